This design comes from an exercise in tuning for small area on the open sky130 flow, not from production work. RTL that was checked went through simulation tests only; none was proved equivalent to the original. Order is by start time. A run may have started before the one above it ended, and the first run may already hold edits. The series may have gaps, and a smaller design here may also do less where the tests do not look. Function not checked in runs 3 to 5 and 14: the RTL went through the layout flow alone. Power and IR drop assume default switching activity.

$ cat run.sh
#!/bin/bash
# synth_recipe.tcl (not shown) runs the flow's synth.tcl, then flattens the netlist and writes it again
# the make line also repeats each setting of config.mk as NAME=value (left out here)
make -C /OpenROAD-flow-scripts/flow DESIGN_CONFIG=/design/flow/config.mk WORK_HOME=/design/flow/orfs CLKGATE_MAP_FILE= SYNTH_SCRIPT=/design/flow/synth_recipe.tcl finish
$ cat config.mk
export PLATFORM = sky130hd
export DESIGN_NAME = k580vm80a
export DESIGN_NICKNAME = k580vm80a
export VERILOG_FILES = /design/flow/design.v
export SDC_FILE = /design/flow/constraint.sdc
export NUM_CORES = 4
export LEC_CHECK = 0
export CAP_MARGIN = 20
export CORE_MARGIN = 2
export CORE_UTILIZATION = 40
export SLEW_MARGIN = 20
$ cat constraint.sdc
create_clock -name core_clock -period 8.0 [get_ports {pin_clk}]
set_input_delay 1.6000 -clock core_clock [delete_from_list [all_inputs] [get_ports {pin_clk}]]
set_output_delay 1.6000 -clock core_clock [all_outputs]
set_load 0.01 [all_outputs]
$ cat design.v
`timescale 1ns / 1ns
module k580vm80a
(
   input         pin_clk,        
   input         pin_f1,         
   input         pin_f2,         
   input         pin_reset,      
   output [15:0] pin_a,          
   output  [7:0] pin_dout,       
   input   [7:0] pin_din,        
   output        pin_aena,       
   output        pin_dena,       
   input         pin_hold,      
   output        pin_hlda,      
   input         pin_ready,     
   output        pin_wait,      
   input         pin_int,       
   output        pin_inte,      
   output        pin_sync,      
   output        pin_dbin,      
   output        pin_wr_n
);
wire  [7:0]    d;
reg   [7:0]    db, di;
reg   [15:0]   a;
wire           clk, f1, f2;
reg            abufena, db_ena, db_stb, dbin_pin, dbinf2;
reg            reset;
wire           ready;
wire           dbin_ext;
reg            t851, t404, t382, t383, t712, t735, t773;
reg            hold, hlda_pin;
wire           hlda, h889;
reg            wr_n, t1124, t1011, sync;
wire           ready_int;
reg   [15:0]   r16_pc, r16_hl, r16_de, r16_bc, r16_sp, r16_wz, mxo;
wire  [15:0]   mxi;
wire           mxr0, mxr1, mxr2, mxr3, mxr4, mxr5;
wire           mxwh, mxwl, mxrh, mxrl, mxw16, mxwadr;
wire           dec16, inc16, iad16;
reg            xchg_dh, xchg_tt, t3144;
wire           t1460, t1467, t1513, t1514, t1519;
wire           sy_inta, sy_wo_n, sy_hlta, sy_out, sy_m1, sy_inp, sy_memr;
reg            sy_stack;
wire           thalt, twt2;
reg            t1, t2, tw, t3, t4, t5;
reg            t1f1, t2f1, twf1, t3f1, t4f1, t5f1;
reg            m1, m2, m3, m4, m5;
reg            m1f1, m2f1, m3f1, m4f1, m5f1;
wire           start, ms0, ms1, m836, m839, m871;
reg            eom, t789, t887, t953, t976, t980;
reg            intr, inta, inte, mstart, minta;
wire           irq;
reg   [7:0]    i;
reg            i25, i14, i03;
wire           imx, acc_sel;
wire           id_op, id_io, id_in, id_popsw, id_pupsw,
               id_nop, id_lxi, id_inx, id_inr, id_dcr, id_idr, id_mvi, id_dad,
               id_dcx, id_opa, id_idm, id_hlt, id_mov, id_opm, id_pop, id_rst,
               id_cxx, id_jxx, id_rxx, id_ret, id_jmp, id_opi, id_out, id_11x,
               id_rlc, id_rxc, id_rar, id_sha, id_daa, id_cma, id_stc, id_cmc,
               id_add, id_adc, id_sub, id_sbb, id_ana, id_xra, id_ora, id_cmp,
               id_lsax, id_mvim, id_shld, id_lhld, id_mvmr, id_mvrm, id_push,
               id_xthl, id_sphl, id_pchl, id_xchg, id_call, id_eidi, id_stlda;
wire           id80, id81, id82, id83, id84, id85, id86, id00, id01,
               id02, id03, id04, id05, id06, id07, id08, id09, id10;
wire           goto, jmpflag;
reg            jmptake, tree0, tree1, tree2;
reg            t2806, t2817, t2819, t3047, t2998, t3363, t3403, t3335, t3361;
reg   [7:0]    xr, r, acc;
wire  [7:0]    x, s, c;
wire           cl, ch, daa, daa_6x, daa_x6;
wire           a398;
reg            a327, a357, a358;
wire           alu_xout, alu_xwr, alu_xrd, alu_ald, alu_awr, alu_ard,
               alu_rld, alu_r00, alu_rwr, alu_srd, alu_zrd, alu_frd;
reg            psw_z, psw_s, psw_p, psw_c, psw_ac, tmp_c;
reg            t2222, t1375, t1497, t1698, t1668, t1780, t1993, t1994;
reg            psw_ld, psw_wr, t2046, t2133, t2175;
assign clk        = pin_clk;
assign f1         = pin_f1;
assign f2         = pin_f2;
assign pin_a      = a;
assign pin_aena   = abufena;
assign pin_dout   = db;
assign pin_dena   = db_ena;
assign dbin_ext = dbinf2;
assign d[7]    = ~reset & ~alu_zrd &
               ( dbin_ext & di[7]
               | mxrl & mxo[7]
               | mxrh & mxo[15]
               | t1f1 & sy_memr
               | alu_xrd & xr[7]
               | alu_ard & acc[7]
               | alu_frd & psw_s
               | alu_srd & s[7] );
assign d[6]    = ~reset & ~alu_zrd &
               ( dbin_ext & di[6]
               | mxrl & mxo[6]
               | mxrh & mxo[14]
               | t1f1 & sy_inp
               | alu_xrd & xr[6]
               | alu_ard & acc[6]
               | alu_frd & psw_z
               | alu_srd & s[6] );
assign d[5]    = ~reset & ~alu_zrd &
               ( dbin_ext & di[5]
               | mxrl & mxo[5]
               | mxrh & mxo[13]
               | t1f1 & sy_m1
               | alu_xrd & xr[5]
               | alu_ard & acc[5]
               | alu_frd & 1'b0
               | alu_srd & s[5] );
assign d[4]    = ~reset & ~alu_zrd &
               ( dbin_ext & di[4]
               | mxrl & mxo[4]
               | mxrh & mxo[12]
               | t1f1 & sy_out
               | alu_xrd & xr[4]
               | alu_ard & acc[4]
               | alu_frd & psw_ac
               | alu_srd & s[4] );
assign d[3]    = ~reset & ~alu_zrd &
               ( dbin_ext & di[3]
               | mxrl & mxo[3]
               | mxrh & mxo[11]
               | t1f1 & sy_hlta
               | alu_xrd & xr[3]
               | alu_ard & acc[3]
               | alu_frd & 1'b0
               | alu_srd & s[3] );
assign d[2]    = ~reset & ~alu_zrd &
               ( dbin_ext & di[2]
               | mxrl & mxo[2]
               | mxrh & mxo[10]
               | t1f1 & sy_stack
               | alu_xrd & xr[2]
               | alu_ard & acc[2]
               | alu_frd & psw_p
               | alu_srd & s[2] );
assign d[1]    = ~reset & ~alu_zrd &
               ( dbin_ext & di[1]
               | mxrl & mxo[1]
               | mxrh & mxo[9]
               | t1f1 & sy_wo_n
               | alu_xrd & xr[1]
               | alu_ard & acc[1]
               | alu_frd & 1'b1
               | alu_srd & s[1] );
assign d[0]    = ~reset & ~alu_zrd &
               ( dbin_ext & di[0]
               | mxrl & mxo[0]
               | mxrh & mxo[8]
               | t1f1 & sy_inta
               | alu_xrd & xr[0]
               | alu_ard & acc[0]
               | alu_frd & psw_c
               | alu_srd & s[0] );
always @(posedge clk)
begin
   if (f2 & db_stb) db <= d;
   if (f2) abufena <=  (~twt2 | ~thalt) & ~hlda_pin;
   if (f1) db_stb <= t1 | (~sy_wo_n & t2);
   if (f1) t851 <= t1 | (~sy_wo_n & (t2 | tw | t3));
   if (f2) db_ena <= ~reset & t851;
end
always @(posedge clk)
begin
   if (f1) t404  <= pin_reset;
   if (f2) reset <= t404;
end
assign pin_hlda = hlda_pin;
assign hlda = hold & (t773 | (t3 & sy_wo_n) | (~m1 & sy_hlta) | t735);
assign h889 = t2f1 | twf1;
always @(posedge clk)
begin
   if (f1)  t712 <= ~sy_wo_n & t3;
   if (f2)  t735 <= t712;
   if (~f2) t382 <= pin_hold;
   if (f2)  t383 <= ((~t382 & hold) | t383);  
   if (~f2) t383 <= 1'b0;
   if (f2)  t773 <= hlda_pin;
   if (f1)  hlda_pin <= hlda;
end
always @(posedge clk)
begin
   if (reset)
      hold <= 1'b0;
   else
      if (f2)
         begin
            if (t382)
               begin
                  if (~sy_inta & h889) hold <= 1'b1;
               end
            else
               hold <= 1'b0;
         end
end
assign pin_dbin   = dbin_pin;
assign pin_wr_n   = wr_n;
assign pin_sync   = sync;
always @(posedge clk)
begin
   dbinf2 <= (f2 | dbin_pin) & ((t1124 & (m1f1 | ~sy_hlta)) | dbinf2);
   if (dbin_pin) di <= pin_din;
   if (f2) dbin_pin <= t1124 & (m1f1 | ~sy_hlta);
   if (f2) sync <= ~ready_int & t1011;
   if (f1) t1011 <= t1 & ~reset;
   if (f1) t1124 <= (t2 | tw) & sy_wo_n;
   if (f1) wr_n <= ~(t3 | tw) | ready_int | sy_wo_n;
end
assign ready_int = (m4 | m5) & id_dad;
assign ready = ready_int | pin_ready;
assign pin_wait = twf1;
assign      t1467    = tree1 | (id04 & t4f1 & ~id_xthl);
assign      t1519    = tree2 | (id00 & t4f1 & ~id_xthl);
assign      mxi      = inc16 ? (a + 16'h0001)
                     : dec16 ? (a - 16'h0001)
                     : a;
assign      inc16    = iad16 & ~dec16;
assign      dec16    = iad16 & id05 & (t4f1 | t5f1 | m4f1 | m5f1);
assign      iad16    = ~(id00 & (t4f1 | t5f1)) & (~minta | m5 | t3144);
assign      mxw16    = t3403;
assign      mxwadr   = t3363 | (t4f1 & ~id_dad & ~id_hlt);
assign      t1513    = (t4f1 & id07) | t3335;
assign      t1514    = (t4f1 & id08) | t3361;
assign      mxrh     = t2998 | (id08 & t4f1 & ~i03);
assign      mxrl     = t3047 | (id08 & t4f1 & i03);
assign      mxwh     = t2817 | (t2806 & ~i03);
assign      mxwl     = t2819 | (t2806 & i03);
assign      mxr0     = tree0;
assign      mxr1     =  xchg_dh & (((t1513 | t1514) & (~i14 & i25)) | t1519)
                     | ~xchg_dh & (t1513 | t1514) & (i14 & ~i25);
assign      mxr2     =  xchg_dh & (t1513 | t1514) & (i14 & ~i25)
                     | ~xchg_dh & (((t1513 | t1514) & (~i14 & i25)) | t1519);
assign      mxr3     = (t1513 | t1514) & (~i14 & ~i25);
assign      mxr4     = t1467 | (t1513 & i14 & i25);
assign      mxr5     = ~(t1467 | t1513 | t1514 | t1519 | mxr0);
always @ (posedge clk)
begin
      if (f1) t3144 <= t4 | t5 | (m4 & ~id02);
      xchg_tt <= id_xchg & t2;
      xchg_dh <= ~reset & ((xchg_tt & ~(id_xchg & t2)) ? ~xchg_dh : xchg_dh);
end
always @ (*)
case ({mxr0, mxr1, mxr2, mxr3, mxr4, mxr5})
   6'b100000:  mxo = r16_pc;
   6'b010000:  mxo = r16_hl;
   6'b001000:  mxo = r16_de;
   6'b000100:  mxo = r16_bc;
   6'b000010:  mxo = r16_sp;
   6'b000001:  mxo = r16_wz;
   default:    mxo = 16'h0000;
endcase
always @ (posedge clk)
if (f2)
begin
   if (mxwadr) a <= mxo;
   if (mxw16)
      begin
         if (mxr0) r16_pc <= mxi;
         if (mxr1) r16_hl <= mxi;
         if (mxr2) r16_de <= mxi;
         if (mxr3) r16_bc <= mxi;
         if (mxr4) r16_sp <= mxi;
         if (mxr5) r16_wz <= mxi;
      end
   else
      begin
         if (mxwl)
            begin
               if (mxr0) r16_pc[7:0] <= d;
               if (mxr1) r16_hl[7:0] <= d;
               if (mxr2) r16_de[7:0] <= d;
               if (mxr3) r16_bc[7:0] <= d;
               if (mxr4) r16_sp[7:0] <= d;
               if (mxr5) r16_wz[7:0] <= d;
            end
         if (mxwh)
            begin
               if (mxr0) r16_pc[15:8] <= d;
               if (mxr1) r16_hl[15:8] <= d;
               if (mxr2) r16_de[15:8] <= d;
               if (mxr3) r16_bc[15:8] <= d;
               if (mxr4) r16_sp[15:8] <= d;
               if (mxr5) r16_wz[15:8] <= d;
            end
      end
end
assign sy_hlta = id_hlt;
assign sy_m1   = m1;
assign sy_inp  = m5 & id_in;
assign sy_out  = m5 & id_out;
assign sy_inta = inta;
assign sy_memr = sy_wo_n & ~sy_inp & ~minta;
assign sy_wo_n  = m1 | m2 | m3 | (((m4 & ~id86) | (m5 & ~id85)) & ~ready_int);
always @(posedge clk)
begin
   if (f1)
      begin
         sy_stack <= (t1 & t1460)
                   | (t3 & m3 & id_cxx & ~jmptake)
                   | (t5 & m1 & id_rxx & ~jmptake);
      end
end
assign twt2    = (t2f1 | twf1) & ~start;
assign thalt   = ~m1 & sy_hlta;
always @(posedge clk)
begin
   if (f1)
      begin
         t1f1 <= t1 & ~reset;  
         t2f1 <= t2;
         twf1 <= tw;
         t3f1 <= t3;
         t4f1 <= t4;
         t5f1 <= t5;
      end
   if (f2)
      begin
         t1 <= start;
         t2 <= ~start & t1f1;
         tw <= ~start & (t2f1 | twf1) & (~ready | thalt);
         t3 <= ~start & (t2f1 | twf1) &  ready & ~thalt;
         t4 <= ~start & t3f1 & ms0 & ~ms1;
         t5 <= ~start & t4f1 & ms0 & ~ms1;
      end
end
assign m836 = m1f1 & id82;
assign m839 = ~t976 | ~sy_hlta;
assign m871 = t789 | id81;
assign start = ~m839
             | t953
             | (eom & ~(hold & t887))
             | (f2 & ((~t382 & hold) | t383) & ~(twf1 | t3f1 | t4f1 | t5f1));
assign ms0 = ~reset & m839 & ~(sy_stack & ~t1f1) & ~(eom & ~m836);
assign ms1 = ~reset & m839 & ~(sy_stack & ~t1f1) & ~(m871 & ~m836) & eom;
always @(posedge clk)
begin
   if (f1)
      begin
         t789 <= (id84 & m3) | (id83 & ~id_mvim & m4) | m5;
         t887 <= hold;
         t953 <= reset;
         t976 <= t980 & m4;
         eom <= t5
              | t4 & m1 & id80
              | t3 & m2
              | t3 & m3
              | t3 & m4
              | t3 & m5 & ~id_xthl;
      end
   if (f2)
      begin
         t980 <= sy_inta;
      end
end
always @(posedge clk)
begin
   if (f1)
      begin
         m1f1 <= m1;
         m2f1 <= m2;
         m3f1 <= m3;
         m4f1 <= m4;
         m5f1 <= m5;
      end
   if (f2)
      begin
         m1 <= (~ms0 & ~ms1) | (~ms1 & m1f1);
         m2 <= (~ms0 | ~ms1) & ((ms0 & m2f1) | (ms1 & m1f1));
         m3 <= (ms0 & m3f1) | (ms1 & m2f1);
         m4 <= (ms0 & m4f1) | (ms1 & m3f1) | (ms0 & ms1);
         m5 <= (ms0 & m5f1) | (ms1 & m4f1);
      end
end
assign irq = intr & inte & ~reset & ~hold;
assign pin_inte = inte;
always @(posedge clk)
begin
   if (f2) intr <= pin_int;
   if (f2) mstart <= ~ms0 & ~ms1;
   if (sy_inta) minta <= 1;
   if (f1 & t1 & m1) minta <= 0;
end
always @(posedge clk or posedge reset)
begin
   if (reset)
      begin
         inta <= 0;
         inte <= 0;
      end
   else
      begin
         if (f1)
            begin
               if (irq & ((tw & sy_hlta) | (mstart & ~id_eidi))) inta <= 1;
               if (~intr | id_eidi | (t5 & id_rst)) inta <= 0;
            end
         if (f2)
            begin
               if (t1f1 & id_eidi) inte <= i[3];
               if (t1f1 & sy_inta) inte <= 0;
            end
      end
end
function cmp
(
   input [7:0] i,
   input [7:0] c,
   input [7:0] m
);
   cmp = &(~(i ^ c) | m);
endfunction
assign imx     = ~(id_op | (id_mov & t4));
assign acc_sel = imx ? (i[5:3] == 3'b111) : (i[2:0] == 3'b111);
assign jmpflag =    (psw_c &  i14 & ~i25)     
                  | (psw_p & ~i14 &  i25)     
                  | (psw_z & ~i14 & ~i25)     
                  | (psw_s &  i14 &  i25);    
always @(posedge clk)
begin
   if (~f2 & (reset | (m1 & t3))) i <= pin_din;
   if (f1)
      begin
         i25 <= imx ? i[5] : i[2];
         i14 <= imx ? i[4] : i[1];
         i03 <= imx ? i[3] : i[0];
      end
end
assign goto    = id_rst | id_jmp | id_call | (jmptake & (id_cxx | id_jxx));
assign t1460   = (t1 & ( (m2 & id00)
                      | (m3 & id00)
                      | (m4 & (id01 | id04))
                      | (m5 & (id01 | id04)))
               | t2 & ( (m2 & id00)
                      | (m4 & id01)
                      | (m5 & id01))
               | t3 & ( (m4 & (id04 | id_sphl)))
               | t5 & ( (m1 & (id04 | id_sphl)))) & ~(~jmptake & id_cxx & t5);
always @(posedge clk)
begin
   if (f2 & t4f1)
      begin
         jmptake <= i03 ? jmpflag : ~jmpflag;
      end
   if (f1)
      begin
         tree0 <= t1 & ( (m1 & ~goto)
                       | (m2 & ~id_xthl)
                       | (m3 & ~id_xthl)
                       | (m4 & id02))
                | t2 & (  m1
                       | (m2 & ~id_xthl)
                       | (m3 & ~id_xthl)
                       | (m4 & (id02 | id_rst | id_cxx | id_call))
                       | (m5 & (id_rst | id_cxx | id_call)))
                | t3 & ( (m4 & (id_ret | id_rxx))
                       | (m5 & (id_ret | id_rxx)))
                | t5 & id_pchl;
         tree1 <= t1460;
         tree2 <= t1 & ( (m4 & (id_mov | id_idr | id_op))
                       | (m5 & id08))
                | t2 & ( (m4 & (id_shld | id00 | id_dad))
                       | (m5 & (id_shld | id00 | id_dad)))
                | t3 & ( (m4 & (id_lhld | id_dad))
                       | (m5 & (id_lhld | id_dad)))
                | t5 & m5;
         t2806 <= id08 & ((t3 & m4) | (t5 & m1));
         t2817 <= reset | (t3 & (m1 | m3 | (m4 & id_io) | (m5 & id06)));
         t2819 <= reset | (t3 & (m2 | (m4 & id06) | (m5 & id_rst)));
         t3047 <= m4 & (t1 | t2) & id_dad
                | t2 & ((m4 & id_shld) | (m5 & id03));
         t2998 <= (t1 | t2) & m5 & id_dad
                | t2 & ((m5 & id_shld) | (m4 & id03));
         t3403 <= t2 & ( (m1 | m2)
                       | (m3 & ~id_xthl)
                       | ((m4 | m5) & ~id_dad & ~id09))
                | t3 & m4 & id09
                | t5 & (m5 | (m1 & ~id08));
         t3363 <= t1 & (m1 | m2 | m3 | ((m4 | m5) & ~id_hlt & ~id_dad));
         t3335 <= id07 & ((t1 & (m4 | m5)) | (t3 & (m2 | m3)) | t5);
         t3361 <= t1 & m4 & id_lsax
                | t2 & id10 & ~sy_wo_n
                | t3 & id10 & sy_wo_n & (m4 | m5)
                | t5 & id08 & m1;
      end
end
assign id_nop     = cmp(i, 8'b00xxx000, 8'b00111000);
assign id_lxi     = cmp(i, 8'b00xx0001, 8'b00110000);
assign id_lsax    = cmp(i, 8'b000xx010, 8'b00011000);
assign id_inx     = cmp(i, 8'b00xx0011, 8'b00110000);
assign id_inr     = cmp(i, 8'b00xxx100, 8'b00111000);
assign id_dcr     = cmp(i, 8'b00xxx101, 8'b00111000);
assign id_idr     = cmp(i, 8'b00xxx10x, 8'b00111001);
assign id_mvi     = cmp(i, 8'b00xxx110, 8'b00111000);
assign id_dad     = cmp(i, 8'b00xx1001, 8'b00110000);
assign id_dcx     = cmp(i, 8'b00xx1011, 8'b00110000);
assign id_opa     = cmp(i, 8'b00xxx111, 8'b00111000);
assign id_idm     = cmp(i, 8'b0011010x, 8'b00000001);
assign id_stlda   = cmp(i, 8'b0011x010, 8'b00001000);
assign id_mvim    = cmp(i, 8'b00110110, 8'b00000000);
assign id_shld    = cmp(i, 8'b00100010, 8'b00000000);
assign id_lhld    = cmp(i, 8'b00101010, 8'b00000000);
assign id_mvmr    = cmp(i, 8'b01110xxx, 8'b00000111) & ~id_hlt;
assign id_mvrm    = cmp(i, 8'b01xxx110, 8'b00111000) & ~id_hlt;
assign id_hlt     = cmp(i, 8'b01110110, 8'b00000000);
assign id_mov     = cmp(i, 8'b01xxxxxx, 8'b00111111);
assign id_op      = cmp(i, 8'b10xxxxxx, 8'b00111111);
assign id_opm     = cmp(i, 8'b10xxx110, 8'b00111000);
assign id_pop     = cmp(i, 8'b11xx0001, 8'b00110000);
assign id_push    = cmp(i, 8'b11xx0101, 8'b00110000);
assign id_rst     = cmp(i, 8'b11xxx111, 8'b00111000);
assign id_xthl    = cmp(i, 8'b11100011, 8'b00000000);
assign id_sphl    = cmp(i, 8'b11111001, 8'b00000000);
assign id_pchl    = cmp(i, 8'b11101001, 8'b00000000);
assign id_xchg    = cmp(i, 8'b11101011, 8'b00000000);
assign id_cxx     = cmp(i, 8'b11xxx100, 8'b00111000);
assign id_jxx     = cmp(i, 8'b11xxx010, 8'b00111000);
assign id_rxx     = cmp(i, 8'b11xxx000, 8'b00111000);
assign id_ret     = cmp(i, 8'b110x1001, 8'b00010000);
assign id_call    = cmp(i, 8'b11xx1101, 8'b00110000);
assign id_eidi    = cmp(i, 8'b1111x011, 8'b00001000);
assign id_jmp     = cmp(i, 8'b1100x011, 8'b00001000);
assign id_io      = cmp(i, 8'b1101x011, 8'b00001000);
assign id_opi     = cmp(i, 8'b11xxx110, 8'b00111000);
assign id_in      = cmp(i, 8'b11011011, 8'b00000000);
assign id_popsw   = cmp(i, 8'b11110001, 8'b00000000);
assign id_out     = cmp(i, 8'b11010011, 8'b00000000);
assign id_11x     = cmp(i, 8'b11xxxxxx, 8'b00111111);
assign id_pupsw   = cmp(i, 8'b11110101, 8'b00000000);
assign id_rxc     = ~i[5] & i[3] & id_opa;
assign id_sha     = ~i[5]        & id_opa;
assign id_rlc     = (i[5:3] == 3'b000) & id_opa;
assign id_rar     = (i[5:3] == 3'b011) & id_opa;
assign id_daa     = (i[5:3] == 3'b100) & id_opa;
assign id_cma     = (i[5:3] == 3'b101) & id_opa;
assign id_stc     = (i[5:3] == 3'b110) & id_opa;
assign id_cmc     = (i[5:3] == 3'b111) & id_opa;
assign id_add     = (i[5:3] == 3'b000) & (id_op | id_opi);
assign id_adc     = (i[5:3] == 3'b001) & (id_op | id_opi);
assign id_sub     = (i[5:3] == 3'b010) & (id_op | id_opi);
assign id_sbb     = (i[5:3] == 3'b011) & (id_op | id_opi);
assign id_ana     = (i[5:3] == 3'b100) & (id_op | id_opi);
assign id_xra     = (i[5:3] == 3'b101) & (id_op | id_opi);
assign id_ora     = (i[5:3] == 3'b110) & (id_op | id_opi);
assign id_cmp     = (i[5:3] == 3'b111) & (id_op | id_opi);
assign id80       = id_lxi  | id_pop   | id_opm  | id_idm  | id_dad
                  | id_xthl | id_xchg  | id_jxx  | id_ret  | id_eidi
                  | id_nop  | id_stlda | id_mvmr | id_mvrm | id_hlt
                  | id_opa  | id_mvim  | id_jmp  | id_io   | id_opi
                  | id_mvi  | id_lsax  | id_lhld | id_shld | id_op;
assign id81       = id_dcx  | id_inx   | id_sphl | id_pchl | id_xchg
                  | id_eidi | id_nop   | id_opa  | id_op   | id_mov
                  | (id_idr & ~id82);
assign id82       = id_pop  | id_push  | id_opm  | id_idm  | id_dad
                  | id_rst  | id_ret   | id_rxx  | id_mvrm | id_mvmr
                  | id_hlt  | id_mvim  | id_io   | id_opi  | id_mvi
                  | id_lsax;
assign id83       = id_opm  | id_stlda | id_mvmr | id_mvrm | id_opi
                  | id_mvi  | id_lsax;
assign id84       = id_lxi  | id_jxx   | id_jmp;
assign id85       = id_push | id_idm   | id_rst  | id_xthl | id_cxx
                  | id_call | id_mvim  | id_shld | (id_io & ~i[3]);
assign id86       = id_push | id_rst   | id_xthl | id_cxx  | id_call
                  | id_mvmr | id_shld  | (~i[3] & (id_lsax | id_stlda));
assign id00       = id_xthl   | id_pchl  | id_sphl;
assign id01       = id_pop    | id_rxx   | id_ret;
assign id02       = id_mvi    | id_opi   | id_io;
assign id03       = id_rst    | id_push  | id_xthl | id_cxx  | id_call;
assign id04       = id_rst    | id_push  | id_xthl | id_cxx  | id_call;
assign id05       = id_rst    | id_push  | id_xthl | id_cxx  | id_call | id_dcx;
assign id06       = id_pop    | id_rxx   | id_ret  | id_dad  | id_lhld | id_io;
assign id07       = id_dcx    | id_inx   | id_lxi  | id_dad;
assign id08       = id_mov    | id_mvi   | id_idr  | id_op;
assign id09       = id_rst    | id_push  | id_xthl | id_cxx  | id_call | id_shld;
assign id10       = id_pop    | id_push  | id_mvrm | id_mvi;
assign alu_xwr  =  (a327 | t4f1 & (id_rst | id_out | ~id_11x));
assign alu_xout = ~(id_sub | id_sbb | id_cmp | id_cma);
assign alu_xrd  = t1698 | a358;
assign x = alu_xout ? xr : ~xr;
assign alu_ald = t2222 & ( id_adc | id_add | id_daa | id_xra | id_sbb
                         | id_sub | id_ana | id_ora | id_sha | id_cma);
assign alu_ard = t1375 | a398;
assign alu_awr = t1497 | a357;
assign alu_r00 = id_dcr & t4f1;
assign alu_srd = t1668;
assign alu_rwr = t1780;
assign alu_rld = t4f1 & (id_sha | id_op | id_opi);
assign daa = id_daa & t4f1;
assign daa_x6 = (acc[3] & (acc[2] | acc[1])) | psw_ac;
assign daa_6x = ((acc[3] & (acc[2] | acc[1])) & acc[4] & acc[7])
              | (acc[7] & (acc[6] | acc[5])) | tmp_c;
assign s  = {7'b0000000, id_rlc & c[7]}
          | ((id_rxc | id_ora | id_ana | id_xra) ? 8'h00 : (x + r + cl))
          | (id_rxc  ? {ch, r[7:1]} : 8'h00)
          | (id_ora  ? (x | r) : 8'h00)
          | (id_ana  ? (x & r) : 8'h00)
          | (id_xra  ? (x ^ r) : 8'h00);
assign cl = tmp_c & ~id_daa & ~id_rlc & ~id_ora & ~id_xra & ~id_rxc;
assign ch = tmp_c & id_rar | r[0] & ~id_rar;
assign c[0] = (r[0] & x[0]) | (cl & (r[0] | x[0]));
assign c[1] = (r[1] & x[1]) | (c[0] & (r[1] | x[1]));
assign c[2] = (r[2] & x[2]) | (c[1] & (r[2] | x[2]));
assign c[3] = (r[3] & x[3]) | (c[2] & (r[3] | x[3]));
assign c[4] = (r[4] & x[4]) | (c[3] & (r[4] | x[4]));
assign c[5] = (r[5] & x[5]) | (c[4] & (r[5] | x[5]));
assign c[6] = (r[6] & x[6]) | (c[5] & (r[6] | x[6]));
assign c[7] = (r[7] & x[7]) | (c[6] & (r[7] | x[7]));
assign alu_frd = t2046;  
assign alu_zrd = m1f1 & t3f1;
assign a398 = t1993 & ((t1994 & id08) | id_opa | id_stlda | id_lsax | id_io);
always @(posedge clk)
begin
   if (f1)
      begin
         t1375 <= t2 & m4 & id_pupsw;
         t1497 <= t3 & m5 & id_popsw;
         t1698 <= t5 & m1 & ~id_inr & ~id_dcr
                | t3 & m5 & id_rst;
         t1668 <= t2 & m5 & (id_inr | id_dcr)
                | t3 & m5 & id_dad
                | t3 & m4 & id_dad
                | t5 & m1 & (id_inr | id_dcr);
         t1780 <= t3 & m1
                | t1 & (m4 | m5) & id_dad;
         t2222 <= (t2 & m1) | (t1 & m5);
         a327  <= t3 & m4 & ~(id_dad | id_out | id_rst)
                | t2 & (m4 | m5) & id_dad;
         a357  <= t3 & m5 & (id_io | id_mvim) & sy_wo_n
                | t3 & m4 & (id_stlda | id_lsax | id_mvmr) & sy_wo_n
                | acc_sel & id08 & (t5 & m1 | t3 & m4);
         a358  <= t2 &  ~sy_wo_n & (id_io | id_mvim | id_stlda | id_lsax | id_mvmr);
         psw_ld   <= t3 & m4 & id_popsw;
         psw_wr   <= t2 & m1 & (id_opi | id_inr | id_dcr | id_daa | id_op);
         t2046    <= t2 & m5 & id_pupsw;   
         t1993    <= t4 & m1;
         t1994    <= acc_sel;
         t2133    <= ~id_rxc & c[7];
         t2175    <= t3 & m1
                   | t2 & m5 & id_dad;
      end
end
always @(posedge clk)
begin
   if (f2)
      begin
         if (alu_xwr) xr <= id_rst ? (i & 8'b00111000) : d;
         if (alu_awr) acc <= d;
         if (alu_ald) acc <= s;
         if (alu_rld) r <= acc;
         if (alu_rwr) r <= d;
         if (alu_r00) r <= 8'hff;
         if (daa)
            begin
               r[1] <= daa_x6;
               r[2] <= daa_x6;
               r[5] <= daa_6x;
               r[6] <= daa_6x;
            end
         if (psw_ld)
            begin
               psw_c  <= d[0];  
               psw_p  <= d[2];
               psw_ac <= d[4];
               psw_z  <= d[6];
               psw_s  <= d[7];
            end
         if (psw_wr)
            begin
               psw_p  <= ~(^s);
               psw_ac <= (c[3] & ~id_xra & ~id_ora & ~id_rxc) | (id_ana & (x[3] | r[3]));
               psw_z  <= ~(|s);
               psw_s  <= s[7];
            end
         if (t2222)
            begin
               if (id_xra | id_stc | id_ora | id_ana | id_cmc)
                  psw_c <= ~tmp_c;
               if (id_cmp | id_sbb | id_sub)
                  psw_c <= ~(t2133 | id_rxc & x[0]);
               if (id_dad | id_sha | id_adc | id_add)
                  psw_c <= t2133 | id_rxc & x[0];
            end
         if (daa & daa_6x)
                  psw_c <= 1'b1;
         if (t2175)
            tmp_c <= psw_c;
         if (t4f1)
            begin
               if (id_sbb)
                  tmp_c <= ~psw_c;
               if (id_inr | id_ora | id_xra | id_ana | id_cmp | id_sub)
                  tmp_c <= 1'b1;
               if (id_dad | id_cma | id_dcr | id_add | id_stc)
                  tmp_c <= 1'b0;
            end
      end
end
endmodule
==> results of run 1 <==
kinds of logic after synthesis:
kind of cell	after synthesis	synth area share, %
multiplexers	16	1.25
flip-flops	253	53.4
XOR/XNOR	29	1.80
buffers and inverters	126	3.79
AND/OR/NAND/NOR	460	16.0
AO/OA/AOI/OAI	412	21.6
adder cells (fa/ha/maj)	23	2.15
how the worst min path moves through the flow:
| stage | startpoint | endpoint | slack [ns] | cells past startpoint |
|---|---|---|---|---|
| global route | t712 | t735 | 0.43 | 0 |
| detailed placement | t712 | t735 | 0.41 | 0 |
| CTS | t712 | t735 | 0.42 | 0 |
| floorplan | reset | inta | 0.27 | 1 |
| finish | t712 | t735 | 0.42 | 0 |
| global placement | t404 | reset | 0.40 | 0 |
synthesized netlist by cell type, drive strengths merged (7+ instances only):
master | n | area, µm²
o31ai | 10 | 75.1
nor4 | 7 | 43.8
nand4 | 12 | 81.3
ha | 21 | 263
nand2 | 141 | 529
nor2b | 19 | 119
nand2b | 21 | 131
a22oi | 11 | 82.6
a222oi | 15 | 150
inv | 54 | 203
or3 | 12 | 75.1
nor3 | 34 | 193
and2 | 18 | 113
o22ai | 14 | 87.6
nor2 | 107 | 402
and3 | 11 | 68.8
xor2 | 17 | 149
clkbuf | 43 | 161
edfxtp | 245 | 7360
o21ai | 93 | 480
a21oi | 84 | 428
mux2i | 12 | 120
nand3 | 48 | 245
o221ai | 7 | 61.3
a31oi | 14 | 118
a211oi | 8 | 60.1
a221o | 11 | 110
o211ai | 16 | 120
a221oi | 18 | 183
buf | 29 | 170
a22o | 14 | 123
xnor2 | 12 | 105
per-stage QoR:
step | util [%] | hold slack (ns) | instance area (µm²) | std cells | setup WS, ns
2_1_floorplan | - | 0.271 | 14100 | 1319 | 3.08
4_1_cts | 46.0 | 0.421 | 15900 | 1825 | 1.92
3_3_place_gp | 43.3 | 0.401 | 15000 | 1773 | 2.06
5_1_grt | 46.0 | 0.429 | 15900 | 1825 | 1.35
6_report | 46.0 | 0.422 | 15900 | 1825 | 1.71
3_5_place_dp | 43.3 | 0.406 | 15000 | 1773 | 1.95
worst register-to-register path: stages, from the launching register on:
cell and delay [ns]:
edfxtp_1 0.83, nand3b_1 0.36, a21oi_1 0.29, buf_4 0.25, a22oi_1 0.12, o21ai_1 0.74
xor2_1 0.26, ha_1 0.30, inv_1 0.09, a2111oi_0 0.92, o2111a_1 0.32, a221oi_1 0.05
o2111ai_1 0.11, a21oi_1 0.14, nor2_1 0.24, o21ai_1 0.17, o21ai_0 0.77
layout make-up:
type                            instances  area (µm²)  area share (%)
Sequential cell                       253        7530            47.3
Multi-Input combinational cell        940        6050            38.0
Clock buffer                           37         764            4.80
Timing Repair Buffer                   71         643            4.04
Tap cell                              455         569            3.58
Inverter                               54         203            1.27
Clock inverter                         15         168            1.05
layer usage:
layer  vias to the layer above  GRT usage (%)  part of all wire, %
met2                       721           38.9                   43
li1                       5167              -                    -
met5                         -              0                    0
met3                       144           5.57                   10
met1                      5781           37.2                   43
met4                         0           10.9                  4.2
cells in the final DEF (no fill, tap or decap), types with 15 or more instances in the layout:
master and count:
a21oi_1 82, a222oi_1 15, and2_1 18, buf_4 25, clkbuf_16 28, clkdlybuf4s50_1 45
edfxtp_1 245, ha_1 21, inv_1 51, nand2_1 141, nand2b_1 21, nand3_1 47
nor2_1 107, nor2b_1 19, nor3_1 31, o211ai_1 16, o21ai_0 81, xor2_1 17
registers in the layout, indices dropped and copies added (netlist names), 8 cells and up:
signal and cells:
a 16, acc 8, db 8, di 8
i 8, r 8, r16_bc 16, r16_de 16
r16_hl 16, r16_pc 16, r16_sp 16, r16_wz 16
xr 8
report_power, final:
part / leakage (nW) / switching [W] / internal, W
combinational: 2.67 / 0.000404 / 0.000215
sequential: 2.44 / 0.0000838 / 0.00158
clock: 0.456 / 0.000556 / 0.000770
total: 5.57 / 0.00104 / 0.00256
==> results.py, run 1 <==
metrics = {
    "run_status": {
        "outcome": "no timing/DRC/antenna violations",
    },
    "synth": {
        "synth.avg_cell_area_um2": 10.7,
        "synthFlopType": "edfxtp_1",
        "synth_cell_types": 99,
        "async_flop_share_pct": 0.791,
        "ys_seq_area_share_pct": 53.4,
        "ys_ff_latch": 253,
        "synth_area_um2": 14100,
        "syn_inst": 1319,
        "synth_edf_count": 245,
        "syn-num-nets": 1357,
        "yosysWarnings": 1,
    },
    "place": {
        "finalWeightedCongestion": 0.987,
        "place_hpwl_mm": 34.5,
        "portBuffers": 46,
    },
    "setup_path": {
        "cp.depth": 16,
        "critPathSlowestCell": "a2111oi_0",
        "crit_buf_inv": 2,
        "crit_path_end": "r16_bc[8]",
        "cp_data_arrival_time_ns": 6.53,
        "crit_chain": "nand3b_1 -> a21oi_1 -> buf_4 -> a22oi_1 -> o21ai_1 -> xor2_1 -> ha_1 -> inv_1 -> a2111oi_0 -> o2111a_1 -> a221oi_1 -> o2111ai_1 -> a21oi_1 -> nor2_1 -> o21ai_1 -> o21ai_0",
        "crit_required_ns": 8.24,
        "crit_type": "reg -> reg",
        "cpLargestDelayFamily": "compound AO/OA/AOI/OAI gates",
        "crit_path_max_incr_delay_ns": 0.92,
        "reg2reg_slack_ns": 1.71,
        "end_kind": "register",
        "reg2reg_to": "r16_bc[8]",
        "crit_fanout": 24,
        "start_kind": "register",
        "r2r-start": "i[1]",
        "crit_path_start": "i[1]",
        "reg2reg_depth": 16,
    },
    "route": {
        "wl_per_cell_um": 26.5,
        "routed_via_density": 6.47,
        "wirelength_mm": 48.3,
        "via_count": 11800,
        "drc": 0,
        "dr.first_iter.drc_count": 1680,
        "drt_pass1_iterations": 6,
        "postRouteAntennaNets": 0,
    },
    "floorplanning": {
        "die_area_um2": 36800,
        "die_h_um": 192,
        "die_w_um": 192,
        "coreArea_um2": 34600,
        "core.rowCount": 68,
        "io_pins": 47,
        "start_util_pct": 40.7,
    },
    "clocking": {
        "cts-resized-gates": 0,
        "clk_pin_slew_worst_paths_ns": 0.06,
        "clock_latency_ns": 0.57,
        "ctsHoldBuffers": 0,
        "cts_buffer_depth": 3,
        "cts_sinks": 253,
        "root_buffer": "clkbuf_16",
        "htree_levels": 1,
        "cts_tree": "built",
        "cts_setup_buffers": 0,
        "cts-buffers-inserted": 28,
    },
    "global_route": {
        "grt_pass1_vias": 11200,
        "grt_start_max_net_pins": 60,
        "gr-total-overflow": 0,
        "antenna_found_initial": 0,
        "grtUsageTotal_pct": 26.2,
        "grt_first_pass_wirelength_mm": 71.4,
    },
    "sta": {
        "worstMarginPinSlew_ns": 1.08,
        "setup-tns-final_ns": 0,
        "min_period_over_period_pct": 78.6,
        "max_freq_mhz": 159,
        "max_slew_margin_pct": 26.5,
        "clock_skew_ns": 0.0167,
        "setup_violations": 0,
        "rsz0062_at_grt": "no",
        "slew_viol_final": 0,
        "finalCriticalPeriod_ns": 6.29,
        "hold_violations": 0,
    },
    "power_and_ir_drop": {
        "leakagePower_nw": 5.57,
        "pwr_density_cell_nw_per_um2": 227,
        "peakVddDrop_v": 0.000137,
        "power_w": 0.00361,
    },
    "worst_hold_path": {
        "hp-class": "reg -> reg",
    },
    "final_layout": {
        "diodes": 0,
        "n_fill_cell": 3185,
        "finalNetCount": 1386,
        "syn2layout_area_growth_pct": 12.9,
        "drive_above_1_share_pct": 8.54,
    },
    "job": {
        "maxCapViolations": 0,
    },
}
==> run 2, diff against run 1 <==
--- a/config.mk
+++ b/config.mk
@@ -5,6 +5,7 @@
 export SDC_FILE = /design/flow/constraint.sdc
 export NUM_CORES = 4
 export LEC_CHECK = 0
+export ABC_AREA = 1
 export CAP_MARGIN = 20
 export CORE_MARGIN = 2
 export CORE_UTILIZATION = 40
==> run 2 against run 1 <==
  * Final cell count rose by 3.1%
  * Highest routed layer unchanged
  * Largest cell class unchanged
  * Sequential power barely moved
  * First-iteration DRC count fell by 31%
==> results.py, run 2 <==
metrics = {
    "run_status": {
        "outcome": "no timing/DRC/antenna violations",
    },
    "final_layout": {
        "drive_above_1_share_pct": 8.27,
        "finalNetCount": 1458,
        "utilization_pct": 46.1,
        "layout_common_cells": "275 x nand2_1, 245 x edfxtp_1, 194 x inv_1, 137 x nor2_1, 76 x o21ai_0",
        "syn2layout_area_growth_pct": 13.8,
        "diodes": 0,
        "final_common_cell": "nand2_1",
    },
    "route": {
        "wl_per_cell_um": 22.5,
        "routed_via_density": 5.60,
        "postRouteAntennaNets": 0,
        "drc": 0,
        "via_count": 10500,
        "drt_pass1_iterations": 6,
        "wirelength_mm": 42.3,
        "dr.first_iter.drc_count": 1162,
    },
    "synth": {
        "synth.most_common_cell": "nand2_1",
        "async_flop_share_pct": 0.791,
        "ys_top_cells_by_area": "edfxtp_1 56%, nand2_1 7.8%, inv_1 5.5%, nor2_1 3.9%, o21ai_0 2.9%",
        "ys_ff_latch": 253,
        "yosys.area.top_type": "edfxtp_1",
        "synth_cell_types": 68,
        "synth_area_um2": 13200,
        "synth.top_cells.by_count": "275 x nand2_1, 245 x edfxtp_1, 194 x inv_1",
        "ys_seq_area_share_pct": 57.2,
        "syn_inst": 1364,
        "synthFlopType": "edfxtp_1",
        "yosysWarnings": 1,
        "synth_edf_count": 245,
        "yosysTopAreaCellShare_pct": 55.9,
        "synth.avg_cell_area_um2": 9.64,
        "syn-num-nets": 1402,
    },
    "setup_path": {
        "crit_path_start": "i[2]",
        "start_kind": "register",
        "critPathSlowestCell": "edfxtp_1",
        "crit_type": "reg -> reg",
        "crit_buf_inv": 4,
        "end_kind": "register",
        "reg2reg_slack_ns": 2.77,
        "r2r-start": "i[2]",
        "cp_data_arrival_time_ns": 5.46,
        "crit_fanout": 11,
        "crit_top_cell": "a21oi_1",
        "crit_required_ns": 8.23,
        "crit_path_max_incr_delay_ns": 0.56,
        "cpLargestDelayFamily": "compound AO/OA/AOI/OAI gates",
    },
    "place": {
        "portBuffers": 46,
        "finalWeightedCongestion": 0.960,
        "place_hpwl_mm": 31.8,
    },
    "global_route": {
        "grt_pass1_vias": 9931,
        "grtUsageTotal_pct": 25.0,
        "grt_start_max_net_pins": 47,
        "top_usage_layer": "met2",
        "use_met3_pct": 2.97,
        "grt_use_met2_pct": 39.2,
        "grt_first_pass_wirelength_mm": 63.3,
        "gr-total-overflow": 0,
        "antenna_found_initial": 0,
        "met1_usage_pct": 36.2,
    },
    "floorplanning": {
        "coreArea_um2": 32500,
        "die_w_um": 185,
        "die_area_um2": 34400,
        "core.rowCount": 66,
        "die_h_um": 185,
        "io_pins": 47,
        "start_util_pct": 40.5,
    },
    "sta": {
        "rsz0062_at_grt": "no",
        "max_freq_mhz": 191,
        "hold_violations": 0,
        "min_period_over_period_pct": 65.4,
        "max_slew_margin_pct": 31.5,
        "slew_viol_final": 0,
        "clock_skew_ns": 0.0132,
        "setup-tns-final_ns": 0,
        "finalCriticalPeriod_ns": 5.23,
        "setup_violations": 0,
        "worstMarginPinSlew_ns": 1.03,
    },
    "clocking": {
        "htree_levels": 1,
        "root_buffer": "clkbuf_16",
        "ctsHoldBuffers": 0,
        "cts_tree": "built",
        "clk_pin_slew_worst_paths_ns": 0.06,
        "cts_setup_buffers": 0,
        "cts_sinks": 253,
        "cts-buffers-inserted": 28,
        "cts_buffer_depth": 3,
        "clock_latency_ns": 0.57,
        "cts-resized-gates": 0,
    },
    "worst_hold_path": {
        "hp-class": "reg -> reg",
        "hp-start": "t712",
    },
    "power_and_ir_drop": {
        "pwr_density_cell_nw_per_um2": 232,
        "peakVddDrop_v": 0.000183,
        "leakagePower_nw": 5.94,
    },
    "job": {
        "maxCapViolations": 0,
    },
}
[run 2: changes by cell type after synthesis, moves of 15 or more]
| cell | previous run | this run |
|---|---|---|
| a21oi_1 | 82 | 61 |
| a222oi_1 | 15 | 0 |
| and2_1 | 18 | 1 |
| clkbuf_1 | 43 | 15 |
| inv_1 | 51 | 194 |
| inv_2 | 3 | 20 |
| nand2_1 | 141 | 275 |
| nand2b_1 | 21 | 0 |
| nand3_1 | 47 | 67 |
| nor2_1 | 107 | 137 |
| nor2b_1 | 19 | 0 |
| nor3_1 | 32 | 17 |
[run 2: worst paths after layout]
check	to	depth (start not counted)
worst max-delay path	r16_wz[14]	27
worst max register to register	r16_wz[14]	27
max in group asynchronous	inta	1
min in group asynchronous	inte	1
worst min register to register	t735	0
worst min-delay path	t735	0
[run 2: cells by family after synthesis]
kind of cell	synth area share (%)
AND/OR/NAND/NOR	19.0
AO/OA/AOI/OAI	12.8
buffers and inverters	7.18
XOR/XNOR	1.53
adder cells (fa/ha/maj)	2.30
flip-flops	57.2
[run 2: worst reg2reg max path, cell delays in order, from the launching register on]
cell and delay, ns:
edfxtp_1 0.56, nand3_1 0.17, nor2_2 0.29, inv_1 0.17, nor2_2 0.14, nand2_1 0.24
nand2_1 0.20, nor2_1 0.07, inv_1 0.08, fa_1 0.17, inv_1 0.07, fa_1 0.43
a21oi_1 0.14, o21ai_0 0.15, a21oi_1 0.16, o21ai_0 0.10, o21ai_0 0.16, a21oi_1 0.06
a21oi_1 0.11, o221ai_1 0.12, a21oi_1 0.33, nor2_1 0.09, a2111oi_2 0.24, nand3_1 0.13
nand2_2 0.13, inv_2 0.06, nand2_1 0.09, o21ai_0 0.22
[run 2: per-layer routing]
layer | routed length, µm | up-vias | part of all wire, %
met1 | 19100 | 5117 | 45
met2 | 19000 | 507 | 45
met4 | 1290 | 0 | 3.0
met5 | 0 | - | 0
met3 | 2830 | 86 | 6.7
li1 | - | 4822 | -
[run 2: area by class of cell]
| cell class | count | area [µm²] |
|---|---|---|
| fill | 3124 | 17500 |
| sequential | 253 | 7530 |
| multi-input combinational | 870 | 4680 |
| inverter | 216 | 812 |
| clock buffer | 37 | 764 |
| tap | 442 | 553 |
| timing repair buffer | 51 | 493 |
| clock inverter | 12 | 135 |
[run 2: power by group]
part	switching, W	internal [W]	total (W)	leakage [nW]
combinational	0.000365	0.000168	0.000533	3.08
clock	0.000539	0.000735	0.00127	0.432
sequential	0.0000779	0.00159	0.00166	2.43
[run 2: through the flow]
| step | power [W] | instance area (µm²) | cells | setup slack (ns) | hold slack, ns |
|---|---|---|---|---|---|
| floorplan | 0.00199 | 13200 | 1364 | 3.91 | 0.269 |
| global placement | 0.00221 | 14100 | 1832 | 3.00 | 0.404 |
| detailed placement | 0.00221 | 14100 | 1832 | 2.89 | 0.417 |
| CTS | 0.00349 | 15000 | 1881 | 2.88 | 0.427 |
| global route | 0.00361 | 15000 | 1881 | 2.27 | 0.431 |
| finish | 0.00347 | 15000 | 1881 | 2.77 | 0.427 |
==> run 3, diff against run 2 <==
--- a/design.v
+++ b/design.v
@@ -24,14 +24,15 @@
 reg   [7:0]    db, di;
 reg   [15:0]   a;
 wire           clk, f1, f2;
-reg            abufena, db_ena, db_stb, dbin_pin, dbinf2;
+reg            abufena, db_ena, dbin_pin, dbinf2;
 reg            reset;
 wire           ready;
 wire           dbin_ext;
-reg            t851, t404, t382, t383, t712, t735, t773;
+reg            t404, t382, t383, t735, t773;
 reg            hold, hlda_pin;
 wire           hlda, h889;
-reg            wr_n, t1124, t1011, sync;
+reg            wr_n, t1124, sync;
+wire           t1011;
 wire           ready_int;
 reg   [15:0]   r16_pc, r16_hl, r16_de, r16_bc, r16_sp, r16_wz, mxo;
 wire  [15:0]   mxi;
@@ -41,14 +42,16 @@
 reg            xchg_dh, xchg_tt, t3144;
 wire           t1460, t1467, t1513, t1514, t1519;
 wire           sy_inta, sy_wo_n, sy_hlta, sy_out, sy_m1, sy_inp, sy_memr;
-reg            sy_stack;
 wire           thalt, twt2;
 reg            t1, t2, tw, t3, t4, t5;
-reg            t1f1, t2f1, twf1, t3f1, t4f1, t5f1;
+reg            twf1;
+wire           t1f1, t2f1, t3f1, t4f1, t5f1;
 reg            m1, m2, m3, m4, m5;
-reg            m1f1, m2f1, m3f1, m4f1, m5f1;
+reg            m1f1;
+wire           m2f1, m3f1, m4f1, m5f1;
 wire           start, ms0, ms1, m836, m839, m871;
-reg            eom, t789, t887, t953, t976, t980;
+reg            t980;
+wire           t887, t953, t976;
 reg            intr, inta, inte, mstart, minta;
 wire           irq;
 reg   [7:0]    i;
@@ -66,17 +69,33 @@
                id02, id03, id04, id05, id06, id07, id08, id09, id10;
 wire           goto, jmpflag;
 reg            jmptake, tree0, tree1, tree2;
-reg            t2806, t2817, t2819, t3047, t2998, t3363, t3403, t3335, t3361;
+reg            t3403, t3361;
 reg   [7:0]    xr, r, acc;
 wire  [7:0]    x, s, c;
 wire           cl, ch, daa, daa_6x, daa_x6;
 wire           a398;
-reg            a327, a357, a358;
+reg            a327, a357;
 wire           alu_xout, alu_xwr, alu_xrd, alu_ald, alu_awr, alu_ard,
                alu_rld, alu_r00, alu_rwr, alu_srd, alu_zrd, alu_frd;
 reg            psw_z, psw_s, psw_p, psw_c, psw_ac, tmp_c;
-reg            t2222, t1375, t1497, t1698, t1668, t1780, t1993, t1994;
-reg            psw_ld, psw_wr, t2046, t2133, t2175;
+reg            t1497;
+wire           t2222, t1993;
+reg            psw_ld;
+assign t1011 = t1 & ~reset;
+assign t1f1  = t1 & ~reset;
+assign t2f1  = t2;
+assign t3f1  = t3;
+assign t4f1  = t4;
+assign t5f1  = t5;
+assign m2f1  = m2;
+assign m3f1  = m3;
+assign m4f1  = m4;
+assign m5f1  = m5;
+assign t887  = hold;
+assign t953  = reset;
+assign t976  = t980 & m4;
+assign t2222 = (t2 & m1) | (t1 & m5);
+assign t1993 = t4 & m1;
 assign clk        = pin_clk;
 assign f1         = pin_f1;
 assign f2         = pin_f2;
@@ -161,8 +180,6 @@
 begin
    if (f2 & db_stb) db <= d;
    if (f2) abufena <=  (~twt2 | ~thalt) & ~hlda_pin;
-   if (f1) db_stb <= t1 | (~sy_wo_n & t2);
-   if (f1) t851 <= t1 | (~sy_wo_n & (t2 | tw | t3));
    if (f2) db_ena <= ~reset & t851;
 end
 always @(posedge clk)
@@ -175,7 +192,6 @@
 assign h889 = t2f1 | twf1;
 always @(posedge clk)
 begin
-   if (f1)  t712 <= ~sy_wo_n & t3;
    if (f2)  t735 <= t712;
    if (~f2) t382 <= pin_hold;
    if (f2)  t383 <= ((~t382 & hold) | t383);  
@@ -207,7 +223,6 @@
    if (dbin_pin) di <= pin_din;
    if (f2) dbin_pin <= t1124 & (m1f1 | ~sy_hlta);
    if (f2) sync <= ~ready_int & t1011;
-   if (f1) t1011 <= t1 & ~reset;
    if (f1) t1124 <= (t2 | tw) & sy_wo_n;
    if (f1) wr_n <= ~(t3 | tw) | ready_int | sy_wo_n;
 end
@@ -300,9 +315,6 @@
 begin
    if (f1)
       begin
-         sy_stack <= (t1 & t1460)
-                   | (t3 & m3 & id_cxx & ~jmptake)
-                   | (t5 & m1 & id_rxx & ~jmptake);
       end
 end
 assign twt2    = (t2f1 | twf1) & ~start;
@@ -311,12 +323,7 @@
 begin
    if (f1)
       begin
-         t1f1 <= t1 & ~reset;  
-         t2f1 <= t2;
          twf1 <= tw;
-         t3f1 <= t3;
-         t4f1 <= t4;
-         t5f1 <= t5;
       end
    if (f2)
       begin
@@ -341,16 +348,6 @@
 begin
    if (f1)
       begin
-         t789 <= (id84 & m3) | (id83 & ~id_mvim & m4) | m5;
-         t887 <= hold;
-         t953 <= reset;
-         t976 <= t980 & m4;
-         eom <= t5
-              | t4 & m1 & id80
-              | t3 & m2
-              | t3 & m3
-              | t3 & m4
-              | t3 & m5 & ~id_xthl;
       end
    if (f2)
       begin
@@ -362,10 +359,6 @@
    if (f1)
       begin
          m1f1 <= m1;
-         m2f1 <= m2;
-         m3f1 <= m3;
-         m4f1 <= m4;
-         m5f1 <= m5;
       end
    if (f2)
       begin
@@ -468,20 +461,11 @@
                 | t3 & ( (m4 & (id_lhld | id_dad))
                        | (m5 & (id_lhld | id_dad)))
                 | t5 & m5;
-         t2806 <= id08 & ((t3 & m4) | (t5 & m1));
-         t2817 <= reset | (t3 & (m1 | m3 | (m4 & id_io) | (m5 & id06)));
-         t2819 <= reset | (t3 & (m2 | (m4 & id06) | (m5 & id_rst)));
-         t3047 <= m4 & (t1 | t2) & id_dad
-                | t2 & ((m4 & id_shld) | (m5 & id03));
-         t2998 <= (t1 | t2) & m5 & id_dad
-                | t2 & ((m5 & id_shld) | (m4 & id03));
          t3403 <= t2 & ( (m1 | m2)
                        | (m3 & ~id_xthl)
                        | ((m4 | m5) & ~id_dad & ~id09))
                 | t3 & m4 & id09
                 | t5 & (m5 | (m1 & ~id08));
-         t3363 <= t1 & (m1 | m2 | m3 | ((m4 | m5) & ~id_hlt & ~id_dad));
-         t3335 <= id07 & ((t1 & (m4 | m5)) | (t3 & (m2 | m3)) | t5);
          t3361 <= t1 & m4 & id_lsax
                 | t2 & id10 & ~sy_wo_n
                 | t3 & id10 & sy_wo_n & (m4 | m5)
@@ -616,31 +600,13 @@
 begin
    if (f1)
       begin
-         t1375 <= t2 & m4 & id_pupsw;
          t1497 <= t3 & m5 & id_popsw;
-         t1698 <= t5 & m1 & ~id_inr & ~id_dcr
-                | t3 & m5 & id_rst;
-         t1668 <= t2 & m5 & (id_inr | id_dcr)
-                | t3 & m5 & id_dad
-                | t3 & m4 & id_dad
-                | t5 & m1 & (id_inr | id_dcr);
-         t1780 <= t3 & m1
-                | t1 & (m4 | m5) & id_dad;
-         t2222 <= (t2 & m1) | (t1 & m5);
          a327  <= t3 & m4 & ~(id_dad | id_out | id_rst)
                 | t2 & (m4 | m5) & id_dad;
          a357  <= t3 & m5 & (id_io | id_mvim) & sy_wo_n
                 | t3 & m4 & (id_stlda | id_lsax | id_mvmr) & sy_wo_n
                 | acc_sel & id08 & (t5 & m1 | t3 & m4);
-         a358  <= t2 &  ~sy_wo_n & (id_io | id_mvim | id_stlda | id_lsax | id_mvmr);
          psw_ld   <= t3 & m4 & id_popsw;
-         psw_wr   <= t2 & m1 & (id_opi | id_inr | id_dcr | id_daa | id_op);
-         t2046    <= t2 & m5 & id_pupsw;   
-         t1993    <= t4 & m1;
-         t1994    <= acc_sel;
-         t2133    <= ~id_rxc & c[7];
-         t2175    <= t3 & m1
-                   | t2 & m5 & id_dad;
       end
 end
 always @(posedge clk)
@@ -699,4 +665,43 @@
             end
       end
 end
+wire           db_stb, t851, t712, sy_stack, eom, t789, t2806, t2817, t2819, t3047, t2998, t3363, t3335, t1375, t1698, t1668, t1780, a358, psw_wr, t2046, t1994, t2133, t2175;
+assign db_stb = t1 | (~sy_wo_n & t2);
+assign t851 = t1 | (~sy_wo_n & (t2 | tw | t3));
+assign t712 = ~sy_wo_n & t3;
+assign sy_stack = (t1 & t1460)
+                   | (t3 & m3 & id_cxx & ~jmptake)
+                   | (t5 & m1 & id_rxx & ~jmptake);
+assign eom = t5
+              | t4 & m1 & id80
+              | t3 & m2
+              | t3 & m3
+              | t3 & m4
+              | t3 & m5 & ~id_xthl;
+assign t789 = (id84 & m3) | (id83 & ~id_mvim & m4) | m5;
+assign t2806 = id08 & ((t3 & m4) | (t5 & m1));
+assign t2817 = reset | (t3 & (m1 | m3 | (m4 & id_io) | (m5 & id06)));
+assign t2819 = reset | (t3 & (m2 | (m4 & id06) | (m5 & id_rst)));
+assign t3047 = m4 & (t1 | t2) & id_dad
+                | t2 & ((m4 & id_shld) | (m5 & id03));
+assign t2998 = (t1 | t2) & m5 & id_dad
+                | t2 & ((m5 & id_shld) | (m4 & id03));
+assign t3363 = t1 & (m1 | m2 | m3 | ((m4 | m5) & ~id_hlt & ~id_dad));
+assign t3335 = id07 & ((t1 & (m4 | m5)) | (t3 & (m2 | m3)) | t5);
+assign t1375 = t2 & m4 & id_pupsw;
+assign t1698 = t5 & m1 & ~id_inr & ~id_dcr
+                | t3 & m5 & id_rst;
+assign t1668 = t2 & m5 & (id_inr | id_dcr)
+                | t3 & m5 & id_dad
+                | t3 & m4 & id_dad
+                | t5 & m1 & (id_inr | id_dcr);
+assign t1780 = t3 & m1
+                | t1 & (m4 | m5) & id_dad;
+assign a358 = t2 &  ~sy_wo_n & (id_io | id_mvim | id_stlda | id_lsax | id_mvmr);
+assign psw_wr = t2 & m1 & (id_opi | id_inr | id_dcr | id_daa | id_op);
+assign t2046 = t2 & m5 & id_pupsw;   
+assign t1994 = acc_sel;
+assign t2133 = ~id_rxc & c[7];
+assign t2175 = t3 & m1
+                   | t2 & m5 & id_dad;
 endmodule
--- a/config.mk
+++ b/config.mk
@@ -8,5 +8,8 @@
 export ABC_AREA = 1
 export CAP_MARGIN = 20
 export CORE_MARGIN = 2
-export CORE_UTILIZATION = 40
+export CORE_UTILIZATION = 55
+export CTS_BUF_LIST = sky130_fd_sc_hd__clkbuf_4
+export CTS_CLUSTER_DIAMETER = 40
+export CTS_CLUSTER_SIZE = 10
 export SLEW_MARGIN = 20
==> run 3 against run 2 <==
  * Still clean on timing, DRC and antenna
  * Cell area decreased by 11%
  * Area after synthesis decreased by 6.7%
  * Synthesized cell count decreased by 1.6%
  * Combinational power increased by 2%
  * Flip-flop and latch count decreased by 37
  * Sequential share of layout area decreased by 2.3 points
  * Critical path type unchanged
  * Critical endpoint is now r16_sp[6]
  * Largest cell class unchanged
  * Highest routed layer unchanged
==> results.py, run 3 <==
metrics = {
    "clocking": {
        "clock_latency_ns": 0.66,
        "cts_sinks": 216,
        "clk_pin_slew_worst_paths_ns": 0.11,
        "htree_levels": 2,
        "ctsHoldBuffers": 0,
        "root_buffer": "clkbuf_4",
        "cts_buffer_depth": 3,
        "cts_tree": "built",
        "cts_setup_buffers": 0,
        "cts-resized-gates": 0,
        "cts-buffers-inserted": 34,
    },
    "setup_path": {
        "crit_type": "reg -> reg",
        "reg2reg_slack_ns": 3.03,
        "crit_top_cell": "nand2_1",
        "reg2reg_depth": 27,
        "crit_path_max_incr_delay_ns": 0.66,
        "start_kind": "register",
        "crit_buf_inv": 6,
        "crit_fanout": 13,
        "cpLargestDelayFamily": "simple AND/OR/NAND/NOR gates",
        "cp.depth": 27,
        "critPathSlowestCell": "edfxtp_1",
        "end_kind": "register",
        "cp_data_arrival_time_ns": 5.32,
        "crit_required_ns": 8.34,
    },
    "sta": {
        "hold_violations": 0,
        "max_slew_margin_pct": 27.7,
        "setup-tns-final_ns": 0,
        "hold_ws_ns": 0.411,
        "min_period_over_period_pct": 62.2,
        "slew_viol_final": 0,
        "worstMarginPinSlew_ns": 1.08,
        "max_freq_mhz": 201,
        "rsz0062_at_grt": "no",
        "finalCriticalPeriod_ns": 4.97,
        "setup_violations": 0,
        "clock_skew_ns": 0.0418,
    },
    "place": {
        "dp_cells": 1643,
        "finalWeightedCongestion": 1.01,
        "place_hpwl_mm": 28.6,
        "portBuffers": 46,
    },
    "floorplanning": {
        "die_w_um": 153,
        "io_pins": 47,
        "core.rowCount": 54,
        "die_h_um": 153,
        "coreArea_um2": 21900,
        "die_area_um2": 23500,
        "start_util_pct": 56.0,
    },
    "final_layout": {
        "final_common_cell": "nand2_1",
        "drive_above_1_share_pct": 11.1,
        "instances_no_fill": 1701,
        "finalNetCount": 1438,
        "layout_common_cells": "287 x nand2_1, 208 x edfxtp_1, 164 x inv_1, 129 x nor2_1, 96 x nand3_1",
        "n_fill_cell": 1957,
        "syn2layout_area_growth_pct": 8.92,
    },
    "power_and_ir_drop": {
        "peakVddDrop_v": 0.000170,
        "leakagePower_nw": 5.40,
        "power_w": 0.00269,
        "pwr_density_cell_nw_per_um2": 201,
    },
    "route": {
        "drt_pass1_iterations": 6,
        "routed_via_density": 6.09,
        "drc": 0,
        "wl_per_cell_um": 22.4,
        "wirelength_mm": 38.0,
        "via_count": 10400,
        "postRouteAntennaNets": 0,
        "dr.first_iter.drc_count": 1436,
    },
    "synth": {
        "synth.most_common_cell": "nand2_1",
        "yosysTopAreaCellShare_pct": 50.9,
        "synth_area_um2": 12300,
        "yosys.area.top_type": "edfxtp_1",
        "synth.avg_cell_area_um2": 9.14,
        "syn-num-nets": 1381,
        "synth.top_cells.by_count": "287 x nand2_1, 208 x edfxtp_1, 164 x inv_1",
        "synthFlopType": "edfxtp_1",
        "ys_top_cells_by_area": "edfxtp_1 51%, nand2_1 8.8%, inv_1 5.0%, nor2_1 3.9%, nand3_1 3.9%",
        "syn_inst": 1342,
        "async_flop_share_pct": 0.926,
        "yosysWarnings": 1,
        "synth_edf_count": 208,
        "ys_ff_latch": 216,
        "ys_seq_area_share_pct": 52.3,
        "synth_cell_types": 63,
    },
    "global_route": {
        "gr-total-overflow": 0,
        "grt_pass1_vias": 9835,
        "grtUsageTotal_pct": 32.1,
        "grt_start_max_net_pins": 33,
        "grt_first_pass_wirelength_mm": 57.8,
        "antenna_found_initial": 1,
    },
    "job": {
        "maxCapViolations": 0,
    },
    "run_status": {
        "outcome": "no timing/DRC/antenna violations",
    },
    "worst_hold_path": {
        "hold_path_depth": 0,
        "hp-class": "reg -> reg",
    },
}
[run 3: changes by cell type in the layout (fill, tap and decap cells not counted), moves of 11 or more]
| cell | change |
|---|---|
| clkbuf_16 | -28 |
| clkbuf_4 | +42 |
| edfxtp_1 | -37 |
| inv_1 | -30 |
| nand2_1 | +12 |
| nand2_2 | +13 |
| nand3_1 | +29 |
| nand3_2 | +11 |
| nand4_1 | +18 |
| o21ai_0 | -27 |
[run 3: cells by family (layout without fill, tap and decap cells)]
family                   count (synthesis)  in the layout  synth area share, %
AND/OR/NAND/NOR                        637            637                 24.2
other                                    0              1                    0
AO/OA/AOI/OAI                          226            226                 11.9
buffers and inverters                  214            292                 7.24
adder cells (fa/ha/maj)                 24             24                 2.57
multiplexers                             1              1               0.0816
XOR/XNOR                                24             24                 1.71
flip-flops                             216            216                 52.3
[run 3: worst paths after layout]
path                                  end   from
worst max-delay path            r16_sp[6]   i[2]
worst min-delay path                reset   t404
worst max register to register  r16_sp[6]   i[2]
worst min register to register      reset   t404
max in group asynchronous            inte  reset
min in group asynchronous            inta  reset
[run 3: area by class of cell]
class	instances	area (µm²)	area share, %
diodes	1	2.50	0.0187
flip-flops and latches	216	6420	48.0
well taps	280	350	2.62
inverters	186	706	5.28
clock buffers	42	315	2.36
repair buffers	49	483	3.61
multi-input cells	912	4970	37.2
clock inverters	15	119	0.889
[run 3: power by group]
part	switching [W]	total (W)	leakage [nW]	internal [W]
Sequential	0.0000714	0.00143	2.07	0.00136
Combinational	0.000369	0.000545	3.08	0.000175
Clock	0.000424	0.000717	0.248	0.000293
[run 3: routing by layer]
metal | GRT usage (%) | up-vias | part of all wire [%]
li1 | - | 4780 | -
met1 | 47.9 | 4931 | 43
met2 | 48.1 | 560 | 44
met3 | 6.12 | 95 | 9.5
met4 | 9.44 | 0 | 2.9
met5 | 0 | - | 0
[run 3: stage by stage]
stage	area [µm²]	utilization, %	setup WS, ns
2_1_floorplan	12300	-	3.87
3_3_place_gp	12900	59.0	3.17
3_5_place_dp	12900	59.0	3.08
4_1_cts	13400	61.0	3.07
5_1_grt	13400	61.0	2.41
6_report	13400	61.0	3.03
==> run 4, diff against run 3 <==
--- a/config.mk
+++ b/config.mk
@@ -9,7 +9,7 @@
 export CAP_MARGIN = 20
 export CORE_MARGIN = 2
 export CORE_UTILIZATION = 55
-export CTS_BUF_LIST = sky130_fd_sc_hd__clkbuf_4
-export CTS_CLUSTER_DIAMETER = 40
-export CTS_CLUSTER_SIZE = 10
+export CTS_BUF_LIST = sky130_fd_sc_hd__clkbuf_8
+export CTS_CLUSTER_DIAMETER = 60
+export CTS_CLUSTER_SIZE = 20
 export SLEW_MARGIN = 20
==> run 4 against run 3 <==
  * Hold slack gained 0.00054 ns
  * Clock power shrank 6.6%
  * Sequential power is essentially flat
  * Combinational power is essentially flat
  * Total power shrank 1.7%
  * Sequential share of layout area grew 0.19 points
  * Count of clock-buffer cells in the layout shrank 23
  * Critical path depth is the same
  * Via count grew 0.11%
  * Routed wire length shrank 0.17%
  * Core utilization shrank 0.23 points
==> results.py, run 4 <==
metrics = {
    "route": {
        "wl_met1_mm": 16.2,
        "met3_length_mm": 3.85,
        "postRouteAntennaNets": 0,
        "dr.max_layer_used": "met4",
        "wirelength_mm": 38.0,
        "drc": 0,
        "drt_pass1_iterations": 19,
        "via_count": 10400,
        "met2_length_mm": 16.7,
        "wl_per_cell_um": 22.6,
        "dr.first_iter.drc_count": 1443,
        "routed_via_density": 6.19,
    },
    "global_route": {
        "grt_start_max_net_pins": 33,
        "gr-total-overflow": 0,
        "antenna_found_initial": 0,
        "grtUsageTotal_pct": 31.8,
        "grt_pass1_vias": 9737,
        "grt_first_pass_wirelength_mm": 57.5,
    },
    "worst_hold_path": {
        "hp-class": "reg -> async",
    },
    "setup_path": {
        "start_kind": "register",
        "crit_top_cell": "nand2_1",
        "critPathSlowestCell": "edfxtp_1",
        "end_kind": "register",
        "reg2reg_to": "r16_hl[6]",
        "crit_required_ns": 8.25,
        "cp_data_arrival_time_ns": 5.25,
        "r2r-start": "i[2]",
        "reg2reg_slack_ns": 3.00,
        "crit_fanout": 13,
        "crit_path_max_incr_delay_ns": 0.67,
        "reg2reg_depth": 27,
        "cpLargestDelayFamily": "simple AND/OR/NAND/NOR gates",
        "crit_buf_inv": 6,
        "crit_type": "reg -> reg",
    },
    "clocking": {
        "htree_levels": 1,
        "cts_sinks": 216,
        "clock_latency_ns": 0.58,
        "cts-buffers-inserted": 19,
        "cts_buffer_depth": 3,
        "root_buffer": "clkbuf_8",
        "clk_pin_slew_worst_paths_ns": 0.11,
        "cts-resized-gates": 0,
        "cts_setup_buffers": 0,
        "ctsHoldBuffers": 0,
        "cts_tree": "built",
    },
    "synth": {
        "yosysTopAreaCellShare_pct": 50.9,
        "ys_ff_latch": 216,
        "synth.most_common_cell": "nand2_1",
        "async_flop_share_pct": 0.926,
        "ys_top_cells_by_area": "edfxtp_1 51%, nand2_1 8.8%, inv_1 5.0%, nor2_1 3.9%, nand3_1 3.9%",
        "synth_cell_types": 63,
        "syn_inst": 1342,
        "yosys.area.top_type": "edfxtp_1",
        "synth_edf_count": 208,
        "synth.avg_cell_area_um2": 9.14,
        "yosysWarnings": 1,
        "synth.top_cells.by_count": "287 x nand2_1, 208 x edfxtp_1, 164 x inv_1",
        "syn-num-nets": 1381,
        "synthFlopType": "edfxtp_1",
        "ys_seq_area_share_pct": 52.3,
        "synth_area_um2": 12300,
    },
    "sta": {
        "slew_viol_final": 0,
        "max_freq_mhz": 200,
        "worstMarginPinSlew_ns": 1.08,
        "hold_violations": 0,
        "finalCriticalPeriod_ns": 5.00,
        "setup_violations": 0,
        "clock_skew_ns": 0.0417,
        "min_period_over_period_pct": 62.5,
        "setup-tns-final_ns": 0,
        "max_slew_margin_pct": 28.0,
        "rsz0062_at_grt": "no",
    },
    "floorplanning": {
        "die_w_um": 153,
        "die_area_um2": 23500,
        "die_h_um": 153,
        "io_pins": 47,
        "core.rowCount": 54,
        "start_util_pct": 56.0,
        "coreArea_um2": 21900,
    },
    "final_layout": {
        "finalNetCount": 1423,
        "instances_no_fill": 1677,
        "syn2layout_area_growth_pct": 8.51,
        "final_common_cell": "nand2_1",
        "diodes": 0,
        "layout_common_cells": "287 x nand2_1, 208 x edfxtp_1, 169 x inv_1, 129 x nor2_1, 96 x nand3_1",
        "drive_above_1_share_pct": 9.38,
    },
    "place": {
        "portBuffers": 46,
        "dp_cells": 1643,
        "place_hpwl_mm": 28.6,
        "finalWeightedCongestion": 1.01,
    },
    "job": {
        "maxCapViolations": 0,
    },
    "run_status": {
        "outcome": "no timing/DRC/antenna violations",
    },
    "power_and_ir_drop": {
        "peakVddDrop_v": 0.000182,
        "pwr_density_cell_nw_per_um2": 199,
        "leakagePower_nw": 5.36,
    },
}
==> run 4: per-layer routing <==
layer / vias to the layer above / GRT usage (%)
li1: 4740 / -
met4: 0 / 9.70
met2: 613 / 48.1
met5: - / 0
met1: 4937 / 47.5
met3: 87 / 5.36
==> run 4: power breakdown <==
part | switching (W) | total (W) | internal (W)
Sequential | 0.0000717 | 0.00143 | 0.00136
Clock | 0.000424 | 0.000670 | 0.000246
Combinational | 0.000370 | 0.000545 | 0.000175
==> run 4: layout make-up <==
type | count | area, µm²
fillers | 1933 | 8580
flip-flops and latches | 216 | 6420
multi-input cells | 912 | 4970
inverters | 186 | 706
repair buffers | 49 | 483
well taps | 280 | 350
clock buffers | 19 | 262
clock inverters | 15 | 124
==> run 4: worst max path at each step <==
stage | startpoint | endpoint | depth (start not counted)
floorplan | i[2] | psw_p | 31
global placement | i[4] | r16_hl[6] | 25
detailed placement | i[2] | r16_de[6] | 27
CTS | i[2] | r16_hl[6] | 27
global route | i[2] | r16_hl[6] | 27
finish | i[2] | r16_hl[6] | 27
==> run 4: cell families (layout without fill, tap and decap cells) <==
kind of cell | Yosys count | in the layout | synth area share (%)
mux | 1 | 1 | 0.0816
flops | 216 | 216 | 52.3
simple gates | 637 | 637 | 24.2
compound gates | 226 | 226 | 11.9
buf+inv | 214 | 269 | 7.24
fa+ha+maj | 24 | 24 | 2.57
xor+xnor | 24 | 24 | 1.71
==> run 4: per-stage QoR <==
stage,cell area [µm²],worst slack [ns],utilization (%),total power (W),hold WS [ns]
final,13300,3.00,60.8,0.00264,0.412
after global routing,13300,2.43,60.8,0.00274,0.446
after CTS,13300,3.07,60.8,0.00263,0.413
after detailed placement,12900,3.08,59.0,0.00199,0.376
after global placement,12900,3.17,59.0,0.00198,0.368
after floorplan,12300,3.87,-,0.00178,0.238
==> run 5, diff against run 4 <==
==> flow/run.sh (new file) <==
#!/bin/bash
# The standard layout (standard.sh), with two changes:
#  - synthesis maps the logic with an area-oriented ABC script (flow/abc_area.script,
#    used in place of ORFS's abc_area.script; registers are not touched by ABC);
#  - port buffers use the smallest buffer cell.
# Each tool's output is in ./logs_flow and under orfs/logs.
set -euo pipefail
here=$PWD
mkdir -p "$here/logs_flow"
rm -rf "$here/scripts_area"
cp -r "$FLOW_HOME/scripts" "$here/scripts_area"
cp "$here/flow/abc_area.script" "$here/scripts_area/abc_area.script"
bash "$here/standard.sh" SCRIPTS_DIR="$here/scripts_area" \
     BUFFER_PORTS_ARGS="-buffer_cell sky130_fd_sc_hd__buf_1" finish \
     > "$here/logs_flow/standard.log" 2>&1
==> flow/abc_area.script (new file) <==
strash
&get -n
&deepsyn -T 60
&put
dch -f
amap
topo
==> standard.sh (new file) <==
#!/bin/bash
# synth_recipe.tcl (not shown) runs the flow's synth.tcl, then flattens the netlist and writes it again
# the make line also repeats each setting of config.mk as NAME=value (left out here)
make -C /OpenROAD-flow-scripts/flow DESIGN_CONFIG=/design/flow/config.mk WORK_HOME=/design/flow/orfs CLKGATE_MAP_FILE= SYNTH_SCRIPT=/design/flow/synth_recipe.tcl "${@:-finish}"
--- a/config.mk
+++ b/config.mk
@@ -11,5 +11,5 @@
 export CORE_UTILIZATION = 55
 export CTS_BUF_LIST = sky130_fd_sc_hd__clkbuf_8
 export CTS_CLUSTER_DIAMETER = 60
-export CTS_CLUSTER_SIZE = 20
+export CTS_CLUSTER_SIZE = 16
 export SLEW_MARGIN = 20
removed: run.sh
==> run 5 against run 4 <==
  * Combinational power down 17%
  * Routed wire length down 7.5%
  * Clock power up 9.9%
  * Highest routed layer unchanged
==> results.py, run 5 <==
metrics = {
    "final_layout": {
        "n_fill_cell": 1654,
        "syn2layout_area_growth_pct": 10.2,
        "layout_common_cells": "208 x edfxtp_1, 196 x nor2_1, 148 x clkinv_1, 89 x nand2_1, 52 x o21ai_0",
        "finalNetCount": 1187,
        "final_common_cell": "edfxtp_1",
        "drive_above_1_share_pct": 4.93,
    },
    "global_route": {
        "gr-total-overflow": 0,
        "use_met3_pct": 6.26,
        "met1_usage_pct": 48.0,
        "grt_start_max_net_pins": 32,
        "grt_pass1_vias": 8809,
        "grt_first_pass_wirelength_mm": 53.5,
        "antenna_found_initial": 1,
        "grtUsageTotal_pct": 33.6,
        "grt_use_met2_pct": 50.6,
        "top_usage_layer": "met2",
    },
    "route": {
        "dr.first_iter.drc_count": 1487,
        "wirelength_mm": 35.1,
        "drc": 0,
        "drt_pass1_iterations": 7,
        "postRouteAntennaNets": 0,
        "routed_via_density": 6.54,
        "wl_per_cell_um": 24.7,
        "via_count": 9309,
    },
    "synth": {
        "synth-xor-area-share_pct": 0.0801,
        "synth_edf_count": 208,
        "synth.most_common_cell": "edfxtp_1",
        "syn-num-nets": 1098,
        "synth_fa_ha_area_share_pct": 2.88,
        "synth_top_family_by_area": "compound AO/OA/AOI/OAI gates",
        "synth_area_um2": 10900,
        "synthFlopType": "edfxtp_1",
        "syn_inst": 1059,
        "muxShareOfSynthArea_pct": 0,
        "yosysTopAreaCellShare_pct": 57.1,
        "yosysWarnings": 1,
        "async_flop_share_pct": 0.926,
        "ys_top_cells_by_area": "edfxtp_1 57%, nor2_1 6.8%, clkinv_1 5.1%, nand2_1 3.1%, a222oi_1 3.0%",
        "yosys.area_share.simple_pct": 14.7,
        "synth.top_cells.by_count": "208 x edfxtp_1, 198 x nor2_1, 148 x clkinv_1",
        "ys_seq_area_share_pct": 58.7,
        "yosys.area.top_type": "edfxtp_1",
        "ys_ff_latch": 216,
        "synth.avg_cell_area_um2": 10.3,
        "synth_compound_area_share_pct": 18.6,
        "synth_cell_types": 49,
    },
    "clocking": {
        "root_buffer": "clkbuf_8",
        "clk_pin_slew_worst_paths_ns": 0.09,
        "cts_buffer_depth": 3,
        "htree_levels": 1,
        "cts-buffers-inserted": 21,
        "clock_latency_ns": 0.55,
        "cts_tree": "built",
        "ctsHoldBuffers": 0,
        "cts_setup_buffers": 0,
        "cts_sinks": 216,
        "cts-resized-gates": 0,
    },
    "sta": {
        "slew_viol_final": 0,
        "hold_violations": 0,
        "clock_skew_ns": 0.0353,
        "finalCriticalPeriod_ns": 7.28,
        "setup-tns-final_ns": 0,
        "max_freq_mhz": 137,
        "max_slew_margin_pct": 23.6,
        "worstMarginPinSlew_ns": 1.14,
        "setup_violations": 0,
        "rsz0062_at_grt": "no",
        "min_period_over_period_pct": 91.0,
    },
    "setup_path": {
        "reg2reg_slack_ns": 0.72,
        "cp_data_arrival_time_ns": 7.47,
        "end_kind": "register",
        "crit_required_ns": 8.19,
        "crit_fanout": 10,
        "reg2reg_to": "r16_hl[14]",
        "reg2reg_depth": 23,
        "start_kind": "register",
        "crit_path_end": "r16_hl[14]",
        "crit_type": "reg -> reg",
        "r2r-start": "i[1]",
        "crit_path_start": "i[1]",
    },
    "worst_hold_path": {
        "hp-class": "reg -> async",
    },
    "floorplanning": {
        "coreArea_um2": 19500,
        "die_h_um": 145,
        "die_w_um": 145,
        "core.rowCount": 51,
        "io_pins": 47,
        "die_area_um2": 21000,
        "start_util_pct": 56.2,
    },
    "run_status": {
        "outcome": "no timing/DRC/antenna violations",
    },
    "place": {
        "finalWeightedCongestion": 0.995,
        "place_hpwl_mm": 26.5,
        "portBuffers": 46,
    },
    "power_and_ir_drop": {
        "peakVddDrop_v": 0.000199,
        "leakagePower_nw": 3.98,
        "pwr_density_cell_nw_per_um2": 216,
        "power_w": 0.00261,
    },
    "job": {
        "maxCapViolations": 0,
    },
}
==> run 5: changes by cell type after synthesis, sizes merged, moves of 17 or more <==
cell / delta
inv: -181
xor2: -17
a31oi: +19
clkinv: +143
nand4: -28
buf: -20
nor2: +54
a222oi: +33
o21ai: -20
nand3: -96
o22ai: +39
nand2: -224
a21oi: -20
==> run 5: final cells by class <==
type	count	area, µm²	share of cell area [%]
clock inverter	11	144	1.19
sequential	216	6420	53.3
antenna	1	2.50	0.0208
tap	265	332	2.75
timing repair buffer	66	324	2.69
clock buffer	21	289	2.40
inverter	148	556	4.61
multi-input combinational	695	3990	33.1
==> run 5: cells by family (layout without fill, tap and decap cells) <==
| logic type | after synthesis | in the layout |
|---|---|---|
| AND/OR/NAND/NOR | 379 | 379 |
| AO/OA/AOI/OAI | 291 | 291 |
| flip-flops | 216 | 216 |
| buffers and inverters | 148 | 246 |
| adder cells (fa/ha/maj) | 24 | 24 |
| XOR/XNOR | 1 | 1 |
| other | 0 | 1 |
==> run 5: report_power, final <==
part	leakage, nW	internal, W	total (W)	switching, W
logic	1.69	0.000139	0.000452	0.000313
registers	2.07	0.00135	0.00142	0.0000649
clock network	0.222	0.000326	0.000736	0.000410
total	3.98	0.00182	0.00261	0.000788
==> run 5: how the worst min path moves through the flow <==
stage                     endpoint  slack, ns  depth (start not counted)
after global placement       reset       0.40                          0
after floorplan               inta       0.26                          1
final                         inte       0.44                          1
after detailed placement     reset       0.41                          0
after CTS                    reset       0.44                          0
after global routing         reset       0.45                          0
==> run 5: critical path, stage by stage, from the launching register on <==
cell and delay (ns):
edfxtp_1 0.38, clkinv_1 0.19, nor2_1 0.25, nand2_1 0.17, clkinv_1 0.14, nor2_1 0.07, nor2_1 0.35, clkinv_1 0.24
o22ai_1 0.64, clkinv_1 0.42, o22ai_1 0.44, fa_1 0.29, clkinv_1 0.11, fa_1 0.45, a21oi_1 0.14, o21ai_0 0.10
nand2_1 0.09, a21boi_0 0.10, or3_1 0.36, a311oi_1 0.52, o221ai_1 0.17, o41ai_1 0.86, buf_4 0.26, o22ai_1 0.19
==> run 5: stage by stage <==
stage / worst slack (ns) / instance area [µm²] / hold slack [ns] / util, % / std cells
after floorplan: 1.99 / 10900 / 0.263 / - / 1059
after global placement: 1.09 / 11600 / 0.403 / 59.7 / 1390
after detailed placement: 0.930 / 11600 / 0.408 / 59.7 / 1390
after CTS: 0.899 / 12000 / 0.439 / 61.9 / 1422
after global routing: 0.0904 / 12000 / 0.454 / 61.9 / 1422
final: 0.722 / 12000 / 0.436 / 61.9 / 1423
==> run 5: routing by layer <==
layer  routed length [µm]  vias to the layer above
li1                     -                     4187
met1                14100                     4375
met2                15400                      626
met3                 3840                      121
met4                 1770                        0
met5                    0                        -
==> run 6, diff against run 5 <==
--- a/design.v
+++ b/design.v
@@ -21,14 +21,16 @@
    output        pin_wr_n
 );
 wire  [7:0]    d;
-reg   [7:0]    db, di;
+reg   [7:0]    db;
+wire  [7:0]    di;
 reg   [15:0]   a;
 wire           clk, f1, f2;
 reg            abufena, db_ena, dbin_pin, dbinf2;
 reg            reset;
 wire           ready;
 wire           dbin_ext;
-reg            t404, t382, t383, t735, t773;
+reg            t404, t382, t383, t735;
+wire           t773;
 reg            hold, hlda_pin;
 wire           hlda, h889;
 reg            wr_n, t1124, sync;
@@ -39,7 +41,7 @@
 wire           mxr0, mxr1, mxr2, mxr3, mxr4, mxr5;
 wire           mxwh, mxwl, mxrh, mxrl, mxw16, mxwadr;
 wire           dec16, inc16, iad16;
-reg            xchg_dh, xchg_tt, t3144;
+reg            xchg_dh, t3144;
 wire           t1460, t1467, t1513, t1514, t1519;
 wire           sy_inta, sy_wo_n, sy_hlta, sy_out, sy_m1, sy_inp, sy_memr;
 wire           thalt, twt2;
@@ -104,6 +106,7 @@
 assign pin_dout   = db;
 assign pin_dena   = db_ena;
 assign dbin_ext = dbinf2;
+assign di       = pin_din;
 assign d[7]    = ~reset & ~alu_zrd &
                ( dbin_ext & di[7]
                | mxrl & mxo[7]
@@ -188,6 +191,7 @@
    if (f2) reset <= t404;
 end
 assign pin_hlda = hlda_pin;
+assign t773 = hlda_pin;
 assign hlda = hold & (t773 | (t3 & sy_wo_n) | (~m1 & sy_hlta) | t735);
 assign h889 = t2f1 | twf1;
 always @(posedge clk)
@@ -196,7 +200,6 @@
    if (~f2) t382 <= pin_hold;
    if (f2)  t383 <= ((~t382 & hold) | t383);  
    if (~f2) t383 <= 1'b0;
-   if (f2)  t773 <= hlda_pin;
    if (f1)  hlda_pin <= hlda;
 end
 always @(posedge clk)
@@ -220,7 +223,6 @@
 always @(posedge clk)
 begin
    dbinf2 <= (f2 | dbin_pin) & ((t1124 & (m1f1 | ~sy_hlta)) | dbinf2);
-   if (dbin_pin) di <= pin_din;
    if (f2) dbin_pin <= t1124 & (m1f1 | ~sy_hlta);
    if (f2) sync <= ~ready_int & t1011;
    if (f1) t1124 <= (t2 | tw) & sy_wo_n;
@@ -256,8 +258,7 @@
 always @ (posedge clk)
 begin
       if (f1) t3144 <= t4 | t5 | (m4 & ~id02);
-      xchg_tt <= id_xchg & t2;
-      xchg_dh <= ~reset & ((xchg_tt & ~(id_xchg & t2)) ? ~xchg_dh : xchg_dh);
+      xchg_dh <= (xchg_dh & ~reset) ^ (f2 & t2 & id_xchg);
 end
 always @ (*)
 case ({mxr0, mxr1, mxr2, mxr3, mxr4, mxr5})
==> flow/run.sh (replaced) <==
#!/bin/bash
# The standard layout (standard.sh), with three changes:
#  - synthesis maps the logic with an area-oriented ABC script (flow/abc_area.script,
#    used in place of ORFS's abc_area.script; ABC does not touch the registers);
#  - port buffers use the smallest buffer cell;
#  - clock tree synthesis inserts no dummy loads.
# The make output is in ./logs_flow/standard.log, each step's log under orfs/logs.
set -euo pipefail
here=$PWD
mkdir -p "$here/logs_flow"
rm -rf "$here/scripts_area"
cp -r "$FLOW_HOME/scripts" "$here/scripts_area"
cp "$here/flow/abc_area.script" "$here/scripts_area/abc_area.script"
bash "$here/standard.sh" SCRIPTS_DIR="$here/scripts_area" \
     BUFFER_PORTS_ARGS="-buffer_cell sky130_fd_sc_hd__buf_1" \
     CTS_ARGS="-sink_clustering_enable -repair_clock_nets -sink_clustering_size 16 -sink_clustering_max_diameter 60 -buf_list sky130_fd_sc_hd__clkbuf_8 -dont_use_dummy_load" \
     finish > "$here/logs_flow/standard.log" 2>&1
==> flow/abc_area.script (replaced) <==
strash
balance
rewrite
refactor
balance
rewrite
rewrite -z
balance
refactor -z
rewrite -z
balance
dch -f
amap -F 4 -A 8
topo
==> run 6 against run 5 <==
  * Total power down 9.6%
  * Routed wire length up 3.7%
  * Global-route usage increased by 1.6 points
  * Combinational power grew 4%
  * Sequential share of layout area decreased by 0.31 points
  * Clock power down 29%
  * Via count grew 1.8%
  * Synthesized cell count fell by 1.3%
  * Hold slack got worse by 0.021 ns
  * Count of clock-buffer cells in the layout is 4 lower
  * Area after synthesis shrank 2.1%
  * Core utilization down 1.9 points
  * Critical endpoint is now r16_hl[6]
  * Largest power group unchanged
==> results.py, run 6 <==
metrics = {
    "sta": {
        "setup-tns-final_ns": 0,
        "rsz0062_at_grt": "no",
        "finalCriticalPeriod_ns": 6.55,
        "max_freq_mhz": 153,
        "layout_setup_ws_ns": 1.45,
        "slew_viol_final": 0,
        "worstMarginPinSlew_ns": 1.13,
        "hold_violations": 0,
        "clock_skew_ns": 0.0433,
        "max_slew_margin_pct": 22.6,
        "min_period_over_period_pct": 81.9,
        "setup_violations": 0,
    },
    "synth": {
        "yosysWarnings": 1,
        "synth_edf_count": 199,
        "ys_top_cells_by_area": "edfxtp_1 56%, nor2_1 5.8%, clkinv_1 4.8%, o21ai_0 4.0%, a222oi_1 3.8%",
        "yosys.area.top_type": "edfxtp_1",
        "async_flop_share_pct": 0.971,
        "synth_area_um2": 10700,
        "synthFlopType": "edfxtp_1",
        "synth.most_common_cell": "edfxtp_1",
        "syn_inst": 1045,
        "synth.avg_cell_area_um2": 10.2,
        "synth.top_cells.by_count": "199 x edfxtp_1, 166 x nor2_1, 136 x clkinv_1",
        "ys_seq_area_share_pct": 57.2,
        "ys_ff_latch": 206,
        "syn-num-nets": 1084,
        "synth_cell_types": 48,
        "yosysTopAreaCellShare_pct": 55.8,
    },
    "clocking": {
        "ctsHoldBuffers": 0,
        "cts-buffers-inserted": 17,
        "clock_latency_ns": 0.53,
        "cts_setup_buffers": 0,
        "cts_tree": "built",
        "cts_sinks": 206,
        "root_buffer": "clkbuf_8",
        "htree_levels": 1,
        "cts_buffer_depth": 3,
        "cts-resized-gates": 0,
        "clk_pin_slew_worst_paths_ns": 0.10,
    },
    "route": {
        "drt_pass1_iterations": 6,
        "wirelength_mm": 36.4,
        "postRouteAntennaNets": 0,
        "wl_per_cell_um": 26.3,
        "routed_via_density": 6.84,
        "via_count": 9477,
        "dr.first_iter.drc_count": 1746,
        "drc": 0,
    },
    "global_route": {
        "grt_pass1_vias": 8780,
        "antenna_found_initial": 0,
        "grt_start_max_net_pins": 30,
        "grt_first_pass_wirelength_mm": 53.5,
        "gr-total-overflow": 0,
        "grtUsageTotal_pct": 35.2,
    },
    "power_and_ir_drop": {
        "power_w": 0.00236,
        "p_seq_share_pct": 57.8,
        "leakagePower_nw": 3.78,
        "peakVddDrop_v": 0.000176,
        "power.share.clock_pct": 22.3,
        "p_comb_share_pct": 20.0,
        "pwr_density_cell_nw_per_um2": 204,
        "internal_power_w": 0.00162,
        "swShare_pct": 31.2,
        "p_sw_w": 0.000736,
    },
    "place": {
        "dp_slack_ns": 1.41,
        "portBuffers": 46,
        "dpl_cell_area_um2": 11300,
        "place_hpwl_mm": 27.1,
        "finalWeightedCongestion": 1.07,
    },
    "final_layout": {
        "final_area_um2": 11600,
        "final_common_cell": "edfxtp_1",
        "syn2layout_area_growth_pct": 8.09,
        "utilization_pct": 60.0,
        "layout_common_cells": "199 x edfxtp_1, 166 x nor2_1, 136 x clkinv_1, 84 x o21ai_0, 82 x nand2_1",
        "finalNetCount": 1162,
        "drive_above_1_share_pct": 3.21,
        "n_fill_cell": 1720,
        "diodes": 0,
    },
    "job": {
        "maxCapViolations": 0,
    },
    "floorplanning": {
        "coreArea_um2": 19300,
        "io_pins": 47,
        "die_w_um": 144,
        "start_util_pct": 55.5,
        "core.rowCount": 51,
        "die_area_um2": 20600,
        "die_h_um": 144,
    },
    "setup_path": {
        "crit_fanout": 10,
        "crit_required_ns": 8.26,
        "reg2reg_slack_ns": 1.45,
        "crit_type": "reg -> reg",
        "end_kind": "register",
        "reg2reg_depth": 25,
        "cp_data_arrival_time_ns": 6.81,
        "r2r-start": "i[0]",
        "reg2reg_to": "r16_hl[6]",
        "start_kind": "register",
    },
    "run_status": {
        "outcome": "no timing/DRC/antenna violations",
    },
    "worst_hold_path": {
        "hp-class": "reg -> async",
    },
}
-- run 6: changes by cell type after synthesis, sizes merged, moves of 5 or more --
cell    delta
nor2      -32
o21ai     +32
a31oi     -16
clkinv    -12
edfxtp     -9
a222oi     +8
nand2      -7
nor4       +7
o31ai      +6
nand4      +5
o221a      -5
-- run 6: through the flow --
stage	std cells	hold WS (ns)
floorplan	1045	0.243
global placement	1368	0.350
detailed placement	1368	0.378
CTS	1385	0.406
global route	1386	0.427
finish	1386	0.415
-- run 6: cell families after synthesis --
logic type | count (synthesis) | share of synthesized area (%)
simple gates | 355 | 14.4
compound gates | 321 | 20.4
flops | 206 | 57.2
buf+inv | 136 | 4.77
fa+ha+maj | 24 | 2.95
xor+xnor | 3 | 0.246
-- run 6: how the worst max path moves through the flow --
stage                     slack, ns   endpoint  start  cells past startpoint
after detailed placement       1.41  r16_wz[5]   i[0]                     22
after CTS                      1.39  r16_wz[6]   i[0]                     25
after global routing           0.86  r16_wz[6]   i[0]                     25
after floorplan                3.06  r16_bc[6]   i[0]                     24
after global placement         1.37  r16_de[6]   i[0]                     25
final                          1.45  r16_hl[6]   i[0]                     25
-- run 6: cell type report --
type / instances / area (µm²) / area share (%)
Tap cell: 265 / 332 / 2.87
Clock buffer: 17 / 234 / 2.02
Inverter: 136 / 510 / 4.41
Sequential cell: 206 / 6130 / 52.9
Multi-Input combinational cell: 703 / 4100 / 35.4
Timing Repair Buffer: 59 / 272 / 2.35
-- run 6: layer usage --
| layer | up-vias | global-route usage (%) | share of wire (%) | wire length [µm] |
|---|---|---|---|---|
| met4 | 0 | 15.1 | 5.2 | 1890 |
| li1 | 4171 | - | - | - |
| met2 | 645 | 53.4 | 45 | 16300 |
| met3 | 144 | 6.53 | 11 | 4150 |
| met5 | - | 0 | 0 | 0 |
| met1 | 4517 | 50.0 | 39 | 14100 |
-- run 6: worst max-delay path: stages, from the launching register on --
cell and delay, ns:
edfxtp_1 0.57, clkinv_1 0.34, nand3_1 0.28, o21ai_1 0.27, o21ai_0 0.24, nor2b_1 0.54, clkinv_1 0.37, o22ai_1 0.41
fa_1 0.30, clkinv_1 0.11, fa_1 0.44, a21oi_1 0.16, o21ai_0 0.10, nand2_1 0.09, nand2_1 0.06, a21oi_1 0.17
o21ai_0 0.09, a21oi_1 0.15, nor3_1 0.13, nor2_1 0.11, a21oi_1 0.05, o211ai_1 0.14, a221oi_1 0.07, nor2_1 0.25
clkinv_1 0.33, o22ai_1 0.49
-- run 6: power by group through the flow --
| stage | registers (W) | clock network, W | logic (W) |
|---|---|---|---|
| 2_1_floorplan | 0.00137 | 0 | 0.000284 |
| 3_3_place_gp | 0.00138 | 0 | 0.000453 |
| 3_5_place_dp | 0.00138 | 0 | 0.000456 |
| 4_1_cts | 0.00136 | 0.000528 | 0.000458 |
| 5_1_grt | 0.00137 | 0.000556 | 0.000513 |
| 6_report | 0.00136 | 0.000525 | 0.000470 |
==> run 7, diff against run 6 <==
--- a/design.v
+++ b/design.v
@@ -21,8 +21,7 @@
    output        pin_wr_n
 );
 wire  [7:0]    d;
-reg   [7:0]    db;
-wire  [7:0]    di;
+reg   [7:0]    db, di;
 reg   [15:0]   a;
 wire           clk, f1, f2;
 reg            abufena, db_ena, dbin_pin, dbinf2;
@@ -106,7 +105,6 @@
 assign pin_dout   = db;
 assign pin_dena   = db_ena;
 assign dbin_ext = dbinf2;
-assign di       = pin_din;
 assign d[7]    = ~reset & ~alu_zrd &
                ( dbin_ext & di[7]
                | mxrl & mxo[7]
@@ -223,6 +221,7 @@
 always @(posedge clk)
 begin
    dbinf2 <= (f2 | dbin_pin) & ((t1124 & (m1f1 | ~sy_hlta)) | dbinf2);
+   if (dbin_pin) di <= pin_din;
    if (f2) dbin_pin <= t1124 & (m1f1 | ~sy_hlta);
    if (f2) sync <= ~ready_int & t1011;
    if (f1) t1124 <= (t2 | tw) & sy_wo_n;
==> run.sh (new file) <==
#!/bin/bash
# synth_recipe.tcl (not shown) runs the flow's synth.tcl, then flattens the netlist and writes it again
# the make line also repeats each setting of config.mk as NAME=value (left out here)
make -C /OpenROAD-flow-scripts/flow DESIGN_CONFIG=/design/flow/config.mk WORK_HOME=/design/flow/orfs CLKGATE_MAP_FILE= SYNTH_SCRIPT=/design/flow/synth_recipe.tcl finish
removed: flow/run.sh
removed: flow/abc_area.script
removed: standard.sh
==> run 7 against run 6 <==
  * Synthesized cell count increased by 30%
  * Largest power group unchanged
  * Sequential power increased by 4%
  * Count of clock-buffer cells in the layout increased by 4
==> results.py, run 7 <==
metrics = {
    "route": {
        "dr.first_iter.drc_count": 1261,
        "drt_pass1_iterations": 5,
        "wl_per_cell_um": 22.9,
        "routed_via_density": 6.17,
        "wirelength_mm": 38.9,
        "drc": 0,
        "postRouteAntennaNets": 0,
        "via_count": 10500,
    },
    "synth": {
        "synth_cell_types": 57,
        "syn-num-nets": 1402,
        "syn_inst": 1363,
        "synth.top_cells.by_count": "324 x nand2_1, 207 x edfxtp_1, 163 x inv_1",
        "synth.most_common_cell": "nand2_1",
        "ys_top_cells_by_area": "edfxtp_1 52%, nand2_1 10%, inv_1 5.1%, nor2_1 4.1%, nand3_1 3.5%",
        "yosysWarnings": 1,
        "async_flop_share_pct": 0.935,
        "yosysTopAreaCellShare_pct": 51.6,
        "synth_edf_count": 207,
        "synth.avg_cell_area_um2": 8.84,
        "yosys.area.top_type": "edfxtp_1",
        "ys_ff_latch": 214,
        "ys_seq_area_share_pct": 52.9,
        "synthFlopType": "edfxtp_1",
        "synth_area_um2": 12000,
    },
    "clocking": {
        "cts_tree": "built",
        "ctsHoldBuffers": 0,
        "cts_sinks": 214,
        "htree_levels": 1,
        "clock_latency_ns": 0.56,
        "cts_buffer_depth": 3,
        "cts-resized-gates": 0,
        "clk_pin_slew_worst_paths_ns": 0.10,
        "cts_setup_buffers": 0,
        "root_buffer": "clkbuf_8",
        "cts-buffers-inserted": 20,
    },
    "sta": {
        "hold_ws_ns": 0.412,
        "max_freq_mhz": 195,
        "setup-tns-final_ns": 0,
        "setup_violations": 0,
        "worstMarginPinSlew_ns": 1.04,
        "min_period_over_period_pct": 64.1,
        "rsz0062_at_grt": "no",
        "finalCriticalPeriod_ns": 5.13,
        "slew_viol_final": 0,
        "max_slew_margin_pct": 30.2,
        "hold_violations": 0,
        "clock_skew_ns": 0.0265,
    },
    "job": {
        "maxCapViolations": 0,
    },
    "setup_path": {
        "crit_type": "reg -> reg",
        "cp_data_arrival_time_ns": 5.33,
        "crit_path_max_incr_delay_ns": 0.53,
        "end_kind": "register",
        "critPathSlowestCell": "edfxtp_1",
        "crit_fanout": 8,
        "crit_top_cell": "nand2_1",
        "crit_required_ns": 8.21,
        "start_kind": "register",
    },
    "global_route": {
        "grt_pass1_vias": 10000,
        "gr-total-overflow": 0,
        "use_met3_pct": 4.59,
        "grt_first_pass_wirelength_mm": 59.2,
        "top_usage_layer": "met2",
        "grt_use_met2_pct": 53.0,
        "grtUsageTotal_pct": 33.3,
        "met1_usage_pct": 46.4,
        "grt_start_max_net_pins": 35,
        "antenna_found_initial": 0,
    },
    "power_and_ir_drop": {
        "p_sw_w": 0.000859,
        "peakVddDrop_v": 0.000163,
        "pwr_density_cell_nw_per_um2": 201,
        "p_seq_share_pct": 53.8,
        "power.share.clock_pct": 25.7,
        "leakagePower_nw": 5.35,
        "swShare_pct": 32.5,
        "internal_power_w": 0.00178,
        "p_comb_share_pct": 20.5,
    },
    "final_layout": {
        "drive_above_1_share_pct": 7.61,
        "syn2layout_area_growth_pct": 8.91,
        "diodes": 0,
        "finalNetCount": 1446,
        "final_common_cell": "nand2_1",
        "instances_no_fill": 1700,
        "layout_common_cells": "324 x nand2_1, 207 x edfxtp_1, 168 x inv_1, 132 x nor2_1, 85 x nand3_1",
        "final_area_um2": 13100,
    },
    "floorplanning": {
        "io_pins": 47,
        "die_area_um2": 23100,
        "die_h_um": 152,
        "coreArea_um2": 21700,
        "start_util_pct": 55.5,
        "core.rowCount": 54,
        "die_w_um": 152,
    },
    "place": {
        "portBuffers": 46,
        "finalWeightedCongestion": 1.07,
        "dpl_cell_area_um2": 12700,
        "dp_cells": 1665,
        "place_hpwl_mm": 29.4,
    },
    "worst_hold_path": {
        "hp-class": "reg -> reg",
    },
    "run_status": {
        "outcome": "no timing/DRC/antenna violations",
    },
}
-- run 7: path summary, 6_finish.rpt --
kind	startpoint	endpoint	slack, ns	depth (start not counted)
setup / recovery	i[0]	r16_pc[15]	2.87	31
max in group asynchronous	reset	inte	7.24	1
hold reg to reg	t404	reset	0.41	0
min in group asynchronous	reset	inta	0.46	1
setup reg to reg	i[0]	r16_pc[15]	2.87	31
hold / removal	t404	reset	0.41	0
-- run 7: area by class of cell --
class	count	area, µm²
Timing Repair Buffer	49	478
Clock inverter	14	103
Sequential cell	214	6370
Tap cell	280	350
Clock buffer	21	289
Fill cell	1901	8570
Multi-Input combinational cell	938	4840
Inverter	184	691
-- run 7: layer usage --
layer,vias to the layer above,share of wire [%],routed length (µm)
met3,132,9.4,3650
met5,-,0,0
li1,4767,-,-
met2,652,46,17800
met1,4943,40,15600
met4,0,4.9,1910
-- run 7: kinds of logic (layout without fill, tap and decap cells) --
kind of cell / Yosys count / count (layout) / synth area share, %
simple gates: 667 / 667 / 24.7
flops: 214 / 214 / 52.9
buf+inv: 211 / 268 / 7.01
compound gates: 222 / 222 / 11.0
xor+xnor: 25 / 25 / 1.82
fa+ha+maj: 24 / 24 / 2.62
-- run 7: worst max-delay path, delay by kind of cell, from the launching register on --
family	cells	cell delay, ns
flip-flops	1	0.53
AO/OA/AOI/OAI	3	0.58
XOR/XNOR	1	0.23
buffers and inverters	6	0.61
adder cells (fa/ha/maj)	1	0.41
AND/OR/NAND/NOR	20	2.41
-- run 7: stage by stage --
| stage | power (W) | worst slack (ns) | util [%] |
|---|---|---|---|
| global placement | 0.00197 | 3.16 | 58.7 |
| detailed placement | 0.00197 | 2.96 | 58.7 |
| global route | 0.00275 | 2.39 | 60.5 |
| floorplan | 0.00177 | 3.82 | - |
| CTS | 0.00263 | 2.95 | 60.5 |
| finish | 0.00264 | 2.87 | 60.5 |
-- run 7: power by group through the flow --
stage | combinational, W | sequential (W) | clock [W]
floorplan | 0.000354 | 0.00141 | 0
global placement | 0.000527 | 0.00144 | 0
detailed placement | 0.000531 | 0.00144 | 0
CTS | 0.000535 | 0.00142 | 0.000683
global route | 0.000597 | 0.00143 | 0.000723
finish | 0.000543 | 0.00142 | 0.000679
==> run 8, diff against run 7 <==
--- a/design.v
+++ b/design.v
@@ -21,14 +21,17 @@
    output        pin_wr_n
 );
 wire  [7:0]    d;
-reg   [7:0]    db, di;
+reg   [7:0]    db;
+wire  [7:0]    di;
 reg   [15:0]   a;
 wire           clk, f1, f2;
-reg            abufena, db_ena, dbin_pin, dbinf2;
+reg            abufena, db_ena, dbin_pin;
+wire           dbinf2;
 reg            reset;
 wire           ready;
 wire           dbin_ext;
-reg            t404, t382, t383, t735;
+reg            t404, t382, t735;
+wire           t383;
 wire           t773;
 reg            hold, hlda_pin;
 wire           hlda, h889;
@@ -48,7 +51,7 @@
 reg            twf1;
 wire           t1f1, t2f1, t3f1, t4f1, t5f1;
 reg            m1, m2, m3, m4, m5;
-reg            m1f1;
+wire           m1f1;
 wire           m2f1, m3f1, m4f1, m5f1;
 wire           start, ms0, ms1, m836, m839, m871;
 reg            t980;
@@ -85,6 +88,9 @@
 assign t1011 = t1 & ~reset;
 assign t1f1  = t1 & ~reset;
 assign t2f1  = t2;
+assign m1f1  = m1;
+assign dbinf2 = dbin_pin;
+assign t383 = 1'b0;
 assign t3f1  = t3;
 assign t4f1  = t4;
 assign t5f1  = t5;
@@ -105,6 +111,7 @@
 assign pin_dout   = db;
 assign pin_dena   = db_ena;
 assign dbin_ext = dbinf2;
+assign di       = pin_din;
 assign d[7]    = ~reset & ~alu_zrd &
                ( dbin_ext & di[7]
                | mxrl & mxo[7]
@@ -196,8 +203,6 @@
 begin
    if (f2)  t735 <= t712;
    if (~f2) t382 <= pin_hold;
-   if (f2)  t383 <= ((~t382 & hold) | t383);  
-   if (~f2) t383 <= 1'b0;
    if (f1)  hlda_pin <= hlda;
 end
 always @(posedge clk)
@@ -220,8 +225,6 @@
 assign pin_sync   = sync;
 always @(posedge clk)
 begin
-   dbinf2 <= (f2 | dbin_pin) & ((t1124 & (m1f1 | ~sy_hlta)) | dbinf2);
-   if (dbin_pin) di <= pin_din;
    if (f2) dbin_pin <= t1124 & (m1f1 | ~sy_hlta);
    if (f2) sync <= ~ready_int & t1011;
    if (f1) t1124 <= (t2 | tw) & sy_wo_n;
@@ -232,9 +235,16 @@
 assign pin_wait = twf1;
 assign      t1467    = tree1 | (id04 & t4f1 & ~id_xthl);
 assign      t1519    = tree2 | (id00 & t4f1 & ~id_xthl);
-assign      mxi      = inc16 ? (a + 16'h0001)
-                     : dec16 ? (a - 16'h0001)
-                     : a;
+wire  [16:0]   mxc;
+assign      mxc[0]   = iad16;
+genvar gk;
+generate
+   for (gk = 0; gk < 16; gk = gk + 1)
+   begin : g_incdec
+      assign mxc[gk+1] = mxc[gk] & (a[gk] ^ dec16);
+      assign mxi[gk]   = a[gk] ^ mxc[gk];
+   end
+endgenerate
 assign      inc16    = iad16 & ~dec16;
 assign      dec16    = iad16 & id05 & (t4f1 | t5f1 | m4f1 | m5f1);
 assign      iad16    = ~(id00 & (t4f1 | t5f1)) & (~minta | m5 | t3144);
@@ -358,7 +368,6 @@
 begin
    if (f1)
       begin
-         m1f1 <= m1;
       end
    if (f2)
       begin
@@ -578,7 +587,7 @@
 assign daa_6x = ((acc[3] & (acc[2] | acc[1])) & acc[4] & acc[7])
               | (acc[7] & (acc[6] | acc[5])) | tmp_c;
 assign s  = {7'b0000000, id_rlc & c[7]}
-          | ((id_rxc | id_ora | id_ana | id_xra) ? 8'h00 : (x + r + cl))
+          | ((id_rxc | id_ora | id_ana | id_xra) ? 8'h00 : (x ^ r ^ {c[6:0], cl}))
           | (id_rxc  ? {ch, r[7:1]} : 8'h00)
           | (id_ora  ? (x | r) : 8'h00)
           | (id_ana  ? (x & r) : 8'h00)
==> flow/run.sh (new file) <==
#!/bin/bash
# The standard layout (standard.sh), with these changes:
#  - synthesis maps the logic with an area-oriented ABC script (flow/abc_area.script,
#    used in place of ORFS's abc_area.script; ABC does not touch the registers),
#    and leaves adders to ABC instead of extracting full/half-adder cells first;
#  - port buffers use the smallest buffer cell;
#  - clock tree synthesis inserts no dummy loads.
# The make output is in ./logs_flow/standard.log, each step's log under orfs/logs.
set -euo pipefail
here=$PWD
mkdir -p "$here/logs_flow"
rm -rf "$here/scripts_area"
cp -r "$FLOW_HOME/scripts" "$here/scripts_area"
cp "$here/flow/abc_area.script" "$here/scripts_area/abc_area.script"
bash "$here/standard.sh" SCRIPTS_DIR="$here/scripts_area" ADDER_MAP_FILE= \
     BUFFER_PORTS_ARGS="-buffer_cell sky130_fd_sc_hd__buf_1" \
     CTS_ARGS="-sink_clustering_enable -repair_clock_nets -sink_clustering_size 16 -sink_clustering_max_diameter 60 -buf_list sky130_fd_sc_hd__clkbuf_8 -dont_use_dummy_load" \
     finish > "$here/logs_flow/standard.log" 2>&1
==> flow/abc_area.script (new file) <==
strash
balance
rewrite
refactor
balance
rewrite
rewrite -z
balance
refactor -z
rewrite -z
balance
dch -f
amap -F 4 -A 8
topo
==> standard.sh (new file) <==
#!/bin/bash
# synth_recipe.tcl (not shown) runs the flow's synth.tcl, then flattens the netlist and writes it again
# the make line also repeats each setting of config.mk as NAME=value (left out here)
make -C /OpenROAD-flow-scripts/flow DESIGN_CONFIG=/design/flow/config.mk WORK_HOME=/design/flow/orfs CLKGATE_MAP_FILE= SYNTH_SCRIPT=/design/flow/synth_recipe.tcl "${@:-finish}"
removed: run.sh
==> run 8 against run 7 <==
  * Critical path depth is 2 lower
  * Sequential power decreased by 6%
  * Register-to-register slack got worse by 2.2 ns
  * Hold slack improved by 0.0011 ns
==> results.py, run 8 <==
metrics = {
    "route": {
        "routed_via_density": 6.85,
        "wl_met1_mm": 14.1,
        "drc": 0,
        "wl_per_cell_um": 26.0,
        "met2_length_mm": 15.6,
        "dr.first_iter.drc_count": 1525,
        "wirelength_mm": 35.7,
        "drt_pass1_iterations": 7,
        "met3_length_mm": 4.41,
        "postRouteAntennaNets": 0,
        "dr.max_layer_used": "met4",
        "via_count": 9421,
    },
    "floorplanning": {
        "core.rowCount": 50,
        "coreArea_um2": 18600,
        "die_h_um": 142,
        "start_util_pct": 56.0,
        "die_w_um": 142,
        "die_area_um2": 20100,
        "io_pins": 47,
    },
    "power_and_ir_drop": {
        "pwr_density_cell_nw_per_um2": 204,
        "leakagePower_nw": 3.64,
        "peakVddDrop_v": 0.000188,
        "power_w": 0.00233,
    },
    "global_route": {
        "grt_pass1_vias": 8734,
        "antenna_found_initial": 0,
        "grt_first_pass_wirelength_mm": 52.4,
        "grtUsageTotal_pct": 35.2,
        "gr-total-overflow": 0,
        "grt_start_max_net_pins": 25,
    },
    "final_layout": {
        "layout_common_cells": "198 x edfxtp_1, 164 x clkinv_1, 160 x nor2_1, 99 x o21ai_0, 80 x nand2_1",
        "diodes": 0,
        "finalNetCount": 1158,
        "final_common_cell": "edfxtp_1",
        "syn2layout_area_growth_pct": 9.43,
        "drive_above_1_share_pct": 4.91,
    },
    "synth": {
        "ys_ff_latch": 203,
        "synth_area_um2": 10400,
        "synth.top_cells.by_count": "198 x edfxtp_1, 165 x clkinv_1, 160 x nor2_1",
        "syn_inst": 1048,
        "yosysTopAreaCellShare_pct": 56.9,
        "yosys.area.top_type": "edfxtp_1",
        "synth.avg_cell_area_um2": 9.96,
        "synth_edf_count": 198,
        "yosysWarnings": 1,
        "ys_top_cells_by_area": "edfxtp_1 57%, clkinv_1 5.9%, nor2_1 5.8%, o21ai_0 4.8%, o221ai_1 3.1%",
        "syn-num-nets": 1063,
        "async_flop_share_pct": 0.985,
        "synth.most_common_cell": "edfxtp_1",
        "ys_seq_area_share_pct": 58.0,
        "synth_cell_types": 46,
        "synthFlopType": "edfxtp_1",
    },
    "setup_path": {
        "critPathSlowestCell": "edfxtp_1",
        "crit_buf_inv": 5,
        "cpLargestDelayFamily": "compound AO/OA/AOI/OAI gates",
        "crit_path_max_incr_delay_ns": 0.42,
        "cp_data_arrival_time_ns": 7.64,
        "end_kind": "register",
        "start_kind": "register",
        "crit_type": "reg -> reg",
        "crit_top_cell": "o221ai_1",
        "crit_required_ns": 8.33,
        "crit_fanout": 15,
    },
    "sta": {
        "finalCriticalPeriod_ns": 7.30,
        "worstMarginPinSlew_ns": 1.07,
        "max_freq_mhz": 137,
        "slew_viol_final": 0,
        "hold_violations": 0,
        "max_slew_margin_pct": 28.2,
        "min_period_over_period_pct": 91.3,
        "setup_violations": 0,
        "clock_skew_ns": 0.0660,
        "hold_ws_ns": 0.413,
    },
    "clocking": {
        "cts_tree": "built",
        "ctsHoldBuffers": 0,
        "cts_buffer_depth": 3,
        "clk_pin_slew_worst_paths_ns": 0.11,
        "clock_latency_ns": 0.55,
        "root_buffer": "clkbuf_8",
        "htree_levels": 1,
        "cts_sinks": 203,
        "cts-buffers-inserted": 19,
    },
    "run_status": {
        "outcome": "no timing/DRC/antenna violations",
    },
    "worst_hold_path": {
        "hp-class": "reg -> async",
    },
    "place": {
        "place_hpwl_mm": 26.6,
        "portBuffers": 46,
        "finalWeightedCongestion": 1.01,
    },
    "job": {
        "maxCapViolations": 0,
    },
}
-- run 8: power breakdown --
| part | switching, W | leakage, nW | internal [W] |
|---|---|---|---|
| logic | 0.000319 | 1.56 | 0.000121 |
| clock network | 0.000342 | 0.137 | 0.000213 |
| registers | 0.0000595 | 1.95 | 0.00128 |
-- run 8: timing repair --
| action | 4_1_cts | 5_1_grt |
|---|---|---|
| resized for setup | 1 | 5 |
| hold endpoints to repair | 0 | 0 |
| endpoints found under the setup margin | 6 | 18 |
| pin swaps | 0 | 0 |
| buffers inserted | 0 | 0 |
-- run 8: worst register-to-register path: cells and delay by family (launching register included) --
| kind | cells | cell delay, ns |
|---|---|---|
| compound gates | 18 | 4.89 |
| xor+xnor | 1 | 0.18 |
| buf+inv | 5 | 0.72 |
| flops | 1 | 0.42 |
| simple gates | 5 | 0.90 |
-- run 8: area by class of cell --
class / count / area (µm²)
Fill cell: 1599 / 7220
Clock buffer: 19 / 262
Multi-Input combinational cell: 680 / 3810
Inverter: 165 / 619
Tap cell: 234 / 293
Timing Repair Buffer: 74 / 383
Sequential cell: 203 / 6060
-- run 8: cells by family (layout without fill, tap and decap cells) --
kind of cell | count (synthesis) | count (layout) | share of synthesized area (%)
AO/OA/AOI/OAI | 341 | 341 | 22.0
buffers and inverters | 165 | 258 | 5.93
AND/OR/NAND/NOR | 337 | 337 | 13.9
flip-flops | 203 | 203 | 58.0
XOR/XNOR | 2 | 2 | 0.168
-- run 8: metrics by stage --
| stage | setup slack, ns | util, % | instances | area (µm²) | setup TNS (ns) |
|---|---|---|---|---|---|
| 2_1_floorplan | 0.200 | - | 1048 | 10400 | 0 |
| 3_3_place_gp | 0.399 | 59.8 | 1356 | 11100 | 0 |
| 3_5_place_dp | -0.0422 | 59.8 | 1356 | 11100 | -0.253 |
| 4_1_cts | 0.115 | 61.2 | 1375 | 11400 | 0 |
| 5_1_grt | -0.0240 | 61.3 | 1375 | 11400 | -0.154 |
| 6_report | 0.696 | 61.3 | 1375 | 11400 | 0 |
-- run 8: path summary, 6_finish.rpt --
path                       startpoint         end  slack (ns)  cells past startpoint
min in group core_clock          t404       reset        0.43                      0
max reg2reg                      i[7]  r16_de[15]        0.70                     29
max in group asynchronous       reset        inta        7.41                      1
max                              i[7]  r16_de[15]        0.70                     29
min reg2reg                     reset        inte        0.41                      1
min                             reset        inte        0.41                      1
-- run 8: routing by layer --
layer  global-route usage (%)  up-vias
met4                     13.2        0
li1                         -     4181
met5                        0        -
met3                     6.41      133
met2                     53.8      713
met1                     50.7     4394
==> run 9, diff against run 8 <==
--- a/flow/run.sh
+++ b/flow/run.sh
@@ -14,5 +14,5 @@
 cp "$here/flow/abc_area.script" "$here/scripts_area/abc_area.script"
 bash "$here/standard.sh" SCRIPTS_DIR="$here/scripts_area" ADDER_MAP_FILE= \
      BUFFER_PORTS_ARGS="-buffer_cell sky130_fd_sc_hd__buf_1" \
-     CTS_ARGS="-sink_clustering_enable -repair_clock_nets -sink_clustering_size 16 -sink_clustering_max_diameter 60 -buf_list sky130_fd_sc_hd__clkbuf_8 -dont_use_dummy_load" \
+     CTS_ARGS="-sink_clustering_enable -repair_clock_nets -sink_clustering_size 10 -sink_clustering_max_diameter 40 -buf_list sky130_fd_sc_hd__clkbuf_4 -dont_use_dummy_load" \
      finish > "$here/logs_flow/standard.log" 2>&1
--- a/config.mk
+++ b/config.mk
@@ -8,8 +8,8 @@
 export ABC_AREA = 1
 export CAP_MARGIN = 20
 export CORE_MARGIN = 2
-export CORE_UTILIZATION = 55
-export CTS_BUF_LIST = sky130_fd_sc_hd__clkbuf_8
-export CTS_CLUSTER_DIAMETER = 60
-export CTS_CLUSTER_SIZE = 16
+export CORE_UTILIZATION = 65
+export CTS_BUF_LIST = sky130_fd_sc_hd__clkbuf_4
+export CTS_CLUSTER_DIAMETER = 40
+export CTS_CLUSTER_SIZE = 10
 export SLEW_MARGIN = 20
==> run 9 against run 8 <==
  * Still clean
  * Critical path depth is 1 higher
  * Area after synthesis stayed put
  * Clock power is 9.0% lower
  * Global-route usage up 8.0 points
  * Total power decreased by 1.2%
  * Highest routed layer unchanged
  * Flip-flop and latch count did not move
  * Largest cell class unchanged
==> results.py, run 9 <==
metrics = {
    "route": {
        "via_count": 10000,
        "routed_via_density": 7.31,
        "dr.first_iter.drc_count": 2093,
        "postRouteAntennaNets": 0,
        "wl_met1_mm": 13.0,
        "drc": 0,
        "wirelength_mm": 36.7,
        "dr.max_layer_used": "met4",
        "drt_pass1_iterations": 12,
        "met2_length_mm": 15.9,
        "met3_length_mm": 5.56,
        "wl_per_cell_um": 26.8,
    },
    "synth": {
        "ys_top_cells_by_area": "edfxtp_1 57%, clkinv_1 5.9%, nor2_1 5.8%, o21ai_0 4.8%, o221ai_1 3.1%",
        "synth.top_cells.by_count": "198 x edfxtp_1, 165 x clkinv_1, 160 x nor2_1",
        "synth.most_common_cell": "edfxtp_1",
        "synth_edf_count": 198,
        "async_flop_share_pct": 0.985,
        "syn_inst": 1048,
        "yosys.area.top_type": "edfxtp_1",
        "synth_cell_types": 46,
        "yosysWarnings": 1,
        "synth.avg_cell_area_um2": 9.96,
        "synth_area_um2": 10400,
        "synthFlopType": "edfxtp_1",
        "ys_ff_latch": 203,
        "ys_seq_area_share_pct": 58.0,
        "yosysTopAreaCellShare_pct": 56.9,
        "syn-num-nets": 1063,
    },
    "final_layout": {
        "finalNetCount": 1169,
        "final_common_cell": "edfxtp_1",
        "drive_above_1_share_pct": 5.90,
        "layout_common_cells": "198 x edfxtp_1, 165 x clkinv_1, 160 x nor2_1, 99 x o21ai_0, 80 x nand2_1",
        "syn2layout_area_growth_pct": 8.97,
    },
    "power_and_ir_drop": {
        "power.share.clock_pct": 21.9,
        "p_seq_share_pct": 58.2,
        "leakagePower_nw": 3.64,
        "pwr_density_cell_nw_per_um2": 202,
        "swShare_pct": 31.9,
        "p_sw_w": 0.000734,
        "internal_power_w": 0.00157,
        "peakVddDrop_v": 0.000184,
        "p_comb_share_pct": 19.9,
    },
    "setup_path": {
        "crit_required_ns": 8.49,
        "crit_fanout": 15,
        "crit_type": "reg -> reg",
        "critPathSlowestCell": "edfxtp_1",
        "reg2reg_depth": 30,
        "crit_top_cell": "o221ai_1",
        "end_kind": "register",
        "cp_data_arrival_time_ns": 7.64,
        "start_kind": "register",
        "crit_path_max_incr_delay_ns": 0.46,
    },
    "clocking": {
        "cts_setup_buffers": 0,
        "ctsHoldBuffers": 0,
        "cts_sinks": 203,
        "clock_latency_ns": 0.74,
        "cts_tree": "built",
        "root_buffer": "clkbuf_4",
        "htree_levels": 1,
        "cts-buffers-inserted": 30,
        "cts-resized-gates": 0,
        "clk_pin_slew_worst_paths_ns": 0.10,
        "cts_buffer_depth": 3,
    },
    "sta": {
        "setup-tns-final_ns": 0,
        "min_period_over_period_pct": 89.4,
        "slew_viol_final": 0,
        "setup_violations": 0,
        "worstMarginPinSlew_ns": 0.984,
        "finalCriticalPeriod_ns": 7.15,
        "clock_skew_ns": 0.164,
        "max_slew_margin_pct": 34.1,
        "layout_setup_ws_ns": 0.850,
        "hold_violations": 0,
        "max_freq_mhz": 140,
        "rsz0062_at_grt": "no",
    },
    "global_route": {
        "gr-total-overflow": 0,
        "grt_pass1_vias": 9189,
        "grt_first_pass_wirelength_mm": 54.2,
        "antenna_found_initial": 1,
        "grt_start_max_net_pins": 30,
        "grtUsageTotal_pct": 43.2,
    },
    "floorplanning": {
        "core.rowCount": 46,
        "start_util_pct": 66.2,
        "die_h_um": 131,
        "io_pins": 47,
        "die_area_um2": 17100,
        "die_w_um": 131,
        "coreArea_um2": 15800,
    },
    "job": {
        "maxCapViolations": 0,
    },
    "place": {
        "portBuffers": 46,
        "finalWeightedCongestion": 1.06,
        "place_hpwl_mm": 26.6,
        "dp_slack_ns": 0.285,
    },
    "worst_hold_path": {
        "hold_path_depth": 0,
        "hp-class": "reg -> reg",
    },
    "run_status": {
        "outcome": "no timing/DRC/antenna violations",
    },
}
run 9: cell counts after synthesis:
No cell type changed its count.
run 9: final timing paths:
check | start | to | slack (ns)
setup / recovery | i[1] | r16_wz[15] | 0.85
hold / removal | t404 | reset | 0.45
setup reg to reg | i[1] | r16_wz[15] | 0.85
hold reg to reg | t404 | reset | 0.45
max in group asynchronous | reset | inte | 7.24
min in group asynchronous | reset | inta | 0.57
run 9: area by class of cell:
cell class	count	area [µm²]
Sequential cell	203	6060
Fill cell	1110	4390
Tap cell	216	270
Antenna cell	1	2.50
Inverter	165	619
Timing Repair Buffer	74	380
Multi-Input combinational cell	680	3830
Clock buffer	30	225
run 9: cell families after synthesis:
logic type             synth area share (%)
XOR/XNOR                              0.168
AND/OR/NAND/NOR                        13.9
AO/OA/AOI/OAI                          22.0
flip-flops                             58.0
buffers and inverters                  5.93
run 9: worst max-delay path: cells and delay by family, from the launching register on:
kind / cells / cell delay [ns]
buffers and inverters: 6 / 0.93
AND/OR/NAND/NOR: 5 / 0.89
XOR/XNOR: 1 / 0.17
AO/OA/AOI/OAI: 18 / 4.61
flip-flops: 1 / 0.46
run 9: metal layers:
layer / global-route usage [%] / vias to the layer above
met1: 60.2 / 4560
met3: 10.9 / 230
met2: 64.7 / 1012
met4: 19.9 / 0
li1: - / 4207
met5: 0 / -
run 9: power groups by stage:
stage	clock, W	combinational, W	sequential (W)
CTS	0.000499	0.000429	0.00133
floorplan	0	0.000255	0.00134
detailed placement	0	0.000425	0.00136
finish	0.000504	0.000458	0.00134
global route	0.000532	0.000487	0.00134
global placement	0	0.000412	0.00135
run 9: stage by stage:
stage / hold WS (ns) / util, % / cells / instance area (µm²) / total power (W)
2_1_floorplan: 0.237 / - / 1048 / 10400 / 0.00160
3_3_place_gp: 0.405 / 70.5 / 1337 / 11100 / 0.00176
3_5_place_dp: 0.395 / 70.5 / 1337 / 11100 / 0.00178
4_1_cts: 0.454 / 71.9 / 1367 / 11300 / 0.00226
5_1_grt: 0.455 / 72.2 / 1369 / 11400 / 0.00236
6_report: 0.449 / 72.2 / 1369 / 11400 / 0.00230
==> run 10, diff against run 9 <==
--- a/flow/run.sh
+++ b/flow/run.sh
@@ -14,5 +14,5 @@
 cp "$here/flow/abc_area.script" "$here/scripts_area/abc_area.script"
 bash "$here/standard.sh" SCRIPTS_DIR="$here/scripts_area" ADDER_MAP_FILE= \
      BUFFER_PORTS_ARGS="-buffer_cell sky130_fd_sc_hd__buf_1" \
-     CTS_ARGS="-sink_clustering_enable -repair_clock_nets -sink_clustering_size 10 -sink_clustering_max_diameter 40 -buf_list sky130_fd_sc_hd__clkbuf_4 -dont_use_dummy_load" \
+     CTS_ARGS="-sink_clustering_enable -repair_clock_nets -sink_clustering_size 16 -sink_clustering_max_diameter 60 -buf_list sky130_fd_sc_hd__clkbuf_8 -dont_use_dummy_load" \
      finish > "$here/logs_flow/standard.log" 2>&1
==> flow/abc_area.script (replaced) <==
strash
ifraig
balance
rewrite
refactor
balance
rewrite
rewrite -z
balance
refactor -z
rewrite -z
balance
dc2
dch -f
amap -F 4 -A 8
strash
balance
rewrite
refactor
balance
rewrite
rewrite -z
balance
refactor -z
rewrite -z
balance
dch -f
amap -F 4 -A 8
strash
balance
rewrite
refactor
balance
rewrite
rewrite -z
balance
refactor -z
rewrite -z
balance
dch -f
amap -F 4 -A 8
topo
--- a/config.mk
+++ b/config.mk
@@ -8,8 +8,9 @@
 export ABC_AREA = 1
 export CAP_MARGIN = 20
 export CORE_MARGIN = 2
-export CORE_UTILIZATION = 65
-export CTS_BUF_LIST = sky130_fd_sc_hd__clkbuf_4
-export CTS_CLUSTER_DIAMETER = 40
-export CTS_CLUSTER_SIZE = 10
+export CORE_UTILIZATION = 55
+export CTS_BUF_LIST = sky130_fd_sc_hd__clkbuf_8
+export CTS_CLUSTER_DIAMETER = 60
+export CTS_CLUSTER_SIZE = 16
+export GPL_TIMING_DRIVEN = 0
 export SLEW_MARGIN = 20
==> run 10 against run 9 <==
  * Global-route usage down 9.3 points
  * First-iteration DRC count down 25%
  * Count of clock-buffer cells in the layout down 12
  * Clock skew down 0.074 ns
  * Core utilization down 11 points
  * Non-clock buffer count down 19
  * Final cell count down 4.5%
  * Critical path depth down 2
  * Maximum frequency down 2.4%
==> results.py, run 10 <==
metrics = {
    "run_status": {
        "outcome": "no timing/DRC/antenna violations",
    },
    "synth": {
        "synthFlopType": "edfxtp_1",
        "yosys.area.top_type": "edfxtp_1",
        "syn_inst": 1005,
        "async_flop_share_pct": 0.985,
        "yosysTopAreaCellShare_pct": 58.2,
        "yosysWarnings": 1,
        "ys_top_cells_by_area": "edfxtp_1 58%, nor2_1 6.1%, clkinv_1 5.0%, o21ai_0 4.6%, a222oi_1 3.9%",
        "synth_cell_types": 44,
        "ys_ff_latch": 203,
        "ys_seq_area_share_pct": 59.3,
        "syn-num-nets": 1020,
        "synth_edf_count": 198,
        "synth.top_cells.by_count": "198 x edfxtp_1, 166 x nor2_1, 136 x clkinv_1",
        "synth_area_um2": 10200,
        "synth.avg_cell_area_um2": 10.2,
        "synth.most_common_cell": "edfxtp_1",
    },
    "setup_path": {
        "critPathSlowestCell": "edfxtp_1",
        "cp_data_arrival_time_ns": 7.65,
        "start_kind": "register",
        "reg2reg_slack_ns": 0.68,
        "crit_fanout": 11,
        "cp.depth": 28,
        "end_kind": "register",
        "crit_buf_inv": 7,
        "crit_path_max_incr_delay_ns": 0.66,
        "reg2reg_depth": 28,
        "crit_top_cell": "clkinv_1",
        "crit_required_ns": 8.33,
        "cpLargestDelayFamily": "compound AO/OA/AOI/OAI gates",
        "crit_type": "reg -> reg",
    },
    "sta": {
        "max_slew_margin_pct": 21.2,
        "worstMarginPinSlew_ns": 1.18,
        "rsz0062_at_grt": "no",
        "layout_setup_ws_ns": 0.675,
        "setup_violations": 0,
        "finalCriticalPeriod_ns": 7.32,
        "min_period_over_period_pct": 91.6,
        "hold_violations": 0,
        "max_freq_mhz": 137,
        "clock_skew_ns": 0.0902,
        "slew_viol_final": 0,
    },
    "global_route": {
        "antenna_found_initial": 0,
        "met1_usage_pct": 47.0,
        "gr-total-overflow": 0,
        "grt_use_met2_pct": 52.9,
        "grtUsageTotal_pct": 33.9,
        "use_met3_pct": 6.84,
        "top_usage_layer": "met2",
        "grt_pass1_vias": 8407,
        "grt_start_max_net_pins": 30,
        "grt_first_pass_wirelength_mm": 50.3,
    },
    "clocking": {
        "cts_sinks": 203,
        "cts_buffer_depth": 3,
        "cts_tree": "built",
        "cts-buffers-inserted": 18,
        "clk_pin_slew_worst_paths_ns": 0.11,
        "cts_setup_buffers": 0,
        "ctsHoldBuffers": 0,
        "clock_latency_ns": 0.56,
        "root_buffer": "clkbuf_8",
        "htree_levels": 1,
    },
    "place": {
        "dpl_cell_area_um2": 10800,
        "finalWeightedCongestion": 1.04,
        "place_hpwl_mm": 25.0,
        "portBuffers": 46,
        "dp_cells": 1289,
        "dp_slack_ns": 0.479,
    },
    "job": {
        "maxCapViolations": 0,
    },
    "final_layout": {
        "layout_common_cells": "198 x edfxtp_1, 164 x nor2_1, 136 x clkinv_1, 92 x o21ai_0, 89 x nand2_1",
        "syn2layout_area_growth_pct": 8.50,
        "utilization_pct": 61.3,
        "finalNetCount": 1095,
        "seq_area_um2": 6060,
        "final_area_um2": 11100,
        "final_common_cell": "edfxtp_1",
        "drive_above_1_share_pct": 3.99,
        "diodes": 0,
        "multi_input_area_um2": 3720,
        "n_fill_cell": 1519,
        "instances_no_fill": 1307,
    },
    "power_and_ir_drop": {
        "pwr_density_cell_nw_per_um2": 206,
        "peakVddDrop_v": 0.000130,
        "leakagePower_nw": 3.54,
    },
    "floorplanning": {
        "io_pins": 47,
        "die_w_um": 140,
        "coreArea_um2": 18100,
        "die_h_um": 140,
        "start_util_pct": 56.5,
        "die_area_um2": 19700,
        "core.rowCount": 49,
    },
    "worst_hold_path": {
        "hp-class": "reg -> async",
    },
    "route": {
        "routed_via_density": 6.88,
        "drc": 0,
        "postRouteAntennaNets": 0,
        "via_count": 8995,
        "dr.first_iter.drc_count": 1560,
        "wirelength_mm": 33.8,
        "drt_pass1_iterations": 9,
        "wl_per_cell_um": 25.8,
    },
}
[run 10: cell count changes after synthesis, sizes merged, moves of 6 or more]
cell and delta:
nor3 +6, clkinv -29, o221ai -9, nand2 +9, or3 -6, nor2 +6
nor4 -10, o21ai -6, a222oi +14, a21boi -11
[run 10: kinds of logic after synthesis]
group | after synthesis | share of synthesized area [%]
flip-flops | 203 | 59.3
XOR/XNOR | 2 | 0.172
AND/OR/NAND/NOR | 336 | 13.7
AO/OA/AOI/OAI | 328 | 21.9
buffers and inverters | 136 | 5.00
[run 10: cell type report]
type	count	share of cell area (%)
inverter	136	4.61
sequential	203	54.7
timing repair buffer	55	2.31
multi-input combinational	666	33.6
tap	229	2.59
clock buffer	18	2.24
[run 10: power breakdown]
part / total [W] / switching (W) / leakage, nW / internal, W
logic: 0.000412 / 0.000299 / 1.46 / 0.000113
registers: 0.00133 / 0.0000558 / 1.95 / 0.00127
clock network: 0.000536 / 0.000333 / 0.129 / 0.000202
total: 0.00228 / 0.000688 / 3.54 / 0.00159
[run 10: final timing paths]
check	from	to
min	reset	inte
max in group asynchronous	reset	inta
max	i[0]	psw_c
min reg2reg	reset	inte
min in group core_clock	t404	reset
max reg2reg	i[0]	psw_c
[run 10: routing by layer]
metal / up-vias / part of all wire (%)
met2: 656 / 44
li1: 4019 / -
met4: 0 / 4.8
met5: - / 0
met1: 4187 / 39
met3: 133 / 12
[run 10: stage by stage]
| stage | power [W] | setup TNS [ns] | hold slack [ns] |
|---|---|---|---|
| 6_report | 0.00228 | 0 | 0.378 |
| 5_1_grt | 0.00235 | 0 | 0.403 |
| 4_1_cts | 0.00226 | 0 | 0.382 |
| 3_5_place_dp | 0.00175 | 0 | 0.410 |
| 3_3_place_gp | 0.00174 | -27.30 | 0.401 |
| 2_1_floorplan | 0.00158 | 0 | 0.248 |
[run 10: repair_timing]
item | 4_1_cts | 5_1_grt
endpoints found under the setup margin | 0 | 50
hold endpoints to repair | 0 | 0
resized for setup | 0 | 5
==> run 11, diff against run 10 <==
--- a/flow/run.sh
+++ b/flow/run.sh
@@ -14,5 +14,5 @@
 cp "$here/flow/abc_area.script" "$here/scripts_area/abc_area.script"
 bash "$here/standard.sh" SCRIPTS_DIR="$here/scripts_area" ADDER_MAP_FILE= \
      BUFFER_PORTS_ARGS="-buffer_cell sky130_fd_sc_hd__buf_1" \
-     CTS_ARGS="-sink_clustering_enable -repair_clock_nets -sink_clustering_size 16 -sink_clustering_max_diameter 60 -buf_list sky130_fd_sc_hd__clkbuf_8 -dont_use_dummy_load" \
+     CTS_ARGS="-sink_clustering_enable -repair_clock_nets -sink_clustering_size 10 -sink_clustering_max_diameter 40 -buf_list sky130_fd_sc_hd__clkbuf_4 -dont_use_dummy_load" \
      finish > "$here/logs_flow/standard.log" 2>&1
==> config.mk (replaced) <==
export PLATFORM = sky130hd
export DESIGN_NAME = k580vm80a
export DESIGN_NICKNAME = k580vm80a
export VERILOG_FILES = /design/flow/design.v
export SDC_FILE = /design/flow/constraint.sdc
export NUM_CORES = 4
export LEC_CHECK = 0
export ABC_AREA = 1
export CAP_MARGIN = 10
export CORE_MARGIN = 2
export CORE_UTILIZATION = 55
export CTS_BUF_LIST = sky130_fd_sc_hd__clkbuf_4
export CTS_CLUSTER_DIAMETER = 40
export CTS_CLUSTER_SIZE = 10
export GPL_TIMING_DRIVEN = 0
export SLEW_MARGIN = 10
==> run 11 against run 10 <==
  * First-iteration DRC count fell by 4.7%
  * Count of clock-buffer cells in the layout rose by 12
  * Critical endpoint unchanged
  * Global-route usage rose by 0.46 points
  * Final cell count rose by 1.1%
  * Sequential power barely moved
  * Cell area fell by 0.21%
  * Largest power group unchanged
  * Via count rose by 0.67%
==> results.py, run 11 <==
metrics = {
    "place": {
        "finalWeightedCongestion": 1.04,
        "place_hpwl_mm": 25.2,
        "dp_cells": 1290,
        "dp_slack_ns": 0.0784,
        "portBuffers": 46,
    },
    "worst_hold_path": {
        "hp-class": "reg -> async",
    },
    "synth": {
        "ys_ff_latch": 203,
        "synth.most_common_cell": "edfxtp_1",
        "syn_inst": 1005,
        "synth_area_um2": 10200,
        "ys_top_cells_by_area": "edfxtp_1 58%, nor2_1 6.1%, clkinv_1 5.0%, o21ai_0 4.6%, a222oi_1 3.9%",
        "yosys.area.top_type": "edfxtp_1",
        "async_flop_share_pct": 0.985,
        "synth_cell_types": 44,
        "synth_edf_count": 198,
        "synthFlopType": "edfxtp_1",
        "syn-num-nets": 1020,
        "synth.avg_cell_area_um2": 10.2,
        "synth.top_cells.by_count": "198 x edfxtp_1, 166 x nor2_1, 136 x clkinv_1",
        "yosysWarnings": 1,
        "yosysTopAreaCellShare_pct": 58.2,
        "ys_seq_area_share_pct": 59.3,
    },
    "power_and_ir_drop": {
        "pwr_density_cell_nw_per_um2": 204,
        "leakagePower_nw": 3.55,
        "power_w": 0.00225,
        "peakVddDrop_v": 0.000133,
    },
    "final_layout": {
        "syn2layout_area_growth_pct": 8.27,
        "drive_above_1_share_pct": 4.77,
        "n_fill_cell": 1536,
        "final_common_cell": "edfxtp_1",
        "utilization_pct": 61.1,
        "seq_area_um2": 6060,
        "multi_input_area_um2": 3700,
        "finalNetCount": 1108,
        "instances_no_fill": 1322,
        "layout_common_cells": "198 x edfxtp_1, 164 x nor2_1, 136 x clkinv_1, 92 x o21ai_0, 89 x nand2_1",
    },
    "setup_path": {
        "crit_required_ns": 8.52,
        "critPathSlowestCell": "edfxtp_1",
        "start_kind": "register",
        "reg2reg_slack_ns": 0.70,
        "end_kind": "register",
        "reg2reg_depth": 29,
        "reg2reg_to": "psw_c",
        "r2r-start": "i[6]",
        "crit_path_max_incr_delay_ns": 0.53,
        "crit_top_cell": "clkinv_1",
        "cp_data_arrival_time_ns": 7.82,
        "crit_fanout": 9,
        "crit_type": "reg -> reg",
    },
    "sta": {
        "max_slew_margin_pct": 15.0,
        "clock_skew_ns": 0.0713,
        "max_freq_mhz": 137,
        "hold_ws_ns": 0.452,
        "finalCriticalPeriod_ns": 7.30,
        "layout_setup_ws_ns": 0.699,
        "worstMarginPinSlew_ns": 1.27,
        "rsz0062_at_grt": "no",
        "slew_viol_final": 0,
        "min_period_over_period_pct": 91.3,
        "hold_violations": 0,
        "setup_violations": 0,
    },
    "global_route": {
        "antenna_found_initial": 2,
        "grt_use_met2_pct": 54.0,
        "met1_usage_pct": 47.6,
        "top_usage_layer": "met2",
        "grt_start_max_net_pins": 30,
        "grt_pass1_vias": 8519,
        "use_met3_pct": 7.38,
        "gr-total-overflow": 0,
        "grt_first_pass_wirelength_mm": 51.0,
        "grtUsageTotal_pct": 34.4,
    },
    "route": {
        "dr.first_iter.drc_count": 1487,
        "wirelength_mm": 34.0,
        "via_count": 9055,
        "routed_via_density": 6.85,
        "postRouteAntennaNets": 0,
        "wl_per_cell_um": 25.7,
        "drc": 0,
        "drt_pass1_iterations": 6,
    },
    "clocking": {
        "cts_buffer_depth": 3,
        "clk_pin_slew_worst_paths_ns": 0.10,
        "cts_setup_buffers": 0,
        "clock_latency_ns": 0.71,
        "cts-resized-gates": 0,
        "htree_levels": 1,
        "cts-buffers-inserted": 30,
        "cts_sinks": 203,
        "root_buffer": "clkbuf_4",
        "cts_tree": "built",
        "ctsHoldBuffers": 0,
    },
    "floorplanning": {
        "die_h_um": 140,
        "die_w_um": 140,
        "io_pins": 47,
        "coreArea_um2": 18100,
        "core.rowCount": 49,
        "die_area_um2": 19700,
        "start_util_pct": 56.5,
    },
    "job": {
        "maxCapViolations": 0,
    },
    "run_status": {
        "outcome": "no timing/DRC/antenna violations",
    },
}
[run 11: cell types whose count changed in the layout (fill, tap and decap cells not counted), sizes merged]
| cell | change |
|---|---|
| clkbuf | +12 |
| diode | +2 |
| buf | +1 |
[run 11: logic make-up (layout without fill, tap and decap cells)]
family                 after synthesis  after routing  share of synthesized area (%)
XOR/XNOR                             2              2                          0.172
buffers and inverters              136            222                           5.00
flip-flops                         203            203                           59.3
AO/OA/AOI/OAI                      328            328                           21.9
other                                0              2                              0
AND/OR/NAND/NOR                    336            336                           13.7
[run 11: final cells by class]
| class | instances | share of cell area (%) |
|---|---|---|
| flip-flops and latches | 203 | 54.8 |
| multi-input cells | 666 | 33.5 |
| inverters | 136 | 4.62 |
| well taps | 229 | 2.59 |
| repair buffers | 56 | 2.44 |
| clock buffers | 30 | 2.04 |
| diodes | 2 | 0.0453 |
[run 11: worst max path at each step]
stage,end,cells past startpoint,startpoint,slack (ns)
finish,psw_c,29,i[6],0.70
detailed placement,r16_de[7],26,i[0],0.08
global placement,psw_c,23,i[2],-0.38
CTS,r16_de[7],27,i[6],0.004
floorplan,r16_bc[15],27,i[7],2.24
global route,r16_pc[6],24,i[0],0.13
[run 11: critical path: cells and delay by family, from the launching register on]
family	cells	cell delay, ns
AOI/OAI and AO/OA	15	3.57
buffers and inverters	7	1.33
DFF	1	0.53
and+or+nand+nor	7	1.69
[run 11: per-stage QoR]
stage | instance area (µm²) | TNS (ns)
6_report | 11100 | 0
5_1_grt | 11100 | 0
4_1_cts | 11000 | 0
3_5_place_dp | 10800 | 0
3_3_place_gp | 10700 | -27.30
2_1_floorplan | 10200 | 0
[run 11: routing by layer]
| layer | routed length, µm | part of all wire (%) |
|---|---|---|
| met2 | 15300 | 45 |
| met3 | 3920 | 12 |
| met4 | 1440 | 4.2 |
| met5 | 9 | 0.026 |
| met1 | 13300 | 39 |
[run 11: power by group]
group	switching (W)	internal, W	leakage (nW)
logic	0.000299	0.000113	1.47
registers	0.0000561	0.00127	1.95
clock network	0.000340	0.000170	0.138
==> run 12, diff against run 11 <==
--- a/design.v
+++ b/design.v
@@ -43,7 +43,8 @@
 wire           mxr0, mxr1, mxr2, mxr3, mxr4, mxr5;
 wire           mxwh, mxwl, mxrh, mxrl, mxw16, mxwadr;
 wire           dec16, inc16, iad16;
-reg            xchg_dh, t3144;
+reg            xchg_dh;
+wire           t3144;
 wire           t1460, t1467, t1513, t1514, t1519;
 wire           sy_inta, sy_wo_n, sy_hlta, sy_out, sy_m1, sy_inp, sy_memr;
 wire           thalt, twt2;
@@ -248,6 +249,7 @@
 assign      inc16    = iad16 & ~dec16;
 assign      dec16    = iad16 & id05 & (t4f1 | t5f1 | m4f1 | m5f1);
 assign      iad16    = ~(id00 & (t4f1 | t5f1)) & (~minta | m5 | t3144);
+assign      t3144    = t4 | t5 | (m4 & (~id02 | (t3 & t3403)));
 assign      mxw16    = t3403;
 assign      mxwadr   = t3363 | (t4f1 & ~id_dad & ~id_hlt);
 assign      t1513    = (t4f1 & id07) | t3335;
@@ -266,7 +268,6 @@
 assign      mxr5     = ~(t1467 | t1513 | t1514 | t1519 | mxr0);
 always @ (posedge clk)
 begin
-      if (f1) t3144 <= t4 | t5 | (m4 & ~id02);
       xchg_dh <= (xchg_dh & ~reset) ^ (f2 & t2 & id_xchg);
 end
 always @ (*)
--- a/config.mk
+++ b/config.mk
@@ -6,11 +6,11 @@
 export NUM_CORES = 4
 export LEC_CHECK = 0
 export ABC_AREA = 1
-export CAP_MARGIN = 10
+export CAP_MARGIN = 0
 export CORE_MARGIN = 2
 export CORE_UTILIZATION = 55
 export CTS_BUF_LIST = sky130_fd_sc_hd__clkbuf_4
 export CTS_CLUSTER_DIAMETER = 40
 export CTS_CLUSTER_SIZE = 10
 export GPL_TIMING_DRIVEN = 0
-export SLEW_MARGIN = 10
+export SLEW_MARGIN = 0
==> run 12 against run 11 <==
  * Critical path type unchanged
  * Hold slack got worse by 0.048 ns
  * Die area stayed put
  * Via count grew 2.5%
  * First-iteration DRC count rose by 3.3%
  * Area after synthesis did not move
  * Cell area fell by 0.37%
  * Global-route usage rose by 0.13 points
  * Critical path depth unchanged
  * Maximum frequency decreased by 1.7%
  * Clock skew grew 0.072 ns
  * Highest routed layer unchanged
  * Sequential share of layout area decreased by 0.067 points
==> results.py, run 12 <==
metrics = {
    "setup_path": {
        "crit_fanout": 10,
        "reg2reg_slack_ns": 0.57,
        "reg2reg_depth": 29,
        "reg2reg_to": "r16_de[15]",
        "crit_path_end": "r16_de[15]",
        "crit_type": "reg -> reg",
        "end_kind": "register",
        "crit_required_ns": 8.44,
        "cp.depth": 29,
        "r2r-start": "i[7]",
        "crit_path_start": "i[7]",
        "cpLargestDelayFamily": "compound AO/OA/AOI/OAI gates",
        "crit_buf_inv": 10,
        "cp_data_arrival_time_ns": 7.87,
        "crit_path_max_incr_delay_ns": 0.62,
        "start_kind": "register",
        "critPathSlowestCell": "nor2_1",
        "crit_top_cell": "clkinv_1",
    },
    "synth": {
        "yosys.area_share.simple_pct": 14.9,
        "synth_edf_count": 197,
        "yosysWarnings": 1,
        "synth-xor-area-share_pct": 0.0858,
        "yosys.area.top_type": "edfxtp_1",
        "ys_ff_latch": 202,
        "syn-num-nets": 1032,
        "async_flop_share_pct": 0.990,
        "synth_top_family_by_area": "compound AO/OA/AOI/OAI gates",
        "ys_top_cells_by_area": "edfxtp_1 58%, nor2_1 6.9%, o21ai_0 4.9%, clkinv_1 4.5%, a222oi_1 4.0%",
        "synth_compound_area_share_pct": 21.5,
        "syn_inst": 1017,
        "synth_fa_ha_area_share_pct": 0,
        "synth_cell_types": 48,
        "synthFlopType": "edfxtp_1",
        "synth_area_um2": 10200,
        "synth.top_cells.by_count": "197 x edfxtp_1, 189 x nor2_1, 123 x clkinv_1",
        "yosysTopAreaCellShare_pct": 57.9,
        "muxShareOfSynthArea_pct": 0,
        "synth.avg_cell_area_um2": 10.0,
        "ys_seq_area_share_pct": 59.0,
        "synth.most_common_cell": "edfxtp_1",
    },
    "power_and_ir_drop": {
        "pwr_density_cell_nw_per_um2": 203,
        "power_w": 0.00224,
        "leakagePower_nw": 3.56,
        "peakVddDrop_v": 0.000170,
    },
    "clocking": {
        "cts_setup_buffers": 0,
        "cts_buffer_depth": 3,
        "cts_sinks": 202,
        "cts_tree": "built",
        "cts-buffers-inserted": 30,
        "clock_latency_ns": 0.72,
        "ctsHoldBuffers": 0,
        "htree_levels": 1,
        "root_buffer": "clkbuf_4",
        "clk_pin_slew_worst_paths_ns": 0.10,
    },
    "route": {
        "postRouteAntennaNets": 0,
        "drt_pass1_iterations": 8,
        "routed_via_density": 6.97,
        "via_count": 9280,
        "dr.first_iter.drc_count": 1536,
        "wirelength_mm": 34.6,
        "drc": 0,
        "wl_per_cell_um": 26.0,
    },
    "floorplanning": {
        "die_area_um2": 19700,
        "die_w_um": 140,
        "coreArea_um2": 18100,
        "die_h_um": 140,
        "start_util_pct": 56.5,
        "core.rowCount": 49,
        "io_pins": 47,
    },
    "worst_hold_path": {
        "hp-class": "reg -> async",
    },
    "global_route": {
        "gr-total-overflow": 0,
        "grt_first_pass_wirelength_mm": 50.9,
        "grt_start_max_net_pins": 29,
        "grtUsageTotal_pct": 34.5,
        "antenna_found_initial": 2,
        "grt_pass1_vias": 8414,
    },
    "final_layout": {
        "final_common_cell": "edfxtp_1",
        "utilization_pct": 60.9,
        "finalNetCount": 1117,
        "drive_above_1_share_pct": 4.27,
        "final_area_um2": 11000,
        "n_fill_cell": 1553,
        "syn2layout_area_growth_pct": 7.87,
        "instances_no_fill": 1331,
        "layout_common_cells": "197 x edfxtp_1, 187 x nor2_1, 123 x clkinv_1, 99 x nand2_1, 99 x o21ai_0",
    },
    "place": {
        "finalWeightedCongestion": 1.04,
        "place_hpwl_mm": 25.7,
        "portBuffers": 46,
        "dp_cells": 1299,
        "dpl_cell_area_um2": 10800,
    },
    "sta": {
        "setup_violations": 0,
        "slew_viol_final": 0,
        "finalCriticalPeriod_ns": 7.43,
        "clock_skew_ns": 0.144,
        "max_slew_margin_pct": 18.9,
        "worstMarginPinSlew_ns": 1.20,
        "min_period_over_period_pct": 92.9,
        "rsz0062_at_grt": "no",
        "max_freq_mhz": 135,
        "hold_violations": 0,
        "hold_ws_ns": 0.404,
    },
    "job": {
        "maxCapViolations": 0,
    },
    "run_status": {
        "outcome": "no timing/DRC/antenna violations",
    },
}
-- run 12: logic make-up (layout without fill, tap and decap cells) --
group	Yosys count	in the layout
AND/OR/NAND/NOR	365	365
flip-flops	202	202
other	0	2
AO/OA/AOI/OAI	326	326
buffers and inverters	123	206
XOR/XNOR	1	1
-- run 12: timing repair --
action                                  CTS  global route
resized for setup                         0             3
endpoints found under the setup margin    0            33
endpoints found under the hold margin     0             0
-- run 12: per-layer routing --
layer / vias to the layer above / global-route usage [%] / routed length, µm / part of all wire, %
li1: 4086 / - / - / -
met1: 4363 / 51.8 / 13800 / 40
met2: 712 / 50.6 / 15100 / 44
met3: 117 / 5.71 / 4340 / 13
met4: 2 / 13.6 / 1420 / 4.1
met5: - / 0 / 10 / 0.029
-- run 12: report_power, final --
| part | switching, W | total (W) | internal [W] |
|---|---|---|---|
| Clock | 0.000329 | 0.000500 | 0.000170 |
| Combinational | 0.000297 | 0.000408 | 0.000110 |
| Sequential | 0.0000639 | 0.00133 | 0.00127 |
| Total | 0.000691 | 0.00224 | 0.00155 |
-- run 12: worst reg2reg max path, delay by kind of cell (launching register included) --
| family | cells | cell delay [ns] |
|---|---|---|
| AO/OA/AOI/OAI | 11 | 2.31 |
| XOR/XNOR | 1 | 0.16 |
| buffers and inverters | 10 | 2.06 |
| flip-flops | 1 | 0.44 |
| AND/OR/NAND/NOR | 7 | 2.30 |
-- run 12: worst min path at each step --
stage	to	startpoint	slack (ns)
after floorplan	inta	reset	0.24
after global routing	inte	reset	0.43
final	inte	reset	0.40
after CTS	inte	reset	0.40
after detailed placement	inta	reset	0.39
after global placement	inta	reset	0.38
-- run 12: through the flow --
| stage | setup TNS, ns | setup WS [ns] |
|---|---|---|
| 2_1_floorplan | 0 | 2.82 |
| 3_3_place_gp | -84.80 | -0.894 |
| 3_5_place_dp | 0 | 0.518 |
| 4_1_cts | 0 | 0.572 |
| 5_1_grt | 0 | 0.160 |
| 6_report | 0 | 0.571 |
-- run 12: layout make-up --
cell class                 count  area [µm²]  share of cell area [%]
tap                          229         287                    2.60
multi-input combinational    692        3770                    34.2
antenna                        2        5.00                  0.0454
inverter                     123         462                    4.19
clock buffer                  30         225                    2.04
timing repair buffer          53         245                    2.23
sequential                   202        6030                    54.7
==> run 13, diff against run 12 <==
--- a/config.mk
+++ b/config.mk
@@ -6,11 +6,11 @@
 export NUM_CORES = 4
 export LEC_CHECK = 0
 export ABC_AREA = 1
-export CAP_MARGIN = 0
+export CAP_MARGIN = 10
 export CORE_MARGIN = 2
 export CORE_UTILIZATION = 55
 export CTS_BUF_LIST = sky130_fd_sc_hd__clkbuf_4
 export CTS_CLUSTER_DIAMETER = 40
 export CTS_CLUSTER_SIZE = 10
 export GPL_TIMING_DRIVEN = 0
-export SLEW_MARGIN = 0
+export SLEW_MARGIN = 10
==> run 13 against run 12 <==
  * Routed wire length decreased by 0.13%
  * Critical path type unchanged
  * Die area stayed put
  * Combinational power about the same
  * Via count is essentially flat
  * Synthesized cell count unchanged
  * Area after synthesis is the same
  * Still clean
  * Cell area is essentially flat
  * Critical endpoint is now r16_pc[15]
  * Highest routed layer is now met4
  * First-iteration DRC count shrank 0.20%
  * Core utilization barely moved
  * Non-clock buffer count increased by 1
==> results.py, run 13 <==
metrics = {
    "floorplanning": {
        "core.rowCount": 49,
        "die_h_um": 140,
        "start_util_pct": 56.5,
        "die_area_um2": 19700,
        "io_pins": 47,
        "coreArea_um2": 18100,
        "die_w_um": 140,
    },
    "power_and_ir_drop": {
        "peakVddDrop_v": 0.000185,
        "internal_power_w": 0.00154,
        "p_comb_share_pct": 18.2,
        "swShare_pct": 30.9,
        "leakagePower_nw": 3.56,
        "pwr_density_cell_nw_per_um2": 203,
        "power.share.clock_pct": 22.2,
        "p_sw_w": 0.000691,
        "p_seq_share_pct": 59.6,
    },
    "setup_path": {
        "start_kind": "register",
        "crit_buf_inv": 10,
        "cp.depth": 29,
        "reg2reg_depth": 29,
        "crit_path_start": "i[7]",
        "reg2reg_to": "r16_pc[15]",
        "reg2reg_slack_ns": 0.50,
        "r2r-start": "i[7]",
        "critPathSlowestCell": "nor2_1",
        "crit_top_cell": "clkinv_1",
        "crit_path_max_incr_delay_ns": 0.63,
        "crit_type": "reg -> reg",
        "end_kind": "register",
        "cpLargestDelayFamily": "simple AND/OR/NAND/NOR gates",
        "crit_fanout": 10,
        "cp_data_arrival_time_ns": 7.92,
        "crit_required_ns": 8.42,
    },
    "global_route": {
        "antenna_found_initial": 1,
        "grtUsageTotal_pct": 34.8,
        "gr-total-overflow": 0,
        "grt_first_pass_wirelength_mm": 51.4,
        "grt_start_max_net_pins": 29,
        "grt_pass1_vias": 8547,
    },
    "route": {
        "drc": 0,
        "wirelength_mm": 34.6,
        "via_count": 9282,
        "drt_pass1_iterations": 6,
        "routed_via_density": 6.97,
        "wl_per_cell_um": 26.0,
        "dr.first_iter.drc_count": 1533,
        "postRouteAntennaNets": 0,
    },
    "clocking": {
        "clk_pin_slew_worst_paths_ns": 0.10,
        "htree_levels": 1,
        "cts_setup_buffers": 0,
        "cts_tree": "built",
        "cts-buffers-inserted": 29,
        "clock_latency_ns": 0.70,
        "cts_sinks": 202,
        "cts_buffer_depth": 3,
        "root_buffer": "clkbuf_4",
    },
    "sta": {
        "finalCriticalPeriod_ns": 7.50,
        "slew_viol_final": 0,
        "min_period_over_period_pct": 93.7,
        "rsz0062_at_grt": "no",
        "worstMarginPinSlew_ns": 1.18,
        "setup_violations": 0,
        "max_slew_margin_pct": 20.5,
        "setup-tns-final_ns": 0,
        "max_freq_mhz": 133,
        "clock_skew_ns": 0.0607,
        "hold_violations": 0,
    },
    "synth": {
        "synth.avg_cell_area_um2": 10.0,
        "yosysWarnings": 1,
        "yosysTopAreaCellShare_pct": 57.9,
        "syn-num-nets": 1032,
        "async_flop_share_pct": 0.990,
        "synth.top_cells.by_count": "197 x edfxtp_1, 189 x nor2_1, 123 x clkinv_1",
        "synthFlopType": "edfxtp_1",
        "yosys.area.top_type": "edfxtp_1",
        "ys_seq_area_share_pct": 59.0,
        "ys_top_cells_by_area": "edfxtp_1 58%, nor2_1 6.9%, o21ai_0 4.9%, clkinv_1 4.5%, a222oi_1 4.0%",
        "synth.most_common_cell": "edfxtp_1",
        "synth_area_um2": 10200,
        "synth_edf_count": 197,
        "syn_inst": 1017,
        "synth_cell_types": 48,
        "ys_ff_latch": 202,
    },
    "place": {
        "place_hpwl_mm": 25.7,
        "finalWeightedCongestion": 1.04,
        "dp_cells": 1300,
        "portBuffers": 46,
    },
    "final_layout": {
        "multi_input_area_um2": 3770,
        "layout_common_cells": "197 x edfxtp_1, 187 x nor2_1, 123 x clkinv_1, 99 x nand2_1, 99 x o21ai_0",
        "instances_no_fill": 1331,
        "seq_area_um2": 6030,
        "finalNetCount": 1117,
        "syn2layout_area_growth_pct": 7.94,
        "drive_above_1_share_pct": 4.27,
        "final_common_cell": "edfxtp_1",
        "n_fill_cell": 1573,
    },
    "job": {
        "maxCapViolations": 0,
    },
    "worst_hold_path": {
        "hp-class": "reg -> async",
    },
    "run_status": {
        "outcome": "no timing/DRC/antenna violations",
    },
}
-- run 13: cell counts after synthesis --
Identical to the previous run, type by type.
-- run 13: repair_timing --
| action | CTS | global route |
|---|---|---|
| endpoints found under the hold margin | 0 | 0 |
| setup endpoints to repair | 0 | 42 |
| resized for setup | 0 | 3 |
| hold buffers | 0 | 0 |
-- run 13: kinds of logic (layout without fill, tap and decap cells) --
family	count (synthesis)	count (layout)	share of synthesized area [%]
buf+inv	123	206	4.52
compound gates	326	326	21.5
other cells	0	2	0
xor+xnor	1	1	0.0858
flops	202	202	59.0
simple gates	365	365	14.9
-- run 13: how the worst max path moves through the flow --
stage	to	slack (ns)
after floorplan	r16_bc[15]	2.82
after global placement	r16_bc[6]	-0.89
after detailed placement	r16_bc[7]	0.51
after CTS	r16_bc[7]	0.52
after global routing	r16_bc[7]	0.07
final	r16_pc[15]	0.50
-- run 13: routing by layer --
metal	track usage [%]	part of all wire (%)	vias to the layer above
met1	50.9	39	4360
met4	12.6	4.1	0
met5	0	0	-
li1	-	-	4092
met2	52.9	44	709
met3	5.74	12	121
-- run 13: worst register-to-register path: cells and delay by family (launching register included) --
kind	cells	cell delay (ns)
compound gates	11	2.29
xor+xnor	1	0.15
buf+inv	10	2.07
flops	1	0.45
simple gates	7	2.33
-- run 13: area by class of cell --
class	count	area share, %
multi-input cells	692	34.2
flip-flops and latches	202	54.7
clock buffers	29	1.98
well taps	229	2.60
inverters	123	4.19
diodes	2	0.0454
repair buffers	54	2.36
-- run 13: through the flow --
step / area [µm²] / util (%) / hold slack (ns) / total power, W / setup slack, ns
detailed placement: 10800 / 59.7 / 0.386 / 0.00175 / 0.513
finish: 11000 / 60.9 / 0.402 / 0.00224 / 0.502
floorplan: 10200 / - / 0.240 / 0.00158 / 2.82
CTS: 11000 / 60.9 / 0.398 / 0.00223 / 0.521
global route: 11000 / 60.9 / 0.425 / 0.00232 / 0.0678
global placement: 10700 / 59.0 / 0.383 / 0.00173 / -0.894
-- run 13: power groups by stage --
stage	combinational, W	sequential, W	clock, W
2_1_floorplan	0.000244	0.00133	0
3_3_place_gp	0.000383	0.00135	0
3_5_place_dp	0.000395	0.00135	0
4_1_cts	0.000397	0.00133	0.000502
5_1_grt	0.000443	0.00134	0.000537
6_report	0.000407	0.00133	0.000496
==> run 14, diff against run 13 <==
--- a/design.v
+++ b/design.v
@@ -35,7 +35,8 @@
 wire           t773;
 reg            hold, hlda_pin;
 wire           hlda, h889;
-reg            wr_n, t1124, sync;
+reg            wr_n, sync;
+wire           t1124;
 wire           t1011;
 wire           ready_int;
 reg   [15:0]   r16_pc, r16_hl, r16_de, r16_bc, r16_sp, r16_wz, mxo;
@@ -73,19 +74,17 @@
 wire           id80, id81, id82, id83, id84, id85, id86, id00, id01,
                id02, id03, id04, id05, id06, id07, id08, id09, id10;
 wire           goto, jmpflag;
-reg            jmptake, tree0, tree1, tree2;
-reg            t3403, t3361;
+reg            jmptake, tree1;
+reg            t3403;
 reg   [7:0]    xr, r, acc;
 wire  [7:0]    x, s, c;
 wire           cl, ch, daa, daa_6x, daa_x6;
 wire           a398;
-reg            a327, a357;
+reg            a327;
 wire           alu_xout, alu_xwr, alu_xrd, alu_ald, alu_awr, alu_ard,
                alu_rld, alu_r00, alu_rwr, alu_srd, alu_zrd, alu_frd;
 reg            psw_z, psw_s, psw_p, psw_c, psw_ac, tmp_c;
-reg            t1497;
 wire           t2222, t1993;
-reg            psw_ld;
 assign t1011 = t1 & ~reset;
 assign t1f1  = t1 & ~reset;
 assign t2f1  = t2;
@@ -227,8 +226,11 @@
 always @(posedge clk)
 begin
    if (f2) dbin_pin <= t1124 & (m1f1 | ~sy_hlta);
+end
+assign t1124 = (t2 | tw) & sy_wo_n & wr_n;
+always @(posedge clk)
+begin
    if (f2) sync <= ~ready_int & t1011;
-   if (f1) t1124 <= (t2 | tw) & sy_wo_n;
    if (f1) wr_n <= ~(t3 | tw) | ready_int | sy_wo_n;
 end
 assign ready_int = (m4 | m5) & id_dad;
@@ -432,6 +434,9 @@
          i14 <= imx ? i[4] : i[1];
          i03 <= imx ? i[3] : i[0];
       end
+   if (f1)
+      begin
+      end
 end
 assign goto    = id_rst | id_jmp | id_call | (jmptake & (id_cxx | id_jxx));
 assign t1460   = (t1 & ( (m2 & id00)
@@ -451,35 +456,12 @@
       end
    if (f1)
       begin
-         tree0 <= t1 & ( (m1 & ~goto)
-                       | (m2 & ~id_xthl)
-                       | (m3 & ~id_xthl)
-                       | (m4 & id02))
-                | t2 & (  m1
-                       | (m2 & ~id_xthl)
-                       | (m3 & ~id_xthl)
-                       | (m4 & (id02 | id_rst | id_cxx | id_call))
-                       | (m5 & (id_rst | id_cxx | id_call)))
-                | t3 & ( (m4 & (id_ret | id_rxx))
-                       | (m5 & (id_ret | id_rxx)))
-                | t5 & id_pchl;
          tree1 <= t1460;
-         tree2 <= t1 & ( (m4 & (id_mov | id_idr | id_op))
-                       | (m5 & id08))
-                | t2 & ( (m4 & (id_shld | id00 | id_dad))
-                       | (m5 & (id_shld | id00 | id_dad)))
-                | t3 & ( (m4 & (id_lhld | id_dad))
-                       | (m5 & (id_lhld | id_dad)))
-                | t5 & m5;
          t3403 <= t2 & ( (m1 | m2)
                        | (m3 & ~id_xthl)
                        | ((m4 | m5) & ~id_dad & ~id09))
                 | t3 & m4 & id09
                 | t5 & (m5 | (m1 & ~id08));
-         t3361 <= t1 & m4 & id_lsax
-                | t2 & id10 & ~sy_wo_n
-                | t3 & id10 & sy_wo_n & (m4 | m5)
-                | t5 & id08 & m1;
       end
 end
 assign id_nop     = cmp(i, 8'b00xxx000, 8'b00111000);
@@ -610,13 +592,8 @@
 begin
    if (f1)
       begin
-         t1497 <= t3 & m5 & id_popsw;
          a327  <= t3 & m4 & ~(id_dad | id_out | id_rst)
                 | t2 & (m4 | m5) & id_dad;
-         a357  <= t3 & m5 & (id_io | id_mvim) & sy_wo_n
-                | t3 & m4 & (id_stlda | id_lsax | id_mvmr) & sy_wo_n
-                | acc_sel & id08 & (t5 & m1 | t3 & m4);
-         psw_ld   <= t3 & m4 & id_popsw;
       end
 end
 always @(posedge clk)
@@ -714,4 +691,35 @@
 assign t2133 = ~id_rxc & c[7];
 assign t2175 = t3 & m1
                    | t2 & m5 & id_dad;
+wire           busclash;
+assign busclash = reset & dbin_pin & ~wr_n;
+wire           tree0, tree2, t3361, t1497, psw_ld, a357;
+assign tree0 = (t1 & ( (m1 & ~goto)
+                       | (m2 & ~id_xthl)
+                       | (m3 & ~id_xthl)
+                       | (m4 & id02))
+                | t2 & (  m1
+                       | (m2 & ~id_xthl)
+                       | (m3 & ~id_xthl)
+                       | (m4 & (id02 | id_rst | id_cxx | id_call))
+                       | (m5 & (id_rst | id_cxx | id_call)))
+                | t3 & ( (m4 & (id_ret | id_rxx))
+                       | (m5 & (id_ret | id_rxx)))
+                | t5 & id_pchl) & ~busclash;
+assign tree2 = (t1 & ( (m4 & (id_mov | id_idr | id_op))
+                       | (m5 & id08))
+                | t2 & ( (m4 & (id_shld | id00 | id_dad))
+                       | (m5 & (id_shld | id00 | id_dad)))
+                | t3 & ( (m4 & (id_lhld | id_dad))
+                       | (m5 & (id_lhld | id_dad)))
+                | t5 & m5) & ~busclash;
+assign t3361 = (t1 & m4 & id_lsax
+                | t2 & id10 & ~sy_wo_n
+                | t3 & id10 & sy_wo_n & (m4 | m5)
+                | t5 & id08 & m1) & ~busclash;
+assign t1497 = (t3 & m5 & id_popsw) & ~busclash;
+assign psw_ld = (t3 & m4 & id_popsw) & ~busclash;
+assign a357 = (t3 & m5 & (id_io | id_mvim) & sy_wo_n
+                | t3 & m4 & (id_stlda | id_lsax | id_mvmr) & sy_wo_n
+                | acc_sel & id08 & (t5 & m1 | t3 & m4)) & ~busclash;
 endmodule
--- a/flow/run.sh
+++ b/flow/run.sh
@@ -14,5 +14,5 @@
 cp "$here/flow/abc_area.script" "$here/scripts_area/abc_area.script"
 bash "$here/standard.sh" SCRIPTS_DIR="$here/scripts_area" ADDER_MAP_FILE= \
      BUFFER_PORTS_ARGS="-buffer_cell sky130_fd_sc_hd__buf_1" \
-     CTS_ARGS="-sink_clustering_enable -repair_clock_nets -sink_clustering_size 10 -sink_clustering_max_diameter 40 -buf_list sky130_fd_sc_hd__clkbuf_4 -dont_use_dummy_load" \
+     CTS_ARGS="-sink_clustering_enable -repair_clock_nets -sink_clustering_size 16 -sink_clustering_max_diameter 60 -buf_list sky130_fd_sc_hd__clkbuf_8 -dont_use_dummy_load" \
      finish > "$here/logs_flow/standard.log" 2>&1
--- a/flow/abc_area.script
+++ b/flow/abc_area.script
@@ -1,5 +1,4 @@
 strash
-ifraig
 balance
 rewrite
 refactor
@@ -10,7 +9,32 @@
 refactor -z
 rewrite -z
 balance
-dc2
+dch -f
+amap -F 4 -A 8
+strash
+balance
+rewrite
+refactor
+balance
+rewrite
+rewrite -z
+balance
+refactor -z
+rewrite -z
+balance
+dch -f
+amap -F 4 -A 8
+strash
+balance
+rewrite
+refactor
+balance
+rewrite
+rewrite -z
+balance
+refactor -z
+rewrite -z
+balance
 dch -f
 amap -F 4 -A 8
 strash
--- a/config.mk
+++ b/config.mk
@@ -9,8 +9,8 @@
 export CAP_MARGIN = 10
 export CORE_MARGIN = 2
 export CORE_UTILIZATION = 55
-export CTS_BUF_LIST = sky130_fd_sc_hd__clkbuf_4
-export CTS_CLUSTER_DIAMETER = 40
-export CTS_CLUSTER_SIZE = 10
+export CTS_BUF_LIST = sky130_fd_sc_hd__clkbuf_8
+export CTS_CLUSTER_DIAMETER = 60
+export CTS_CLUSTER_SIZE = 16
 export GPL_TIMING_DRIVEN = 0
 export SLEW_MARGIN = 10
==> run 14 against run 13 <==
  * Critical path depth fell by 2
  * Count of clock-buffer cells in the layout fell by 12
  * Clock skew fell by 0.017 ns
==> results.py, run 14 <==
metrics = {
    "run_status": {
        "outcome": "no timing/DRC/antenna violations",
    },
    "synth": {
        "ys_top_cells_by_area": "edfxtp_1 57%, nor2_1 6.3%, clkinv_1 5.2%, o21ai_0 4.6%, a222oi_1 4.3%",
        "yosysTopAreaCellShare_pct": 56.9,
        "async_flop_share_pct": 1.03,
        "synth_compound_area_share_pct": 22.1,
        "ys_ff_latch": 195,
        "synth.avg_cell_area_um2": 9.99,
        "yosys.area_share.simple_pct": 14.6,
        "yosysWarnings": 1,
        "yosys.area.top_type": "edfxtp_1",
        "synth_area_um2": 10000,
        "syn-num-nets": 1019,
        "synth_edf_count": 190,
        "synth-xor-area-share_pct": 0.175,
        "syn_inst": 1004,
        "synth.top_cells.by_count": "190 x edfxtp_1, 167 x nor2_1, 138 x clkinv_1",
        "synth_cell_types": 47,
        "synth_fa_ha_area_share_pct": 0,
        "ys_seq_area_share_pct": 58.0,
        "synth_top_family_by_area": "compound AO/OA/AOI/OAI gates",
        "muxShareOfSynthArea_pct": 0,
        "synthFlopType": "edfxtp_1",
        "synth.most_common_cell": "edfxtp_1",
    },
    "final_layout": {
        "diodes": 0,
        "multi_input_area_um2": 3840,
        "syn2layout_area_growth_pct": 10.1,
        "instances_no_fill": 1316,
        "layout_common_cells": "190 x edfxtp_1, 163 x nor2_1, 135 x clkinv_1, 99 x nand2_1, 88 x o21ai_0",
        "n_fill_cell": 1534,
        "final_common_cell": "edfxtp_1",
        "seq_area_um2": 5820,
        "drive_above_1_share_pct": 6.16,
        "utilization_pct": 61.7,
        "finalNetCount": 1104,
    },
    "setup_path": {
        "critPathSlowestCell": "edfxtp_1",
        "crit_path_max_incr_delay_ns": 0.48,
        "crit_fanout": 10,
        "r2r-start": "i[0]",
        "reg2reg_depth": 27,
        "crit_path_end": "psw_c",
        "reg2reg_slack_ns": 0.62,
        "cp_data_arrival_time_ns": 7.55,
        "crit_path_start": "i[0]",
        "end_kind": "register",
        "crit_required_ns": 8.17,
        "reg2reg_to": "psw_c",
        "crit_top_cell": "clkinv_1",
        "crit_type": "reg -> reg",
        "start_kind": "register",
    },
    "sta": {
        "finalCriticalPeriod_ns": 7.38,
        "max_freq_mhz": 135,
        "max_slew_margin_pct": 24.1,
        "clock_skew_ns": 0.0438,
        "slew_viol_final": 0,
        "setup_violations": 0,
        "hold_ws_ns": 0.438,
        "hold_violations": 0,
        "setup-tns-final_ns": 0,
        "min_period_over_period_pct": 92.3,
        "layout_setup_ws_ns": 0.618,
        "worstMarginPinSlew_ns": 1.12,
    },
    "route": {
        "drc": 0,
        "via_count": 9017,
        "dr.first_iter.drc_count": 1359,
        "routed_via_density": 6.85,
        "postRouteAntennaNets": 0,
        "wirelength_mm": 33.6,
        "drt_pass1_iterations": 9,
        "wl_per_cell_um": 25.5,
    },
    "floorplanning": {
        "core.rowCount": 49,
        "die_w_um": 139,
        "die_area_um2": 19300,
        "start_util_pct": 56.0,
        "coreArea_um2": 17900,
        "die_h_um": 139,
        "io_pins": 47,
    },
    "global_route": {
        "antenna_found_initial": 1,
        "grtUsageTotal_pct": 34.6,
        "grt_pass1_vias": 8456,
        "gr-total-overflow": 0,
        "grt_first_pass_wirelength_mm": 50.5,
        "grt_start_max_net_pins": 30,
    },
    "clocking": {
        "cts_sinks": 195,
        "cts-buffers-inserted": 17,
        "clk_pin_slew_worst_paths_ns": 0.09,
        "clock_latency_ns": 0.48,
        "cts_buffer_depth": 2,
        "ctsHoldBuffers": 0,
        "cts_tree": "built",
        "htree_levels": 4,
        "root_buffer": "clkbuf_8",
    },
    "power_and_ir_drop": {
        "peakVddDrop_v": 0.000159,
        "pwr_density_cell_nw_per_um2": 201,
        "leakagePower_nw": 3.56,
    },
    "place": {
        "place_hpwl_mm": 24.7,
        "dp_cells": 1290,
        "portBuffers": 46,
        "dp_slack_ns": -1.47,
        "finalWeightedCongestion": 1.02,
    },
    "job": {
        "maxCapViolations": 0,
    },
    "worst_hold_path": {
        "hp-class": "reg -> async",
    },
}
-- run 14: cell count changes after synthesis, sizes merged, moves of 6 or more --
| cell | previous run | this run |
|---|---|---|
| edfxtp | 197 | 190 |
| a221oi | 4 | 13 |
| o21a | 7 | 1 |
| nor2 | 189 | 167 |
| clkinv | 123 | 138 |
| o21ai | 100 | 93 |
-- run 14: cell type report --
type / count / area share [%]
tap: 229 / 2.59
sequential: 195 / 52.7
timing repair buffer: 66 / 3.07
inverter: 138 / 4.76
multi-input combinational: 671 / 34.8
clock buffer: 17 / 2.12
-- run 14: kinds of logic (layout without fill, tap and decap cells) --
| family | after synthesis | count (layout) |
|---|---|---|
| buf+inv | 138 | 221 |
| flops | 195 | 195 |
| compound gates | 322 | 322 |
| xor+xnor | 2 | 2 |
| simple gates | 347 | 347 |
-- run 14: timing repair --
action                     4_1_cts  5_1_grt
setup endpoints to repair      128       43
resized for setup               14       18
pin swaps                        0        2
setup buffers                    0        9
-- run 14: worst max-delay path: cells and delay by family (launching register included) --
family / cells / cell delay, ns
AND/OR/NAND/NOR: 11 / 2.63
AO/OA/AOI/OAI: 10 / 2.31
flip-flops: 1 / 0.48
buffers and inverters: 6 / 1.67
-- run 14: per-stage QoR --
step	power, W	area [µm²]
finish	0.00222	11000
global route	0.00230	11000
CTS	0.00220	10900
detailed placement	0.00172	10600
global placement	0.00170	10500
floorplan	0.00155	10000
-- run 14: routing by layer --
layer	GRT usage (%)	part of all wire [%]
met1	48.7	39
met2	53.9	45
met4	13.1	4.0
met5	0	0
met3	6.56	11
-- run 14: how the worst min path moves through the flow --
stage	cells after the start	from	endpoint
after floorplan	1	reset	inta
after global placement	1	reset	inta
after detailed placement	0	t404	reset
after CTS	1	reset	inta
after global routing	1	reset	inta
final	1	reset	inta
-- run 14: report_power, final --
| part | leakage (nW) | switching, W | internal [W] |
|---|---|---|---|
| logic | 1.58 | 0.000318 | 0.000122 |
| registers | 1.86 | 0.0000585 | 0.00123 |
| clock network | 0.122 | 0.000309 | 0.000189 |
==> run 15, diff against run 14 <==
--- a/design.v
+++ b/design.v
@@ -61,7 +61,6 @@
 reg            intr, inta, inte, mstart, minta;
 wire           irq;
 reg   [7:0]    i;
-reg            i25, i14, i03;
 wire           imx, acc_sel;
 wire           id_op, id_io, id_in, id_popsw, id_pupsw,
                id_nop, id_lxi, id_inx, id_inr, id_dcr, id_idr, id_mvi, id_dad,
@@ -430,12 +429,6 @@
    if (~f2 & (reset | (m1 & t3))) i <= pin_din;
    if (f1)
       begin
-         i25 <= imx ? i[5] : i[2];
-         i14 <= imx ? i[4] : i[1];
-         i03 <= imx ? i[3] : i[0];
-      end
-   if (f1)
-      begin
       end
 end
 assign goto    = id_rst | id_jmp | id_call | (jmptake & (id_cxx | id_jxx));
@@ -693,7 +686,7 @@
                    | t2 & m5 & id_dad;
 wire           busclash;
 assign busclash = reset & dbin_pin & ~wr_n;
-wire           tree0, tree2, t3361, t1497, psw_ld, a357;
+wire           tree0, tree2, t3361, t1497, psw_ld, a357, i25, i14, i03;
 assign tree0 = (t1 & ( (m1 & ~goto)
                        | (m2 & ~id_xthl)
                        | (m3 & ~id_xthl)
@@ -722,4 +715,7 @@
 assign a357 = (t3 & m5 & (id_io | id_mvim) & sy_wo_n
                 | t3 & m4 & (id_stlda | id_lsax | id_mvmr) & sy_wo_n
                 | acc_sel & id08 & (t5 & m1 | t3 & m4)) & ~busclash;
+assign i25 = imx ? i[5] : i[2];
+assign i14 = imx ? i[4] : i[1];
+assign i03 = imx ? i[3] : i[0];
 endmodule
--- a/config.mk
+++ b/config.mk
@@ -12,5 +12,5 @@
 export CTS_BUF_LIST = sky130_fd_sc_hd__clkbuf_8
 export CTS_CLUSTER_DIAMETER = 60
 export CTS_CLUSTER_SIZE = 16
-export GPL_TIMING_DRIVEN = 0
+export GPL_TIMING_DRIVEN = 1
 export SLEW_MARGIN = 10
==> run 15 against run 14 <==
  * Still clean
  * Non-clock buffer count rose by 13
  * Critical path depth fell by 1
  * Combinational power rose by 2%
  * Sequential share of layout area rose by 0.23 points
  * Die area fell by 1.8%
  * Critical endpoint is now r16_pc[15]
  * Highest routed layer unchanged
==> results.py, run 15 <==
metrics = {
    "synth": {
        "muxShareOfSynthArea_pct": 0,
        "synth.most_common_cell": "edfxtp_1",
        "ys_ff_latch": 192,
        "async_flop_share_pct": 1.04,
        "synth.avg_cell_area_um2": 10.2,
        "synth.top_cells.by_count": "187 x edfxtp_1, 168 x nor2_1, 131 x clkinv_1",
        "synth_fa_ha_area_share_pct": 0,
        "synth_top_family_by_area": "compound AO/OA/AOI/OAI gates",
        "yosys.area_share.simple_pct": 13.7,
        "ys_top_cells_by_area": "edfxtp_1 57%, nor2_1 6.4%, clkinv_1 5.0%, a222oi_1 4.9%, o21ai_0 4.5%",
        "synth_cell_types": 45,
        "syn-num-nets": 977,
        "yosysTopAreaCellShare_pct": 57.1,
        "ys_seq_area_share_pct": 58.2,
        "yosysWarnings": 1,
        "synth_compound_area_share_pct": 22.5,
        "synth_edf_count": 187,
        "synth-xor-area-share_pct": 0.623,
        "synth_area_um2": 9840,
        "synthFlopType": "edfxtp_1",
        "syn_inst": 962,
        "yosys.area.top_type": "edfxtp_1",
    },
    "sta": {
        "min_period_over_period_pct": 92.7,
        "hold_ws_ns": 0.442,
        "slew_viol_final": 0,
        "max_slew_margin_pct": 27.0,
        "worstMarginPinSlew_ns": 1.09,
        "setup_violations": 0,
        "clock_skew_ns": 0.0441,
        "max_freq_mhz": 135,
        "finalCriticalPeriod_ns": 7.42,
        "hold_violations": 0,
    },
    "floorplanning": {
        "core.rowCount": 48,
        "start_util_pct": 56.5,
        "coreArea_um2": 17400,
        "io_pins": 47,
        "die_area_um2": 19000,
        "die_h_um": 138,
        "die_w_um": 138,
    },
    "setup_path": {
        "start_kind": "register",
        "crit_fanout": 16,
        "end_kind": "register",
        "crit_top_cell": "o221ai_1",
        "cp_data_arrival_time_ns": 7.65,
        "crit_path_max_incr_delay_ns": 0.53,
        "crit_required_ns": 8.23,
        "critPathSlowestCell": "edfxtp_1",
        "crit_type": "reg -> reg",
    },
    "global_route": {
        "grt_start_max_net_pins": 28,
        "gr-total-overflow": 0,
        "grt_pass1_vias": 8201,
        "grt_first_pass_wirelength_mm": 49.8,
        "antenna_found_initial": 0,
        "grtUsageTotal_pct": 36.3,
    },
    "clocking": {
        "clock_latency_ns": 0.48,
        "root_buffer": "clkbuf_8",
        "cts_buffer_depth": 2,
        "htree_levels": 4,
        "clk_pin_slew_worst_paths_ns": 0.09,
        "ctsHoldBuffers": 0,
        "cts_tree": "built",
        "cts-resized-gates": 0,
        "cts_setup_buffers": 0,
        "cts-buffers-inserted": 17,
        "cts_sinks": 192,
    },
    "place": {
        "place_hpwl_mm": 24.7,
        "finalWeightedCongestion": 1.05,
        "portBuffers": 46,
    },
    "power_and_ir_drop": {
        "pwr_density_cell_nw_per_um2": 205,
        "peakVddDrop_v": 0.000115,
        "leakagePower_nw": 3.44,
        "power_w": 0.00222,
    },
    "route": {
        "via_count": 8926,
        "dr.first_iter.drc_count": 1754,
        "routed_via_density": 6.96,
        "postRouteAntennaNets": 0,
        "drc": 0,
        "drt_pass1_iterations": 8,
        "wirelength_mm": 33.5,
        "wl_per_cell_um": 26.1,
    },
    "final_layout": {
        "final_common_cell": "edfxtp_1",
        "drive_above_1_share_pct": 5.67,
        "syn2layout_area_growth_pct": 10.0,
        "utilization_pct": 62.2,
        "finalNetCount": 1075,
        "layout_common_cells": "187 x edfxtp_1, 166 x nor2_1, 130 x clkinv_1, 85 x o21ai_0, 82 x nand2_1",
        "n_fill_cell": 1468,
        "diodes": 0,
    },
    "worst_hold_path": {
        "hp-class": "reg -> async",
    },
    "job": {
        "maxCapViolations": 0,
    },
    "run_status": {
        "outcome": "no timing/DRC/antenna violations",
    },
}
run 15: cell families after synthesis:
| kind of cell | count (synthesis) |
|---|---|
| buffers and inverters | 131 |
| AND/OR/NAND/NOR | 322 |
| XOR/XNOR | 7 |
| AO/OA/AOI/OAI | 310 |
| flip-flops | 192 |
run 15: per-layer routing:
metal  routed length [µm]  track usage, %  vias up  part of all wire, %
li1                     -               -     3936                    -
met5                    0               0        -                    0
met1                13300            51.9     4205                   40
met4                 1390            15.1        0                  4.1
met2                14800            54.2      679                   44
met3                 4030            7.65      106                   12
run 15: area by class of cell:
type / count / area, µm² / share of cell area [%]
clock buffer: 17 / 234 / 2.16
inverter: 131 / 495 / 4.58
sequential: 192 / 5730 / 52.9
timing repair buffer: 79 / 420 / 3.88
tap: 225 / 282 / 2.60
multi-input combinational: 639 / 3670 / 33.9
run 15: path summary, 6_finish.rpt:
| kind | from | cells after the start | end | slack [ns] |
|---|---|---|---|---|
| max | i[0] | 26 | r16_pc[15] | 0.58 |
| min | reset | 1 | inta | 0.44 |
| max reg2reg | i[0] | 26 | r16_pc[15] | 0.58 |
| min reg2reg | reset | 1 | inta | 0.44 |
| max in group asynchronous | reset | 1 | inte | 7.43 |
| min in group core_clock | t404 | 0 | reset | 0.44 |
run 15: metrics by stage:
| step | area, µm² | instances | worst slack, ns | setup TNS (ns) |
|---|---|---|---|---|
| after floorplan | 9840 | 962 | 1.07 | 0 |
| after global placement | 10600 | 1266 | 0.510 | 0 |
| after detailed placement | 10600 | 1266 | 0.273 | 0 |
| after CTS | 10800 | 1283 | 0.125 | 0 |
| after global routing | 10800 | 1283 | -0.0462 | -0.214 |
| final | 10800 | 1283 | 0.584 | 0 |
run 15: power breakdown:
group          switching, W  internal (W)  leakage (nW)  total, W
sequential        0.0000579       0.00121          1.83   0.00127
combinational      0.000320      0.000128          1.49  0.000448
clock              0.000310      0.000189         0.122  0.000499
run 15: worst max-delay path: cells and delay by family, from the launching register on:
family	cells	cell delay, ns
AO/OA/AOI/OAI	17	4.70
flip-flops	1	0.53
XOR/XNOR	1	0.18
AND/OR/NAND/NOR	4	0.86
buffers and inverters	4	0.92
==> run 16, diff against run 15 <==
--- a/flow/run.sh
+++ b/flow/run.sh
@@ -14,5 +14,5 @@
 cp "$here/flow/abc_area.script" "$here/scripts_area/abc_area.script"
 bash "$here/standard.sh" SCRIPTS_DIR="$here/scripts_area" ADDER_MAP_FILE= \
      BUFFER_PORTS_ARGS="-buffer_cell sky130_fd_sc_hd__buf_1" \
-     CTS_ARGS="-sink_clustering_enable -repair_clock_nets -sink_clustering_size 16 -sink_clustering_max_diameter 60 -buf_list sky130_fd_sc_hd__clkbuf_8 -dont_use_dummy_load" \
+     CTS_ARGS="-sink_clustering_enable -repair_clock_nets -sink_clustering_size 14 -sink_clustering_max_diameter 50 -buf_list sky130_fd_sc_hd__clkbuf_8 -dont_use_dummy_load" \
      finish > "$here/logs_flow/standard.log" 2>&1
--- a/config.mk
+++ b/config.mk
@@ -10,7 +10,7 @@
 export CORE_MARGIN = 2
 export CORE_UTILIZATION = 55
 export CTS_BUF_LIST = sky130_fd_sc_hd__clkbuf_8
-export CTS_CLUSTER_DIAMETER = 60
-export CTS_CLUSTER_SIZE = 16
+export CTS_CLUSTER_DIAMETER = 50
+export CTS_CLUSTER_SIZE = 14
 export GPL_TIMING_DRIVEN = 1
 export SLEW_MARGIN = 10
==> run 16 against run 15 <==
  * Sequential power is essentially flat
  * Count of clock-buffer cells in the layout unchanged
  * Maximum frequency unchanged
  * Core utilization unchanged
  * Critical path type unchanged
  * Cell area unchanged
  * Largest power group unchanged
==> results.py, run 16 <==
metrics = {
    "sta": {
        "max_freq_mhz": 135,
        "finalCriticalPeriod_ns": 7.42,
        "clock_skew_ns": 0.0441,
        "layout_setup_ws_ns": 0.584,
        "min_period_over_period_pct": 92.7,
        "setup_violations": 0,
        "worstMarginPinSlew_ns": 1.09,
        "max_slew_margin_pct": 27.0,
        "setup-tns-final_ns": 0,
        "slew_viol_final": 0,
        "hold_violations": 0,
    },
    "route": {
        "routed_via_density": 6.96,
        "postRouteAntennaNets": 0,
        "wirelength_mm": 33.5,
        "wl_per_cell_um": 26.1,
        "drc": 0,
        "via_count": 8926,
        "dr.first_iter.drc_count": 1754,
        "drt_pass1_iterations": 8,
    },
    "global_route": {
        "grtUsageTotal_pct": 36.3,
        "gr-total-overflow": 0,
        "grt_start_max_net_pins": 28,
        "grt_pass1_vias": 8201,
        "antenna_found_initial": 0,
        "grt_first_pass_wirelength_mm": 49.8,
    },
    "final_layout": {
        "syn2layout_area_growth_pct": 10.0,
        "final_area_um2": 10800,
        "diodes": 0,
        "layout_common_cells": "187 x edfxtp_1, 166 x nor2_1, 130 x clkinv_1, 85 x o21ai_0, 82 x nand2_1",
        "finalNetCount": 1075,
        "final_common_cell": "edfxtp_1",
        "n_fill_cell": 1468,
        "instances_no_fill": 1283,
        "utilization_pct": 62.2,
        "drive_above_1_share_pct": 5.67,
    },
    "clocking": {
        "cts-resized-gates": 0,
        "clk_pin_slew_worst_paths_ns": 0.09,
        "cts-buffers-inserted": 17,
        "cts_setup_buffers": 0,
        "ctsHoldBuffers": 0,
        "clock_latency_ns": 0.48,
        "cts_sinks": 192,
        "cts_buffer_depth": 2,
        "htree_levels": 4,
        "root_buffer": "clkbuf_8",
        "cts_tree": "built",
    },
    "floorplanning": {
        "start_util_pct": 56.5,
        "die_area_um2": 19000,
        "die_h_um": 138,
        "io_pins": 47,
        "coreArea_um2": 17400,
        "core.rowCount": 48,
        "die_w_um": 138,
    },
    "place": {
        "dp_cells": 1266,
        "dpl_cell_area_um2": 10600,
        "finalWeightedCongestion": 1.05,
        "portBuffers": 46,
        "dp_slack_ns": 0.273,
        "place_hpwl_mm": 24.7,
    },
    "synth": {
        "ys_ff_latch": 192,
        "syn_inst": 962,
        "synth.top_cells.by_count": "187 x edfxtp_1, 168 x nor2_1, 131 x clkinv_1",
        "synth_area_um2": 9840,
        "synth_cell_types": 45,
        "syn-num-nets": 977,
        "async_flop_share_pct": 1.04,
        "yosysTopAreaCellShare_pct": 57.1,
        "synth.avg_cell_area_um2": 10.2,
        "yosys.area.top_type": "edfxtp_1",
        "synth.most_common_cell": "edfxtp_1",
        "yosysWarnings": 1,
        "synthFlopType": "edfxtp_1",
        "ys_seq_area_share_pct": 58.2,
        "synth_edf_count": 187,
        "ys_top_cells_by_area": "edfxtp_1 57%, nor2_1 6.4%, clkinv_1 5.0%, a222oi_1 4.9%, o21ai_0 4.5%",
    },
    "setup_path": {
        "crit_type": "reg -> reg",
        "cp_data_arrival_time_ns": 7.65,
        "crit_fanout": 16,
        "crit_required_ns": 8.23,
        "start_kind": "register",
        "end_kind": "register",
    },
    "worst_hold_path": {
        "hp-class": "reg -> async",
    },
    "power_and_ir_drop": {
        "leakagePower_nw": 3.44,
        "peakVddDrop_v": 0.000115,
        "pwr_density_cell_nw_per_um2": 205,
    },
    "run_status": {
        "outcome": "no timing/DRC/antenna violations",
    },
    "job": {
        "maxCapViolations": 0,
    },
}
-- run 16: cell counts after synthesis --
No cell type changed its count.
-- run 16: layer usage --
metal / track usage, % / vias up / part of all wire [%]
li1: - / 3936 / -
met1: 51.9 / 4205 / 40
met2: 54.2 / 679 / 44
met3: 7.65 / 106 / 12
met4: 15.1 / 0 / 4.1
met5: 0 / - / 0
-- run 16: worst max-delay path, stage by stage, from the launching register on --
cell        delay, ns
edfxtp_1         0.53
clkinv_1         0.22
nor2_2           0.26
nand3_1          0.19
nor3_2           0.32
clkinv_1         0.13
o21ai_1          0.22
o21ai_0          0.16
nand2_1          0.09
a41oi_1          0.19
o221ai_1         0.15
buf_4            0.28
clkinvlp_4       0.29
a221oi_1         0.46
o221ai_1         0.24
a221oi_1         0.37
o221ai_1         0.26
a221oi_2         0.31
o221ai_1         0.25
a221oi_1         0.36
o221ai_1         0.24
a221oi_1         0.35
o221ai_1         0.25
a221oi_1         0.37
o221ai_1         0.21
xor2_1           0.18
o21ai_1          0.31
-- run 16: worst paths after layout --
path | from | end | slack [ns] | cells past startpoint
max | i[0] | r16_pc[15] | 0.58 | 26
min | reset | inta | 0.44 | 1
max reg2reg | i[0] | r16_pc[15] | 0.58 | 26
min reg2reg | reset | inta | 0.44 | 1
max in group asynchronous | reset | inte | 7.43 | 1
min in group core_clock | t404 | reset | 0.44 | 0
-- run 16: cell families after synthesis --
| family | count (synthesis) | synth area share (%) |
|---|---|---|
| buffers and inverters | 131 | 5.00 |
| flip-flops | 192 | 58.2 |
| AO/OA/AOI/OAI | 310 | 22.5 |
| XOR/XNOR | 7 | 0.623 |
| AND/OR/NAND/NOR | 322 | 13.7 |
-- run 16: power by group --
part / total [W] / switching, W / internal [W]
Combinational: 0.000448 / 0.000320 / 0.000128
Clock: 0.000499 / 0.000310 / 0.000189
Sequential: 0.00127 / 0.0000579 / 0.00121
-- run 16: cell type report --
type / instances / area (µm²) / area share, %
sequential: 192 / 5730 / 52.9
multi-input combinational: 639 / 3670 / 33.9
inverter: 131 / 495 / 4.58
timing repair buffer: 79 / 420 / 3.88
tap: 225 / 282 / 2.60
clock buffer: 17 / 234 / 2.16
-- run 16: through the flow --
stage	hold slack, ns	power, W
6_report	0.442	0.00222
5_1_grt	0.450	0.00229
4_1_cts	0.432	0.00220
3_5_place_dp	0.408	0.00172
3_3_place_gp	0.406	0.00172
2_1_floorplan	0.254	0.00154
==> run 17, diff against run 16 <==
--- a/flow/run.sh
+++ b/flow/run.sh
@@ -14,5 +14,5 @@
 cp "$here/flow/abc_area.script" "$here/scripts_area/abc_area.script"
 bash "$here/standard.sh" SCRIPTS_DIR="$here/scripts_area" ADDER_MAP_FILE= \
      BUFFER_PORTS_ARGS="-buffer_cell sky130_fd_sc_hd__buf_1" \
-     CTS_ARGS="-sink_clustering_enable -repair_clock_nets -sink_clustering_size 14 -sink_clustering_max_diameter 50 -buf_list sky130_fd_sc_hd__clkbuf_8 -dont_use_dummy_load" \
+     CTS_ARGS="-sink_clustering_enable -repair_clock_nets -sink_clustering_size 16 -sink_clustering_max_diameter 60 -buf_list sky130_fd_sc_hd__clkbuf_8 -dont_use_dummy_load" \
      finish > "$here/logs_flow/standard.log" 2>&1
--- a/config.mk
+++ b/config.mk
@@ -6,11 +6,11 @@
 export NUM_CORES = 4
 export LEC_CHECK = 0
 export ABC_AREA = 1
-export CAP_MARGIN = 10
+export CAP_MARGIN = 0
 export CORE_MARGIN = 2
 export CORE_UTILIZATION = 55
 export CTS_BUF_LIST = sky130_fd_sc_hd__clkbuf_8
-export CTS_CLUSTER_DIAMETER = 50
-export CTS_CLUSTER_SIZE = 14
+export CTS_CLUSTER_DIAMETER = 60
+export CTS_CLUSTER_SIZE = 16
 export GPL_TIMING_DRIVEN = 1
-export SLEW_MARGIN = 10
+export SLEW_MARGIN = 0
==> run 17 against run 16 <==
  * Hold slack stayed put
  * Final cell count stayed put
  * Core utilization stayed put
  * Global-route usage stayed put
  * Sequential share of layout area stayed put
  * Largest cell class unchanged
==> results.py, run 17 <==
metrics = {
    "run_status": {
        "outcome": "no timing/DRC/antenna violations",
    },
    "sta": {
        "max_slew_margin_pct": 27.0,
        "hold_violations": 0,
        "slew_viol_final": 0,
        "worstMarginPinSlew_ns": 1.09,
        "clock_skew_ns": 0.0441,
        "finalCriticalPeriod_ns": 7.42,
        "max_freq_mhz": 135,
        "setup-tns-final_ns": 0,
        "setup_violations": 0,
        "min_period_over_period_pct": 92.7,
    },
    "power_and_ir_drop": {
        "leakagePower_nw": 3.44,
        "peakVddDrop_v": 0.000115,
        "pwr_density_cell_nw_per_um2": 205,
    },
    "synth": {
        "yosysTopAreaCellShare_pct": 57.1,
        "ys_top_cells_by_area": "edfxtp_1 57%, nor2_1 6.4%, clkinv_1 5.0%, a222oi_1 4.9%, o21ai_0 4.5%",
        "syn_inst": 962,
        "synthFlopType": "edfxtp_1",
        "synth.most_common_cell": "edfxtp_1",
        "synth_cell_types": 45,
        "ys_ff_latch": 192,
        "synth_area_um2": 9840,
        "synth.avg_cell_area_um2": 10.2,
        "synth.top_cells.by_count": "187 x edfxtp_1, 168 x nor2_1, 131 x clkinv_1",
        "syn-num-nets": 977,
        "async_flop_share_pct": 1.04,
        "yosysWarnings": 1,
        "yosys.area.top_type": "edfxtp_1",
        "ys_seq_area_share_pct": 58.2,
        "synth_edf_count": 187,
    },
    "clocking": {
        "clk_pin_slew_worst_paths_ns": 0.09,
        "cts_buffer_depth": 2,
        "ctsHoldBuffers": 0,
        "root_buffer": "clkbuf_8",
        "clock_latency_ns": 0.48,
        "htree_levels": 4,
        "cts_tree": "built",
        "cts_sinks": 192,
        "cts_setup_buffers": 0,
        "cts-buffers-inserted": 17,
    },
    "route": {
        "postRouteAntennaNets": 0,
        "wirelength_mm": 33.5,
        "wl_per_cell_um": 26.1,
        "drc": 0,
        "dr.first_iter.drc_count": 1754,
        "routed_via_density": 6.96,
        "drt_pass1_iterations": 8,
        "via_count": 8926,
    },
    "global_route": {
        "gr-total-overflow": 0,
        "grt_first_pass_wirelength_mm": 49.8,
        "grtUsageTotal_pct": 36.3,
        "grt_pass1_vias": 8201,
        "grt_start_max_net_pins": 28,
        "antenna_found_initial": 0,
    },
    "setup_path": {
        "end_kind": "register",
        "start_kind": "register",
        "crit_top_cell": "o221ai_1",
        "crit_type": "reg -> reg",
        "crit_fanout": 16,
        "cp_data_arrival_time_ns": 7.65,
        "crit_path_max_incr_delay_ns": 0.53,
        "critPathSlowestCell": "edfxtp_1",
        "crit_required_ns": 8.23,
    },
    "place": {
        "dp_cells": 1266,
        "portBuffers": 46,
        "place_hpwl_mm": 24.7,
        "finalWeightedCongestion": 1.05,
    },
    "floorplanning": {
        "die_h_um": 138,
        "die_w_um": 138,
        "io_pins": 47,
        "die_area_um2": 19000,
        "coreArea_um2": 17400,
        "core.rowCount": 48,
        "start_util_pct": 56.5,
    },
    "final_layout": {
        "drive_above_1_share_pct": 5.67,
        "final_common_cell": "edfxtp_1",
        "instances_no_fill": 1283,
        "syn2layout_area_growth_pct": 10.0,
        "diodes": 0,
        "n_fill_cell": 1468,
        "layout_common_cells": "187 x edfxtp_1, 166 x nor2_1, 130 x clkinv_1, 85 x o21ai_0, 82 x nand2_1",
        "finalNetCount": 1075,
        "utilization_pct": 62.2,
    },
    "job": {
        "maxCapViolations": 0,
    },
    "worst_hold_path": {
        "hp-class": "reg -> async",
    },
}
[run 17: kinds of logic after synthesis]
group	synth area share (%)
xor+xnor	0.623
buf+inv	5.00
flops	58.2
simple gates	13.7
compound gates	22.5
[run 17: critical path: cells and delay by family (launching register included)]
family | cells | cell delay (ns)
buffers and inverters | 4 | 0.92
AOI/OAI and AO/OA | 17 | 4.70
DFF | 1 | 0.53
and+or+nand+nor | 4 | 0.86
xor gates and xnor gates | 1 | 0.18
[run 17: worst paths after layout]
| path | startpoint | to | slack, ns | cells past startpoint |
|---|---|---|---|---|
| setup reg to reg | i[0] | r16_pc[15] | 0.58 | 26 |
| hold reg to reg | reset | inta | 0.44 | 1 |
| max in group asynchronous | reset | inte | 7.43 | 1 |
| hold / removal | reset | inta | 0.44 | 1 |
| min in group core_clock | t404 | reset | 0.44 | 0 |
| setup / recovery | i[0] | r16_pc[15] | 0.58 | 26 |
[run 17: layer usage]
layer	GRT usage [%]	routed length, µm	vias up
met5	0	0	-
met4	15.1	1390	0
met3	7.65	4030	106
met2	54.2	14800	679
met1	51.9	13300	4205
li1	-	-	3936
[run 17: through the flow]
stage / worst slack [ns] / power [W] / area, µm² / hold slack [ns]
2_1_floorplan: 1.07 / 0.00154 / 9840 / 0.254
3_3_place_gp: 0.510 / 0.00172 / 10600 / 0.406
3_5_place_dp: 0.273 / 0.00172 / 10600 / 0.408
4_1_cts: 0.125 / 0.00220 / 10800 / 0.432
5_1_grt: -0.0462 / 0.00229 / 10800 / 0.450
6_report: 0.584 / 0.00222 / 10800 / 0.442
[run 17: power breakdown]
part	leakage (nW)	switching [W]	internal, W
clock	0.122	0.000310	0.000189
sequential	1.83	0.0000579	0.00121
combinational	1.49	0.000320	0.000128
total	3.44	0.000688	0.00153
[run 17: what timing repair did]
action | in CTS | in global routing
endpoints found under the hold margin | 0 | 0
endpoints found under the setup margin | 0 | 37
gates resized for setup | 0 | 9
[run 17: area by class of cell]
cell class	count	area (µm²)	area share (%)
flip-flops and latches	192	5730	52.9
repair buffers	79	420	3.88
multi-input cells	639	3670	33.9
clock buffers	17	234	2.16
inverters	131	495	4.58
well taps	225	282	2.60
==> run 18, diff against run 17 <==
--- a/config.mk
+++ b/config.mk
@@ -6,11 +6,11 @@
 export NUM_CORES = 4
 export LEC_CHECK = 0
 export ABC_AREA = 1
-export CAP_MARGIN = 0
+export CAP_MARGIN = 10
 export CORE_MARGIN = 2
-export CORE_UTILIZATION = 55
+export CORE_UTILIZATION = 62
 export CTS_BUF_LIST = sky130_fd_sc_hd__clkbuf_8
 export CTS_CLUSTER_DIAMETER = 60
 export CTS_CLUSTER_SIZE = 16
 export GPL_TIMING_DRIVEN = 1
-export SLEW_MARGIN = 0
+export SLEW_MARGIN = 10
==> run 18 against run 17 <==
  * Flip-flop and latch count did not move
  * Sequential power barely moved
  * Die area fell by 11%
  * Via count rose by 4.1%
  * Sequential share of layout area fell by 0.10 points
  * Final cell count fell by 0.47%
  * Cell area rose by 0.20%
  * Count of clock-buffer cells in the layout did not move
  * Area after synthesis did not move
  * Critical path type unchanged
  * Critical endpoint is now psw_c
  * Highest routed layer unchanged
==> results.py, run 18 <==
metrics = {
    "run_status": {
        "outcome": "no timing/DRC/antenna violations",
    },
    "setup_path": {
        "crit_type": "reg -> reg",
        "crit_path_max_incr_delay_ns": 0.56,
        "start_kind": "register",
        "cp_data_arrival_time_ns": 7.69,
        "end_kind": "register",
        "crit_fanout": 9,
        "crit_top_cell": "clkinv_1",
        "critPathSlowestCell": "edfxtp_1",
        "crit_required_ns": 8.19,
    },
    "sta": {
        "max_slew_margin_pct": 26.0,
        "slew_viol_final": 0,
        "setup-tns-final_ns": 0,
        "finalCriticalPeriod_ns": 7.51,
        "hold_violations": 0,
        "rsz0062_at_grt": "no",
        "clock_skew_ns": 0.0449,
        "layout_setup_ws_ns": 0.495,
        "min_period_over_period_pct": 93.8,
        "worstMarginPinSlew_ns": 1.10,
        "max_freq_mhz": 133,
        "setup_violations": 0,
    },
    "clocking": {
        "cts_sinks": 192,
        "clock_latency_ns": 0.49,
        "cts-buffers-inserted": 17,
        "cts_buffer_depth": 2,
        "htree_levels": 4,
        "cts_tree": "built",
        "cts_setup_buffers": 0,
        "root_buffer": "clkbuf_8",
        "clk_pin_slew_worst_paths_ns": 0.09,
    },
    "route": {
        "wirelength_mm": 34.2,
        "via_count": 9289,
        "drc": 0,
        "dr.first_iter.drc_count": 2079,
        "drt_pass1_iterations": 8,
        "wl_per_cell_um": 26.8,
        "postRouteAntennaNets": 0,
        "routed_via_density": 7.27,
    },
    "final_layout": {
        "diodes": 0,
        "utilization_pct": 69.0,
        "drive_above_1_share_pct": 6.03,
        "final_common_cell": "edfxtp_1",
        "layout_common_cells": "187 x edfxtp_1, 167 x nor2_1, 130 x clkinv_1, 87 x o21ai_0, 82 x nand2_1",
        "syn2layout_area_growth_pct": 10.2,
        "finalNetCount": 1078,
        "multi_input_area_um2": 3680,
        "seq_area_um2": 5730,
        "n_fill_cell": 1163,
        "instances_no_fill": 1277,
    },
    "place": {
        "finalWeightedCongestion": 1.10,
        "dp_cells": 1260,
        "place_hpwl_mm": 25.3,
        "portBuffers": 46,
        "dp_slack_ns": 0.0990,
    },
    "global_route": {
        "gr-total-overflow": 0,
        "grt_first_pass_wirelength_mm": 49.8,
        "grtUsageTotal_pct": 40.5,
        "antenna_found_initial": 0,
        "grt_start_max_net_pins": 26,
        "grt_pass1_vias": 8412,
    },
    "floorplanning": {
        "core.rowCount": 46,
        "start_util_pct": 62.6,
        "die_area_um2": 16900,
        "die_h_um": 130,
        "coreArea_um2": 15700,
        "io_pins": 47,
        "die_w_um": 130,
    },
    "synth": {
        "ys_ff_latch": 192,
        "synth.top_cells.by_count": "187 x edfxtp_1, 168 x nor2_1, 131 x clkinv_1",
        "async_flop_share_pct": 1.04,
        "syn-num-nets": 977,
        "synth.most_common_cell": "edfxtp_1",
        "synth_area_um2": 9840,
        "synthFlopType": "edfxtp_1",
        "synth_edf_count": 187,
        "synth.avg_cell_area_um2": 10.2,
        "ys_seq_area_share_pct": 58.2,
        "yosysTopAreaCellShare_pct": 57.1,
        "synth_cell_types": 45,
        "yosys.area.top_type": "edfxtp_1",
        "yosysWarnings": 1,
        "ys_top_cells_by_area": "edfxtp_1 57%, nor2_1 6.4%, clkinv_1 5.0%, a222oi_1 4.9%, o21ai_0 4.5%",
        "syn_inst": 962,
    },
    "power_and_ir_drop": {
        "pwr_density_cell_nw_per_um2": 205,
        "peakVddDrop_v": 0.000115,
        "power_w": 0.00222,
        "leakagePower_nw": 3.46,
    },
    "job": {
        "maxCapViolations": 0,
    },
    "worst_hold_path": {
        "hp-class": "reg -> async",
    },
}
## run 18: layer usage
layer / routed length, µm / global-route usage, %
met1: 12100 / 54.5
met2: 15100 / 62.1
met3: 5030 / 10.8
met4: 2020 / 18.7
met5: 0 / 0
## run 18: through the flow
step	cell area (µm²)	hold slack [ns]
2_1_floorplan	9840	0.254
3_3_place_gp	10600	0.405
3_5_place_dp	10600	0.406
4_1_cts	10800	0.381
5_1_grt	10800	0.401
6_report	10800	0.387
## run 18: logic make-up (layout without fill, tap and decap cells)
| logic type | Yosys count | after routing | share of synthesized area [%] |
|---|---|---|---|
| buf+inv | 131 | 230 | 5.00 |
| xor+xnor | 7 | 7 | 0.623 |
| flops | 192 | 192 | 58.2 |
| compound gates | 310 | 310 | 22.5 |
| simple gates | 322 | 322 | 13.7 |
## run 18: path summary, 6_finish.rpt
kind	startpoint	end	slack, ns	cells past startpoint
worst max-delay path	i[0]	psw_c	0.49	32
worst max register to register	i[0]	psw_c	0.49	32
worst min-delay path	reset	inte	0.39	1
min in group core_clock	t404	reset	0.42	0
max in group asynchronous	reset	inta	7.48	1
worst min register to register	reset	inte	0.39	1
## run 18: repair_timing
item,in CTS,in global routing
hold buffers,0,0
setup endpoints to repair,0,19
gates resized for setup,0,8
## run 18: area by class of cell
type,count,area share [%]
multi-input combinational,639,33.9
inverter,131,4.57
sequential,192,52.8
clock buffer,17,2.16
tap,216,2.49
timing repair buffer,82,4.08
## run 18: critical path, delay by kind of cell, from the launching register on
family	cells	cell delay [ns]
flip-flops	1	0.56
AND/OR/NAND/NOR	10	1.93
AO/OA/AOI/OAI	13	3.06
buffers and inverters	9	1.68
## run 18: power by group
group | switching, W | internal [W] | total (W)
registers | 0.0000602 | 0.00121 | 0.00127
logic | 0.000326 | 0.000129 | 0.000455
clock network | 0.000308 | 0.000188 | 0.000496

## afterwards: timing with drivers on the ports
In the flow no input, the clock included, has a driving cell. The finished layouts below were timed again as built, in two steps. Step 1 (the two cells are an assumption about what drives the block):
set clk [get_ports {pin_clk}]
set_driving_cell -lib_cell sky130_fd_sc_hd__clkbuf_16 $clk
set_driving_cell -lib_cell sky130_fd_sc_hd__buf_2 [delete_from_list [all_inputs] $clk]
Step 2, shift: input delay + t, output delay - t, t = (earliest + latest rising clock arrival at the registers) / 2. This alone moves slack from input paths to output paths. Three values: no drivers, after step 1, after step 2; two values: the first two.
run | t (ns) | slack for setup (ns) | worst hold slack (ns) | worst setup path after step 2 | worst register clock-pin slew, ns
run 1 | 0.617 | 1.713 / 1.713 / 1.713 | 0.422 / 0.422 / 0.422 | register to register | 0.07 / 0.07
run 2 | 0.614 | 2.771 / 2.771 / 2.771 | 0.427 / 0.427 / 0.427 | register to register | 0.06 / 0.06
run 3 | 0.685 | 3.025 / 3.025 / 3.025 | 0.411 / 0.411 / 0.411 | register to register | 0.11 / 0.11
run 4 | 0.602 | 3.000 / 3.000 / 3.000 | 0.412 / 0.412 / 0.412 | register to register | 0.12 / 0.12
run 5 | 0.581 | 0.722 / 0.722 / 0.722 | 0.436 / 0.436 / 0.436 | register to register | 0.10 / 0.10
run 6 | 0.545 | 1.447 / 1.447 / 1.447 | 0.415 / 0.415 / 0.415 | register to register | 0.11 / 0.11
run 7 | 0.596 | 2.873 / 2.873 / 2.873 | 0.412 / 0.412 / 0.412 | register to register | 0.11 / 0.11
run 8 | 0.564 | 0.696 / 0.696 / 0.696 | 0.413 / 0.413 / 0.413 | register to register | 0.11 / 0.11
run 9 | 0.696 | 0.850 / 0.850 / 0.850 | 0.449 / 0.449 / 0.449 | register to register | 0.11 / 0.11
run 10 | 0.555 | 0.675 / 0.675 / 0.675 | 0.378 / 0.378 / 0.378 | register to register | 0.11 / 0.11
run 11 | 0.715 | 0.699 / 0.699 / 0.699 | 0.452 / 0.452 / 0.452 | register to register | 0.11 / 0.11
run 12 | 0.692 | 0.571 / 0.571 / 0.571 | 0.404 / 0.404 / 0.404 | register to register | 0.11 / 0.11
run 13 | 0.706 | 0.502 / 0.502 / 0.502 | 0.402 / 0.402 / 0.402 | register to register | 0.11 / 0.11
run 14 | 0.502 | 0.618 / 0.618 / 0.618 | 0.438 / 0.438 / 0.438 | register to register | 0.11 / 0.11
run 15 | 0.504 | 0.584 / 0.584 / 0.584 | 0.442 / 0.442 / 0.442 | register to register | 0.12 / 0.12
run 16 | 0.504 | 0.584 / 0.584 / 0.584 | 0.442 / 0.442 / 0.442 | register to register | 0.12 / 0.12
run 17 | 0.504 | 0.584 / 0.584 / 0.584 | 0.442 / 0.442 / 0.442 | register to register | 0.12 / 0.12
run 18 | 0.516 | 0.495 / 0.495 / 0.495 | 0.387 / 0.387 / 0.387 | register to register | 0.11 / 0.11
After both steps setup and hold are still met in every run listed.
